Context: an optimization exercise on an open-source flow, tuned for small area. The choices shown serve that exercise and are no tape-out recipe.
Only simulation tests tie the RTL to the original design; equivalence was not proved.
Order is by start time. A run may have started before the one above it ended, and the first run may already hold edits.
The series may have gaps, and a smaller design here may also do less where the tests do not look.
The flow treats the clock pin as an ideal source, which a real chip does not have.
Power is estimated from default activity; no workload was simulated.

==> constraint.sdc <==
create_clock -name core_clock -period 16.0 [get_ports {clk}]
set_input_delay 3.2000 -clock core_clock [delete_from_list [all_inputs] [get_ports {clk}]]
set_output_delay 3.2000 -clock core_clock [all_outputs]
set_load 0.01 [all_outputs]
==> config.mk <==
export PLATFORM = sky130hd
export DESIGN_NAME = ddr_main
export DESIGN_NICKNAME = ddr_main
export VERILOG_FILES = /design/flow/design.v
export SDC_FILE = /design/flow/constraint.sdc
export NUM_CORES = 4
export LEC_CHECK = 0
export CAP_MARGIN = 20
export CORE_MARGIN = 2
export CORE_UTILIZATION = 40
export SLEW_MARGIN = 20
==> design.v <==
`timescale 1ns / 1ps
module ddr_main
#(
parameter STATE_GAME = 0,
parameter STATE_PAUSE = 1,
parameter STATE_RESET = 2,
parameter STATE_BITS = 1,
parameter RANDOM_BITS = 6,
parameter NUM_ARROWS = 11,
parameter NUM_ARROWS_BITS = 4,
parameter ARROW_UP = 10,
parameter ARROW_DOWN = 11,
parameter ARROW_LEFT = 12,
parameter ARROW_RIGHT = 13,
parameter ARROW_UP_DOWN = 14,
parameter ARROW_UP_LEFT = 15,
parameter ARROW_UP_RIGHT = 16,
parameter ARROW_DOWN_LEFT = 17,
parameter ARROW_DOWN_RIGHT = 18,
parameter ARROW_LEFT_RIGHT = 19,
parameter ARROW_NONE = 20,
parameter SEG_ARROW_UP = 7'b1111110,
parameter SEG_ARROW_DOWN = 7'b1110111,
parameter SEG_ARROW_LEFT = 7'b1001111,
parameter SEG_ARROW_RIGHT = 7'b1111001,
parameter SEG_ARROW_UP_DOWN = SEG_ARROW_UP & SEG_ARROW_DOWN,
parameter SEG_ARROW_UP_LEFT = SEG_ARROW_UP & SEG_ARROW_LEFT,
parameter SEG_ARROW_UP_RIGHT = SEG_ARROW_UP & SEG_ARROW_RIGHT,
parameter SEG_ARROW_DOWN_LEFT = SEG_ARROW_DOWN & SEG_ARROW_LEFT,
parameter SEG_ARROW_DOWN_RIGHT = SEG_ARROW_DOWN & SEG_ARROW_RIGHT,
parameter SEG_ARROW_LEFT_RIGHT = SEG_ARROW_LEFT & SEG_ARROW_RIGHT,
parameter SEG_ARROW_NONE = 7'b1111111,
parameter SEG_ZERO = 7'b1000000,  
parameter SEG_ONE = 7'b1111001,  
parameter SEG_TWO = 7'b0100100,  
parameter SEG_THREE = 7'b0110000,  
parameter SEG_FOUR = 7'b0011001,  
parameter SEG_FIVE = 7'b0010010,  
parameter SEG_SIX = 7'b0000010,  
parameter SEG_SEVEN = 7'b1111000,  
parameter SEG_EIGHT = 7'b0000000,  
parameter SEG_NINE = 7'b0011000  
)
(
						clk, rst, btnU, btnD, btnL, btnR, sw,
						led, seg, an
    );
input clk;
input rst;
input btnU;
input btnD;
input btnL;
input btnR;
input [7:0] sw;
output [7:0] led;
output [6:0] seg;
output [3:0] an;
wire oneHz;
wire oneHz_tick;
wire display;
wire combo_en;
wire [13:0] score;
wire [13:0] comboCount;
wire [RANDOM_BITS:0] randomNum;
wire [NUM_ARROWS_BITS:0] randomArrow;
wire [STATE_BITS:0] state;
wire [NUM_ARROWS_BITS:0] curArrow0;
wire [NUM_ARROWS_BITS:0] curArrow1;
wire [NUM_ARROWS_BITS:0] curArrow2;
wire [NUM_ARROWS_BITS:0] curArrow3;
wire correctHit;
wire incorrectHit;
wire [3:0] multiplier;
wire partialArrow;
clock clkModule ( .clk(clk), .rst(rst), .state(state), .oneHz_CLK(oneHz), .oneHz_tick(oneHz_tick), .display_CLK(display));
stateGenerator stateModule (.output_state(state), .display_combo_en(combo_en), .clk(clk), .rst_in(rst), .pauseSwitch(sw[0]), .btnR(btnR), .btnL(btnL));
random randomModule(.clk(clk), .rst(rst), .tick(oneHz_tick), .sw(sw[7:1]), .random_num(randomNum), .random_arrow(randomArrow), .state(state));
score scoreModule (.clk(clk), .rst(rst), .state(state), .multiplier(multiplier), .comboCount(comboCount), .score(score), .correctHit(correctHit), .incorrectHit(incorrectHit));
arrow arrowModule(.state(state), .clk(clk), .rst(rst), .metronome_clk(oneHz), .next_arrow(randomArrow), .arrow0(curArrow0), .arrow1(curArrow1), .arrow2(curArrow2), .arrow3(curArrow3));
display displayModule (.seg(seg), .an(an), .clk(clk), .rst(rst), .en(display), .metronome_clk(oneHz), .state(state),  .cur_arrow0(curArrow0), .cur_arrow1(curArrow1), .cur_arrow2(curArrow2), .cur_arrow3(curArrow3), .score(score), .comboCount(comboCount), .combo_enable(combo_en));
collision collisionModule(.partialArrow(partialArrow), .clk(clk), .rst(rst), .state(state), .metronome_clk(oneHz), .btnU(btnU), .btnD(btnD), .btnL(btnL), .btnR(btnR), .arrow(curArrow3), .correctHit(correctHit), .incorrectHit(incorrectHit));
assign led[7] = multiplier[3];
assign led[6] = multiplier[2];
assign led[5] = multiplier[1];
assign led[4] = multiplier[0];
assign led[3] = correctHit;
assign led[2] = incorrectHit;
assign led[1] = state[1];
assign led[0] = state[0];
endmodule
`timescale 1ns / 1ps
module clock
#(
parameter STATE_GAME = 0,
parameter STATE_PAUSE = 1,
parameter STATE_RESET = 2,
parameter STATE_BITS = 1,
parameter RANDOM_BITS = 6,
parameter NUM_ARROWS = 11,
parameter NUM_ARROWS_BITS = 4,
parameter ARROW_UP = 10,
parameter ARROW_DOWN = 11,
parameter ARROW_LEFT = 12,
parameter ARROW_RIGHT = 13,
parameter ARROW_UP_DOWN = 14,
parameter ARROW_UP_LEFT = 15,
parameter ARROW_UP_RIGHT = 16,
parameter ARROW_DOWN_LEFT = 17,
parameter ARROW_DOWN_RIGHT = 18,
parameter ARROW_LEFT_RIGHT = 19,
parameter ARROW_NONE = 20,
parameter SEG_ARROW_UP = 7'b1111110,
parameter SEG_ARROW_DOWN = 7'b1110111,
parameter SEG_ARROW_LEFT = 7'b1001111,
parameter SEG_ARROW_RIGHT = 7'b1111001,
parameter SEG_ARROW_UP_DOWN = SEG_ARROW_UP & SEG_ARROW_DOWN,
parameter SEG_ARROW_UP_LEFT = SEG_ARROW_UP & SEG_ARROW_LEFT,
parameter SEG_ARROW_UP_RIGHT = SEG_ARROW_UP & SEG_ARROW_RIGHT,
parameter SEG_ARROW_DOWN_LEFT = SEG_ARROW_DOWN & SEG_ARROW_LEFT,
parameter SEG_ARROW_DOWN_RIGHT = SEG_ARROW_DOWN & SEG_ARROW_RIGHT,
parameter SEG_ARROW_LEFT_RIGHT = SEG_ARROW_LEFT & SEG_ARROW_RIGHT,
parameter SEG_ARROW_NONE = 7'b1111111,
parameter SEG_ZERO = 7'b1000000,  
parameter SEG_ONE = 7'b1111001,  
parameter SEG_TWO = 7'b0100100,  
parameter SEG_THREE = 7'b0110000,  
parameter SEG_FOUR = 7'b0011001,  
parameter SEG_FIVE = 7'b0010010,  
parameter SEG_SIX = 7'b0000010,  
parameter SEG_SEVEN = 7'b1111000,  
parameter SEG_EIGHT = 7'b0000000,  
parameter SEG_NINE = 7'b0011000  
)
(   
                    clk, rst, state,
                    oneHz_CLK,
                    oneHz_tick,
                    display_CLK
						  );
localparam DISPLAY_DIV = 1;
input clk;
input rst;
input [1:0] state;
output oneHz_CLK;
output oneHz_tick;
output display_CLK;
wire [8:0]  oneHz_counter;
reg [7:0]   oneHz_dv;
reg         oneHz_en;
reg         oneHz_rise;
reg         display_en;
wire [1:0] display_counter;
reg [0:0] display_dv;
assign display_counter = display_dv + 1;
assign oneHz_counter = oneHz_dv + 1;
always @ (posedge clk)
    if (rst || state == STATE_RESET)
		begin
			display_dv <= 0;
			oneHz_dv <= 0;
			oneHz_en <= 0;
			oneHz_rise <= 0;
			display_en <= 0;
        end
    else
		begin
			if(display_dv == DISPLAY_DIV)
				begin
					display_en <= 1;
					display_dv <= 0;
				end
			else
				begin
					display_en <= 0;
					display_dv <= display_counter[0:0];
				end
			if(display_en)
				begin
					oneHz_dv <= oneHz_counter[7:0];
					oneHz_en <= ~oneHz_counter[8];  
					oneHz_rise <= ~oneHz_counter[8] & ~oneHz_en;
				end
			else
				oneHz_rise <= 0;
		end
assign oneHz_CLK = oneHz_en;
assign oneHz_tick = oneHz_rise;
assign display_CLK = display_en;
endmodule
module stateGenerator
#(
parameter STATE_GAME = 0,
parameter STATE_PAUSE = 1,
parameter STATE_RESET = 2,
parameter STATE_BITS = 1,
parameter RANDOM_BITS = 6,
parameter NUM_ARROWS = 11,
parameter NUM_ARROWS_BITS = 4,
parameter ARROW_UP = 10,
parameter ARROW_DOWN = 11,
parameter ARROW_LEFT = 12,
parameter ARROW_RIGHT = 13,
parameter ARROW_UP_DOWN = 14,
parameter ARROW_UP_LEFT = 15,
parameter ARROW_UP_RIGHT = 16,
parameter ARROW_DOWN_LEFT = 17,
parameter ARROW_DOWN_RIGHT = 18,
parameter ARROW_LEFT_RIGHT = 19,
parameter ARROW_NONE = 20,
parameter SEG_ARROW_UP = 7'b1111110,
parameter SEG_ARROW_DOWN = 7'b1110111,
parameter SEG_ARROW_LEFT = 7'b1001111,
parameter SEG_ARROW_RIGHT = 7'b1111001,
parameter SEG_ARROW_UP_DOWN = SEG_ARROW_UP & SEG_ARROW_DOWN,
parameter SEG_ARROW_UP_LEFT = SEG_ARROW_UP & SEG_ARROW_LEFT,
parameter SEG_ARROW_UP_RIGHT = SEG_ARROW_UP & SEG_ARROW_RIGHT,
parameter SEG_ARROW_DOWN_LEFT = SEG_ARROW_DOWN & SEG_ARROW_LEFT,
parameter SEG_ARROW_DOWN_RIGHT = SEG_ARROW_DOWN & SEG_ARROW_RIGHT,
parameter SEG_ARROW_LEFT_RIGHT = SEG_ARROW_LEFT & SEG_ARROW_RIGHT,
parameter SEG_ARROW_NONE = 7'b1111111,
parameter SEG_ZERO = 7'b1000000,  
parameter SEG_ONE = 7'b1111001,  
parameter SEG_TWO = 7'b0100100,  
parameter SEG_THREE = 7'b0110000,  
parameter SEG_FOUR = 7'b0011001,  
parameter SEG_FIVE = 7'b0010010,  
parameter SEG_SIX = 7'b0000010,  
parameter SEG_SEVEN = 7'b1111000,  
parameter SEG_EIGHT = 7'b0000000,  
parameter SEG_NINE = 7'b0011000  
)
(
	output_state, display_combo_en,
	btnR, clk, rst_in, btnL, pauseSwitch
	);
output [STATE_BITS:0] output_state;
output display_combo_en;
input btnR;  
input btnL;  
input pauseSwitch;  
input clk;
input rst_in;
reg [STATE_BITS:0] state;
reg display_combo_reg;
wire 			rst;
reg [1:0]	arst_ff;
assign rst = arst_ff[0];
always @ (posedge clk)
	if (rst_in)
		arst_ff <= 2'b00;
	else if (btnR)
		arst_ff <= 2'b11;
	else
		arst_ff <= {1'b0, arst_ff[1]};
wire 			display_combo_i;
reg [1:0]	async_displayCombo_ff;
assign display_combo_i = async_displayCombo_ff[0];
always @ (posedge clk)
	if (rst_in)
		async_displayCombo_ff <= 2'b00;
	else if (btnL)
		async_displayCombo_ff <= 2'b11;
	else
		async_displayCombo_ff <= {1'b0, async_displayCombo_ff[1]};
always @ (posedge clk)
    if (rst_in)
        begin
            state <= STATE_RESET;
            display_combo_reg <= 0;
        end
    else
    begin
        if (pauseSwitch)  
            begin
                if (rst)
                    state <= STATE_RESET;
                else
                    state <= STATE_PAUSE;
            end
        else
            begin
                state <= STATE_GAME;
            end
        if (pauseSwitch && display_combo_i)
            display_combo_reg <= 1;
        else
            display_combo_reg <= 0;
    end
assign output_state = state;
assign display_combo_en = display_combo_reg;
endmodule
`timescale 1ns / 1ps
module random
#(
parameter STATE_GAME = 0,
parameter STATE_PAUSE = 1,
parameter STATE_RESET = 2,
parameter STATE_BITS = 1,
parameter RANDOM_BITS = 6,
parameter NUM_ARROWS = 11,
parameter NUM_ARROWS_BITS = 4,
parameter ARROW_UP = 10,
parameter ARROW_DOWN = 11,
parameter ARROW_LEFT = 12,
parameter ARROW_RIGHT = 13,
parameter ARROW_UP_DOWN = 14,
parameter ARROW_UP_LEFT = 15,
parameter ARROW_UP_RIGHT = 16,
parameter ARROW_DOWN_LEFT = 17,
parameter ARROW_DOWN_RIGHT = 18,
parameter ARROW_LEFT_RIGHT = 19,
parameter ARROW_NONE = 20,
parameter SEG_ARROW_UP = 7'b1111110,
parameter SEG_ARROW_DOWN = 7'b1110111,
parameter SEG_ARROW_LEFT = 7'b1001111,
parameter SEG_ARROW_RIGHT = 7'b1111001,
parameter SEG_ARROW_UP_DOWN = SEG_ARROW_UP & SEG_ARROW_DOWN,
parameter SEG_ARROW_UP_LEFT = SEG_ARROW_UP & SEG_ARROW_LEFT,
parameter SEG_ARROW_UP_RIGHT = SEG_ARROW_UP & SEG_ARROW_RIGHT,
parameter SEG_ARROW_DOWN_LEFT = SEG_ARROW_DOWN & SEG_ARROW_LEFT,
parameter SEG_ARROW_DOWN_RIGHT = SEG_ARROW_DOWN & SEG_ARROW_RIGHT,
parameter SEG_ARROW_LEFT_RIGHT = SEG_ARROW_LEFT & SEG_ARROW_RIGHT,
parameter SEG_ARROW_NONE = 7'b1111111,
parameter SEG_ZERO = 7'b1000000,  
parameter SEG_ONE = 7'b1111001,  
parameter SEG_TWO = 7'b0100100,  
parameter SEG_THREE = 7'b0110000,  
parameter SEG_FOUR = 7'b0011001,  
parameter SEG_FIVE = 7'b0010010,  
parameter SEG_SIX = 7'b0000010,  
parameter SEG_SEVEN = 7'b1111000,  
parameter SEG_EIGHT = 7'b0000000,  
parameter SEG_NINE = 7'b0011000  
)
(
    clk, rst, tick, sw, state,
    random_num,
    random_arrow
    );
input clk;
input rst;
input tick;
input [STATE_BITS:0] state;
input [RANDOM_BITS:0] sw;
output [RANDOM_BITS:0] random_num;
output [NUM_ARROWS_BITS:0] random_arrow;
reg [RANDOM_BITS:0] random_reg;
reg newBit;
always @ (posedge clk)
begin
    if(rst) begin
        random_reg <= 0;
        newBit <= 0;
    end
    else if(state == STATE_RESET) begin
        random_reg <= sw;
        newBit <= 0;
    end
    else if(tick) begin
        newBit <= random_num[RANDOM_BITS] + random_reg[RANDOM_BITS-1] + 1;
        random_reg <= {newBit, random_reg[RANDOM_BITS:1]};
    end
end
assign random_num = random_reg;
assign random_arrow = (random_reg % NUM_ARROWS) + 10;
endmodule
`timescale 1ns / 1ps
module arrow
#(
parameter STATE_GAME = 0,
parameter STATE_PAUSE = 1,
parameter STATE_RESET = 2,
parameter STATE_BITS = 1,
parameter RANDOM_BITS = 6,
parameter NUM_ARROWS = 11,
parameter NUM_ARROWS_BITS = 4,
parameter ARROW_UP = 10,
parameter ARROW_DOWN = 11,
parameter ARROW_LEFT = 12,
parameter ARROW_RIGHT = 13,
parameter ARROW_UP_DOWN = 14,
parameter ARROW_UP_LEFT = 15,
parameter ARROW_UP_RIGHT = 16,
parameter ARROW_DOWN_LEFT = 17,
parameter ARROW_DOWN_RIGHT = 18,
parameter ARROW_LEFT_RIGHT = 19,
parameter ARROW_NONE = 20,
parameter SEG_ARROW_UP = 7'b1111110,
parameter SEG_ARROW_DOWN = 7'b1110111,
parameter SEG_ARROW_LEFT = 7'b1001111,
parameter SEG_ARROW_RIGHT = 7'b1111001,
parameter SEG_ARROW_UP_DOWN = SEG_ARROW_UP & SEG_ARROW_DOWN,
parameter SEG_ARROW_UP_LEFT = SEG_ARROW_UP & SEG_ARROW_LEFT,
parameter SEG_ARROW_UP_RIGHT = SEG_ARROW_UP & SEG_ARROW_RIGHT,
parameter SEG_ARROW_DOWN_LEFT = SEG_ARROW_DOWN & SEG_ARROW_LEFT,
parameter SEG_ARROW_DOWN_RIGHT = SEG_ARROW_DOWN & SEG_ARROW_RIGHT,
parameter SEG_ARROW_LEFT_RIGHT = SEG_ARROW_LEFT & SEG_ARROW_RIGHT,
parameter SEG_ARROW_NONE = 7'b1111111,
parameter SEG_ZERO = 7'b1000000,  
parameter SEG_ONE = 7'b1111001,  
parameter SEG_TWO = 7'b0100100,  
parameter SEG_THREE = 7'b0110000,  
parameter SEG_FOUR = 7'b0011001,  
parameter SEG_FIVE = 7'b0010010,  
parameter SEG_SIX = 7'b0000010,  
parameter SEG_SEVEN = 7'b1111000,  
parameter SEG_EIGHT = 7'b0000000,  
parameter SEG_NINE = 7'b0011000  
)
(
    arrow0, arrow1, arrow2, arrow3,
    clk, rst, metronome_clk, next_arrow, state);
input clk;
input rst;
input metronome_clk;
input [NUM_ARROWS_BITS:0] next_arrow;
input [STATE_BITS:0] state;
output [NUM_ARROWS_BITS:0] arrow0;
output [NUM_ARROWS_BITS:0] arrow1;
output [NUM_ARROWS_BITS:0] arrow2;
output [NUM_ARROWS_BITS:0] arrow3;
reg [NUM_ARROWS_BITS:0] arrow0_reg;
reg [NUM_ARROWS_BITS:0] arrow1_reg;
reg [NUM_ARROWS_BITS:0] arrow2_reg;
reg [NUM_ARROWS_BITS:0] arrow3_reg;
reg [2:0] posedge_metronome_clk;
reg is_posedge_metronome_clk;
always @ (posedge clk) begin
    if (rst) begin
        posedge_metronome_clk <= 0;
        is_posedge_metronome_clk <= 0;
    end else begin
        posedge_metronome_clk <= {metronome_clk, posedge_metronome_clk[2:1]};
        is_posedge_metronome_clk <= ~posedge_metronome_clk[0] & posedge_metronome_clk[1];
    end
end
always @ (posedge clk) begin
    if (rst) begin
        arrow3_reg <= ARROW_NONE;
        arrow2_reg <= ARROW_NONE;
        arrow1_reg <= ARROW_NONE;
        arrow0_reg <= ARROW_NONE;
    end else
    case(state)
        STATE_GAME: begin
            if(is_posedge_metronome_clk) begin
            arrow3_reg <= arrow2_reg;
            arrow2_reg <= arrow1_reg;
            arrow1_reg <= arrow0_reg;
            arrow0_reg <= next_arrow;
            end
        end
        STATE_RESET: begin
            arrow3_reg <= ARROW_NONE;
            arrow2_reg <= ARROW_NONE;
            arrow1_reg <= ARROW_NONE;
            arrow0_reg <= ARROW_NONE;
        end
        default: ;
    endcase
end
assign arrow0 = arrow0_reg;
assign arrow1 = arrow1_reg;
assign arrow2 = arrow2_reg;
assign arrow3 = arrow3_reg;
endmodule
`timescale 1ns / 1ps
module score
#(
parameter STATE_GAME = 0,
parameter STATE_PAUSE = 1,
parameter STATE_RESET = 2,
parameter STATE_BITS = 1,
parameter RANDOM_BITS = 6,
parameter NUM_ARROWS = 11,
parameter NUM_ARROWS_BITS = 4,
parameter ARROW_UP = 10,
parameter ARROW_DOWN = 11,
parameter ARROW_LEFT = 12,
parameter ARROW_RIGHT = 13,
parameter ARROW_UP_DOWN = 14,
parameter ARROW_UP_LEFT = 15,
parameter ARROW_UP_RIGHT = 16,
parameter ARROW_DOWN_LEFT = 17,
parameter ARROW_DOWN_RIGHT = 18,
parameter ARROW_LEFT_RIGHT = 19,
parameter ARROW_NONE = 20,
parameter SEG_ARROW_UP = 7'b1111110,
parameter SEG_ARROW_DOWN = 7'b1110111,
parameter SEG_ARROW_LEFT = 7'b1001111,
parameter SEG_ARROW_RIGHT = 7'b1111001,
parameter SEG_ARROW_UP_DOWN = SEG_ARROW_UP & SEG_ARROW_DOWN,
parameter SEG_ARROW_UP_LEFT = SEG_ARROW_UP & SEG_ARROW_LEFT,
parameter SEG_ARROW_UP_RIGHT = SEG_ARROW_UP & SEG_ARROW_RIGHT,
parameter SEG_ARROW_DOWN_LEFT = SEG_ARROW_DOWN & SEG_ARROW_LEFT,
parameter SEG_ARROW_DOWN_RIGHT = SEG_ARROW_DOWN & SEG_ARROW_RIGHT,
parameter SEG_ARROW_LEFT_RIGHT = SEG_ARROW_LEFT & SEG_ARROW_RIGHT,
parameter SEG_ARROW_NONE = 7'b1111111,
parameter SEG_ZERO = 7'b1000000,  
parameter SEG_ONE = 7'b1111001,  
parameter SEG_TWO = 7'b0100100,  
parameter SEG_THREE = 7'b0110000,  
parameter SEG_FOUR = 7'b0011001,  
parameter SEG_FIVE = 7'b0010010,  
parameter SEG_SIX = 7'b0000010,  
parameter SEG_SEVEN = 7'b1111000,  
parameter SEG_EIGHT = 7'b0000000,  
parameter SEG_NINE = 7'b0011000  
)
(
    clk, rst, correctHit, incorrectHit, state,
    score, comboCount, multiplier);
input clk;
input rst;
input [STATE_BITS:0] state;
input correctHit;
input incorrectHit;
output [13:0] score;
output [13:0] comboCount;
output [3:0] multiplier;
reg [13:0] score_q;
reg [3:0] multiplier_q;
reg [13:0] combos_q;
reg [13:0] score_reg;
reg [3:0] multiplier_reg;
reg [13:0] combos;
reg [2:0] posedge_correctHit;
reg is_posedge_correctHit;
always @ (posedge clk) begin
    if (rst) begin
        posedge_correctHit <= 0;
        is_posedge_correctHit <= 0;
    end else begin
        posedge_correctHit <= {correctHit, posedge_correctHit[2:1]};
        is_posedge_correctHit <= ~posedge_correctHit[0] & posedge_correctHit[1];
    end
end
reg [2:0] posedge_incorrectHit;
reg is_posedge_incorrectHit;
always @ (posedge clk) begin
    if (rst) begin
        posedge_incorrectHit <= 0;
        is_posedge_incorrectHit <= 0;
    end else begin
        posedge_incorrectHit <= {incorrectHit, posedge_incorrectHit[2:1]};
        is_posedge_incorrectHit <= ~posedge_incorrectHit[0] & posedge_incorrectHit[1];
    end
end
always @(posedge clk) begin
    score_reg = score_q;
    multiplier_reg = multiplier_q;
    combos = combos_q;
    if (is_posedge_correctHit) begin
        if (combos >= 15)
            multiplier_reg = 8;
        else if (combos >= 10)
            multiplier_reg = 4;
        else if (combos >= 4)
            multiplier_reg = 2;
        else
            multiplier_reg = 1;
    end
    if (is_posedge_incorrectHit) begin
        multiplier_reg = 1;
        combos = 0;
    end
    case(state)
        STATE_RESET: begin  
            score_reg = 0;
            combos = 0;
            multiplier_reg = 1;
        end
        STATE_GAME: begin
            score_reg = score_reg + (is_posedge_correctHit * multiplier_reg);
            combos = combos + is_posedge_correctHit;
        end
        default: ;
    endcase
    if (rst) begin
        score_q <= 0;
        combos_q <= 0;
        multiplier_q <= 1;
    end else begin
        score_q <= score_reg;
        combos_q <= combos;
        multiplier_q <= multiplier_reg;
    end
end
assign score = score_q;
assign comboCount = combos_q;
assign multiplier = multiplier_q;
endmodule
`timescale 1ns / 1ps
module display
#(
parameter STATE_GAME = 0,
parameter STATE_PAUSE = 1,
parameter STATE_RESET = 2,
parameter STATE_BITS = 1,
parameter RANDOM_BITS = 6,
parameter NUM_ARROWS = 11,
parameter NUM_ARROWS_BITS = 4,
parameter ARROW_UP = 10,
parameter ARROW_DOWN = 11,
parameter ARROW_LEFT = 12,
parameter ARROW_RIGHT = 13,
parameter ARROW_UP_DOWN = 14,
parameter ARROW_UP_LEFT = 15,
parameter ARROW_UP_RIGHT = 16,
parameter ARROW_DOWN_LEFT = 17,
parameter ARROW_DOWN_RIGHT = 18,
parameter ARROW_LEFT_RIGHT = 19,
parameter ARROW_NONE = 20,
parameter SEG_ARROW_UP = 7'b1111110,
parameter SEG_ARROW_DOWN = 7'b1110111,
parameter SEG_ARROW_LEFT = 7'b1001111,
parameter SEG_ARROW_RIGHT = 7'b1111001,
parameter SEG_ARROW_UP_DOWN = SEG_ARROW_UP & SEG_ARROW_DOWN,
parameter SEG_ARROW_UP_LEFT = SEG_ARROW_UP & SEG_ARROW_LEFT,
parameter SEG_ARROW_UP_RIGHT = SEG_ARROW_UP & SEG_ARROW_RIGHT,
parameter SEG_ARROW_DOWN_LEFT = SEG_ARROW_DOWN & SEG_ARROW_LEFT,
parameter SEG_ARROW_DOWN_RIGHT = SEG_ARROW_DOWN & SEG_ARROW_RIGHT,
parameter SEG_ARROW_LEFT_RIGHT = SEG_ARROW_LEFT & SEG_ARROW_RIGHT,
parameter SEG_ARROW_NONE = 7'b1111111,
parameter SEG_ZERO = 7'b1000000,  
parameter SEG_ONE = 7'b1111001,  
parameter SEG_TWO = 7'b0100100,  
parameter SEG_THREE = 7'b0110000,  
parameter SEG_FOUR = 7'b0011001,  
parameter SEG_FIVE = 7'b0010010,  
parameter SEG_SIX = 7'b0000010,  
parameter SEG_SEVEN = 7'b1111000,  
parameter SEG_EIGHT = 7'b0000000,  
parameter SEG_NINE = 7'b0011000  
)
(
	seg, an,
	clk, rst, en, metronome_clk, state, cur_arrow0, cur_arrow1, cur_arrow2, cur_arrow3, score, comboCount, combo_enable);
input clk;
input rst;
input en;  
input metronome_clk;
input [STATE_BITS:0] state;
input [NUM_ARROWS_BITS:0] cur_arrow3;
input [NUM_ARROWS_BITS:0] cur_arrow2;
input [NUM_ARROWS_BITS:0] cur_arrow1;
input [NUM_ARROWS_BITS:0] cur_arrow0;
input [13:0] score;
input [13:0] comboCount;
input combo_enable;
reg [NUM_ARROWS_BITS:0] num0;
reg [NUM_ARROWS_BITS:0] num1;
reg [NUM_ARROWS_BITS:0] num2;
reg [NUM_ARROWS_BITS:0] num3;
output [6:0] seg;
output [3:0] an;
reg [1:0] numTracker;  
reg [NUM_ARROWS_BITS:0] numToDisplay;  
reg [3:0] anToDisplay;
reg [6:0] segToDisplay;
reg [2:0] posedge_metronome_clk;
reg is_posedge_metronome_clk;
always @ (posedge clk) begin
    if (rst) begin
        posedge_metronome_clk <= 0;
        is_posedge_metronome_clk <= 0;
    end else if (en) begin
        posedge_metronome_clk <= {metronome_clk, posedge_metronome_clk[2:1]};
        is_posedge_metronome_clk <= ~posedge_metronome_clk[1] & posedge_metronome_clk[2];
    end
end
always @(posedge clk) begin
  if (rst) begin
    num0 = ARROW_NONE;
    num1 = ARROW_NONE;
    num2 = ARROW_NONE;
    num3 = ARROW_NONE;
    numTracker = 0;
    numToDisplay = ARROW_NONE;
    anToDisplay = 4'b1111;
    segToDisplay = SEG_ARROW_NONE;
  end else if (en) begin
    case(state)
        STATE_GAME: begin
            if(is_posedge_metronome_clk) begin
                num3 = cur_arrow3;  
                num2 = cur_arrow2;
                num1 = cur_arrow1;
                num0 = cur_arrow0;
            end
        end
        STATE_PAUSE:
        begin
            if (combo_enable)
            begin
	            num0 = comboCount / 1000;
	            num1 = (comboCount % 1000) / 100;
	            num2 = (comboCount % 100) / 10;
	            num3 = comboCount % 10;
            end
            else
            begin
	            num0 = score / 1000;
	            num1 = (score % 1000) / 100;
	            num2 = (score % 100) / 10;
	            num3 = score % 10;
            end
        end
        default: ;
    endcase
	numTracker = numTracker + 1;
	case(numTracker)
		0: begin
			anToDisplay = 4'b0111;
			numToDisplay = num0;
		end
		1: begin
			anToDisplay = 4'b1011;
			numToDisplay = num1;
		end
		2: begin
			anToDisplay = 4'b1101;
			numToDisplay = num2;
		end
		3: begin
			anToDisplay = 4'b1110;
			numToDisplay = num3;
		end
		default: ;
	endcase
    case(numToDisplay)
        0: segToDisplay = SEG_ZERO;
        1: segToDisplay = SEG_ONE;
        2: segToDisplay = SEG_TWO;
        3: segToDisplay = SEG_THREE;
        4: segToDisplay = SEG_FOUR;
        5: segToDisplay = SEG_FIVE;
        6: segToDisplay = SEG_SIX;
        7: segToDisplay = SEG_SEVEN;
        8: segToDisplay = SEG_EIGHT;
        9: segToDisplay = SEG_NINE;
        10: segToDisplay = SEG_ARROW_UP;
        11: segToDisplay = SEG_ARROW_DOWN;
        12: segToDisplay = SEG_ARROW_LEFT;
        13: segToDisplay = SEG_ARROW_RIGHT;
        14: segToDisplay = SEG_ARROW_UP_DOWN;
        15: segToDisplay = SEG_ARROW_UP_LEFT;
        16: segToDisplay = SEG_ARROW_UP_RIGHT;
        17: segToDisplay = SEG_ARROW_DOWN_LEFT;
        18: segToDisplay = SEG_ARROW_DOWN_RIGHT;
        19: segToDisplay = SEG_ARROW_LEFT_RIGHT;
        20: segToDisplay = SEG_ARROW_NONE;
        default: ;
    endcase
  end
end
assign seg = segToDisplay;
assign an = anToDisplay;
endmodule
`timescale 1ns / 1ps
module collision
#(
parameter STATE_GAME = 0,
parameter STATE_PAUSE = 1,
parameter STATE_RESET = 2,
parameter STATE_BITS = 1,
parameter RANDOM_BITS = 6,
parameter NUM_ARROWS = 11,
parameter NUM_ARROWS_BITS = 4,
parameter ARROW_UP = 10,
parameter ARROW_DOWN = 11,
parameter ARROW_LEFT = 12,
parameter ARROW_RIGHT = 13,
parameter ARROW_UP_DOWN = 14,
parameter ARROW_UP_LEFT = 15,
parameter ARROW_UP_RIGHT = 16,
parameter ARROW_DOWN_LEFT = 17,
parameter ARROW_DOWN_RIGHT = 18,
parameter ARROW_LEFT_RIGHT = 19,
parameter ARROW_NONE = 20,
parameter SEG_ARROW_UP = 7'b1111110,
parameter SEG_ARROW_DOWN = 7'b1110111,
parameter SEG_ARROW_LEFT = 7'b1001111,
parameter SEG_ARROW_RIGHT = 7'b1111001,
parameter SEG_ARROW_UP_DOWN = SEG_ARROW_UP & SEG_ARROW_DOWN,
parameter SEG_ARROW_UP_LEFT = SEG_ARROW_UP & SEG_ARROW_LEFT,
parameter SEG_ARROW_UP_RIGHT = SEG_ARROW_UP & SEG_ARROW_RIGHT,
parameter SEG_ARROW_DOWN_LEFT = SEG_ARROW_DOWN & SEG_ARROW_LEFT,
parameter SEG_ARROW_DOWN_RIGHT = SEG_ARROW_DOWN & SEG_ARROW_RIGHT,
parameter SEG_ARROW_LEFT_RIGHT = SEG_ARROW_LEFT & SEG_ARROW_RIGHT,
parameter SEG_ARROW_NONE = 7'b1111111,
parameter SEG_ZERO = 7'b1000000,  
parameter SEG_ONE = 7'b1111001,  
parameter SEG_TWO = 7'b0100100,  
parameter SEG_THREE = 7'b0110000,  
parameter SEG_FOUR = 7'b0011001,  
parameter SEG_FIVE = 7'b0010010,  
parameter SEG_SIX = 7'b0000010,  
parameter SEG_SEVEN = 7'b1111000,  
parameter SEG_EIGHT = 7'b0000000,  
parameter SEG_NINE = 7'b0011000  
)
(
	clk, rst, metronome_clk, btnU, btnD, btnL, btnR, arrow, state,
	correctHit, incorrectHit, partialArrow
);
input clk;
input rst;
input metronome_clk;
input btnU;
input btnD;
input btnL;
input btnR;
input [STATE_BITS:0] state;
input [NUM_ARROWS_BITS:0] arrow;
output correctHit;
output incorrectHit;
output partialArrow;
reg [2:0] posedge_up;
reg is_posedge_up;
always @ (posedge clk) begin
    if (rst) begin
        posedge_up <= 0;
        is_posedge_up <= 0;
    end else begin
        posedge_up <= {btnU, posedge_up[2:1]};
        is_posedge_up <= ~posedge_up[0] & posedge_up[1];
    end
end
reg [2:0] posedge_down;
reg is_posedge_down;
always @ (posedge clk) begin
    if (rst) begin
        posedge_down <= 0;
        is_posedge_down <= 0;
    end else begin
        posedge_down <= {btnD, posedge_down[2:1]};
        is_posedge_down <= ~posedge_down[0] & posedge_down[1];
    end
end
reg [2:0] posedge_left;
reg is_posedge_left;
always @ (posedge clk) begin
    if (rst) begin
        posedge_left <= 0;
        is_posedge_left <= 0;
    end else begin
        posedge_left <= {btnL, posedge_left[2:1]};
        is_posedge_left <= ~posedge_left[0] & posedge_left[1];
    end
end
reg [2:0] posedge_right;
reg is_posedge_right;
always @ (posedge clk) begin
    if (rst) begin
        posedge_right <= 0;
        is_posedge_right <= 0;
    end else begin
        posedge_right <= {btnR, posedge_right[2:1]};
        is_posedge_right <= ~posedge_right[0] & posedge_right[1];
    end
end
reg [2:0] posedge_metronome_clk;
reg is_posedge_metronome_clk;
always @ (posedge clk) begin
    if (rst) begin
        posedge_metronome_clk <= 0;
        is_posedge_metronome_clk <= 0;
    end else begin
        posedge_metronome_clk <= {metronome_clk, posedge_metronome_clk[2:1]};
        is_posedge_metronome_clk <= ~posedge_metronome_clk[0] & posedge_metronome_clk[1];
    end
end
reg hasPressedPartialArrow_q;
reg [NUM_ARROWS_BITS:0] keysPressed_q;
reg correctHit_q;
reg incorrectHit_q;
reg hasPressedPartialArrow;
reg [NUM_ARROWS_BITS:0] keysPressed;
reg correctHit_reg;
reg incorrectHit_reg;
always @(posedge clk) begin
    hasPressedPartialArrow = hasPressedPartialArrow_q;
    keysPressed = keysPressed_q;
    correctHit_reg = correctHit_q;
    incorrectHit_reg = incorrectHit_q;
    if(is_posedge_metronome_clk) begin
        correctHit_reg = 0;
        incorrectHit_reg = 0;
		keysPressed = ARROW_NONE;
        hasPressedPartialArrow = 0;
    end
    if(state == STATE_GAME) begin
        if(metronome_clk && !correctHit_reg && !incorrectHit_reg) begin
            if(is_posedge_up) begin
                case(keysPressed) 
                    ARROW_NONE: keysPressed = ARROW_UP;
                    ARROW_LEFT: keysPressed = ARROW_UP_LEFT;
                    ARROW_RIGHT: keysPressed = ARROW_UP_RIGHT;
                    ARROW_DOWN: keysPressed = ARROW_UP_DOWN;
                    default: incorrectHit_reg = 1;
                endcase
            end
            if(is_posedge_down) begin
                case(keysPressed) 
                    ARROW_NONE: keysPressed = ARROW_DOWN;
                    ARROW_LEFT: keysPressed = ARROW_DOWN_LEFT;
                    ARROW_RIGHT: keysPressed = ARROW_DOWN_RIGHT;
                    ARROW_UP: keysPressed = ARROW_UP_DOWN;
                    default: incorrectHit_reg = 1;
                endcase
            end
            if(is_posedge_left) begin
                case(keysPressed) 
                    ARROW_NONE: keysPressed = ARROW_LEFT;
                    ARROW_RIGHT: keysPressed = ARROW_LEFT_RIGHT;
                    ARROW_UP: keysPressed = ARROW_UP_LEFT;
                    ARROW_DOWN: keysPressed = ARROW_DOWN_LEFT;
                    default: incorrectHit_reg = 1;
                endcase
            end
            if(is_posedge_right) begin
                case(keysPressed) 
                    ARROW_NONE: keysPressed = ARROW_RIGHT;
                    ARROW_LEFT: keysPressed = ARROW_LEFT_RIGHT;
                    ARROW_UP: keysPressed = ARROW_UP_RIGHT;
                    ARROW_DOWN: keysPressed = ARROW_DOWN_RIGHT;
                    default: incorrectHit_reg = 1;
                endcase
            end
            if(keysPressed == arrow) begin 
                correctHit_reg = 1;
                hasPressedPartialArrow = 0;
            end
            else if(keysPressed != ARROW_NONE) begin
                case(arrow) 
                    ARROW_UP_DOWN: begin
                        hasPressedPartialArrow = (keysPressed == ARROW_UP || keysPressed == ARROW_DOWN);
                    end
                    ARROW_UP_LEFT: begin
                        hasPressedPartialArrow = (keysPressed == ARROW_UP || keysPressed == ARROW_LEFT);
                    end
                    ARROW_UP_RIGHT: begin
                        hasPressedPartialArrow = (keysPressed == ARROW_UP || keysPressed == ARROW_RIGHT); 
                    end
                    ARROW_DOWN_LEFT: begin
                        hasPressedPartialArrow = (keysPressed == ARROW_DOWN || keysPressed == ARROW_LEFT); 
                    end
                    ARROW_DOWN_RIGHT: begin
                        hasPressedPartialArrow = (keysPressed == ARROW_DOWN || keysPressed == ARROW_RIGHT); 
                    end
                    ARROW_LEFT_RIGHT: begin
                        hasPressedPartialArrow = (keysPressed == ARROW_LEFT || keysPressed == ARROW_RIGHT); 
                    end
                    default:
                        hasPressedPartialArrow = 0;
                endcase
                if(!hasPressedPartialArrow && !correctHit_reg)
                    incorrectHit_reg = 1;
            end  
        end  
        else if(!metronome_clk) begin
            if(is_posedge_up || is_posedge_down || is_posedge_left || is_posedge_right) begin
                incorrectHit_reg = 1;
            end
            if(!incorrectHit_reg && !correctHit_reg) begin
                incorrectHit_reg = 1;
            end
        end
    end  
    if (rst) begin
        hasPressedPartialArrow_q <= 0;
        keysPressed_q <= ARROW_NONE;
        correctHit_q <= 0;
        incorrectHit_q <= 0;
    end else begin
        hasPressedPartialArrow_q <= hasPressedPartialArrow;
        keysPressed_q <= keysPressed;
        correctHit_q <= correctHit_reg;
        incorrectHit_q <= incorrectHit_reg;
    end
end
assign correctHit = correctHit_q;
assign incorrectHit = incorrectHit_q;
assign partialArrow = hasPressedPartialArrow_q;
endmodule
==> run.sh <==
#!/bin/bash
# synth_recipe.tcl (not shown) runs the flow's synth.tcl, then flattens the netlist and writes it again
# the make line also repeats each setting of config.mk as NAME=value (left out here)
make -C /OpenROAD-flow-scripts/flow DESIGN_CONFIG=/design/flow/config.mk WORK_HOME=/design/flow/orfs CLKGATE_MAP_FILE= SYNTH_SCRIPT=/design/flow/synth_recipe.tcl finish
==> flow_summary_export.csv, run 1 <==
group,metric,value,unit
outcome,status,"timing/DRC/antenna clean",
cts,holdBufCountCts,0,
die,dieArea,36100,um^2
placement,dp_hpwl,28100,um
worst_setup_path,path_max_fanout,40,
hold_path,worstHoldPathCells,1,
power_and_ir_drop,ir_drop,0.000103,V
detailed_routing,drtIter0Drc,959,
detailed_routing,wl,38600,um
cells_and_area,num_antenna_cells,0,
cts,ctsLongestPathBuffers,2,
worst_setup_path,end_kind,"flip-flop",
global_route,grt_overflow_total,0,
synthesis,syn_area,13800,um^2
hold_path,hold_path_class,"flip-flop to flip-flop",
cts,cts_made_buffers,17,
die,rows,68,
cells_and_area,area_growth,8.04,%
global_route,grt_pass1_vias,13200,
synthesis,synth_common_cells,"nor2_1, nand2_1, dfxtp_1",
synthesis,synthFlopType,"dfxtp_1",
cts,clkTransAtPathRegs,0.07,ns
synthesis,ys_types,111,
global_route,grt_pass1_wl,64700,um
job,cap_violations,0,
power_and_ir_drop,p_leak,0.00527,uW
synthesis,async_flop_share,0,
synthesis,yosys-top-cells-area,"dfxtp_1, nor2_1, nand2_1",
timing,setup_viol,0,
cts,cts-resized-gates,0,
worst_setup_path,cp-start-kind,"flip-flop",
cts,clk_latency,0.43,ns
detailed_routing,detail-route-antenna-nets,0,
cts,clock_sinks,148,
worst_setup_path,cp_data_arrival_time,13.65,ns
timing,slew_headroom,0.308,
power_and_ir_drop,power_density,63.0,nW/um^2
die,start_util,0.403,
synthesis,yosys.area.top_type_share,0.214,
worst_setup_path,r2r_cells,36,
timing,clock.fmax,75.1,MHz
timing,worst_slew_pin_slew,1.03,ns
synthesis,syn_nets,1921,
global_route,grtUsageTotal,0.213,
timing,fin_setup_tns,0,ns
timing,period_needed,13.32,ns
die,ios,33,
global_route,grt_max_degree,67,
placement,gp_congestion,0.882,
timing,post-route-period-util,0.833,
cells_and_area,largestRegisters,"scoreModule.combos_q x14, scoreModule.score_q x14, clkModule.oneHz_dv x8",
cells_and_area,finish.utilization,0.436,
synthesis,yosysTopAreaCell,"dfxtp_1",
synthesis,ys_warn_count,7,
timing,grt_setup_unrepaired,"no",
cells_and_area,layout.nets,1877,
die,die_w,190,um
synthesis,synth-edff-count,0,
die,die_y,190,um
die,coreArea,34300,um^2
cts,h-tree-depth,4,
cts,cts_tree,"done",
worst_setup_path,required,16.32,ns
timing,skew,0.00743,ns
worst_setup_path,crit_top_cell,"nor2_1",
detailed_routing,drt_pre_antenna_iters,5,
detailed_routing,wire_per_inst,16.7,um
global_route,antenna_found_initial,0,
worst_setup_path,critical_path_class,"flip-flop to flip-flop",
cells_and_area,fillCellCount,3475,
cells_and_area,drive_gt1_frac,0.0798,
detailed_routing,drc,0,
worst_setup_path,crit_slowest_cell,"o31ai_2",
synthesis,yosysSeqAreaShare,0.214,
cts,clock-root-buffer,"clkbuf_16",
worst_setup_path,cp_slowest_stage_delay,0.88,ns
timing,hold_viol_final,0,
timing,slew_violations,0,
detailed_routing,viasPerCell,6.09,
synthesis,synthCells,1886,
timing,hold_ws,0.382,ns
synthesis,ys_ff_latch,148,
placement,port_buffers,32,
synthesis,syn-mean-instance-area,7.33,um^2
cts,postCtsSetupRepairBufs,0,
synthesis,synth_most_common_cell,"nor2_1",
detailed_routing,vias,14100,
where the power goes:
part	leakage (uW)	switching (uW)	total, uW	internal, uW
Combinational	0.00378	94.3	160	65.7
Clock	0.000282	174	397	223
Sequential	0.00120	9.16	384	375
Total	0.00527	278	942	664
stage by stage:
stage / worst slack (ns) / std cells / total power (uW) / area (um^2)
floorplan: 5.81 / 1886 / 517 / 13800
global placement: 3.18 / 2278 / 548 / 14400
detailed placement: 2.82 / 2278 / 551 / 14400
CTS: 2.80 / 2310 / 948 / 14900
global route: 1.54 / 2310 / 985 / 14900
finish: 2.68 / 2310 / 942 / 14900
metal layers:
layer / part of all wire / track usage / up-vias
li1: - / - / 6929
met1: 0.46 / 0.277 / 6720
met2: 0.48 / 0.368 / 371
met3: 0.039 / 0.0229 / 56
met4: 0.021 / 0.0713 / 0
met5: 0 / 0 / -
layout by cell type, fill, tap and decap left out, types with 25 or more instances in the layout:
master	Yosys	routed
a21oi_1	132	132
dfxtp_1	148	146
nand4_1	25	25
nor2b_1	57	57
xnor2_1	79	79
xor2_1	26	26
a211oi_1	36	36
nand2b_1	33	33
nor2_1	222	222
mux2i_1	52	51
nor3_1	58	58
nand2_1	185	185
clkdlybuf4s50_1	0	31
nand3_1	70	70
inv_1	30	30
o21ai_0	107	107
final cells by class:
class	instances	area (um^2)	area share
multi-input combinational	1595	10300	0.687
clock buffer	18	439	0.0294
sequential	148	2970	0.199
tap	455	569	0.0381
timing repair buffer	50	453	0.0303
clock inverter	14	143	0.00955
inverter	30	113	0.00754
cell families after synthesis:
| logic type | after synthesis | share of synthesized area |
|---|---|---|
| buffers and inverters | 143 | 0.0443 |
| AND/OR/NAND/NOR | 766 | 0.269 |
| AO/OA/AOI/OAI | 608 | 0.311 |
| XOR/XNOR | 108 | 0.0705 |
| flip-flops | 148 | 0.214 |
| multiplexers | 83 | 0.0655 |
| adder cells (fa/ha/maj) | 30 | 0.0261 |
worst paths after layout:
path	startpoint	endpoint	slack (ns)
worst max-delay path	stateModule.display_combo_reg$_SDFF_PP0_	displayModule.segToDisplay[5]$_SDFFE_PP1P_	2.68
worst min-delay path	scoreModule.posedge_correctHit[0]$_SDFF_PP0_	scoreModule.is_posedge_correctHit$_SDFF_PP0_	0.38
worst max register to register	stateModule.display_combo_reg$_SDFF_PP0_	displayModule.segToDisplay[5]$_SDFFE_PP1P_	2.68
worst min register to register	scoreModule.posedge_correctHit[0]$_SDFF_PP0_	scoreModule.is_posedge_correctHit$_SDFF_PP0_	0.38
worst max-delay path, delay by kind of cell (launching register included):
| kind | cells | cell delay (ns) |
|---|---|---|
| DFF | 1 | 0.31 |
| adders and majority gates | 1 | 0.40 |
| buffers and inverters | 2 | 1.00 |
| and+or+nand+nor | 10 | 2.64 |
| xor gates and xnor gates | 1 | 0.43 |
| muxes | 3 | 1.38 |
| AOI/OAI and AO/OA | 19 | 6.99 |
==> run 2: changes to the inputs <==
==> design.v (replaced) <==
`timescale 1ns / 1ps
module ddr_main (
    input        clk,
    input        rst,
    input        btnU,
    input        btnD,
    input        btnL,
    input        btnR,
    input  [7:0] sw,
    output [7:0] led,
    output [6:0] seg,
    output [3:0] an
);
localparam [1:0] ST_GAME = 2'd0, ST_PAUSE = 2'd1, ST_RESET = 2'd2;
reg [1:0] state;
wire s_game  = (state == ST_GAME);
wire s_pause = (state == ST_PAUSE);
wire s_reset = (state == ST_RESET);
reg [2:0] pu, pd, pl, pr;
reg isU, isD, isL, isR;
always @(posedge clk)
    if (rst) begin
        pu <= 0; pd <= 0; pl <= 0; pr <= 0;
        isU <= 0; isD <= 0; isL <= 0; isR <= 0;
    end else begin
        pu <= {btnU, pu[2:1]};
        pd <= {btnD, pd[2:1]};
        pl <= {btnL, pl[2:1]};
        pr <= {btnR, pr[2:1]};
        isU <= ~pu[0] & pu[1];
        isD <= ~pd[0] & pd[1];
        isL <= ~pl[0] & pl[1];
        isR <= ~pr[0] & pr[1];
    end
wire game_rst   = pr[2] | pr[1];
wire combo_hold = pl[2] | pl[1];
reg combo_en;
always @(posedge clk)
    if (rst) begin
        state <= ST_RESET;
        combo_en <= 1'b0;
    end else begin
        state <= sw[0] ? (game_rst ? ST_RESET : ST_PAUSE) : ST_GAME;
        combo_en <= sw[0] & combo_hold;
    end
reg ddv, den;
reg [7:0] dv;
always @(posedge clk)
    if (rst || s_reset) begin
        ddv <= 1'b0;
        den <= 1'b0;
        dv <= 8'd0;
    end else begin
        ddv <= ~ddv;
        den <= ddv;
        if (den) dv <= dv + 8'd1;
    end
wire met  = |dv;                  
wire tick = (dv == 8'd1) & ddv;   
reg [6:0] rr;
reg nb;
always @(posedge clk)
    if (rst) begin
        rr <= 7'd0;
        nb <= 1'b0;
    end else if (s_reset) begin
        rr <= sw[7:1];
        nb <= 1'b0;
    end else if (tick) begin
        nb <= ~(rr[6] ^ rr[5]);
        rr <= {nb, rr[6:1]};
    end
reg [3:0] next_mask;
always @* begin
    case (rr % 7'd11)
        7'd0:  next_mask = 4'b1000;
        7'd1:  next_mask = 4'b0100;
        7'd2:  next_mask = 4'b0010;
        7'd3:  next_mask = 4'b0001;
        7'd4:  next_mask = 4'b1100;
        7'd5:  next_mask = 4'b1010;
        7'd6:  next_mask = 4'b1001;
        7'd7:  next_mask = 4'b0110;
        7'd8:  next_mask = 4'b0101;
        7'd9:  next_mask = 4'b0011;
        default: next_mask = 4'b0000;
    endcase
end
reg [2:0] pm;
reg isM;
always @(posedge clk)
    if (rst) begin
        pm <= 0;
        isM <= 0;
    end else begin
        pm <= {met, pm[2:1]};
        isM <= ~pm[0] & pm[1];
    end
reg [3:0] q0, q1, q2, q3;
always @(posedge clk)
    if (rst || s_reset) begin
        q0 <= 0; q1 <= 0; q2 <= 0; q3 <= 0;
    end else if (s_game && isM) begin
        q3 <= q2; q2 <= q1; q1 <= q0; q0 <= next_mask;
    end
reg [3:0] keys;
reg hitC, hitI;
reg [3:0] k;
reg c, i;
always @* begin
    k = keys; c = hitC; i = hitI;
    if (isM) begin
        k = 4'd0; c = 1'b0; i = 1'b0;
    end
    if (s_game) begin
        if (met && !c && !i) begin
            if (isU) begin if (!k[3] && !(k[2]&k[1]) && !(k[2]&k[0]) && !(k[1]&k[0])) k[3] = 1'b1; else i = 1'b1; end
            if (isD) begin if (!k[2] && !(k[3]&k[1]) && !(k[3]&k[0]) && !(k[1]&k[0])) k[2] = 1'b1; else i = 1'b1; end
            if (isL) begin if (!k[1] && !(k[3]&k[2]) && !(k[3]&k[0]) && !(k[2]&k[0])) k[1] = 1'b1; else i = 1'b1; end
            if (isR) begin if (!k[0] && !(k[3]&k[2]) && !(k[3]&k[1]) && !(k[2]&k[1])) k[0] = 1'b1; else i = 1'b1; end
            if (k == q3)
                c = 1'b1;
            else if (k != 4'd0 && (k & ~q3) != 4'd0)
                i = 1'b1;
        end else if (!met) begin
            if (isU | isD | isL | isR) i = 1'b1;
            if (!i && !c) i = 1'b1;
        end
    end
end
always @(posedge clk)
    if (rst) begin
        keys <= 0; hitC <= 0; hitI <= 0;
    end else begin
        keys <= k; hitC <= c; hitI <= i;
    end
reg [2:0] pc, pi;
reg isC, isI;
always @(posedge clk)
    if (rst) begin
        pc <= 0; pi <= 0; isC <= 0; isI <= 0;
    end else begin
        pc <= {hitC, pc[2:1]};
        pi <= {hitI, pi[2:1]};
        isC <= ~pc[0] & pc[1];
        isI <= ~pi[0] & pi[1];
    end
reg [4:0] sT, cT;
reg [3:0] sH, sE, sO, cH, cE, cO;
reg [1:0] mul;    
wire ge4  = (cT != 0) | (cH != 0) | (cE != 0) | (cO >= 4);
wire ge10 = (cT != 0) | (cH != 0) | (cE != 0);
wire ge15 = (cT != 0) | (cH != 0) | (cE >= 2) | ((cE == 1) & (cO >= 5));
reg [1:0] mul_n;
always @* begin
    mul_n = mul;
    if (isC) mul_n = ge15 ? 2'd3 : ge10 ? 2'd2 : ge4 ? 2'd1 : 2'd0;
    if (isI) mul_n = 2'd0;
end
wire [3:0] addv = isC ? (4'd1 << mul_n) : 4'd0;
wire [4:0] so_s = sO + addv;
wire       so_c = (so_s >= 10);
wire [3:0] so_n = so_c ? so_s - 5'd10 : so_s[3:0];
wire [3:0] se_s = sE + so_c;
wire       se_c = (se_s == 10);
wire [3:0] se_n = se_c ? 4'd0 : se_s;
wire [3:0] sh_s = sH + se_c;
wire       sh_c = (sh_s == 10);
wire [3:0] sh_n = sh_c ? 4'd0 : sh_s;
wire [4:0] st_n = sT + sh_c;
wire s_wrap = (st_n == 16) & (sh_n == 3) & ((se_n == 9) | ((se_n == 8) & (so_n >= 4)));
wire [3:0] sw_o = (se_n == 9) ? so_n + 4'd6 : so_n - 4'd4;
wire cwrap = (cT == 16) & (cH == 3) & (cE == 8) & (cO == 3);
wire co_c  = (cO == 9);
wire ce_c  = co_c & (cE == 9);
wire ch_c  = ce_c & (cH == 9);
always @(posedge clk)
    if (rst || s_reset) begin
        sT <= 0; sH <= 0; sE <= 0; sO <= 0;
        cT <= 0; cH <= 0; cE <= 0; cO <= 0;
        mul <= 2'd0;
    end else begin
        mul <= mul_n;
        if (s_game) begin
            if (s_wrap) begin
                sT <= 0; sH <= 0; sE <= 0; sO <= sw_o;
            end else begin
                sT <= st_n; sH <= sh_n; sE <= se_n; sO <= so_n;
            end
        end
        if (isI) begin
            cT <= 0; cH <= 0; cE <= 0; cO <= (s_game & isC) ? 4'd1 : 4'd0;
        end else if (s_game & isC) begin
            if (cwrap) begin
                cT <= 0; cH <= 0; cE <= 0; cO <= 0;
            end else begin
                cO <= co_c ? 4'd0 : cO + 4'd1;
                if (co_c) cE <= ce_c ? 4'd0 : cE + 4'd1;
                if (ce_c) cH <= ch_c ? 4'd0 : cH + 4'd1;
                if (ch_c) cT <= cT + 5'd1;
            end
        end
    end
reg dp2, dp1, disM;
always @(posedge clk)
    if (rst) begin
        dp2 <= 0; dp1 <= 0; disM <= 0;
    end else if (den) begin
        dp2 <= met;
        dp1 <= dp2;
        disM <= ~dp1 & dp2;
    end
reg dmode;            
reg [4:0] n0;
reg [3:0] n1, n2, n3;
reg [1:0] trk;
reg shown;
always @(posedge clk)
    if (rst) begin
        dmode <= 0; n0 <= 0; n1 <= 0; n2 <= 0; n3 <= 0;
        trk <= 0; shown <= 0;
    end else if (den) begin
        if (s_game && disM) begin
            dmode <= 1'b0;
            n0 <= {1'b0, q0}; n1 <= q1; n2 <= q2; n3 <= q3;
        end else if (s_pause) begin
            dmode <= 1'b1;
            if (combo_en) begin
                n0 <= cT; n1 <= cH; n2 <= cE; n3 <= cO;
            end else begin
                n0 <= sT; n1 <= sH; n2 <= sE; n3 <= sO;
            end
        end
        trk <= trk + 2'd1;
        shown <= 1'b1;
    end
reg [4:0] cur;
always @* begin
    case (trk)
        2'd0: cur = n0;
        2'd1: cur = {1'b0, n1};
        2'd2: cur = {1'b0, n2};
        default: cur = {1'b0, n3};
    endcase
end
reg [3:0] amask;
always @* begin
    if (!dmode) amask = cur[3:0];
    else case (cur)
        5'd10: amask = 4'b1000;
        5'd11: amask = 4'b0100;
        5'd12: amask = 4'b0010;
        5'd13: amask = 4'b0001;
        5'd14: amask = 4'b1100;
        5'd15: amask = 4'b1010;
        5'd16: amask = 4'b1001;
        default: amask = 4'b0000;
    endcase
end
reg [6:0] dseg;
always @* begin
    case (cur[3:0])
        4'd0: dseg = 7'b1000000;
        4'd1: dseg = 7'b1111001;
        4'd2: dseg = 7'b0100100;
        4'd3: dseg = 7'b0110000;
        4'd4: dseg = 7'b0011001;
        4'd5: dseg = 7'b0010010;
        4'd6: dseg = 7'b0000010;
        4'd7: dseg = 7'b1111000;
        4'd8: dseg = 7'b0000000;
        default: dseg = 7'b0011000;
    endcase
end
wire [6:0] aseg = {1'b1, ~amask[1], ~amask[1], ~amask[2], ~amask[0], ~amask[0], ~amask[3]};
wire is_digit = dmode & (cur < 5'd10);
assign seg = !shown ? 7'b1111111 : is_digit ? dseg : aseg;
assign an  = !shown ? 4'b1111 : ~(4'b1000 >> trk);
assign led = {4'b0001 << mul, hitC, hitI, state};
endmodule
==> flow_summary_export.csv, run 2 <==
group,metric,value,unit
synthesis,synth-edff-count,0,
global_route,antenna_found_initial,0,
power_and_ir_drop,ir_drop,0.0000714,V
detailed_routing,drc,0,
cts,h-tree-depth,4,
synthesis,ys_types,78,
cells_and_area,num_antenna_cells,0,
timing,worst_slew_pin_slew,1.00,ns
cells_and_area,layout.nets,996,
die,die_y,141,um
cts,clkTransAtPathRegs,0.06,ns
timing,setup_viol,0,
synthesis,synthCells,931,
detailed_routing,wl,17200,um
worst_setup_path,cp-start-kind,"flip-flop",
power_and_ir_drop,p_leak,0.00316,uW
placement,gp_congestion,0.855,
synthesis,yosysSeqAreaShare,0.347,
timing,slew_violations,0,
synthesis,synth_compound_area_frac,0.190,
cells_and_area,drive_gt1_frac,0.0539,
die,dieArea,20000,um^2
cts,clock_sinks,131,
synthesis,yosys.area_share.simple,0.236,
synthesis,ys_warn_count,1,
synthesis,yosys.area.top_type_share,0.347,
die,coreArea,18600,um^2
synthesis,ys_ff_latch,131,
cells_and_area,layout_common_cells,"dfxtp_1, nor2_1, nand2_1",
power_and_ir_drop,power_density,94.8,nW/um^2
synthesis,yosys-top-cells-area,"dfxtp_1, ha_1, nor2_1",
die,start_util,0.405,
timing,fin_setup_tns,0,ns
cts,clock-root-buffer,"clkbuf_16",
cts,clk_latency,0.43,ns
synthesis,synth_xor_area_frac,0.0406,
global_route,grt_max_degree,65,
worst_setup_path,path_max_fanout,6,
timing,grt_setup_unrepaired,"no",
global_route,grtUsageTotal,0.180,
worst_setup_path,end_kind,"output port",
cells_and_area,area_growth,12.9,%
synthesis,syn_nets,993,
global_route,grt_pass1_vias,5948,
synthesis,yosysTopAreaCell,"dfxtp_1",
cells_and_area,fillCellCount,1855,
timing,skew,0.0193,ns
global_route,grt_pass1_wl,29400,um
job,cap_violations,0,
cts,ctsLongestPathBuffers,2,
cts,holdBufCountCts,0,
timing,slew_headroom,0.330,
detailed_routing,vias,6346,
die,die_w,141,um
die,ios,33,
die,rows,50,
synthesis,synth_most_common_cell,"dfxtp_1",
worst_setup_path,critical_path_class,"flip-flop to output port",
timing,hold_viol_final,0,
timing,post-route-period-util,0.454,
detailed_routing,drtIter0Drc,391,
placement,port_buffers,32,
cells_and_area,largestRegisters,"dv x8, rr x7",
outcome,status,"timing/DRC/antenna clean",
cells_and_area,largest_reg_flops,8,
cts,cts-resized-gates,0,
synthesis,synth_top_family_by_area,"simple AND/OR/NAND/NOR gates",
synthesis,async_flop_share,0,
synthesis,synthAdderAreaFrac,0.0805,
cts,cts_made_buffers,17,
synthesis,syn-mean-instance-area,8.11,um^2
global_route,grt_overflow_total,0,
cts,cts_tree,"done",
worst_setup_path,required,12.80,ns
hold_path,hold_path_class,"flip-flop to flip-flop",
detailed_routing,viasPerCell,5.37,
detailed_routing,wire_per_inst,14.5,um
detailed_routing,detail-route-antenna-nets,0,
timing,clock.fmax,138,MHz
cells_and_area,top_register,"dv",
synthesis,synthMuxAreaShare,0.0577,
cells_and_area,finish.utilization,0.457,
cts,postCtsSetupRepairBufs,0,
cells_and_area,final_common_cell,"dfxtp_1",
synthesis,synth_common_cells,"dfxtp_1, nor2_1, nand2_1",
worst_setup_path,cp_data_arrival_time,4.07,ns
timing,period_needed,7.27,ns
placement,dp_hpwl,12100,um
synthesis,syn_area,7550,um^2
synthesis,synthFlopType,"dfxtp_1",
detailed_routing,drt_pre_antenna_iters,7,
-- run 2: cell count changes in the layout (fill, tap and decap cells not counted), sizes merged, moves of 27 or more --
cell,delta
nor2,-101
o21ai,-84
xnor2,-64
nor3,-44
ha,+27
nand2,-102
a21oi,-69
nand3,-50
-- run 2: report_power, final --
group / internal [uW] / total [uW] / switching [uW]
Sequential: 332 / 345 / 13.4
Clock: 208 / 360 / 152
Combinational: 46.2 / 104 / 57.4
Total: 586 / 809 / 223
-- run 2: final timing paths --
check,start,slack (ns),to,cells after the start
worst max-delay path,trk[0]$_SDFFE_PP0P_,8.73,seg[4],15
worst min-delay path,pr[0]$_SDFF_PP0_,0.38,isR$_SDFF_PP0_,1
worst max register to register,cE[0]$_SDFFE_PP0P_,9.42,sO[2]$_SDFFE_PP0N_,29
worst min register to register,pr[0]$_SDFF_PP0_,0.38,isR$_SDFF_PP0_,1
-- run 2: final cells by class --
| type | count | area [um^2] | share of cell area |
|---|---|---|---|
| timing repair buffer | 35 | 338 | 0.0396 |
| clock inverter | 13 | 101 | 0.0119 |
| clock buffer | 19 | 453 | 0.0531 |
| tap | 234 | 293 | 0.0343 |
| sequential | 131 | 2620 | 0.308 |
| inverter | 38 | 143 | 0.0167 |
| multi-input combinational | 711 | 4580 | 0.537 |
-- run 2: worst max-delay path, stage by stage (launching register included) --
cell and delay, ns:
dfxtp_1 0.42, inv_1 0.09, ha_1 0.27, a222oi_1 0.36, nand2_1 0.08, o21ai_0 0.29
inv_1 0.17, ha_1 0.30, nand2_1 0.10, nand2b_1 0.07, a21boi_0 0.23, a21boi_1 0.12
o2111a_1 0.13, o31ai_1 0.34, a31o_2 0.16, clkdlybuf4s50_1 0.53
-- run 2: per-stage QoR --
stage	power (uW)	std cells	hold WS [ns]	area, um^2	worst slack [ns]
final	809	1181	0.378	8530	8.73
after CTS	820	1181	0.381	8530	8.75
after global routing	849	1181	0.392	8530	8.33
after detailed placement	455	1149	0.375	7970	9.22
after floorplan	432	931	0.367	7550	10.09
after global placement	454	1149	0.372	7970	9.35
-- run 2: cells by family (layout without fill, tap and decap cells) --
family,count (synthesis),in the layout
simple gates,367,367
compound gates,218,218
flops,131,131
buf+inv,89,105
fa+ha+maj,48,48
mux,43,43
xor+xnor,35,35
-- run 2: per-layer routing --
metal,up-vias,GRT usage,part of all wire
met2,87,0.289,0.46
met3,15,0.0368,0.025
met5,-,0,0
met1,2959,0.240,0.50
met4,0,0.0626,0.013
li1,3285,-,-
==> run 3: changes to the inputs <==
--- a/config.mk
+++ b/config.mk
@@ -5,7 +5,11 @@
 export SDC_FILE = /design/flow/constraint.sdc
 export NUM_CORES = 4
 export LEC_CHECK = 0
+export ABC_AREA = 1
 export CAP_MARGIN = 20
 export CORE_MARGIN = 2
-export CORE_UTILIZATION = 40
+export CORE_UTILIZATION = 60
+export CTS_BUF_LIST = sky130_fd_sc_hd__clkbuf_8
+export CTS_CLUSTER_DIAMETER = 200
+export CTS_CLUSTER_SIZE = 40
 export SLEW_MARGIN = 20
==> flow_summary_export.csv, run 3 <==
group,metric,value,unit
power_and_ir_drop,clockPowerShare,0.388,
cells_and_area,num_antenna_cells,0,
synthesis,ys_warn_count,1,
cells_and_area,largestRegisters,"dv x8, rr x7",
synthesis,syn_nets,1107,
timing,slew_headroom,0.419,
timing,setup_viol,0,
die,ios,33,
timing,fin_setup_tns,0,ns
synthesis,synthFlopType,"dfxtp_1",
global_route,grtUsageTotal,0.266,
timing,period_needed,7.49,ns
detailed_routing,detail-route-antenna-nets,0,
global_route,grt_pass1_vias,5986,
die,start_util,0.611,
cts,cts_tree,"done",
synthesis,syn_area,7280,um^2
power_and_ir_drop,p_leak,0.00348,uW
placement,placedCellCount,1197,
worst_setup_path,end_kind,"flip-flop",
global_route,antenna_found_initial,0,
cts,clock_sinks,131,
power_and_ir_drop,internal_power,482,uW
detailed_routing,drt_pre_antenna_iters,7,
worst_setup_path,required,16.39,ns
cells_and_area,post-route-cell-area,8080,um^2
cts,cts_made_buffers,17,
worst_setup_path,rrSetupSlack,8.51,ns
worst_setup_path,rr_endpoint,"sO[3]$_SDFFE_PP0N_",
timing,grt_setup_unrepaired,"no",
synthesis,synth_most_common_cell,"nand2_1",
global_route,use_met1,0.342,
power_and_ir_drop,swShare,0.320,
placement,dpl_cell_area,7680,um^2
cells_and_area,layout_common_cells,"nand2_1, inv_1, dfxtp_1",
worst_setup_path,path_max_fanout,6,
cts,ctsLongestPathBuffers,2,
power_and_ir_drop,seq_power_share,0.475,
synthesis,yosysTopAreaCell,"dfxtp_1",
detailed_routing,vias,6708,
cells_and_area,finish.utilization,0.678,
cells_and_area,drive_gt1_frac,0.0545,
cells_and_area,layout.nets,1131,
worst_setup_path,cp-start-kind,"flip-flop",
cts,clkTransAtPathRegs,0.10,ns
global_route,grt_use_met3,0.0519,
synthesis,synth-edff-count,0,
power_and_ir_drop,ir_drop,0.0000782,V
cells_and_area,top_register,"dv",
synthesis,yosys.area.top_type_share,0.360,
detailed_routing,viasPerCell,5.46,
timing,clock.fmax,134,MHz
cts,h-tree-depth,4,
detailed_routing,wl,16800,um
detailed_routing,drc,0,
cts,cts-resized-gates,0,
worst_setup_path,crit_slowest_cell,"o41ai_1",
die,die_w,114,um
cells_and_area,area_growth,10.9,%
job,cap_violations,0,
cells_and_area,final_common_cell,"nand2_1",
global_route,grt_use_met2,0.445,
cts,clk_latency,0.46,ns
timing,skew,0.0134,ns
placement,gp_congestion,0.948,
cells_and_area,stdcell_count,1229,
worst_setup_path,critical_path_class,"flip-flop to flip-flop",
detailed_routing,wire_per_inst,13.7,um
hold_path,hold_path_class,"flip-flop to flip-flop",
detailed_routing,drtIter0Drc,603,
hold_path,worst_hold_startpoint,"pl[0]$_SDFF_PP0_",
cts,holdBufCountCts,0,
placement,dp_hpwl,12400,um
cells_and_area,largest_reg_flops,8,
power_and_ir_drop,p_switching,227,uW
synthesis,ys_types,46,
timing,slew_violations,0,
timing,worst_slew_pin_slew,0.871,ns
worst_setup_path,timing.rr.start,"cE[0]$_SDFFE_PP0P_",
outcome,status,"timing/DRC/antenna clean",
global_route,grt_pass1_wl,27800,um
die,rows,40,
synthesis,yosys-top-cells-area,"dfxtp_1, nand2_1, ha_1",
die,die_y,114,um
global_route,grt_busiest_layer,"met2",
worst_setup_path,worstSetupStartpoint,"cE[0]$_SDFFE_PP0P_",
global_route,grt_max_degree,48,
worst_setup_path,cp_slowest_stage_delay,0.68,ns
power_and_ir_drop,power_density,87.8,nW/um^2
synthesis,ys_ff_latch,131,
worst_setup_path,cp_data_arrival_time,7.88,ns
synthesis,synth_common_cells,"nand2_1, inv_1, dfxtp_1",
placement,port_buffers,32,
hold_path,worstHoldPathCells,1,
synthesis,synthCells,1045,
cts,postCtsSetupRepairBufs,0,
timing,post-route-period-util,0.468,
synthesis,syn-mean-instance-area,6.97,um^2
hold_path,min_to,"isL$_SDFF_PP0_",
synthesis,async_flop_share,0,
power_and_ir_drop,combPwrFrac,0.138,
global_route,grt_overflow_total,0,
die,dieArea,13000,um^2
worst_setup_path,r2r_cells,37,
cts,clock-root-buffer,"clkbuf_8",
die,coreArea,11900,um^2
timing,hold_viol_final,0,
synthesis,yosysSeqAreaShare,0.360,
==> run 3: cell count changes after synthesis, sizes merged, moves of 36 or more <==
cell / before / now
inv: 37 / 161
nand3: 20 / 63
nand2: 85 / 197
nor2b: 42 / 0
o21ai: 36 / 72
mux2i: 39 / 1
==> run 3: per-layer routing <==
metal / up-vias / wire (um)
met3: 30 / 673
met1: 3044 / 7790
met2: 147 / 7930
met4: 0 / 416
met5: - / 0
li1: 3487 / -
==> run 3: worst max-delay path by stage <==
stage,depth (start not counted),end
2_1_floorplan,43,sO[3]$_SDFFE_PP0N_
3_3_place_gp,37,sO[3]$_SDFFE_PP0N_
3_5_place_dp,37,sO[3]$_SDFFE_PP0N_
4_1_cts,37,sO[3]$_SDFFE_PP0N_
5_1_grt,37,sO[3]$_SDFFE_PP0N_
6_report,37,sO[3]$_SDFFE_PP0N_
==> run 3: final cells by class <==
| type | instances | area, um^2 |
|---|---|---|
| Multi-Input combinational cell | 716 | 3900 |
| Fill cell | 1098 | 3840 |
| Sequential cell | 131 | 2620 |
| Inverter | 167 | 627 |
| Timing Repair Buffer | 36 | 345 |
| Clock buffer | 17 | 234 |
| Tap cell | 147 | 184 |
| Clock inverter | 15 | 160 |
==> run 3: cell families after synthesis <==
group           synth area share
buf+inv                    0.104
flops                      0.360
xor+xnor                  0.0180
compound gates             0.174
mux                      0.00138
fa+ha+maj                 0.0835
simple gates               0.259
==> run 3: metrics by stage <==
stage               worst slack [ns]  hold slack (ns)  power (uW)
floorplan                       9.48            0.373         420
global placement                8.91            0.374         441
detailed placement              8.68            0.383         442
CTS                             8.61            0.392         715
global route                    7.66            0.398         744
finish                          8.51            0.387         709
==> run 3: power by group through the flow <==
stage	registers (uW)	logic, uW	clock network [uW]
6_report	337	97.8	275
5_1_grt	337	113	294
4_1_cts	337	98.4	280
3_5_place_dp	344	98.0	0
3_3_place_gp	344	97.3	0
2_1_floorplan	342	78.5	0
==> run 3: critical path, delay by kind of cell, from the launching register on <==
| family | cells | cell delay, ns |
|---|---|---|
| and+or+nand+nor | 9 | 2.09 |
| buffers and inverters | 8 | 0.72 |
| DFF | 1 | 0.38 |
| xor gates and xnor gates | 4 | 0.65 |
| AOI/OAI and AO/OA | 7 | 1.55 |
| adders and majority gates | 9 | 2.04 |
==> run 4: changes to the inputs <==
--- a/config.mk
+++ b/config.mk
@@ -8,8 +8,7 @@
 export ABC_AREA = 1
 export CAP_MARGIN = 20
 export CORE_MARGIN = 2
-export CORE_UTILIZATION = 60
-export CTS_BUF_LIST = sky130_fd_sc_hd__clkbuf_8
-export CTS_CLUSTER_DIAMETER = 200
-export CTS_CLUSTER_SIZE = 40
+export CORE_UTILIZATION = 70
+export CTS_CLUSTER_DIAMETER = 500
+export CTS_CLUSTER_SIZE = 100
 export SLEW_MARGIN = 20
==> flow_summary_export.csv, run 4 <==
group,metric,value,unit
worst_setup_path,rr_endpoint,"sO[3]$_SDFFE_PP0N_",
detailed_routing,drc,0,
cts,clock-root-buffer,"clkbuf_8",
synthesis,yosys.area.top_type_share,0.360,
die,die_w,106,um
die,die_y,106,um
cells_and_area,num_antenna_cells,0,
synthesis,synth-edff-count,0,
hold_path,worst_hold_startpoint,"pr[0]$_SDFF_PP0_",
worst_setup_path,cp-start-kind,"flip-flop",
timing,fin_setup_tns,0,ns
cells_and_area,drive_gt1_frac,0.0527,
placement,port_buffers,32,
timing,grt_setup_unrepaired,"no",
job,cap_violations,0,
synthesis,yosys-top-cells-area,"dfxtp_1, nand2_1, ha_1",
global_route,grt_max_degree,48,
timing,slew_headroom,0.258,
timing,slew_violations,0,
timing,setup_viol,0,
cts,postCtsSetupRepairBufs,0,
timing,period_needed,7.78,ns
hold_path,worstHoldPathCells,1,
die,dieArea,11200,um^2
power_and_ir_drop,p_leak,0.00356,uW
timing,post-route-period-util,0.487,
global_route,grtUsageTotal,0.320,
synthesis,syn_area,7280,um^2
cts,clk_latency,0.53,ns
synthesis,ys_ff_latch,131,
detailed_routing,detail-route-antenna-nets,0,
timing,clock.fmax,128,MHz
detailed_routing,wl,17400,um
cells_and_area,area_growth,13.0,%
worst_setup_path,cp_data_arrival_time,8.24,ns
cts,ctsLongestPathBuffers,2,
synthesis,ys_types,46,
global_route,grt_use_met3,0.0619,
detailed_routing,wire_per_inst,14.3,um
cts,cts_made_buffers,17,
synthesis,syn-mean-instance-area,6.97,um^2
synthesis,synth_most_common_cell,"nand2_1",
cells_and_area,layout_common_cells,"nand2_1, inv_1, dfxtp_1",
global_route,grt_busiest_layer,"met2",
power_and_ir_drop,p_total,805,uW
cells_and_area,largest_reg_flops,8,
placement,gp_congestion,0.955,
synthesis,yosysTopAreaCell,"dfxtp_1",
cts,holdBufCountCts,0,
synthesis,synthCells,1045,
global_route,antenna_found_initial,0,
die,rows,37,
global_route,grt_pass1_vias,6377,
worst_setup_path,end_kind,"flip-flop",
power_and_ir_drop,power_density,97.9,nW/um^2
worst_setup_path,r2r_cells,37,
cts,cts-resized-gates,0,
global_route,grt_use_met2,0.558,
cts,clkTransAtPathRegs,0.06,ns
global_route,grt_pass1_wl,28900,um
worst_setup_path,crit_slowest_cell,"o41ai_1",
synthesis,yosysSeqAreaShare,0.360,
cells_and_area,top_register,"dv",
worst_setup_path,rrSetupSlack,8.22,ns
global_route,grt_overflow_total,0,
outcome,status,"timing/DRC/antenna clean",
placement,dp_hpwl,12400,um
die,ios,33,
synthesis,ys_warn_count,1,
cts,clock_sinks,131,
global_route,use_met1,0.394,
detailed_routing,drtIter0Drc,655,
hold_path,hold_path_class,"flip-flop to flip-flop",
worst_setup_path,path_max_fanout,6,
worst_setup_path,required,16.46,ns
cts,h-tree-depth,4,
worst_setup_path,timing.rr.start,"cE[1]$_SDFFE_PP0P_",
detailed_routing,viasPerCell,5.67,
cells_and_area,layout.nets,1130,
power_and_ir_drop,ir_drop,0.0000843,V
cts,cts_tree,"done",
die,start_util,0.712,
die,coreArea,10200,um^2
timing,skew,0.00483,ns
timing,hold_viol_final,0,
timing,worst_slew_pin_slew,1.11,ns
detailed_routing,vias,6900,
worst_setup_path,critical_path_class,"flip-flop to flip-flop",
synthesis,synth_common_cells,"nand2_1, inv_1, dfxtp_1",
hold_path,min_to,"isR$_SDFF_PP0_",
synthesis,syn_nets,1107,
cells_and_area,largestRegisters,"dv x8, rr x7",
synthesis,synthFlopType,"dfxtp_1",
worst_setup_path,cp_slowest_stage_delay,0.70,ns
cells_and_area,final_common_cell,"nand2_1",
synthesis,async_flop_share,0,
detailed_routing,drt_pre_antenna_iters,7,
-- run 4: cell counts after synthesis --
No cell type changed its count.
-- run 4: cells by family (layout without fill, tap and decap cells) --
logic type	count (synthesis)	in the layout	share of synthesized area
AO/OA/AOI/OAI	218	218	0.174
XOR/XNOR	15	15	0.0180
adder cells (fa/ha/maj)	48	48	0.0835
buffers and inverters	198	234	0.104
flip-flops	131	131	0.360
multiplexers	1	1	0.00138
AND/OR/NAND/NOR	434	434	0.259
-- run 4: worst max-delay path by stage --
stage,start,endpoint,cells after the start
finish,cE[1]$_SDFFE_PP0P_,sO[3]$_SDFFE_PP0N_,37
global route,cE[1]$_SDFFE_PP0P_,sO[3]$_SDFFE_PP0N_,37
CTS,cE[1]$_SDFFE_PP0P_,sO[3]$_SDFFE_PP0N_,37
detailed placement,cE[1]$_SDFFE_PP0P_,sO[3]$_SDFFE_PP0N_,37
global placement,cE[0]$_SDFFE_PP0P_,sO[3]$_SDFFE_PP0N_,37
floorplan,cE[1]$_SDFFE_PP0P_,sO[3]$_SDFFE_PP0N_,43
-- run 4: cell type report --
cell class | count | area, um^2
multi-input combinational | 716 | 3900
fill | 741 | 2000
tap | 136 | 170
sequential | 131 | 2620
clock buffer | 19 | 432
clock inverter | 13 | 135
inverter | 167 | 627
timing repair buffer | 35 | 338
-- run 4: where the power goes --
group | switching (uW) | internal [uW]
logic | 64.6 | 34.0
clock network | 143 | 225
registers | 6.17 | 332
total | 214 | 591
-- run 4: per-layer routing --
layer | up-vias | routed length (um) | share of wire
met2 | 262 | 8460 | 0.49
li1 | 3481 | - | -
met3 | 43 | 1050 | 0.060
met1 | 3114 | 7470 | 0.43
met4 | 0 | 419 | 0.024
met5 | - | 0 | 0
-- run 4: critical path, delay by kind of cell, from the launching register on --
kind,cells,cell delay (ns)
buffers and inverters,8,0.78
adder cells (fa/ha/maj),9,2.07
AO/OA/AOI/OAI,7,1.61
AND/OR/NAND/NOR,9,2.21
XOR/XNOR,4,0.67
flip-flops,1,0.35
-- run 4: metrics by stage --
stage	cell area, um^2	setup slack [ns]	hold WS, ns	instances	utilization
after floorplan	7280	9.48	0.373	1045	-
after global placement	7660	8.92	0.376	1185	0.749
after detailed placement	7660	8.49	0.380	1185	0.749
after CTS	8230	8.34	0.390	1217	0.804
after global routing	8230	7.60	0.396	1217	0.804
final	8230	8.22	0.389	1217	0.804
==> run 5: changes to the inputs <==
==> flow/run.sh (new file) <==
#!/bin/bash
# Own layout flow: the standard synthesis, then an area re-mapping of the
# combinational logic (registers untouched), then the standard layout steps
# with the clock tree built without dummy loads.
set -euo pipefail
W=$(pwd)
R=$W/orfs/results/${FLOW_PLATFORM}/ddr_main/base
YOSYS=yosys
if ! command -v yosys >/dev/null 2>&1; then
  YOSYS=$FLOW_HOME/../tools/install/yosys/bin/yosys
fi

bash standard.sh synth > $W/log_synth.txt 2>&1
cp $R/1_2_yosys.v $W/standard_synth.v
REOPT_IN=$W/standard_synth.v REOPT_OUT=$W/reopt.v REOPT_ABC=$W/flow/area.abc \
  $YOSYS -c $W/flow/reopt.tcl > $W/log_reopt.txt 2>&1
cp $W/reopt.v $R/1_2_yosys.v
touch $R/1_2_yosys.v

CTS="-sink_clustering_enable -repair_clock_nets -dont_use_dummy_load"
CTS="$CTS -buf_list sky130_fd_sc_hd__clkbuf_8 -sink_clustering_size 40 -sink_clustering_max_diameter 200"
bash standard.sh "CTS_ARGS=$CTS" finish > $W/log_layout.txt 2>&1
==> flow/area.abc (new file) <==
strash
balance; rewrite; refactor; balance; rewrite; rewrite -z; balance; refactor -z; rewrite -z; balance
balance; rewrite; refactor; balance; rewrite; rewrite -z; balance; refactor -z; rewrite -z; balance
dch -f
amap
==> flow/reopt.tcl (new file) <==
# Re-map the combinational logic of the standard synthesis netlist for area.
# Registers (and every other cell that is not plain combinational logic) are
# kept as they are, with their instance names.
yosys -import
set lib $::env(FLOW_HOME)/platforms/sky130hd/lib/sky130_fd_sc_hd__tt_025C_1v80.lib
set net $::env(REOPT_IN)
set out $::env(REOPT_OUT)
set script $::env(REOPT_ABC)

read_liberty -ignore_miss_func $lib
foreach m {sky130_fd_sc_hd__dfxtp_1 sky130_fd_sc_hd__conb_1} {
  blackbox =$m
}
read_verilog $net
hierarchy -top ddr_main
flatten -wb
opt_clean -purge
tee -o $::env(REOPT_OUT).before.txt stat -liberty $lib
abc -liberty $lib -dont_use *probe* -dont_use *lpflow* -script $script
opt_clean -purge
splitnets
opt_clean -purge
hilomap -singleton -hicell sky130_fd_sc_hd__conb_1 HI -locell sky130_fd_sc_hd__conb_1 LO
insbuf -buf sky130_fd_sc_hd__buf_4 A X
opt_clean -purge
tee -o $::env(REOPT_OUT).after.txt stat -liberty $lib
check
write_verilog -noattr -nohex -nodec -selected $out
==> standard.sh (new file) <==
#!/bin/bash
# synth_recipe.tcl (not shown) runs the flow's synth.tcl, then flattens the netlist and writes it again
# the make line also repeats each setting of config.mk as NAME=value (left out here)
make -C /OpenROAD-flow-scripts/flow DESIGN_CONFIG=/design/flow/config.mk WORK_HOME=/design/flow/orfs CLKGATE_MAP_FILE= SYNTH_SCRIPT=/design/flow/synth_recipe.tcl "${@:-finish}"
==> config.mk (replaced) <==
export PLATFORM = sky130hd
export DESIGN_NAME = ddr_main
export DESIGN_NICKNAME = ddr_main
export VERILOG_FILES = /design/flow/design.v
export SDC_FILE = /design/flow/constraint.sdc
export NUM_CORES = 4
export LEC_CHECK = 0
export CAP_MARGIN = 20
export CORE_MARGIN = 2
export CORE_UTILIZATION = 60
export SLEW_MARGIN = 20
removed: run.sh
==> flow_summary_export.csv, run 5 <==
group,metric,value,unit
timing,post-route-period-util,0.441,
timing,setup_viol,0,
worst_setup_path,critical_path_class,"flip-flop to output port",
power_and_ir_drop,p_leak,0.00237,uW
detailed_routing,vias,6354,
cells_and_area,largest_reg_flops,8,
timing,clock.fmax,142,MHz
synthesis,ys_warn_count,1,
die,dieArea,11300,um^2
detailed_routing,drtIter0Drc,615,
cells_and_area,drive_gt1_frac,0.0230,
global_route,grtUsageTotal,0.292,
cells_and_area,top_register,"dv",
global_route,grt_max_degree,61,
cts,cts-resized-gates,0,
worst_setup_path,rrSetupSlack,9.63,ns
timing,fin_setup_tns,0,ns
die,rows,37,
synthesis,syn_nets,880,
global_route,grt_pass1_wl,26400,um
worst_setup_path,required,12.80,ns
cells_and_area,layout.nets,930,
global_route,antenna_found_initial,0,
timing,grt_setup_unrepaired,"no",
cells_and_area,layout_common_cells,"nor2_1, dfxtp_1, clkinv_1",
placement,gp_congestion,0.939,
timing,slew_violations,0,
cts,cts_made_buffers,17,
cells_and_area,seqCellArea,2620,um^2
worst_setup_path,timing.rr.start,"cT[0]$_SDFFE_PP0P_",
hold_path,hold_path_class,"flip-flop to flip-flop",
timing,period_needed,7.05,ns
global_route,grt_pass1_vias,5779,
cells_and_area,area_growth,11.3,%
timing,slew_headroom,0.353,
worst_setup_path,cp-start-kind,"flip-flop",
cts,clkTransAtPathRegs,0.09,ns
cells_and_area,multi_input_area,3170,um^2
detailed_routing,wire_per_inst,15.2,um
hold_path,worst_hold_startpoint,"pd[0]$_SDFF_PP0_",
cts,postCtsSetupRepairBufs,0,
cts,cts_tree,"done",
global_route,grt_overflow_total,0,
cells_and_area,largestRegisters,"dv x8, rr x7",
detailed_routing,viasPerCell,6.05,
worst_setup_path,end_kind,"output port",
hold_path,worstHoldPathCells,1,
cts,clk_latency,0.44,ns
power_and_ir_drop,power_density,85.8,nW/um^2
timing,skew,0.0299,ns
detailed_routing,drc,0,
worst_setup_path,r2r_cells,33,
die,die_w,106,um
worst_setup_path,path_max_fanout,8,
cts,holdBufCountCts,0,
die,die_y,106,um
detailed_routing,drt_pre_antenna_iters,6,
die,start_util,0.615,
synthesis,synthCells,866,
placement,dp_hpwl,11700,um
die,ios,33,
cts,clock_sinks,131,
synthesis,syn_area,6290,um^2
timing,worst_slew_pin_slew,0.964,ns
synthesis,syn-mean-instance-area,7.26,um^2
power_and_ir_drop,ir_drop,0.0000775,V
placement,port_buffers,32,
cts,h-tree-depth,4,
worst_setup_path,rr_endpoint,"sO[2]$_SDFFE_PP0N_",
worst_setup_path,cp_data_arrival_time,3.85,ns
job,cap_violations,0,
cells_and_area,num_antenna_cells,0,
cells_and_area,finish.utilization,0.684,
detailed_routing,wl,16000,um
detailed_routing,detail-route-antenna-nets,0,
outcome,status,"timing/DRC/antenna clean",
timing,hold_viol_final,0,
cts,ctsLongestPathBuffers,2,
cells_and_area,fillCellCount,873,
cells_and_area,final_common_cell,"nor2_1",
cts,clock-root-buffer,"clkbuf_8",
hold_path,min_to,"isD$_SDFF_PP0_",
die,coreArea,10200,um^2
-- run 5: critical path, cell delays in order (launching register included) --
cell and delay, ns:
dfxtp_1 0.45, clkinv_1 0.12, and3_1 0.17, o32ai_1 0.66, clkinv_1 0.34, nor2_1 0.25, nand4_1 0.16, a31oi_1 0.24
a31oi_1 0.08, nor2_1 0.16, o21ai_0 0.13, a31o_1 0.22, clkdlybuf4s50_1 0.47
-- run 5: stage by stage --
stage | total power (uW) | cell area (um^2) | hold WS [ns] | std cells | setup WS [ns]
3_5_place_dp | 410 | 6770 | 0.371 | 1033 | 9.46
6_report | 600 | 7000 | 0.387 | 1050 | 8.95
2_1_floorplan | 390 | 6290 | 0.367 | 866 | 10.33
3_3_place_gp | 408 | 6770 | 0.372 | 1033 | 9.72
5_1_grt | 627 | 7000 | 0.396 | 1050 | 8.59
4_1_cts | 604 | 7000 | 0.387 | 1050 | 9.00
-- run 5: routing by layer --
metal  wire [um]  track usage
met1        6920        0.362
met5           0            0
met4         418        0.116
met2        7600        0.494
met3        1040       0.0656
-- run 5: cell type report --
class	instances	share of cell area
sequential	131	0.375
multi-input combinational	606	0.452
timing repair buffer	35	0.0483
inverter	125	0.0670
tap	136	0.0243
clock buffer	17	0.0334
-- run 5: report_power, final --
part	switching (uW)	leakage, uW	internal (uW)
Clock	102	0.000122	93.0
Sequential	7.35	0.00106	332
Combinational	43.3	0.00118	22.8
Total	153	0.00237	447
-- run 5: worst max path at each step --
stage / start / endpoint / slack (ns)
6_report: trk[1]$_SDFFE_PP0P_ / seg[2] / 8.95
2_1_floorplan: trk[1]$_SDFFE_PP0P_ / seg[4] / 10.33
3_3_place_gp: trk[1]$_SDFFE_PP0P_ / seg[4] / 9.72
3_5_place_dp: trk[1]$_SDFFE_PP0P_ / seg[2] / 9.46
5_1_grt: trk[1]$_SDFFE_PP0P_ / seg[2] / 8.59
4_1_cts: trk[1]$_SDFFE_PP0P_ / seg[2] / 9.00
==> run 6: changes to the inputs <==
--- a/config.mk
+++ b/config.mk
@@ -5,6 +5,7 @@
 export SDC_FILE = /design/flow/constraint.sdc
 export NUM_CORES = 4
 export LEC_CHECK = 0
+export ABC_AREA = 1
 export CAP_MARGIN = 20
 export CORE_MARGIN = 2
 export CORE_UTILIZATION = 60
==> flow_summary_export.csv, run 6 <==
group,metric,value,unit
worst_setup_path,r2r_cells,30,
die,ios,33,
timing,skew,0.0258,ns
worst_setup_path,cp_cell_sequence,"nor2b_1 > a22oi_1 > nand3_1 > o21ai_0 > clkinv_1 > a211oi_1 > clkinv_1 > nor3_1 > clkinv_1 > o221ai_1 > clkdlybuf4s50_1",
power_and_ir_drop,ir_drop,0.0000860,V
synthesis,syn-mean-instance-area,7.62,um^2
cts,cts_made_buffers,17,
timing,post-route-period-util,0.441,
worst_setup_path,worstSetupStartpoint,"trk[1]$_SDFFE_PP0P_",
power_and_ir_drop,p_total,592,uW
worst_setup_path,timing.rr.start,"isC$_SDFF_PP0_",
timing,period_needed,7.06,ns
power_and_ir_drop,combPwrFrac,0.095,
detailed_routing,wire_per_inst,15.2,um
job,cap_violations,0,
timing,slew_violations,0,
cells_and_area,final_common_cell,"nor2_1",
cells_and_area,top_register,"dv",
timing,setup_viol,0,
die,coreArea,9770,um^2
detailed_routing,drtIter0Drc,427,
synthesis,syn_nets,805,
detailed_routing,drt_pre_antenna_iters,5,
cts,cts-resized-gates,0,
cts,clock_sinks,131,
die,die_y,104,um
placement,gp_congestion,1.01,
outcome,status,"timing/DRC/antenna clean",
global_route,grt_max_degree,50,
placement,port_buffers,32,
timing,fin_setup_tns,0,ns
synthesis,ys_warn_count,1,
detailed_routing,detail-route-antenna-nets,0,
timing,slew_headroom,0.370,
timing,clock.fmax,142,MHz
global_route,grt_pass1_vias,5411,
worst_setup_path,end_kind,"output port",
hold_path,worstHoldPathCells,1,
cells_and_area,largest_reg_flops,8,
cells_and_area,layout.nets,856,
worst_setup_path,critical_path_buf_inv_count,4,
cts,h-tree-depth,4,
timing,worst_slew_pin_slew,0.942,ns
worst_setup_path,crit_top_cell,"clkinv_1",
detailed_routing,drc,0,
cts,holdBufCountCts,0,
worst_setup_path,cp.depth,11,
worst_setup_path,rrSetupSlack,9.94,ns
power_and_ir_drop,seq_power_share,0.568,
cells_and_area,largestRegisters,"dv x8, rr x7",
cts,ctsLongestPathBuffers,2,
global_route,grt_overflow_total,0,
cts,clkTransAtPathRegs,0.07,ns
synthesis,synthCells,791,
power_and_ir_drop,p_leak,0.00221,uW
detailed_routing,vias,5864,
die,rows,36,
timing,grt_setup_unrepaired,"no",
die,dieArea,10900,um^2
cts,clock-root-buffer,"clkbuf_8",
worst_setup_path,cp-start-kind,"flip-flop",
detailed_routing,wl,14800,um
hold_path,worst_hold_startpoint,"pi[0]$_SDFF_PP0_",
synthesis,syn_area,6030,um^2
power_and_ir_drop,internal_power,444,uW
worst_setup_path,crit_family,"compound AO/OA/AOI/OAI gates",
cells_and_area,drive_gt1_frac,0.0262,
worst_setup_path,cp_data_arrival_time,3.86,ns
cts,cts_tree,"done",
global_route,grtUsageTotal,0.282,
cells_and_area,num_antenna_cells,0,
die,die_w,104,um
detailed_routing,viasPerCell,6.03,
power_and_ir_drop,power_density,87.7,nW/um^2
cells_and_area,layout_common_cells,"nor2_1, dfxtp_1, clkinv_1",
cts,postCtsSetupRepairBufs,0,
worst_setup_path,critical_path_class,"flip-flop to output port",
worst_setup_path,crit_slowest_cell,"a211oi_1",
global_route,antenna_found_initial,0,
die,start_util,0.617,
power_and_ir_drop,clockPowerShare,0.337,
timing,hold_viol_final,0,
power_and_ir_drop,swShare,0.249,
global_route,grt_pass1_wl,24600,um
cells_and_area,area_growth,11.9,%
worst_setup_path,cp_slowest_stage_delay,0.66,ns
cts,clk_latency,0.45,ns
worst_setup_path,required,12.80,ns
hold_path,hold_path_class,"flip-flop to flip-flop",
power_and_ir_drop,p_switching,147,uW
worst_setup_path,path_max_fanout,8,
placement,dp_hpwl,11100,um
## run 6: metal layers
metal / share of wire / global-route usage
met5: 0 / 0
met4: 0.042 / 0.162
met3: 0.053 / 0.0664
met2: 0.46 / 0.459
met1: 0.44 / 0.343
## run 6: power groups by stage
| stage | registers, uW | logic (uW) | clock network, uW |
|---|---|---|---|
| floorplan | 342 | 38.5 | 0 |
| global placement | 343 | 52.6 | 0 |
| detailed placement | 343 | 55.4 | 0 |
| CTS | 336 | 55.7 | 203 |
| global route | 336 | 63.1 | 215 |
| finish | 336 | 56.4 | 199 |
## run 6: worst paths after layout
path	to
setup / recovery	seg[0]
hold reg to reg	isI$_SDFF_PP0_
setup reg to reg	sO[3]$_SDFFE_PP0N_
hold / removal	isI$_SDFF_PP0_
## run 6: cell type report
class	count	area [um^2]
clock buffers	17	234
flip-flops and latches	131	2620
multi-input cells	539	2940
well taps	133	166
inverters	117	439
repair buffers	36	345
fillers	843	3030
## run 6: per-stage QoR
stage / std cells / utilization / worst slack, ns / cell area (um^2) / hold slack [ns]
final: 973 / 0.690 / 8.94 / 6750 / 0.381
after global routing: 973 / 0.690 / 8.75 / 6750 / 0.404
after CTS: 973 / 0.690 / 8.99 / 6750 / 0.381
after detailed placement: 956 / 0.666 / 9.48 / 6510 / 0.371
after global placement: 955 / 0.665 / 9.76 / 6500 / 0.373
after floorplan: 791 / - / 10.45 / 6030 / 0.367
==> run 7: changes to the inputs <==
--- a/flow/run.sh
+++ b/flow/run.sh
@@ -18,5 +18,6 @@
 touch $R/1_2_yosys.v
 
 CTS="-sink_clustering_enable -repair_clock_nets -dont_use_dummy_load"
-CTS="$CTS -buf_list sky130_fd_sc_hd__clkbuf_8 -sink_clustering_size 40 -sink_clustering_max_diameter 200"
-bash standard.sh "CTS_ARGS=$CTS" finish > $W/log_layout.txt 2>&1
+CTS="$CTS -buf_list sky130_fd_sc_hd__clkbuf_16 -sink_clustering_size 100 -sink_clustering_max_diameter 500"
+BUF="-inputs -outputs -buffer_cell sky130_fd_sc_hd__buf_1"
+bash standard.sh "CTS_ARGS=$CTS" "BUFFER_PORTS_ARGS=$BUF" finish > $W/log_layout.txt 2>&1
==> flow_summary_export.csv, run 7 <==
group,metric,value,unit
worst_setup_path,required,12.80,ns
placement,port_buffers,32,
cts,cts-resized-gates,0,
synthesis,syn_area,6030,um^2
detailed_routing,wl,15400,um
cells_and_area,layout.nets,856,
hold_path,worstHoldPathCells,1,
detailed_routing,drtIter0Drc,455,
die,ios,33,
cells_and_area,seqCellArea,2620,um^2
detailed_routing,detail-route-antenna-nets,0,
outcome,status,"timing/DRC/antenna clean",
timing,hold_viol_final,0,
power_and_ir_drop,power_density,103,nW/um^2
die,rows,36,
cells_and_area,largestRegisters,"dv x8, rr x7",
cells_and_area,num_antenna_cells,0,
die,coreArea,9770,um^2
detailed_routing,wire_per_inst,15.8,um
cts,holdBufCountCts,0,
job,cap_violations,0,
timing,fin_setup_tns,0,ns
timing,skew,0.0196,ns
power_and_ir_drop,p_leak,0.00221,uW
detailed_routing,drt_pre_antenna_iters,7,
die,start_util,0.617,
cells_and_area,area_growth,11.9,%
die,die_y,104,um
cells_and_area,multi_input_area,2940,um^2
worst_setup_path,timing.rr.start,"isC$_SDFF_PP0_",
timing,post-route-period-util,0.410,
worst_setup_path,r2r_cells,30,
cts,clock-root-buffer,"clkbuf_16",
global_route,grt_max_degree,50,
cts,cts_tree,"done",
cts,cts_made_buffers,17,
global_route,grtUsageTotal,0.292,
cts,clkTransAtPathRegs,0.05,ns
global_route,grt_pass1_vias,5399,
hold_path,hold_path_class,"flip-flop to flip-flop",
detailed_routing,vias,5937,
synthesis,ys_warn_count,1,
synthesis,synthCells,791,
cells_and_area,largest_reg_flops,8,
worst_setup_path,path_max_fanout,8,
placement,dp_hpwl,11200,um
die,dieArea,10900,um^2
worst_setup_path,critical_path_class,"flip-flop to output port",
worst_setup_path,end_kind,"output port",
synthesis,syn-mean-instance-area,7.62,um^2
cts,h-tree-depth,4,
timing,fin_ws,9.44,ns
timing,grt_setup_unrepaired,"no",
synthesis,syn_nets,805,
worst_setup_path,rrSetupSlack,9.98,ns
cells_and_area,fillCellCount,841,
cells_and_area,drive_gt1_frac,0.0274,
power_and_ir_drop,ir_drop,0.0000935,V
cells_and_area,top_register,"dv",
timing,clock.fmax,152,MHz
global_route,antenna_found_initial,0,
hold_path,min_to,"isL$_SDFF_PP0_",
placement,gp_congestion,0.945,
timing,worst_slew_pin_slew,0.979,ns
placement,pre_cts_ws,9.93,ns
cells_and_area,final_common_cell,"nor2_1",
cts,ctsLongestPathBuffers,2,
detailed_routing,drc,0,
global_route,grt_pass1_wl,25600,um
cts,clk_latency,0.41,ns
timing,slew_violations,0,
cts,clock_sinks,131,
timing,period_needed,6.56,ns
global_route,grt_overflow_total,0,
timing,slew_headroom,0.345,
cells_and_area,layout_common_cells,"nor2_1, dfxtp_1, clkinv_1",
worst_setup_path,cp-start-kind,"flip-flop",
worst_setup_path,cp_data_arrival_time,3.36,ns
cts,postCtsSetupRepairBufs,0,
worst_setup_path,rr_endpoint,"sO[3]$_SDFFE_PP0N_",
die,die_w,104,um
timing,setup_viol,0,
power_and_ir_drop,p_total,692,uW
detailed_routing,viasPerCell,6.10,
hold_path,worst_hold_startpoint,"pl[0]$_SDFF_PP0_",
-- run 7: area by class of cell --
| cell class | count | share of cell area |
|---|---|---|
| Clock buffer | 17 | 0.0631 |
| Sequential cell | 131 | 0.389 |
| Timing Repair Buffer | 36 | 0.0224 |
| Tap cell | 133 | 0.0247 |
| Multi-Input combinational cell | 539 | 0.436 |
| Inverter | 117 | 0.0651 |
-- run 7: worst max path at each step --
stage                         from                 end  slack [ns]  depth (start not counted)
2_1_floorplan  trk[1]$_SDFFE_PP0P_              seg[0]       10.45                         10
3_3_place_gp                   rst  cO[2]$_SDFFE_PP0P_       10.10                          5
3_5_place_dp   trk[1]$_SDFFE_PP0P_              seg[0]        9.93                         11
4_1_cts        trk[1]$_SDFFE_PP0P_              seg[0]        9.54                         11
5_1_grt        trk[1]$_SDFFE_PP0P_              seg[0]        9.02                         11
6_report       trk[1]$_SDFFE_PP0P_              seg[0]        9.44                         11
-- run 7: critical path: stages (launching register included) --
cell,delay [ns]
dfxtp_1,0.36
nor2b_1,0.19
a22oi_1,0.20
nand3_1,0.09
o21ai_0,0.18
clkinv_1,0.28
a211oi_1,0.62
clkinv_1,0.27
nor3_1,0.31
clkinv_1,0.12
o221ai_1,0.18
buf_1,0.18
-- run 7: stage by stage --
stage,utilization,cell area [um^2],instances,hold slack (ns)
after global placement,0.646,6320,956,0.375
final,0.690,6750,973,0.382
after CTS,0.690,6740,973,0.387
after detailed placement,0.646,6320,956,0.373
after floorplan,-,6030,791,0.367
after global routing,0.690,6750,973,0.398
-- run 7: power breakdown --
group          internal (uW)  total (uW)  switching, uW
logic                   17.7        53.5           35.9
clock network            183         301            118
registers                332         337           5.06
total                    532         692            159
-- run 7: per-layer routing --
| layer | up-vias | part of all wire | global-route usage |
|---|---|---|---|
| met2 | 205 | 0.48 | 0.484 |
| met1 | 2764 | 0.45 | 0.378 |
| met5 | - | 0 | 0 |
| li1 | 2937 | - | - |
| met4 | 0 | 0.020 | 0.0898 |
| met3 | 31 | 0.059 | 0.0670 |
==> run 8: changes to the inputs <==
--- a/flow/run.sh
+++ b/flow/run.sh
@@ -18,6 +18,6 @@
 touch $R/1_2_yosys.v
 
 CTS="-sink_clustering_enable -repair_clock_nets -dont_use_dummy_load"
-CTS="$CTS -buf_list sky130_fd_sc_hd__clkbuf_16 -sink_clustering_size 100 -sink_clustering_max_diameter 500"
+CTS="$CTS -buf_list sky130_fd_sc_hd__clkbuf_8 -sink_clustering_size 40 -sink_clustering_max_diameter 200"
 BUF="-inputs -outputs -buffer_cell sky130_fd_sc_hd__buf_1"
 bash standard.sh "CTS_ARGS=$CTS" "BUFFER_PORTS_ARGS=$BUF" finish > $W/log_layout.txt 2>&1
==> flow_summary_export.csv, run 8 <==
group,metric,value,unit
outcome,status,"timing/DRC/antenna clean",
global_route,grt_overflow_total,0,
placement,port_buffers,32,
die,die_y,104,um
timing,worst_slew_pin_slew,0.993,ns
cells_and_area,largest_reg_flops,8,
worst_setup_path,required,12.80,ns
global_route,grtUsageTotal,0.287,
cts,clk_latency,0.44,ns
detailed_routing,drt_pre_antenna_iters,7,
placement,gp_congestion,0.945,
global_route,antenna_found_initial,0,
cts,clock_sinks,131,
die,start_util,0.617,
detailed_routing,detail-route-antenna-nets,0,
synthesis,ys_warn_count,1,
cts,clkTransAtPathRegs,0.07,ns
power_and_ir_drop,ir_drop,0.0000769,V
worst_setup_path,end_kind,"output port",
synthesis,synthCells,791,
detailed_routing,wl,15100,um
detailed_routing,viasPerCell,6.06,
global_route,grt_pass1_vias,5250,
timing,slew_violations,0,
die,dieArea,10900,um^2
die,die_w,104,um
timing,fin_setup_tns,0,ns
power_and_ir_drop,p_total,589,uW
worst_setup_path,critical_path_class,"flip-flop to output port",
worst_setup_path,timing.rr.start,"isC$_SDFF_PP0_",
cells_and_area,top_register,"dv",
cells_and_area,layout_common_cells,"nor2_1, dfxtp_1, clkinv_1",
cells_and_area,finish.utilization,0.671,
placement,dp_hpwl,11200,um
detailed_routing,drc,0,
die,rows,36,
cells_and_area,drive_gt1_frac,0.0274,
synthesis,syn_nets,805,
cts,ctsLongestPathBuffers,2,
global_route,grt_max_degree,50,
power_and_ir_drop,power_density,89.8,nW/um^2
detailed_routing,wire_per_inst,15.5,um
cts,holdBufCountCts,0,
cts,postCtsSetupRepairBufs,0,
timing,skew,0.0259,ns
synthesis,syn_area,6030,um^2
timing,grt_setup_unrepaired,"no",
die,coreArea,9770,um^2
cts,cts-resized-gates,0,
timing,period_needed,6.58,ns
hold_path,worst_hold_startpoint,"pl[0]$_SDFF_PP0_",
power_and_ir_drop,p_leak,0.00212,uW
timing,hold_viol_final,0,
timing,setup_viol,0,
cells_and_area,area_growth,8.69,%
cells_and_area,final_common_cell,"nor2_1",
timing,slew_headroom,0.335,
synthesis,syn-mean-instance-area,7.62,um^2
cells_and_area,num_antenna_cells,0,
cells_and_area,layout.nets,856,
cells_and_area,largestRegisters,"dv x8, rr x7",
detailed_routing,vias,5893,
timing,clock.fmax,152,MHz
cts,cts_made_buffers,17,
timing,post-route-period-util,0.411,
cts,h-tree-depth,4,
worst_setup_path,path_max_fanout,8,
worst_setup_path,cp-start-kind,"flip-flop",
worst_setup_path,cp_data_arrival_time,3.38,ns
cells_and_area,fillCellCount,871,
die,ios,33,
detailed_routing,drtIter0Drc,480,
worst_setup_path,worstSetupStartpoint,"trk[1]$_SDFFE_PP0P_",
cts,cts_tree,"done",
cts,clock-root-buffer,"clkbuf_8",
global_route,grt_pass1_wl,25100,um
job,cap_violations,0,
hold_path,hold_path_class,"flip-flop to flip-flop",
==> run 8: cell type report <==
cell class | count | area, um^2 | share of cell area
multi-input cells | 539 | 2940 | 0.449
flip-flops and latches | 131 | 2620 | 0.400
inverters | 117 | 439 | 0.0670
clock buffers | 17 | 234 | 0.0357
well taps | 133 | 166 | 0.0254
repair buffers | 36 | 151 | 0.0231
==> run 8: final timing paths <==
kind | slack, ns | depth (start not counted) | end
worst min register to register | 0.38 | 1 | isL$_SDFF_PP0_
worst min-delay path | 0.38 | 1 | isL$_SDFF_PP0_
worst max-delay path | 9.42 | 11 | seg[0]
worst max register to register | 10.10 | 30 | sO[3]$_SDFFE_PP0N_
==> run 8: per-stage QoR <==
stage	hold WS (ns)	instance area, um^2	std cells	setup slack (ns)
final	0.383	6550	973	9.42
after global routing	0.396	6550	973	8.99
after CTS	0.384	6550	973	9.50
after detailed placement	0.373	6320	956	9.93
after global placement	0.375	6320	956	10.10
after floorplan	0.367	6030	791	10.45
==> run 8: worst max-delay path, stage by stage, from the launching register on <==
cell and delay [ns]:
dfxtp_1 0.36, nor2b_1 0.19, a22oi_1 0.19, nand3_1 0.09, o21ai_0 0.18, clkinv_1 0.28
a211oi_1 0.62, clkinv_1 0.27, nor3_1 0.30, clkinv_1 0.12, o221ai_1 0.18, buf_1 0.18
==> run 8: metal layers <==
metal  part of all wire  vias up  track usage
met4              0.018        0       0.0927
met5                  0        -            0
met2               0.48      218        0.475
met3              0.070       23       0.0576
li1                   -     2943            -
met1               0.43     2709        0.378
==> run 8: power breakdown <==
group	total, uW	switching, uW	leakage [uW]	internal [uW]
combinational	53.3	35.6	0.000941	17.7
sequential	336	4.96	0.00106	331
clock	199	106	0.000122	93.2
total	589	147	0.00212	442
==> run 9: changes to the inputs <==
--- a/design.v
+++ b/design.v
@@ -16,54 +16,53 @@
 wire s_game  = (state == ST_GAME);
 wire s_pause = (state == ST_PAUSE);
 wire s_reset = (state == ST_RESET);
-reg [2:0] pu, pd, pl, pr;
-reg isU, isD, isL, isR;
+reg [2:1] pu, pd, pl, pr;    
+reg pu0, pd0, pl0, pr0;      
+reg isU, isD, isL, isR;      
 always @(posedge clk)
     if (rst) begin
         pu <= 0; pd <= 0; pl <= 0; pr <= 0;
-        isU <= 0; isD <= 0; isL <= 0; isR <= 0;
-    end else begin
-        pu <= {btnU, pu[2:1]};
-        pd <= {btnD, pd[2:1]};
-        pl <= {btnL, pl[2:1]};
-        pr <= {btnR, pr[2:1]};
-        isU <= ~pu[0] & pu[1];
-        isD <= ~pd[0] & pd[1];
-        isL <= ~pl[0] & pl[1];
-        isR <= ~pr[0] & pr[1];
-    end
+    end else begin
+        pu <= {btnU, pu[2]};
+        pd <= {btnD, pd[2]};
+        pl <= {btnL, pl[2]};
+        pr <= {btnR, pr[2]};
+    end
+always @(posedge clk) begin
+    pu0 <= pu[1]; pd0 <= pd[1]; pl0 <= pl[1]; pr0 <= pr[1];
+    isU <= ~pu0 & pu[1];
+    isD <= ~pd0 & pd[1];
+    isL <= ~pl0 & pl[1];
+    isR <= ~pr0 & pr[1];
+end
 wire game_rst   = pr[2] | pr[1];
 wire combo_hold = pl[2] | pl[1];
-reg combo_en;
-always @(posedge clk)
-    if (rst) begin
+reg combo_en;    
+always @(posedge clk) begin
+    if (rst)
         state <= ST_RESET;
-        combo_en <= 1'b0;
-    end else begin
+    else
         state <= sw[0] ? (game_rst ? ST_RESET : ST_PAUSE) : ST_GAME;
-        combo_en <= sw[0] & combo_hold;
-    end
+    combo_en <= sw[0] & combo_hold;
+end
 reg ddv, den;
 reg [7:0] dv;
-always @(posedge clk)
+always @(posedge clk) begin
     if (rst || s_reset) begin
-        ddv <= 1'b0;
         den <= 1'b0;
         dv <= 8'd0;
     end else begin
-        ddv <= ~ddv;
         den <= ddv;
         if (den) dv <= dv + 8'd1;
     end
+    ddv <= ~s_reset & ~ddv;
+end
 wire met  = |dv;                  
 wire tick = (dv == 8'd1) & ddv;   
 reg [6:0] rr;
 reg nb;
 always @(posedge clk)
-    if (rst) begin
-        rr <= 7'd0;
-        nb <= 1'b0;
-    end else if (s_reset) begin
+    if (s_reset) begin
         rr <= sw[7:1];
         nb <= 1'b0;
     end else if (tick) begin
@@ -86,19 +85,19 @@
         default: next_mask = 4'b0000;
     endcase
 end
-reg [2:0] pm;
-reg isM;
-always @(posedge clk)
-    if (rst) begin
+reg [2:1] pm;    
+reg pm0, isM;    
+always @(posedge clk) begin
+    if (rst)
         pm <= 0;
-        isM <= 0;
-    end else begin
-        pm <= {met, pm[2:1]};
-        isM <= ~pm[0] & pm[1];
-    end
+    else
+        pm <= {met, pm[2]};
+    pm0 <= pm[1];
+    isM <= ~pm0 & pm[1];
+end
 reg [3:0] q0, q1, q2, q3;
 always @(posedge clk)
-    if (rst || s_reset) begin
+    if (s_reset) begin
         q0 <= 0; q1 <= 0; q2 <= 0; q3 <= 0;
     end else if (s_game && isM) begin
         q3 <= q2; q2 <= q1; q1 <= q0; q0 <= next_mask;
@@ -134,82 +133,106 @@
     end else begin
         keys <= k; hitC <= c; hitI <= i;
     end
-reg [2:0] pc, pi;
-reg isC, isI;
-always @(posedge clk)
-    if (rst) begin
-        pc <= 0; pi <= 0; isC <= 0; isI <= 0;
-    end else begin
-        pc <= {hitC, pc[2:1]};
-        pi <= {hitI, pi[2:1]};
-        isC <= ~pc[0] & pc[1];
-        isI <= ~pi[0] & pi[1];
-    end
+reg [2:1] pc, pi;     
+reg pc0, pi0, isC, isI;   
+always @(posedge clk) begin
+    if (rst) begin
+        pc <= 0; pi <= 0;
+    end else begin
+        pc <= {hitC, pc[2]};
+        pi <= {hitI, pi[2]};
+    end
+    pc0 <= pc[1]; pi0 <= pi[1];
+    isC <= ~pc0 & pc[1];
+    isI <= ~pi0 & pi[1];
+end
 reg [4:0] sT, cT;
 reg [3:0] sH, sE, sO, cH, cE, cO;
 reg [1:0] mul;    
-wire ge4  = (cT != 0) | (cH != 0) | (cE != 0) | (cO >= 4);
-wire ge10 = (cT != 0) | (cH != 0) | (cE != 0);
-wire ge15 = (cT != 0) | (cH != 0) | (cE >= 2) | ((cE == 1) & (cO >= 5));
+wire c_hi = (|cT) | (|cH);
+wire ge4  = c_hi | (|cE) | cO[3] | cO[2];
+wire ge10 = c_hi | (|cE);
+wire ge15 = c_hi | cE[3] | cE[2] | cE[1] | (cE[0] & (cO[3] | (cO[2] & (cO[1] | cO[0]))));
 reg [1:0] mul_n;
 always @* begin
     mul_n = mul;
     if (isC) mul_n = ge15 ? 2'd3 : ge10 ? 2'd2 : ge4 ? 2'd1 : 2'd0;
     if (isI) mul_n = 2'd0;
 end
-wire [3:0] addv = isC ? (4'd1 << mul_n) : 4'd0;
+function [4:0] binc;
+    input [3:0] d;
+    input e;
+    begin
+        binc[0] = d[0] ^ e;
+        binc[1] = d[1] ^ (e & d[0] & ~d[3]);
+        binc[2] = d[2] ^ (e & d[0] & d[1]);
+        binc[3] = (d[3] & ~(e & d[0])) | (e & d[0] & d[1] & d[2]);
+        binc[4] = e & d[0] & d[3];
+    end
+endfunction
+function [4:0] tinc;
+    input [4:0] t;
+    input e;
+    begin
+        tinc[0] = t[0] ^ e;
+        tinc[1] = t[1] ^ (e & t[0]);
+        tinc[2] = t[2] ^ (e & t[0] & t[1]);
+        tinc[3] = t[3] ^ (e & t[0] & t[1] & t[2]);
+        tinc[4] = t[4] | (e & t[0] & t[1] & t[2] & t[3]);
+    end
+endfunction
+wire       sadd = s_game & isC;
+wire [3:0] addv = sadd ? (4'd1 << mul_n) : 4'd0;
 wire [4:0] so_s = sO + addv;
-wire       so_c = (so_s >= 10);
-wire [3:0] so_n = so_c ? so_s - 5'd10 : so_s[3:0];
-wire [3:0] se_s = sE + so_c;
-wire       se_c = (se_s == 10);
-wire [3:0] se_n = se_c ? 4'd0 : se_s;
-wire [3:0] sh_s = sH + se_c;
-wire       sh_c = (sh_s == 10);
-wire [3:0] sh_n = sh_c ? 4'd0 : sh_s;
-wire [4:0] st_n = sT + sh_c;
-wire s_wrap = (st_n == 16) & (sh_n == 3) & ((se_n == 9) | ((se_n == 8) & (so_n >= 4)));
-wire [3:0] sw_o = (se_n == 9) ? so_n + 4'd6 : so_n - 4'd4;
-wire cwrap = (cT == 16) & (cH == 3) & (cE == 8) & (cO == 3);
-wire co_c  = (cO == 9);
-wire ce_c  = co_c & (cE == 9);
-wire ch_c  = ce_c & (cH == 9);
-always @(posedge clk)
-    if (rst || s_reset) begin
+wire       so_c = (so_s >= 5'd10);
+wire [3:0] so_n = so_c ? so_s[3:0] - 4'd10 : so_s[3:0];
+wire [4:0] se_i = binc(sE, so_c);
+wire [4:0] sh_i = binc(sH, se_i[4]);
+wire [4:0] st_n = tinc(sT, sh_i[4]);
+wire [3:0] se_n = se_i[3:0];
+wire [3:0] sh_n = sh_i[3:0];
+wire s_wrap = st_n[4] & (sh_n == 4'd3) & se_n[3] & (se_n[0] | so_n[3] | so_n[2]);
+wire [3:0] sw_o = se_n[0] ? so_n + 4'd6 : so_n - 4'd4;
+wire cinc = s_game & isC;
+wire cwrap = cT[4] & (cH == 4'd3) & (cE == 4'd8) & (cO == 4'd3);
+wire [4:0] co_i = binc(cO, cinc);
+wire [4:0] ce_i = binc(cE, co_i[4]);
+wire [4:0] ch_i = binc(cH, ce_i[4]);
+wire [4:0] ct_n = tinc(cT, ch_i[4]);
+always @(posedge clk)
+    if (rst || s_reset)
+        mul <= 2'd0;
+    else
+        mul <= mul_n;
+always @(posedge clk)
+    if (s_reset) begin
         sT <= 0; sH <= 0; sE <= 0; sO <= 0;
         cT <= 0; cH <= 0; cE <= 0; cO <= 0;
-        mul <= 2'd0;
-    end else begin
-        mul <= mul_n;
-        if (s_game) begin
-            if (s_wrap) begin
-                sT <= 0; sH <= 0; sE <= 0; sO <= sw_o;
-            end else begin
-                sT <= st_n; sH <= sh_n; sE <= se_n; sO <= so_n;
-            end
+    end else begin
+        if (s_wrap) begin
+            sT <= 0; sH <= 0; sE <= 0; sO <= sw_o;
+        end else begin
+            sT <= st_n; sH <= sh_n; sE <= se_n; sO <= so_n;
         end
         if (isI) begin
-            cT <= 0; cH <= 0; cE <= 0; cO <= (s_game & isC) ? 4'd1 : 4'd0;
-        end else if (s_game & isC) begin
-            if (cwrap) begin
-                cT <= 0; cH <= 0; cE <= 0; cO <= 0;
-            end else begin
-                cO <= co_c ? 4'd0 : cO + 4'd1;
-                if (co_c) cE <= ce_c ? 4'd0 : cE + 4'd1;
-                if (ce_c) cH <= ch_c ? 4'd0 : cH + 4'd1;
-                if (ch_c) cT <= cT + 5'd1;
-            end
+            cT <= 0; cH <= 0; cE <= 0; cO <= {3'b000, cinc};
+        end else if (cinc & cwrap) begin
+            cT <= 0; cH <= 0; cE <= 0; cO <= 0;
+        end else begin
+            cT <= ct_n; cH <= ch_i[3:0]; cE <= ce_i[3:0]; cO <= co_i[3:0];
         end
     end
-reg dp2, dp1, disM;
-always @(posedge clk)
-    if (rst) begin
-        dp2 <= 0; dp1 <= 0; disM <= 0;
+reg dp2, dp1;    
+reg disM;        
+always @(posedge clk)
+    if (rst) begin
+        dp2 <= 0; dp1 <= 0;
     end else if (den) begin
         dp2 <= met;
         dp1 <= dp2;
-        disM <= ~dp1 & dp2;
-    end
+    end
+always @(posedge clk)
+    if (den) disM <= ~dp1 & dp2;
 reg dmode;            
 reg [4:0] n0;
 reg [3:0] n1, n2, n3;
@@ -274,7 +297,7 @@
 end
 wire [6:0] aseg = {1'b1, ~amask[1], ~amask[1], ~amask[2], ~amask[0], ~amask[0], ~amask[3]};
 wire is_digit = dmode & (cur < 5'd10);
-assign seg = !shown ? 7'b1111111 : is_digit ? dseg : aseg;
+assign seg = is_digit ? dseg : aseg;
 assign an  = !shown ? 4'b1111 : ~(4'b1000 >> trk);
 assign led = {4'b0001 << mul, hitC, hitI, state};
 endmodule
--- a/flow/reopt.tcl
+++ b/flow/reopt.tcl
@@ -8,9 +8,8 @@
 set script $::env(REOPT_ABC)
 
 read_liberty -ignore_miss_func $lib
-foreach m {sky130_fd_sc_hd__dfxtp_1 sky130_fd_sc_hd__conb_1} {
-  blackbox =$m
-}
+# keep every flip-flop, latch, delay cell and tie cell as it is
+blackbox =sky130_fd_sc_hd__*df* =sky130_fd_sc_hd__*dl* =sky130_fd_sc_hd__conb_1
 read_verilog $net
 hierarchy -top ddr_main
 flatten -wb
==> flow_summary_export.csv, run 9 <==
group,metric,value,unit
power_and_ir_drop,power_density,101,nW/um^2
cts,clock_sinks,131,
timing,clock.fmax,158,MHz
global_route,grt_pass1_wl,22300,um
worst_setup_path,end_kind,"output port",
global_route,grt_overflow_total,0,
die,die_w,101,um
job,cap_violations,0,
cells_and_area,final_common_cell,"nor2_1",
worst_setup_path,crit_family,"compound AO/OA/AOI/OAI gates",
placement,gp_congestion,0.996,
outcome,status,"timing/DRC/antenna clean",
power_and_ir_drop,ir_drop,0.0000978,V
worst_setup_path,cp_cell_sequence,"clkinv_1 > nor2_1 > a222oi_1 > o21ai_0 > clkinv_1 > o21ai_0 > nor2_1 > o22ai_1 > o311a_1 > a31o_1 > buf_1",
detailed_routing,drc,0,
detailed_routing,detail-route-antenna-nets,0,
detailed_routing,vias,5228,
synthesis,ys_warn_count,1,
timing,setup_viol,0,
global_route,antenna_found_initial,0,
global_route,grtUsageTotal,0.278,
cells_and_area,drive_gt1_frac,0.0267,
worst_setup_path,critical_path_buf_inv_count,3,
placement,dp_hpwl,9660,um
worst_setup_path,crit_slowest_cell,"dfxtp_1",
detailed_routing,viasPerCell,6.09,
timing,hold_viol_final,0,
cells_and_area,num_antenna_cells,0,
timing,slew_violations,0,
power_and_ir_drop,p_leak,0.00211,uW
cells_and_area,largestRegisters,"dv x8, rr x7",
worst_setup_path,required,12.80,ns
cells_and_area,top_register,"dv",
synthesis,syn-mean-instance-area,8.11,um^2
cts,cts-resized-gates,0,
die,dieArea,10300,um^2
worst_setup_path,path_max_fanout,9,
worst_setup_path,cp_data_arrival_time,3.13,ns
global_route,grt_pass1_vias,4856,
timing,worst_slew_pin_slew,0.910,ns
cells_and_area,largest_reg_flops,8,
timing,fin_setup_tns,0,ns
synthesis,synthCells,700,
cells_and_area,layout.nets,764,
cts,cts_tree,"done",
die,die_y,101,um
timing,slew_headroom,0.387,
worst_setup_path,cp-start-kind,"flip-flop",
timing,post-route-period-util,0.395,
cts,holdBufCountCts,0,
detailed_routing,wire_per_inst,15.5,um
cts,clk_latency,0.44,ns
cts,cts_made_buffers,17,
cts,postCtsSetupRepairBufs,0,
placement,dpl_cell_area,5930,um^2
cells_and_area,layout_common_cells,"nor2_1, dfxtp_1, clkinv_1",
timing,period_needed,6.33,ns
cts,h-tree-depth,4,
die,rows,35,
die,coreArea,9200,um^2
worst_setup_path,critical_path_class,"flip-flop to output port",
timing,skew,0.0282,ns
placement,port_buffers,32,
worst_setup_path,cp_slowest_stage_delay,0.40,ns
cells_and_area,area_growth,8.55,%
global_route,grt_max_degree,30,
hold_path,hold_path_class,"flip-flop to flip-flop",
cts,clkTransAtPathRegs,0.08,ns
detailed_routing,wl,13300,um
cells_and_area,post-route-cell-area,6160,um^2
synthesis,syn_area,5680,um^2
die,ios,33,
synthesis,syn_nets,714,
cts,clock-root-buffer,"clkbuf_8",
die,start_util,0.618,
detailed_routing,drtIter0Drc,346,
cts,ctsLongestPathBuffers,2,
timing,grt_setup_unrepaired,"no",
detailed_routing,drt_pre_antenna_iters,7,
[run 9: worst reg2reg max path, delay by kind of cell, from the launching register on]
family | cells | cell delay [ns]
and+or+nand+nor | 16 | 3.28
DFF | 1 | 0.37
buffers and inverters | 3 | 0.51
AOI/OAI and AO/OA | 5 | 1.27
[run 9: final timing paths]
kind / from / endpoint / slack [ns] / cells past startpoint
max reg2reg: cT[2]$_SDFF_PP0_ / sT[2]$_SDFF_PP0_ / 10.43 / 24
min reg2reg: pm[1]$_SDFF_PP0_ / pm0$_DFF_P_ / 0.33 / 0
max: trk[0]$_SDFFE_PP0P_ / seg[0] / 9.67 / 11
min: pm[1]$_SDFF_PP0_ / pm0$_DFF_P_ / 0.33 / 0
[run 9: power breakdown]
part / total (uW) / internal [uW] / switching (uW)
Sequential: 343 / 338 / 5.50
Clock: 198 / 93.2 / 105
Combinational: 83.3 / 28.7 / 54.6
[run 9: layout make-up]
cell class / instances / area [um^2]
multi-input combinational: 482 / 2640
tap: 111 / 139
inverter: 83 / 312
timing repair buffer: 35 / 143
sequential: 131 / 2700
fill: 813 / 3030
clock buffer: 17 / 234
[run 9: layer usage]
| metal | vias to the layer above | part of all wire | track usage |
|---|---|---|---|
| li1 | 2614 | - | - |
| met1 | 2417 | 0.46 | 0.361 |
| met2 | 164 | 0.46 | 0.441 |
| met3 | 33 | 0.057 | 0.0676 |
| met4 | 0 | 0.028 | 0.125 |
| met5 | - | 0 | 0 |
[run 9: through the flow]
step                      setup slack, ns  total power (uW)  cells  hold slack [ns]   util
after floorplan                     10.62               413    700            0.324      -
after global placement              10.37               429    842            0.329  0.645
after detailed placement            10.18               432    842            0.332  0.645
after CTS                            9.70               626    859            0.340  0.670
after global routing                 9.36               653    859            0.347  0.670
final                                9.67               624    859            0.334  0.670
==> run 10: changes to the inputs <==
--- a/config.mk
+++ b/config.mk
@@ -8,5 +8,5 @@
 export ABC_AREA = 1
 export CAP_MARGIN = 20
 export CORE_MARGIN = 2
-export CORE_UTILIZATION = 60
+export CORE_UTILIZATION = 80
 export SLEW_MARGIN = 20
==> flow_summary_export.csv, run 10 <==
group,metric,value,unit
cells_and_area,largestRegisters,"dv x8, rr x7",
die,ios,33,
die,die_y,88.3,um
worst_setup_path,rr_endpoint,"sH[2]$_SDFF_PP0_",
global_route,grt_pass1_vias,5188,
worst_setup_path,path_max_fanout,9,
timing,fin_setup_tns,0,ns
global_route,grt_pass1_wl,23600,um
cells_and_area,finish.utilization,0.900,
worst_setup_path,rrSetupSlack,10.03,ns
detailed_routing,viasPerCell,6.65,
power_and_ir_drop,power_density,103,nW/um^2
synthesis,syn-mean-instance-area,8.11,um^2
placement,pre_cts_ws,10.09,ns
cts,postCtsSetupRepairBufs,0,
cts,clock_sinks,131,
cells_and_area,multi_input_area,2640,um^2
global_route,grt_overflow_total,0,
cts,clk_latency,0.44,ns
die,start_util,0.831,
worst_setup_path,crit_family,"compound AO/OA/AOI/OAI gates",
detailed_routing,drc,0,
placement,port_buffers,32,
cells_and_area,drive_gt1_frac,0.0267,
cts,ctsLongestPathBuffers,2,
power_and_ir_drop,ir_drop,0.0000956,V
global_route,grt_max_degree,31,
worst_setup_path,critical_path_class,"flip-flop to output port",
detailed_routing,vias,5613,
timing,skew,0.0197,ns
detailed_routing,drtIter0Drc,801,
cells_and_area,fillCellCount,334,
hold_path,worstHoldPathCells,0,
detailed_routing,detail-route-antenna-nets,0,
timing,grt_setup_unrepaired,"no",
worst_setup_path,crit_slowest_cell,"dfxtp_1",
cells_and_area,layout.nets,764,
global_route,grtUsageTotal,0.397,
worst_setup_path,critical_path_buf_inv_count,3,
timing,fin_ws,9.52,ns
cells_and_area,largest_reg_flops,8,
synthesis,ys_warn_count,1,
synthesis,syn_nets,714,
placement,dp_hpwl,10300,um
timing,worst_slew_pin_slew,0.897,ns
die,rows,30,
worst_setup_path,cp_cell_sequence,"clkinv_1 > nor2_1 > a222oi_1 > o21ai_0 > clkinv_1 > o21ai_0 > nor2_1 > o22ai_1 > o311a_1 > a31o_1 > buf_1",
hold_path,min_to,"pm0$_DFF_P_",
detailed_routing,drt_pre_antenna_iters,9,
worst_setup_path,cp_slowest_stage_delay,0.39,ns
worst_setup_path,r2r_cells,25,
worst_setup_path,end_kind,"output port",
cts,clock-root-buffer,"clkbuf_8",
cts,h-tree-depth,4,
timing,hold_viol_final,0,
timing,slew_violations,0,
timing,post-route-period-util,0.405,
synthesis,synthCells,700,
die,die_w,88.3,um
timing,period_needed,6.48,ns
hold_path,hold_path_class,"flip-flop to flip-flop",
cts,cts-resized-gates,0,
detailed_routing,wl,14900,um
timing,hold_ws,0.352,ns
power_and_ir_drop,p_leak,0.00211,uW
hold_path,worst_hold_startpoint,"pm[1]$_SDFF_PP0_",
job,cap_violations,0,
worst_setup_path,cp_data_arrival_time,3.28,ns
worst_setup_path,required,12.80,ns
global_route,antenna_found_initial,0,
cells_and_area,seqCellArea,2700,um^2
timing,clock.fmax,154,MHz
outcome,status,"timing/DRC/antenna clean",
cells_and_area,layout_common_cells,"nor2_1, dfxtp_1, clkinv_1",
cts,holdBufCountCts,0,
placement,gp_congestion,1.00,
die,coreArea,6830,um^2
die,dieArea,7790,um^2
timing,setup_viol,0,
synthesis,syn_area,5680,um^2
cells_and_area,top_register,"dv",
cells_and_area,area_growth,8.22,%
cells_and_area,final_common_cell,"nor2_1",
worst_setup_path,cp-start-kind,"flip-flop",
cts,clkTransAtPathRegs,0.07,ns
detailed_routing,wire_per_inst,17.7,um
timing,slew_headroom,0.396,
cells_and_area,num_antenna_cells,0,
worst_setup_path,timing.rr.start,"isC$_DFF_P_",
cts,cts_tree,"done",
cts,cts_made_buffers,17,
-- run 10: cell counts in the layout (fill, tap and decap cells not counted) --
No cell type changed its count.
-- run 10: layout make-up --
class,instances,share of cell area
Timing Repair Buffer,35,0.0232
Multi-Input combinational cell,482,0.429
Tap cell,96,0.0195
Clock buffer,17,0.0381
Inverter,83,0.0507
Sequential cell,131,0.440
-- run 10: metal layers --
| layer | track usage | wire length, um | vias up | share of wire |
|---|---|---|---|---|
| met1 | 0.457 | 5590 | 2515 | 0.37 |
| met5 | 0 | 0 | - | 0 |
| met4 | 0.197 | 762 | 0 | 0.051 |
| met2 | 0.661 | 7010 | 399 | 0.47 |
| li1 | - | - | 2598 | - |
| met3 | 0.136 | 1540 | 101 | 0.10 |
-- run 10: power breakdown --
part	leakage [uW]	internal, uW	switching, uW	total, uW
logic	0.000913	28.7	59.6	88.4
clock network	0.000122	93.2	106	199
registers	0.00107	338	5.79	344
total	0.00211	460	172	631
-- run 10: worst max-delay path by stage --
stage	from	endpoint	slack (ns)	depth (start not counted)
global placement	trk[0]$_SDFFE_PP0P_	seg[0]	10.41	11
CTS	trk[0]$_SDFFE_PP0P_	seg[0]	9.62	11
global route	trk[0]$_SDFFE_PP0P_	seg[0]	9.30	11
detailed placement	trk[0]$_SDFFE_PP0P_	seg[0]	10.09	11
floorplan	trk[0]$_SDFFE_PP0P_	seg[3]	10.62	10
finish	trk[0]$_SDFFE_PP0P_	seg[0]	9.52	11
-- run 10: through the flow --
step	cells	area (um^2)	total power (uW)
after floorplan	700	5680	413
after global placement	827	5910	427
after detailed placement	827	5910	434
after CTS	844	6150	625
after global routing	844	6150	651
final	844	6150	631
-- run 10: worst register-to-register path, delay by kind of cell, from the launching register on --
| family | cells | cell delay (ns) |
|---|---|---|
| AO/OA/AOI/OAI | 5 | 1.35 |
| AND/OR/NAND/NOR | 16 | 3.49 |
| flip-flops | 1 | 0.33 |
| buffers and inverters | 4 | 0.68 |
==> run 11: changes to the inputs <==
--- a/flow/run.sh
+++ b/flow/run.sh
@@ -20,4 +20,5 @@
 CTS="-sink_clustering_enable -repair_clock_nets -dont_use_dummy_load"
 CTS="$CTS -buf_list sky130_fd_sc_hd__clkbuf_8 -sink_clustering_size 40 -sink_clustering_max_diameter 200"
 BUF="-inputs -outputs -buffer_cell sky130_fd_sc_hd__buf_1"
-bash standard.sh "CTS_ARGS=$CTS" "BUFFER_PORTS_ARGS=$BUF" finish > $W/log_layout.txt 2>&1
+bash standard.sh "CTS_ARGS=$CTS" "BUFFER_PORTS_ARGS=$BUF" \
+  "PRE_CTS_TCL=$W/flow/pre_cts.tcl" "CLK_SLEW_TARGET=0.100" ${STOP_AT:-finish} > $W/log_layout.txt 2>&1
==> flow/downsize.tcl (new file) <==
# Downsize clock tree buffers while every register clock pin keeps a slew
# below the target (placement parasitics).
proc clk_max_slew {} {
  set mx 0
  foreach pin [get_pins -hierarchical */CLK] {
    foreach rf {rise fall} {
      set s [get_property $pin slew_max_$rf]
      if {$s > $mx} {set mx $s}
    }
  }
  return $mx
}
proc downsize_clock_buffers {target} {
  set db [ord::get_db]
  set block [ord::get_db_block]
  set sizes {sky130_fd_sc_hd__clkbuf_1 sky130_fd_sc_hd__clkbuf_2 sky130_fd_sc_hd__clkbuf_4 sky130_fd_sc_hd__clkbuf_8 sky130_fd_sc_hd__clkbuf_16}
  set bufs {}
  foreach inst [$block getInsts] {
    set m [[$inst getMaster] getName]
    if {[string match "clkbuf_*" [$inst getName]] && [lsearch $sizes $m] >= 0} {
      lappend bufs $inst
    }
  }
  # leaves first (their output nets drive registers)
  set changed 1
  while {$changed} {
    set changed 0
    foreach inst $bufs {
      set m [[$inst getMaster] getName]
      set i [lsearch $sizes $m]
      if {$i <= 0} continue
      set smaller [lindex $sizes [expr {$i - 1}]]
      $inst swapMaster [$db findMaster $smaller]
      estimate_parasitics -placement
      if {[clk_max_slew] > $target} {
        $inst swapMaster [$db findMaster $m]
        estimate_parasitics -placement
      } else {
        set changed 1
      }
    }
  }
  puts "clock buffer downsizing done: max clock pin slew [clk_max_slew]"
}
==> flow/pre_cts.tcl (new file) <==
# Hook sourced by ORFS's cts.tcl before clock tree synthesis: after the
# standard clock_tree_synthesis, shrink clock buffers that have slew margin.
source [file join [file dirname [info script]] downsize.tcl]
rename clock_tree_synthesis orfs_clock_tree_synthesis
proc clock_tree_synthesis {args} {
  orfs_clock_tree_synthesis {*}$args
  set_propagated_clock [all_clocks]
  estimate_parasitics -placement
  puts "clock buffers before downsizing: max clock pin slew [clk_max_slew]"
  downsize_clock_buffers $::env(CLK_SLEW_TARGET)
}
--- a/config.mk
+++ b/config.mk
@@ -8,5 +8,5 @@
 export ABC_AREA = 1
 export CAP_MARGIN = 20
 export CORE_MARGIN = 2
-export CORE_UTILIZATION = 80
+export CORE_UTILIZATION = 75
 export SLEW_MARGIN = 20
==> flow_summary_export.csv, run 11 <==
group,metric,value,unit
die,die_w,91.0,um
die,die_y,91.0,um
cts,clk_latency,0.54,ns
synthesis,syn_area,5680,um^2
cells_and_area,num_antenna_cells,0,
cts,cts_tree,"done",
cells_and_area,final_common_cell,"nor2_1",
timing,slew_violations,0,
worst_setup_path,end_kind,"output port",
cells_and_area,drive_gt1_frac,0.0268,
detailed_routing,drt_pre_antenna_iters,6,
global_route,grt_overflow_total,0,
timing,worst_slew_pin_slew,0.970,ns
power_and_ir_drop,power_density,96.2,nW/um^2
power_and_ir_drop,p_leak,0.00207,uW
timing,grt_setup_unrepaired,"no",
detailed_routing,drtIter0Drc,582,
placement,dp_hpwl,10000,um
die,start_util,0.779,
timing,slew_headroom,0.346,
detailed_routing,wire_per_inst,16.5,um
global_route,grt_pass1_wl,23500,um
timing,fin_setup_tns,0,ns
placement,pre_cts_ws,10.18,ns
placement,gp_congestion,0.989,
placement,port_buffers,32,
cts,postCtsSetupRepairBufs,0,
outcome,status,"timing/DRC/antenna clean",
timing,post-route-period-util,0.403,
worst_setup_path,path_max_fanout,9,
timing,hold_ws,0.350,ns
cells_and_area,area_growth,6.79,%
die,coreArea,7290,um^2
worst_setup_path,required,12.80,ns
placement,dpl_cell_area,5920,um^2
synthesis,syn_nets,714,
worst_setup_path,cp_data_arrival_time,3.25,ns
detailed_routing,viasPerCell,6.43,
global_route,grt_max_degree,30,
timing,skew,0.0449,ns
cts,clkTransAtPathRegs,0.10,ns
cells_and_area,layout_common_cells,"nor2_1, dfxtp_1, clkinv_1",
global_route,grtUsageTotal,0.350,
die,dieArea,8280,um^2
timing,fin_ws,9.55,ns
worst_setup_path,critical_path_class,"flip-flop to output port",
global_route,grt_pass1_vias,5206,
cts,cts_made_buffers,17,
cells_and_area,finish.utilization,0.832,
worst_setup_path,cp-start-kind,"flip-flop",
cells_and_area,layout.nets,763,
timing,setup_viol,0,
cts,holdBufCountCts,0,
synthesis,synthCells,700,
job,cap_violations,0,
timing,period_needed,6.45,ns
timing,clock.fmax,155,MHz
worst_setup_path,crit_family,"compound AO/OA/AOI/OAI gates",
detailed_routing,vias,5443,
die,ios,33,
cts,cts-resized-gates,0,
worst_setup_path,crit_slowest_cell,"dfxtp_1",
power_and_ir_drop,ir_drop,0.0000843,V
hold_path,hold_path_class,"flip-flop to flip-flop",
worst_setup_path,critical_path_buf_inv_count,3,
cells_and_area,largestRegisters,"dv x8, rr x7",
worst_setup_path,cp_cell_sequence,"clkinv_1 > nor2_1 > a222oi_1 > o21ai_0 > clkinv_1 > o21ai_0 > nor2_1 > o22ai_1 > o311a_1 > a31o_1 > buf_1",
synthesis,ys_warn_count,1,
detailed_routing,wl,14000,um
cells_and_area,largest_reg_flops,8,
timing,hold_viol_final,0,
detailed_routing,detail-route-antenna-nets,0,
cells_and_area,post-route-cell-area,6060,um^2
cts,clock_sinks,131,
cells_and_area,top_register,"dv",
detailed_routing,drc,0,
worst_setup_path,cp_slowest_stage_delay,0.41,ns
global_route,antenna_found_initial,0,
synthesis,syn-mean-instance-area,8.11,um^2
die,rows,31,
run 11: where the power goes:
part / leakage [uW] / switching [uW] / total, uW / internal (uW)
registers: 0.00107 / 5.49 / 343 / 337
clock network: 0.0000846 / 102 / 154 / 52.6
logic: 0.000911 / 57.4 / 86.1 / 28.7
run 11: final timing paths:
path | cells past startpoint | end | slack [ns] | from
max | 11 | seg[0] | 9.55 | trk[0]$_SDFFE_PP0P_
min | 0 | pm0$_DFF_P_ | 0.35 | pm[1]$_SDFF_PP0_
max reg2reg | 25 | sT[3]$_SDFF_PP0_ | 10.00 | isC$_DFF_P_
min reg2reg | 0 | pm0$_DFF_P_ | 0.35 | pm[1]$_SDFF_PP0_
run 11: cell type report:
class | instances | area (um^2)
tap | 99 | 124
timing repair buffer | 34 | 135
inverter | 83 | 312
sequential | 131 | 2700
clock buffer | 17 | 139
multi-input combinational | 482 | 2650
fill | 507 | 1230
run 11: per-stage QoR:
| stage | instances | power (uW) |
|---|---|---|
| finish | 846 | 583 |
| global route | 846 | 605 |
| CTS | 846 | 579 |
| detailed placement | 829 | 434 |
| global placement | 829 | 428 |
| floorplan | 700 | 413 |
run 11: metal layers:
| layer | GRT usage | vias to the layer above | part of all wire |
|---|---|---|---|
| met4 | 0.129 | 0 | 0.030 |
| li1 | - | 2597 | - |
| met3 | 0.0921 | 50 | 0.083 |
| met2 | 0.576 | 287 | 0.47 |
| met1 | 0.445 | 2509 | 0.41 |
| met5 | 0 | - | 0 |
==> run 12: changes to the inputs <==
--- a/flow/run.sh
+++ b/flow/run.sh
@@ -12,7 +12,7 @@
 
 bash standard.sh synth > $W/log_synth.txt 2>&1
 cp $R/1_2_yosys.v $W/standard_synth.v
-REOPT_IN=$W/standard_synth.v REOPT_OUT=$W/reopt.v REOPT_ABC=$W/flow/area.abc \
+REOPT_IN=$W/standard_synth.v REOPT_OUT=$W/reopt.v REOPT_ABC="$W/flow/area.abc $W/flow/area_lut.abc $W/flow/area_deep.abc" \
   $YOSYS -c $W/flow/reopt.tcl > $W/log_reopt.txt 2>&1
 cp $W/reopt.v $R/1_2_yosys.v
 touch $R/1_2_yosys.v
==> flow/area_deep.abc (new file) <==
strash
balance; rewrite; refactor; balance; rewrite; rewrite -z; balance; refactor -z; rewrite -z; balance
&get -n
&deepsyn -T 20
&put
dch -f
amap
==> flow/area_lut.abc (new file) <==
strash
balance; rewrite; refactor; balance; rewrite; rewrite -z; balance; refactor -z; rewrite -z; balance
balance; rewrite; refactor; balance; rewrite; rewrite -z; balance; refactor -z; rewrite -z; balance
dch -f
if -K 4 -a
strash
dch -f
amap
--- a/flow/reopt.tcl
+++ b/flow/reopt.tcl
@@ -5,7 +5,7 @@
 set lib $::env(FLOW_HOME)/platforms/sky130hd/lib/sky130_fd_sc_hd__tt_025C_1v80.lib
 set net $::env(REOPT_IN)
 set out $::env(REOPT_OUT)
-set script $::env(REOPT_ABC)
+set scripts $::env(REOPT_ABC)
 
 read_liberty -ignore_miss_func $lib
 # keep every flip-flop, latch, delay cell and tie cell as it is
@@ -15,7 +15,26 @@
 flatten -wb
 opt_clean -purge
 tee -o $::env(REOPT_OUT).before.txt stat -liberty $lib
-abc -liberty $lib -dont_use *probe* -dont_use *lpflow* -script $script
+design -save base
+# map with each script given and keep the smallest result
+set best_area 1e18
+foreach script $scripts {
+  design -load base
+  abc -liberty $lib -dont_use *probe* -dont_use *lpflow* -script $script
+  opt_clean -purge
+  tee -q -o $out.try.txt stat -liberty $lib
+  set fh [open $out.try.txt r]
+  set txt [read $fh]
+  close $fh
+  regexp {Chip area for module '\\ddr_main': ([0-9.]+)} $txt -> area
+  puts "REOPT script $script area $area"
+  if {$area < $best_area} {
+    set best_area $area
+    design -save best
+  }
+}
+design -load best
+puts "REOPT best area $best_area"
 opt_clean -purge
 splitnets
 opt_clean -purge
==> flow_summary_export.csv, run 12 <==
group,metric,value,unit
worst_setup_path,cp_cell_sequence,"clkinv_1 > nand2_1 > o22ai_1 > nor2_1 > clkinv_1 > nand2_1 > nor3_1 > a21oi_1 > nor2_1 > a2111oi_0 > nor2_1 > o211a_1 > nor3_1 > buf_1",
detailed_routing,drtIter0Drc,638,
worst_setup_path,rrSetupSlack,9.97,ns
timing,hold_viol_final,0,
global_route,grt_overflow_total,0,
die,ios,33,
cells_and_area,largest_reg_flops,8,
global_route,grtUsageTotal,0.370,
worst_setup_path,end_kind,"output port",
worst_setup_path,cp_slowest_stage_delay,0.49,ns
worst_setup_path,worstSetupStartpoint,"trk[0]$_SDFFE_PP0P_",
cells_and_area,final_common_cell,"nor2_1",
cells_and_area,drive_gt1_frac,0.0268,
die,coreArea,7210,um^2
detailed_routing,detail-route-antenna-nets,0,
global_route,grt_pass1_wl,24200,um
cells_and_area,layout_common_cells,"nor2_1, dfxtp_1, clkinv_1",
die,start_util,0.773,
synthesis,syn-mean-instance-area,7.99,um^2
placement,placedCellCount,827,
power_and_ir_drop,ir_drop,0.000101,V
placement,port_buffers,32,
hold_path,worstHoldPathCells,0,
global_route,grt_use_met3,0.0796,
cts,cts_made_buffers,17,
detailed_routing,drc,0,
cells_and_area,finish.utilization,0.825,
timing,fin_setup_tns,0,ns
global_route,grt_busiest_layer,"met2",
cts,clock_sinks,131,
synthesis,synthCells,698,
power_and_ir_drop,p_leak,0.00201,uW
timing,slew_headroom,0.285,
cells_and_area,fillCellCount,476,
die,rows,31,
placement,dp_hpwl,10400,um
hold_path,min_to,"pd0$_DFF_P_",
worst_setup_path,critical_path_class,"flip-flop to output port",
timing,worst_slew_pin_slew,1.07,ns
timing,skew,0.0614,ns
detailed_routing,wl,14300,um
timing,grt_setup_unrepaired,"no",
hold_path,worst_hold_startpoint,"pd[1]$_SDFF_PP0_",
worst_setup_path,cp_data_arrival_time,3.82,ns
die,die_w,90.2,um
worst_setup_path,path_max_fanout,8,
detailed_routing,drt_pre_antenna_iters,6,
hold_path,hold_path_class,"flip-flop to flip-flop",
worst_setup_path,cp-start-kind,"flip-flop",
timing,fin_ws,8.98,ns
cells_and_area,area_growth,6.75,%
cts,cts-resized-gates,0,
global_route,grt_max_degree,26,
global_route,grt_pass1_vias,5135,
detailed_routing,wire_per_inst,17.0,um
worst_setup_path,rr_endpoint,"sT[1]$_SDFF_PP0_",
timing,slew_violations,0,
worst_setup_path,crit_slowest_cell,"a2111oi_0",
cts,clk_latency,0.70,ns
worst_setup_path,required,12.80,ns
detailed_routing,viasPerCell,6.43,
synthesis,ys_warn_count,1,
die,die_y,90.2,um
cells_and_area,seqCellArea,2700,um^2
cells_and_area,multi_input_area,2420,um^2
global_route,antenna_found_initial,0,
timing,post-route-period-util,0.439,
cells_and_area,num_antenna_cells,0,
outcome,status,"timing/DRC/antenna clean",
die,dieArea,8140,um^2
cells_and_area,largestRegisters,"dv x8, rr x7",
worst_setup_path,r2r_cells,21,
global_route,grt_use_met2,0.613,
cells_and_area,top_register,"dv",
worst_setup_path,crit_top_cell,"nor2_1",
synthesis,syn_area,5580,um^2
cells_and_area,stdcell_count,844,
cts,cts_tree,"done",
timing,clock.fmax,142,MHz
cts,postCtsSetupRepairBufs,0,
cts,clkTransAtPathRegs,0.11,ns
placement,gp_congestion,1.05,
timing,setup_viol,0,
placement,pre_cts_ws,9.91,ns
job,cap_violations,0,
synthesis,syn_nets,712,
detailed_routing,vias,5425,
cells_and_area,layout.nets,761,
global_route,use_met1,0.485,
timing,period_needed,7.02,ns
worst_setup_path,timing.rr.start,"isC$_DFF_P_",
cts,holdBufCountCts,0,
power_and_ir_drop,power_density,104,nW/um^2
==> run 12: how the worst max path moves through the flow <==
stage                     endpoint  slack [ns]
after floorplan             seg[1]       10.35
after global placement      seg[3]       10.05
after detailed placement    seg[3]        9.91
after CTS                   seg[3]        9.18
after global routing        seg[3]        8.75
final                       seg[3]        8.98
==> run 12: area by class of cell <==
cell class | count | share of cell area
Clock buffer | 17 | 0.0240
Inverter | 115 | 0.0725
Multi-Input combinational cell | 448 | 0.406
Sequential cell | 131 | 0.454
Tap cell | 99 | 0.0208
Timing Repair Buffer | 34 | 0.0227
==> run 12: critical path: cells and delay by family, from the launching register on <==
kind	cells	cell delay, ns
AND/OR/NAND/NOR	7	1.10
AO/OA/AOI/OAI	4	0.95
buffers and inverters	3	0.65
flip-flops	1	0.44
==> run 12: per-layer routing <==
layer / vias to the layer above / part of all wire / wire length, um
met5: - / 0 / 0
met4: 0 / 0.028 / 395
met3: 60 / 0.097 / 1390
met2: 361 / 0.47 / 6730
met1: 2441 / 0.41 / 5830
li1: 2563 / - / -
==> run 12: power breakdown <==
group	internal (uW)	switching (uW)	leakage, uW	total (uW)
combinational	34.0	74.2	0.000848	108
clock	53.9	101	0.0000868	155
sequential	343	11.7	0.00107	354
==> run 12: stage by stage <==
stage	area [um^2]	total power [uW]	hold WS [ns]
3_3_place_gp	5810	457	0.328
6_report	5950	617	0.334
3_5_place_dp	5810	464	0.331
5_1_grt	5950	643	0.345
2_1_floorplan	5580	437	0.324
4_1_cts	5950	611	0.340
==> run 13: changes to the inputs <==
--- a/design.v
+++ b/design.v
@@ -35,16 +35,13 @@
     isL <= ~pl0 & pl[1];
     isR <= ~pr0 & pr[1];
 end
-wire game_rst   = pr[2] | pr[1];
-wire combo_hold = pl[2] | pl[1];
-reg combo_en;    
-always @(posedge clk) begin
+wire game_rst = pr[2] | pr[1];
+wire combo_en = pl[1] | pl0;
+always @(posedge clk)
     if (rst)
         state <= ST_RESET;
     else
         state <= sw[0] ? (game_rst ? ST_RESET : ST_PAUSE) : ST_GAME;
-    combo_en <= sw[0] & combo_hold;
-end
 reg ddv, den;
 reg [7:0] dv;
 always @(posedge clk) begin
@@ -53,7 +50,7 @@
         dv <= 8'd0;
     end else begin
         den <= ddv;
-        if (den) dv <= dv + 8'd1;
+        if (den) dv <= {dv[6:0], dv[7] ^ dv[5] ^ dv[4] ^ dv[3] ^ (dv[6:0] == 7'd0)};
     end
     ddv <= ~s_reset & ~ddv;
 end
@@ -70,6 +67,7 @@
         rr <= {nb, rr[6:1]};
     end
 reg [3:0] next_mask;
+wire [3:0] next_nmask = ~next_mask;
 always @* begin
     case (rr % 7'd11)
         7'd0:  next_mask = 4'b1000;
@@ -98,10 +96,11 @@
 reg [3:0] q0, q1, q2, q3;
 always @(posedge clk)
     if (s_reset) begin
-        q0 <= 0; q1 <= 0; q2 <= 0; q3 <= 0;
+        q0 <= 4'hf; q1 <= 4'hf; q2 <= 4'hf; q3 <= 4'hf;
     end else if (s_game && isM) begin
-        q3 <= q2; q2 <= q1; q1 <= q0; q0 <= next_mask;
+        q3 <= q2; q2 <= q1; q1 <= q0; q0 <= next_nmask;
     end
+wire [3:0] arrow = ~q3;
 reg [3:0] keys;
 reg hitC, hitI;
 reg [3:0] k;
@@ -117,9 +116,9 @@
             if (isD) begin if (!k[2] && !(k[3]&k[1]) && !(k[3]&k[0]) && !(k[1]&k[0])) k[2] = 1'b1; else i = 1'b1; end
             if (isL) begin if (!k[1] && !(k[3]&k[2]) && !(k[3]&k[0]) && !(k[2]&k[0])) k[1] = 1'b1; else i = 1'b1; end
             if (isR) begin if (!k[0] && !(k[3]&k[2]) && !(k[3]&k[1]) && !(k[2]&k[1])) k[0] = 1'b1; else i = 1'b1; end
-            if (k == q3)
+            if (k == arrow)
                 c = 1'b1;
-            else if (k != 4'd0 && (k & ~q3) != 4'd0)
+            else if (k != 4'd0 && (k & q3) != 4'd0)
                 i = 1'b1;
         end else if (!met) begin
             if (isU | isD | isL | isR) i = 1'b1;
@@ -240,7 +239,7 @@
 reg shown;
 always @(posedge clk)
     if (rst) begin
-        dmode <= 0; n0 <= 0; n1 <= 0; n2 <= 0; n3 <= 0;
+        dmode <= 0; n0 <= 5'h0f; n1 <= 4'hf; n2 <= 4'hf; n3 <= 4'hf;
         trk <= 0; shown <= 0;
     end else if (den) begin
         if (s_game && disM) begin
@@ -266,18 +265,18 @@
         default: cur = {1'b0, n3};
     endcase
 end
-reg [3:0] amask;
+reg [3:0] namask;
 always @* begin
-    if (!dmode) amask = cur[3:0];
+    if (!dmode) namask = cur[3:0];
     else case (cur)
-        5'd10: amask = 4'b1000;
-        5'd11: amask = 4'b0100;
-        5'd12: amask = 4'b0010;
-        5'd13: amask = 4'b0001;
-        5'd14: amask = 4'b1100;
-        5'd15: amask = 4'b1010;
-        5'd16: amask = 4'b1001;
-        default: amask = 4'b0000;
+        5'd10: namask = 4'b0111;
+        5'd11: namask = 4'b1011;
+        5'd12: namask = 4'b1101;
+        5'd13: namask = 4'b1110;
+        5'd14: namask = 4'b0011;
+        5'd15: namask = 4'b0101;
+        5'd16: namask = 4'b0110;
+        default: namask = 4'b1111;
     endcase
 end
 reg [6:0] dseg;
@@ -295,7 +294,7 @@
         default: dseg = 7'b0011000;
     endcase
 end
-wire [6:0] aseg = {1'b1, ~amask[1], ~amask[1], ~amask[2], ~amask[0], ~amask[0], ~amask[3]};
+wire [6:0] aseg = {1'b1, namask[1], namask[1], namask[2], namask[0], namask[0], namask[3]};
 wire is_digit = dmode & (cur < 5'd10);
 assign seg = is_digit ? dseg : aseg;
 assign an  = !shown ? 4'b1111 : ~(4'b1000 >> trk);
--- a/flow/run.sh
+++ b/flow/run.sh
@@ -12,8 +12,32 @@
 
 bash standard.sh synth > $W/log_synth.txt 2>&1
 cp $R/1_2_yosys.v $W/standard_synth.v
-REOPT_IN=$W/standard_synth.v REOPT_OUT=$W/reopt.v REOPT_ABC="$W/flow/area.abc $W/flow/area_lut.abc $W/flow/area_deep.abc" \
-  $YOSYS -c $W/flow/reopt.tcl > $W/log_reopt.txt 2>&1
+# Re-map the combinational logic with several ABC scripts in parallel and
+# keep the smallest netlist.
+R2="balance; rewrite; refactor; balance; rewrite; rewrite -z; balance; refactor -z; rewrite -z; balance"
+mkdir -p $W/reopt
+SCRIPTS="$W/flow/area.abc $W/flow/area_lut.abc"
+for seed in ${DEEP_SEEDS:-1 2 3 4 5 6 7 8 9 10}; do
+  printf "strash\n$R2\n&get -n\n&deepsyn -S $seed -T ${DEEP_T:-40}\n&put\ndch -f\namap\n" > $W/reopt/deep$seed.abc
+  SCRIPTS="$SCRIPTS $W/reopt/deep$seed.abc"
+done
+n=0
+for sc in $SCRIPTS; do
+  n=$((n+1))
+  REOPT_IN=$W/standard_synth.v REOPT_OUT=$W/reopt/r$n.v REOPT_ABC=$sc \
+    $YOSYS -c $W/flow/reopt.tcl > $W/reopt/log_r$n.txt 2>&1 &
+  if (( n % ${NUM_CORES:-4} == 0 )); then wait; fi
+done
+wait
+best=""
+best_area=1e18
+for f in $W/reopt/r*.v; do
+  a=$(sed -n "s/.*Chip area for module '.ddr_main': \([0-9.]*\).*/\1/p" $f.after.txt)
+  echo "$f $a" >> $W/log_reopt.txt
+  if awk "BEGIN{exit !($a < $best_area)}"; then best=$f; best_area=$a; fi
+done
+echo "best $best $best_area" >> $W/log_reopt.txt
+cp $best $W/reopt.v
 cp $W/reopt.v $R/1_2_yosys.v
 touch $R/1_2_yosys.v
 
@@ -21,4 +45,4 @@
 CTS="$CTS -buf_list sky130_fd_sc_hd__clkbuf_8 -sink_clustering_size 40 -sink_clustering_max_diameter 200"
 BUF="-inputs -outputs -buffer_cell sky130_fd_sc_hd__buf_1"
 bash standard.sh "CTS_ARGS=$CTS" "BUFFER_PORTS_ARGS=$BUF" \
-  "PRE_CTS_TCL=$W/flow/pre_cts.tcl" "CLK_SLEW_TARGET=0.100" ${STOP_AT:-finish} > $W/log_layout.txt 2>&1
+  "PRE_CTS_TCL=$W/flow/pre_cts.tcl" "CLK_SLEW_TARGET=0.090" ${STOP_AT:-finish} > $W/log_layout.txt 2>&1
removed: flow/area_deep.abc
==> flow_summary_export.csv, run 13 <==
group,metric,value,unit
worst_setup_path,rrSetupSlack,11.02,ns
detailed_routing,wl,13400,um
die,rows,31,
timing,period_needed,6.69,ns
cells_and_area,fillCellCount,506,
hold_path,hold_path_class,"flip-flop to flip-flop",
timing,setup_viol,0,
worst_setup_path,worstSetupStartpoint,"trk[1]$_SDFFE_PP0P_",
detailed_routing,drt_pre_antenna_iters,8,
die,dieArea,7970,um^2
placement,dpl_cell_area,5680,um^2
cells_and_area,top_register,"dv",
synthesis,syn-mean-instance-area,8.02,um^2
cells_and_area,finish.utilization,0.817,
cells_and_area,layout.nets,742,
cts,clock_sinks,130,
cts,holdBufCountCts,0,
cells_and_area,layout_common_cells,"nor2_1, dfxtp_1, clkinv_1",
timing,worst_slew_pin_slew,0.753,ns
global_route,grtUsageTotal,0.347,
worst_setup_path,cp-endpoint,"seg[1]",
placement,dp_hpwl,9730,um
cells_and_area,seqCellArea,2680,um^2
die,die_w,89.3,um
cts,cts_tree,"done",
power_and_ir_drop,power_density,95.3,nW/um^2
power_and_ir_drop,swShare,0.258,
cells_and_area,num_antenna_cells,0,
synthesis,syn_area,5460,um^2
die,coreArea,7140,um^2
die,start_util,0.765,
timing,skew,0.0339,ns
detailed_routing,vias,5152,
global_route,grt_overflow_total,0,
cts,clk_latency,0.54,ns
synthesis,ys_warn_count,1,
detailed_routing,drc,0,
cells_and_area,largest_reg_flops,8,
placement,port_buffers,32,
power_and_ir_drop,combPwrFrac,0.101,
timing,hold_ws,0.325,ns
global_route,antenna_found_initial,0,
outcome,status,"timing/DRC/antenna clean",
worst_setup_path,critical_path_class,"flip-flop to output port",
placement,gp_congestion,0.966,
cells_and_area,largestRegisters,"dv x8, rr x7",
power_and_ir_drop,internal_power,413,uW
job,cap_violations,0,
die,die_y,89.3,um
power_and_ir_drop,seq_power_share,0.612,
die,ios,33,
cells_and_area,multi_input_area,2380,um^2
cells_and_area,area_growth,6.93,%
global_route,grt_pass1_vias,4650,
synthesis,syn_nets,694,
detailed_routing,detail-route-antenna-nets,0,
power_and_ir_drop,clockPowerShare,0.287,
timing,slew_headroom,0.495,
timing,clock.fmax,149,MHz
worst_setup_path,rr_endpoint,"sO[1]$_SDFF_PP0_",
worst_setup_path,timing.rr.start,"cT[0]$_SDFF_PP0_",
detailed_routing,wire_per_inst,16.3,um
detailed_routing,drtIter0Drc,537,
power_and_ir_drop,p_switching,143,uW
timing,fin_ws,9.31,ns
worst_setup_path,path_max_fanout,9,
worst_setup_path,required,12.80,ns
worst_setup_path,r2r_cells,23,
cts,postCtsSetupRepairBufs,0,
global_route,grt_max_degree,31,
cells_and_area,post-route-cell-area,5830,um^2
cts,cts-resized-gates,0,
timing,slew_violations,0,
cts,cts_made_buffers,17,
global_route,grt_pass1_wl,20900,um
worst_setup_path,cp_data_arrival_time,3.49,ns
worst_setup_path,cp-start-kind,"flip-flop",
power_and_ir_drop,ir_drop,0.0000798,V
placement,pre_cts_ws,10.02,ns
cells_and_area,drive_gt1_frac,0.0248,
power_and_ir_drop,p_leak,0.00198,uW
synthesis,synthCells,680,
timing,grt_setup_unrepaired,"no",
detailed_routing,viasPerCell,6.24,
cells_and_area,final_common_cell,"nor2_1",
timing,hold_viol_final,0,
cts,clkTransAtPathRegs,0.08,ns
timing,fin_setup_tns,0,ns
worst_setup_path,end_kind,"output port",
timing,post-route-period-util,0.418,
-- run 13: power by group through the flow --
stage	clock network (uW)	logic (uW)	registers, uW
6_report	159	56.0	341
5_1_grt	172	62.6	341
4_1_cts	158	54.9	340
3_5_place_dp	0	54.7	348
3_3_place_gp	0	51.3	347
2_1_floorplan	0	40.9	346
-- run 13: area by class of cell --
class | count | area share
Clock buffer | 17 | 0.0268
Inverter | 96 | 0.0618
Multi-Input combinational cell | 450 | 0.409
Sequential cell | 130 | 0.460
Tap cell | 99 | 0.0212
Timing Repair Buffer | 33 | 0.0219
-- run 13: through the flow --
stage          power [uW]  cells
2_1_floorplan         387    680
3_3_place_gp          399    808
3_5_place_dp          402    808
4_1_cts               553    825
5_1_grt               576    825
6_report              556    825
-- run 13: critical path: stages (launching register included) --
cell and delay (ns):
dfxtp_1 0.48, clkinv_1 0.22, nand2_1 0.18, o221ai_1 0.13
a31oi_1 0.41, clkinv_1 0.28, or3_1 0.43, nor2_1 0.15
a22oi_1 0.09, o21ai_0 0.19, nor2_1 0.12, a21oi_1 0.13
buf_1 0.16
-- run 13: worst min-delay path by stage --
stage | from | endpoint | slack [ns] | cells after the start
5_1_grt | pi[1]$_SDFF_PP0_ | pi0$_DFF_P_ | 0.34 | 0
2_1_floorplan | pc[1]$_SDFF_PP0_ | pc0$_DFF_P_ | 0.32 | 0
3_3_place_gp | pu[1]$_SDFF_PP0_ | pu0$_DFF_P_ | 0.33 | 0
6_report | pi[1]$_SDFF_PP0_ | pi0$_DFF_P_ | 0.33 | 0
4_1_cts | pi[1]$_SDFF_PP0_ | pi0$_DFF_P_ | 0.33 | 0
3_5_place_dp | pc[1]$_SDFF_PP0_ | pc0$_DFF_P_ | 0.33 | 0
-- run 13: routing by layer --
| layer | global-route usage | part of all wire | up-vias | wire length, um |
|---|---|---|---|---|
| met1 | 0.435 | 0.41 | 2392 | 5560 |
| met5 | 0 | 0 | - | 0 |
| met2 | 0.576 | 0.48 | 236 | 6380 |
| met4 | 0.138 | 0.020 | 0 | 265 |
| li1 | - | - | 2497 | - |
| met3 | 0.0868 | 0.090 | 27 | 1200 |
==> run 14: changes to the inputs <==
--- a/flow/run.sh
+++ b/flow/run.sh
@@ -17,8 +17,8 @@
 R2="balance; rewrite; refactor; balance; rewrite; rewrite -z; balance; refactor -z; rewrite -z; balance"
 mkdir -p $W/reopt
 SCRIPTS="$W/flow/area.abc $W/flow/area_lut.abc"
-for seed in ${DEEP_SEEDS:-1 2 3 4 5 6 7 8 9 10}; do
-  printf "strash\n$R2\n&get -n\n&deepsyn -S $seed -T ${DEEP_T:-40}\n&put\ndch -f\namap\n" > $W/reopt/deep$seed.abc
+for seed in ${DEEP_SEEDS:-$(seq 1 22)}; do
+  printf "strash\n$R2\n&get -n\n&deepsyn -S $seed -T ${DEEP_T:-30}\n&put\ndch -f\namap\n" > $W/reopt/deep$seed.abc
   SCRIPTS="$SCRIPTS $W/reopt/deep$seed.abc"
 done
 n=0
@@ -45,4 +45,4 @@
 CTS="$CTS -buf_list sky130_fd_sc_hd__clkbuf_8 -sink_clustering_size 40 -sink_clustering_max_diameter 200"
 BUF="-inputs -outputs -buffer_cell sky130_fd_sc_hd__buf_1"
 bash standard.sh "CTS_ARGS=$CTS" "BUFFER_PORTS_ARGS=$BUF" \
-  "PRE_CTS_TCL=$W/flow/pre_cts.tcl" "CLK_SLEW_TARGET=0.090" ${STOP_AT:-finish} > $W/log_layout.txt 2>&1
+  "PRE_CTS_TCL=$W/flow/pre_cts.tcl" "CLK_SLEW_TARGET=0.095" ${STOP_AT:-finish} > $W/log_layout.txt 2>&1
==> flow_summary_export.csv, run 14 <==
group,metric,value,unit
outcome,status,"timing/DRC/antenna clean",
global_route,grtUsageTotal,0.346,
synthesis,syn-mean-instance-area,8.02,um^2
cts,cts-resized-gates,0,
timing,fin_setup_tns,0,ns
cells_and_area,layout_common_cells,"nor2_1, dfxtp_1, clkinv_1",
global_route,antenna_found_initial,0,
timing,hold_viol_final,0,
detailed_routing,drc,0,
cells_and_area,area_growth,6.81,%
die,coreArea,7140,um^2
hold_path,hold_path_class,"flip-flop to flip-flop",
placement,dpl_cell_area,5680,um^2
job,cap_violations,0,
worst_setup_path,critical_path_class,"flip-flop to output port",
global_route,grt_overflow_total,0,
cells_and_area,post-route-cell-area,5830,um^2
cells_and_area,drive_gt1_frac,0.0248,
die,ios,33,
worst_setup_path,cp_data_arrival_time,3.51,ns
timing,post-route-period-util,0.420,
synthesis,syn_nets,694,
cts,cts_made_buffers,17,
timing,skew,0.0503,ns
cells_and_area,top_register,"dv",
die,start_util,0.765,
detailed_routing,vias,5177,
timing,clock.fmax,149,MHz
cts,clk_latency,0.55,ns
cells_and_area,num_antenna_cells,0,
timing,period_needed,6.71,ns
placement,gp_congestion,0.966,
detailed_routing,viasPerCell,6.28,
synthesis,synthCells,680,
synthesis,ys_warn_count,1,
global_route,grt_pass1_vias,4634,
global_route,grt_max_degree,31,
timing,grt_setup_unrepaired,"no",
timing,worst_slew_pin_slew,0.738,ns
cts,clkTransAtPathRegs,0.08,ns
detailed_routing,wl,13400,um
detailed_routing,wire_per_inst,16.2,um
global_route,grt_pass1_wl,20900,um
placement,port_buffers,32,
detailed_routing,detail-route-antenna-nets,0,
placement,dp_hpwl,9730,um
timing,slew_violations,0,
worst_setup_path,cp-start-kind,"flip-flop",
cells_and_area,largestRegisters,"dv x8, rr x7",
cells_and_area,layout.nets,742,
cts,clock_sinks,130,
worst_setup_path,path_max_fanout,9,
detailed_routing,drtIter0Drc,503,
cells_and_area,largest_reg_flops,8,
detailed_routing,drt_pre_antenna_iters,6,
worst_setup_path,end_kind,"output port",
die,die_y,89.3,um
timing,hold_ws,0.325,ns
synthesis,syn_area,5460,um^2
cells_and_area,final_common_cell,"nor2_1",
die,rows,31,
cts,cts_tree,"done",
die,die_w,89.3,um
worst_setup_path,required,12.80,ns
die,dieArea,7970,um^2
timing,setup_viol,0,
cts,postCtsSetupRepairBufs,0,
cts,holdBufCountCts,0,
power_and_ir_drop,p_leak,0.00197,uW
power_and_ir_drop,ir_drop,0.0000799,V
power_and_ir_drop,power_density,94.8,nW/um^2
timing,slew_headroom,0.505,
run 14: cell type report:
cell class / instances / area, um^2
multi-input combinational: 450 / 2380
tap: 99 / 124
sequential: 130 / 2680
fill: 508 / 1310
clock buffer: 17 / 150
inverter: 96 / 360
timing repair buffer: 33 / 128
run 14: worst paths after layout:
check / to / startpoint / slack [ns] / cells past startpoint
setup reg to reg: sO[1]$_SDFF_PP0_ / cT[1]$_SDFF_PP0_ / 10.94 / 23
hold reg to reg: pi0$_DFF_P_ / pi[1]$_SDFF_PP0_ / 0.33 / 0
setup / recovery: seg[1] / trk[1]$_SDFFE_PP0P_ / 9.29 / 12
hold / removal: pi0$_DFF_P_ / pi[1]$_SDFF_PP0_ / 0.33 / 0
run 14: report_power, final:
group | internal [uW] | switching, uW
registers | 334 | 5.96
logic | 18.0 | 37.8
clock network | 57.5 | 98.7
total | 410 | 142
run 14: worst max-delay path, cell delays in order, from the launching register on:
cell	delay, ns
dfxtp_1	0.48
clkinv_1	0.22
nand2_1	0.18
o221ai_1	0.14
a31oi_1	0.41
clkinv_1	0.27
or3_1	0.43
nor2_1	0.16
a22oi_1	0.10
o21ai_0	0.19
nor2_1	0.12
a21oi_1	0.13
buf_1	0.16
run 14: layer usage:
| layer | up-vias | GRT usage | wire (um) |
|---|---|---|---|
| met1 | 2399 | 0.434 | 5590 |
| met3 | 33 | 0.0859 | 1160 |
| li1 | 2494 | - | - |
| met2 | 251 | 0.578 | 6420 |
| met4 | 0 | 0.132 | 236 |
| met5 | - | 0 | 0 |
run 14: metrics by stage:
| step | util | worst slack (ns) | total power (uW) | std cells |
|---|---|---|---|---|
| 6_report | 0.817 | 9.29 | 552 | 825 |
| 5_1_grt | 0.817 | 9.13 | 573 | 825 |
| 4_1_cts | 0.817 | 9.45 | 550 | 825 |
| 3_5_place_dp | 0.796 | 10.02 | 402 | 808 |
| 3_3_place_gp | 0.796 | 10.18 | 399 | 808 |
| 2_1_floorplan | - | 10.48 | 387 | 680 |
==> run 15: changes to the inputs <==
--- a/flow/run.sh
+++ b/flow/run.sh
@@ -17,8 +17,8 @@
 R2="balance; rewrite; refactor; balance; rewrite; rewrite -z; balance; refactor -z; rewrite -z; balance"
 mkdir -p $W/reopt
 SCRIPTS="$W/flow/area.abc $W/flow/area_lut.abc"
-for seed in ${DEEP_SEEDS:-$(seq 1 22)}; do
-  printf "strash\n$R2\n&get -n\n&deepsyn -S $seed -T ${DEEP_T:-30}\n&put\ndch -f\namap\n" > $W/reopt/deep$seed.abc
+for seed in ${DEEP_SEEDS:-1 2 3 4 5 6 7 8 9 10}; do
+  printf "strash\n$R2\n&get -n\n&deepsyn -S $seed -T ${DEEP_T:-40}\n&put\ndch -f\namap\n" > $W/reopt/deep$seed.abc
   SCRIPTS="$SCRIPTS $W/reopt/deep$seed.abc"
 done
 n=0
@@ -45,4 +45,4 @@
 CTS="$CTS -buf_list sky130_fd_sc_hd__clkbuf_8 -sink_clustering_size 40 -sink_clustering_max_diameter 200"
 BUF="-inputs -outputs -buffer_cell sky130_fd_sc_hd__buf_1"
 bash standard.sh "CTS_ARGS=$CTS" "BUFFER_PORTS_ARGS=$BUF" \
-  "PRE_CTS_TCL=$W/flow/pre_cts.tcl" "CLK_SLEW_TARGET=0.095" ${STOP_AT:-finish} > $W/log_layout.txt 2>&1
+  "PRE_CTS_TCL=$W/flow/pre_cts.tcl" "CLK_SLEW_TARGET=0.090" ${STOP_AT:-finish} > $W/log_layout.txt 2>&1
--- a/config.mk
+++ b/config.mk
@@ -8,5 +8,5 @@
 export ABC_AREA = 1
 export CAP_MARGIN = 20
 export CORE_MARGIN = 2
-export CORE_UTILIZATION = 75
+export CORE_UTILIZATION = 88
 export SLEW_MARGIN = 20
==> flow_summary_export.csv, run 15 <==
group,metric,value,unit
synthesis,syn_nets,694,
die,die_y,82.7,um
synthesis,syn-mean-instance-area,8.02,um^2
synthesis,syn_area,5460,um^2
die,rows,28,
outcome,status,"stopped before the end",
synthesis,synthCells,680,
outcome,firstError,"[ERROR GPL-0301] Utilization 105.084 % exceeds 100%.",
die,die_w,82.7,um
outcome,stop_stage,"global placement without I/O",
synthesis,ys_warn_count,1,
die,start_util,0.916,
==> run 16: changes to the inputs <==
--- a/design.v
+++ b/design.v
@@ -232,6 +232,20 @@
     end
 always @(posedge clk)
     if (den) disM <= ~dp1 & dp2;
+wire [4:0] tsel = combo_en ? cT : sT;
+reg [4:0] tcode;
+always @* begin
+    case (tsel)
+        5'd10: tcode = 5'b10111;
+        5'd11: tcode = 5'b11011;
+        5'd12: tcode = 5'b11101;
+        5'd13: tcode = 5'b11110;
+        5'd14: tcode = 5'b10011;
+        5'd15: tcode = 5'b10101;
+        5'd16: tcode = 5'b10110;
+        default: tcode = {1'b0, tsel[3:0]};
+    endcase
+end
 reg dmode;            
 reg [4:0] n0;
 reg [3:0] n1, n2, n3;
@@ -239,44 +253,31 @@
 reg shown;
 always @(posedge clk)
     if (rst) begin
-        dmode <= 0; n0 <= 5'h0f; n1 <= 4'hf; n2 <= 4'hf; n3 <= 4'hf;
+        dmode <= 0; n0 <= 5'h1f; n1 <= 4'hf; n2 <= 4'hf; n3 <= 4'hf;
         trk <= 0; shown <= 0;
     end else if (den) begin
         if (s_game && disM) begin
             dmode <= 1'b0;
-            n0 <= {1'b0, q0}; n1 <= q1; n2 <= q2; n3 <= q3;
+            n0 <= {1'b1, q0}; n1 <= q1; n2 <= q2; n3 <= q3;
         end else if (s_pause) begin
             dmode <= 1'b1;
+            n0 <= tcode;
             if (combo_en) begin
-                n0 <= cT; n1 <= cH; n2 <= cE; n3 <= cO;
+                n1 <= cH; n2 <= cE; n3 <= cO;
             end else begin
-                n0 <= sT; n1 <= sH; n2 <= sE; n3 <= sO;
+                n1 <= sH; n2 <= sE; n3 <= sO;
             end
         end
         trk <= trk + 2'd1;
         shown <= 1'b1;
     end
-reg [4:0] cur;
+reg [4:0] cur;        
 always @* begin
     case (trk)
         2'd0: cur = n0;
-        2'd1: cur = {1'b0, n1};
-        2'd2: cur = {1'b0, n2};
-        default: cur = {1'b0, n3};
-    endcase
-end
-reg [3:0] namask;
-always @* begin
-    if (!dmode) namask = cur[3:0];
-    else case (cur)
-        5'd10: namask = 4'b0111;
-        5'd11: namask = 4'b1011;
-        5'd12: namask = 4'b1101;
-        5'd13: namask = 4'b1110;
-        5'd14: namask = 4'b0011;
-        5'd15: namask = 4'b0101;
-        5'd16: namask = 4'b0110;
-        default: namask = 4'b1111;
+        2'd1: cur = {~dmode, n1};
+        2'd2: cur = {~dmode, n2};
+        default: cur = {~dmode, n3};
     endcase
 end
 reg [6:0] dseg;
@@ -294,8 +295,8 @@
         default: dseg = 7'b0011000;
     endcase
 end
-wire [6:0] aseg = {1'b1, namask[1], namask[1], namask[2], namask[0], namask[0], namask[3]};
-wire is_digit = dmode & (cur < 5'd10);
+wire [6:0] aseg = {1'b1, cur[1], cur[1], cur[2], cur[0], cur[0], cur[3]};
+wire is_digit = ~cur[4];
 assign seg = is_digit ? dseg : aseg;
 assign an  = !shown ? 4'b1111 : ~(4'b1000 >> trk);
 assign led = {4'b0001 << mul, hitC, hitI, state};
--- a/flow/run.sh
+++ b/flow/run.sh
@@ -17,8 +17,8 @@
 R2="balance; rewrite; refactor; balance; rewrite; rewrite -z; balance; refactor -z; rewrite -z; balance"
 mkdir -p $W/reopt
 SCRIPTS="$W/flow/area.abc $W/flow/area_lut.abc"
-for seed in ${DEEP_SEEDS:-1 2 3 4 5 6 7 8 9 10}; do
-  printf "strash\n$R2\n&get -n\n&deepsyn -S $seed -T ${DEEP_T:-40}\n&put\ndch -f\namap\n" > $W/reopt/deep$seed.abc
+for seed in ${DEEP_SEEDS:-$(seq 1 22)}; do
+  printf "strash\n$R2\n&get -n\n&deepsyn -S $seed -T ${DEEP_T:-30}\n&put\ndch -f\namap\n" > $W/reopt/deep$seed.abc
   SCRIPTS="$SCRIPTS $W/reopt/deep$seed.abc"
 done
 n=0
@@ -45,4 +45,4 @@
 CTS="$CTS -buf_list sky130_fd_sc_hd__clkbuf_8 -sink_clustering_size 40 -sink_clustering_max_diameter 200"
 BUF="-inputs -outputs -buffer_cell sky130_fd_sc_hd__buf_1"
 bash standard.sh "CTS_ARGS=$CTS" "BUFFER_PORTS_ARGS=$BUF" \
-  "PRE_CTS_TCL=$W/flow/pre_cts.tcl" "CLK_SLEW_TARGET=0.090" ${STOP_AT:-finish} > $W/log_layout.txt 2>&1
+  "PRE_CTS_TCL=$W/flow/pre_cts.tcl" "CLK_SLEW_TARGET=0.095" ${STOP_AT:-finish} > $W/log_layout.txt 2>&1
--- a/config.mk
+++ b/config.mk
@@ -8,5 +8,5 @@
 export ABC_AREA = 1
 export CAP_MARGIN = 20
 export CORE_MARGIN = 2
-export CORE_UTILIZATION = 88
+export CORE_UTILIZATION = 75
 export SLEW_MARGIN = 20
==> flow_summary_export.csv, run 16 <==
group,metric,value,unit
cells_and_area,largest_reg_flops,8,
die,start_util,0.766,
worst_setup_path,crit_family,"compound AO/OA/AOI/OAI gates",
cells_and_area,top_register,"dv",
placement,dp_hpwl,10200,um
die,ios,33,
cells_and_area,layout.nets,747,
worst_setup_path,cp_data_arrival_time,3.15,ns
global_route,grt_overflow_total,0,
timing,post-route-period-util,0.397,
worst_setup_path,path_max_fanout,8,
die,dieArea,8030,um^2
placement,port_buffers,32,
detailed_routing,drt_pre_antenna_iters,5,
timing,slew_violations,0,
worst_setup_path,worstSetupStartpoint,"trk[1]$_SDFFE_PP0P_",
detailed_routing,wire_per_inst,16.9,um
global_route,antenna_found_initial,0,
cts,postCtsSetupRepairBufs,0,
timing,period_needed,6.35,ns
hold_path,worst_hold_startpoint,"pu[1]$_SDFF_PP0_",
power_and_ir_drop,ir_drop,0.0000851,V
worst_setup_path,cp-start-kind,"flip-flop",
placement,gp_congestion,1.03,
worst_setup_path,timing.rr.start,"cH[3]$_SDFF_PP0_",
cells_and_area,layout_common_cells,"nor2_1, dfxtp_1, clkinv_1",
cells_and_area,largestRegisters,"dv x8, rr x7",
power_and_ir_drop,swShare,0.262,
cells_and_area,num_antenna_cells,0,
die,rows,31,
cts,cts-resized-gates,0,
detailed_routing,vias,5281,
synthesis,syn_area,5500,um^2
synthesis,syn_nets,698,
timing,slew_headroom,0.440,
power_and_ir_drop,p_total,559,uW
timing,fin_setup_tns,0,ns
cts,holdBufCountCts,0,
detailed_routing,viasPerCell,6.36,
timing,hold_ws,0.351,ns
hold_path,hold_path_class,"flip-flop to flip-flop",
global_route,grt_pass1_vias,4743,
cells_and_area,finish.utilization,0.820,
timing,hold_viol_final,0,
cts,clk_latency,0.70,ns
detailed_routing,wl,14000,um
global_route,grtUsageTotal,0.359,
cts,cts_made_buffers,17,
power_and_ir_drop,combPwrFrac,0.095,
power_and_ir_drop,seq_power_share,0.614,
worst_setup_path,cp_cell_sequence,"clkinv_1 > nand2_1 > o22ai_1 > nor2_1 > clkinv_1 > nand2_1 > nor2_1 > o22ai_1 > nand2b_1 > o21ai_0 > clkinv_1 > o21ai_0 > buf_1",
global_route,grt_pass1_wl,21800,um
power_and_ir_drop,internal_power,412,uW
synthesis,synthCells,684,
die,coreArea,7180,um^2
power_and_ir_drop,clockPowerShare,0.291,
worst_setup_path,cp_slowest_stage_delay,0.46,ns
cts,clkTransAtPathRegs,0.09,ns
worst_setup_path,critical_path_buf_inv_count,4,
detailed_routing,drtIter0Drc,571,
timing,clock.fmax,158,MHz
synthesis,ys_warn_count,1,
worst_setup_path,end_kind,"output port",
detailed_routing,detail-route-antenna-nets,0,
die,die_y,89.6,um
power_and_ir_drop,p_leak,0.00202,uW
power_and_ir_drop,p_switching,147,uW
outcome,status,"timing/DRC/antenna clean",
timing,grt_setup_unrepaired,"no",
timing,setup_viol,0,
worst_setup_path,required,12.80,ns
global_route,grt_max_degree,22,
synthesis,syn-mean-instance-area,8.04,um^2
job,cap_violations,0,
cts,clock_sinks,130,
cells_and_area,final_common_cell,"nor2_1",
die,die_w,89.6,um
detailed_routing,drc,0,
worst_setup_path,critical_path_class,"flip-flop to output port",
cells_and_area,area_growth,7.01,%
cts,cts_tree,"done",
cells_and_area,drive_gt1_frac,0.0260,
timing,skew,0.0303,ns
worst_setup_path,crit_top_cell,"clkinv_1",
power_and_ir_drop,power_density,95.0,nW/um^2
timing,worst_slew_pin_slew,0.838,ns
worst_setup_path,crit_slowest_cell,"dfxtp_1",
-- run 16: area by class of cell --
cell class,instances,area (um^2)
Multi-Input combinational cell,463,2460
Fill cell,452,1290
Tap cell,99,124
Clock buffer,17,156
Sequential cell,130,2680
Timing Repair Buffer,34,135
Inverter,87,327
-- run 16: worst paths after layout --
path | endpoint | slack (ns) | cells past startpoint
setup / recovery | seg[5] | 9.65 | 13
hold reg to reg | pu0$_DFF_P_ | 0.35 | 0
setup reg to reg | sO[1]$_SDFF_PP0_ | 10.19 | 22
hold / removal | pu0$_DFF_P_ | 0.35 | 0
-- run 16: power groups by stage --
| stage | clock, uW | combinational, uW | sequential (uW) |
|---|---|---|---|
| final | 162 | 53.3 | 343 |
| after global routing | 174 | 59.1 | 344 |
| after CTS | 161 | 52.4 | 343 |
| after detailed placement | 0 | 52.2 | 350 |
| after global placement | 0 | 50.1 | 350 |
| after floorplan | 0 | 38.4 | 348 |
-- run 16: per-layer routing --
layer,share of wire,GRT usage
met1,0.39,0.429
met2,0.48,0.601
met3,0.089,0.104
met4,0.042,0.159
met5,0,0
-- run 16: worst reg2reg max path, delay by kind of cell, from the launching register on --
| family | cells | cell delay (ns) |
|---|---|---|
| flops | 1 | 0.36 |
| simple gates | 13 | 3.50 |
| buf+inv | 2 | 0.23 |
| compound gates | 7 | 1.63 |
-- run 16: stage by stage --
stage / worst slack, ns / instances / area (um^2)
after floorplan: 10.65 / 684 / 5500
after global placement: 10.69 / 813 / 5730
after detailed placement: 10.39 / 813 / 5730
after CTS: 9.76 / 830 / 5880
after global routing: 9.33 / 830 / 5880
final: 9.65 / 830 / 5880
==> run 17: changes to the inputs <==
--- a/design.v
+++ b/design.v
@@ -18,7 +18,7 @@
 wire s_reset = (state == ST_RESET);
 reg [2:1] pu, pd, pl, pr;    
 reg pu0, pd0, pl0, pr0;      
-reg isU, isD, isL, isR;      
+reg isUn, isDn, isLn, isRn;  
 always @(posedge clk)
     if (rst) begin
         pu <= 0; pd <= 0; pl <= 0; pr <= 0;
@@ -30,11 +30,12 @@
     end
 always @(posedge clk) begin
     pu0 <= pu[1]; pd0 <= pd[1]; pl0 <= pl[1]; pr0 <= pr[1];
-    isU <= ~pu0 & pu[1];
-    isD <= ~pd0 & pd[1];
-    isL <= ~pl0 & pl[1];
-    isR <= ~pr0 & pr[1];
+    isUn <= pu0 | ~pu[1];
+    isDn <= pd0 | ~pd[1];
+    isLn <= pl0 | ~pl[1];
+    isRn <= pr0 | ~pr[1];
 end
+wire isU = ~isUn, isD = ~isDn, isL = ~isLn, isR = ~isRn;
 wire game_rst = pr[2] | pr[1];
 wire combo_en = pl[1] | pl0;
 always @(posedge clk)
@@ -43,14 +44,15 @@
     else
         state <= sw[0] ? (game_rst ? ST_RESET : ST_PAUSE) : ST_GAME;
 reg ddv, den;
-reg [7:0] dv;
+reg [7:0] dvn;    
+wire [7:0] dv = ~dvn;
 always @(posedge clk) begin
     if (rst || s_reset) begin
         den <= 1'b0;
-        dv <= 8'd0;
+        dvn <= 8'hff;
     end else begin
         den <= ddv;
-        if (den) dv <= {dv[6:0], dv[7] ^ dv[5] ^ dv[4] ^ dv[3] ^ (dv[6:0] == 7'd0)};
+        if (den) dvn <= ~{dv[6:0], dv[7] ^ dv[5] ^ dv[4] ^ dv[3] ^ (dv[6:0] == 7'd0)};
     end
     ddv <= ~s_reset & ~ddv;
 end
@@ -101,7 +103,8 @@
         q3 <= q2; q2 <= q1; q1 <= q0; q0 <= next_nmask;
     end
 wire [3:0] arrow = ~q3;
-reg [3:0] keys;
+reg [3:0] keysn;    
+wire [3:0] keys = ~keysn;
 reg hitC, hitI;
 reg [3:0] k;
 reg c, i;
@@ -128,12 +131,12 @@
 end
 always @(posedge clk)
     if (rst) begin
-        keys <= 0; hitC <= 0; hitI <= 0;
+        keysn <= 4'hf; hitC <= 0; hitI <= 0;
     end else begin
-        keys <= k; hitC <= c; hitI <= i;
+        keysn <= ~k; hitC <= c; hitI <= i;
     end
 reg [2:1] pc, pi;     
-reg pc0, pi0, isC, isI;   
+reg pc0, pi0, isCn, isIn;   
 always @(posedge clk) begin
     if (rst) begin
         pc <= 0; pi <= 0;
@@ -142,12 +145,14 @@
         pi <= {hitI, pi[2]};
     end
     pc0 <= pc[1]; pi0 <= pi[1];
-    isC <= ~pc0 & pc[1];
-    isI <= ~pi0 & pi[1];
+    isCn <= pc0 | ~pc[1];
+    isIn <= pi0 | ~pi[1];
 end
+wire isC = ~isCn, isI = ~isIn;
 reg [4:0] sT, cT;
 reg [3:0] sH, sE, sO, cH, cE, cO;
-reg [1:0] mul;    
+reg [1:0] muln;   
+wire [1:0] mul = ~muln;
 wire c_hi = (|cT) | (|cH);
 wire ge4  = c_hi | (|cE) | cO[3] | cO[2];
 wire ge10 = c_hi | (|cE);
@@ -200,9 +205,9 @@
 wire [4:0] ct_n = tinc(cT, ch_i[4]);
 always @(posedge clk)
     if (rst || s_reset)
-        mul <= 2'd0;
+        muln <= 2'b11;
     else
-        mul <= mul_n;
+        muln <= ~mul_n;
 always @(posedge clk)
     if (s_reset) begin
         sT <= 0; sH <= 0; sE <= 0; sO <= 0;
@@ -232,52 +237,52 @@
     end
 always @(posedge clk)
     if (den) disM <= ~dp1 & dp2;
-wire [4:0] tsel = combo_en ? cT : sT;
-reg [4:0] tcode;
-always @* begin
-    case (tsel)
-        5'd10: tcode = 5'b10111;
-        5'd11: tcode = 5'b11011;
-        5'd12: tcode = 5'b11101;
-        5'd13: tcode = 5'b11110;
-        5'd14: tcode = 5'b10011;
-        5'd15: tcode = 5'b10101;
-        5'd16: tcode = 5'b10110;
-        default: tcode = {1'b0, tsel[3:0]};
-    endcase
-end
 reg dmode;            
 reg [4:0] n0;
 reg [3:0] n1, n2, n3;
-reg [1:0] trk;
+reg [1:0] trkn;    
+wire [1:0] trk = ~trkn;
 reg shown;
 always @(posedge clk)
     if (rst) begin
-        dmode <= 0; n0 <= 5'h1f; n1 <= 4'hf; n2 <= 4'hf; n3 <= 4'hf;
-        trk <= 0; shown <= 0;
+        dmode <= 0; n0 <= 5'h0f; n1 <= 4'hf; n2 <= 4'hf; n3 <= 4'hf;
+        trkn <= 2'b11; shown <= 0;
     end else if (den) begin
         if (s_game && disM) begin
             dmode <= 1'b0;
-            n0 <= {1'b1, q0}; n1 <= q1; n2 <= q2; n3 <= q3;
+            n0 <= {1'b0, q0}; n1 <= q1; n2 <= q2; n3 <= q3;
         end else if (s_pause) begin
             dmode <= 1'b1;
-            n0 <= tcode;
             if (combo_en) begin
-                n1 <= cH; n2 <= cE; n3 <= cO;
+                n0 <= cT; n1 <= cH; n2 <= cE; n3 <= cO;
             end else begin
-                n1 <= sH; n2 <= sE; n3 <= sO;
+                n0 <= sT; n1 <= sH; n2 <= sE; n3 <= sO;
             end
         end
-        trk <= trk + 2'd1;
+        trkn <= ~(trk + 2'd1);
         shown <= 1'b1;
     end
-reg [4:0] cur;        
+reg [4:0] cur;
 always @* begin
     case (trk)
         2'd0: cur = n0;
-        2'd1: cur = {~dmode, n1};
-        2'd2: cur = {~dmode, n2};
-        default: cur = {~dmode, n3};
+        2'd1: cur = {1'b0, n1};
+        2'd2: cur = {1'b0, n2};
+        default: cur = {1'b0, n3};
+    endcase
+end
+reg [3:0] namask;
+always @* begin
+    if (!dmode) namask = cur[3:0];
+    else case (cur)
+        5'd10: namask = 4'b0111;
+        5'd11: namask = 4'b1011;
+        5'd12: namask = 4'b1101;
+        5'd13: namask = 4'b1110;
+        5'd14: namask = 4'b0011;
+        5'd15: namask = 4'b0101;
+        5'd16: namask = 4'b0110;
+        default: namask = 4'b1111;
     endcase
 end
 reg [6:0] dseg;
@@ -295,8 +300,8 @@
         default: dseg = 7'b0011000;
     endcase
 end
-wire [6:0] aseg = {1'b1, cur[1], cur[1], cur[2], cur[0], cur[0], cur[3]};
-wire is_digit = ~cur[4];
+wire [6:0] aseg = {1'b1, namask[1], namask[1], namask[2], namask[0], namask[0], namask[3]};
+wire is_digit = dmode & (cur < 5'd10);
 assign seg = is_digit ? dseg : aseg;
 assign an  = !shown ? 4'b1111 : ~(4'b1000 >> trk);
 assign led = {4'b0001 << mul, hitC, hitI, state};
==> flow_summary_export.csv, run 17 <==
group,metric,value,unit
cts,clkTransAtPathRegs,0.09,ns
global_route,grt_pass1_vias,4764,
detailed_routing,wire_per_inst,17.2,um
power_and_ir_drop,seq_power_share,0.611,
cells_and_area,largestRegisters,"dvn x8, rr x7",
global_route,grt_use_met2,0.586,
synthesis,ys_warn_count,1,
worst_setup_path,cp_slowest_stage_delay,0.62,ns
placement,dp_hpwl,10300,um
cts,clk_latency,0.68,ns
power_and_ir_drop,ir_drop,0.0000831,V
job,cap_violations,0,
cts,postCtsSetupRepairBufs,0,
die,dieArea,7900,um^2
power_and_ir_drop,clockPowerShare,0.275,
placement,port_buffers,32,
global_route,antenna_found_initial,0,
cells_and_area,layout.nets,717,
worst_setup_path,cp_data_arrival_time,3.41,ns
die,coreArea,6870,um^2
timing,hold_viol_final,0,
detailed_routing,viasPerCell,6.48,
worst_setup_path,path_max_fanout,7,
detailed_routing,drt_pre_antenna_iters,8,
cts,cts_tree,"done",
cells_and_area,layout_common_cells,"nor2_1, dfxtp_1, clkinv_1",
global_route,grt_overflow_total,0,
detailed_routing,drtIter0Drc,850,
worst_setup_path,cp-start-kind,"flip-flop",
global_route,grtUsageTotal,0.369,
timing,setup_viol,0,
worst_setup_path,crit_slowest_cell,"a221oi_1",
worst_setup_path,worstSetupStartpoint,"trkn[0]$_SDFFE_PP1P_",
cts,clock_sinks,130,
cells_and_area,top_register,"dvn",
cts,holdBufCountCts,0,
power_and_ir_drop,p_switching,145,uW
power_and_ir_drop,p_leak,0.00203,uW
power_and_ir_drop,swShare,0.259,
timing,slew_headroom,0.323,
cells_and_area,final_common_cell,"nor2_1",
synthesis,syn_area,5400,um^2
cells_and_area,num_antenna_cells,0,
power_and_ir_drop,power_density,96.6,nW/um^2
synthesis,syn_nets,668,
power_and_ir_drop,combPwrFrac,0.114,
detailed_routing,wl,13700,um
timing,hold_ws,0.349,ns
timing,post-route-period-util,0.413,
die,ios,33,
cells_and_area,area_growth,6.95,%
die,die_y,88.9,um
cts,cts-resized-gates,0,
detailed_routing,drc,0,
cells_and_area,largest_reg_flops,8,
hold_path,hold_path_class,"flip-flop to flip-flop",
placement,gp_congestion,0.975,
timing,skew,0.0392,ns
worst_setup_path,critical_path_class,"flip-flop to output port",
detailed_routing,vias,5166,
power_and_ir_drop,internal_power,414,uW
outcome,status,"timing/DRC/antenna clean",
timing,slew_violations,0,
die,die_w,88.9,um
die,start_util,0.787,
global_route,use_met1,0.455,
worst_setup_path,crit_top_cell,"nor2_1",
detailed_routing,detail-route-antenna-nets,0,
global_route,grt_use_met3,0.102,
global_route,grt_pass1_wl,22100,um
cts,cts_made_buffers,17,
hold_path,worst_hold_startpoint,"pm[1]$_SDFF_PP0_",
synthesis,synthCells,654,
cells_and_area,drive_gt1_frac,0.0271,
global_route,grt_busiest_layer,"met2",
timing,clock.fmax,151,MHz
timing,period_needed,6.61,ns
die,rows,30,
global_route,grt_max_degree,24,
synthesis,syn-mean-instance-area,8.26,um^2
worst_setup_path,cp_cell_sequence,"clkinv_1 > nor2_1 > a22o_1 > a221oi_1 > nand2_1 > nor2_1 > nor2_1 > a22oi_1 > nor4_1 > a21oi_1 > nand2_1 > o21ai_0 > buf_1",
timing,fin_setup_tns,0,ns
worst_setup_path,required,12.80,ns
timing,worst_slew_pin_slew,1.01,ns
timing,grt_setup_unrepaired,"no",
worst_setup_path,end_kind,"output port",
worst_setup_path,timing.rr.start,"cT[2]$_SDFF_PP0_",
[run 17: changes by cell type in the layout (fill, tap and decap cells not counted), moves of 4 or more]
| cell | change |
|---|---|
| a21oi_1 | +5 |
| a221oi_1 | +4 |
| a222oi_1 | +15 |
| clkinv_1 | -11 |
| nand2_1 | +6 |
| nand3_1 | +9 |
| nor2_1 | -10 |
| nor2b_1 | -8 |
| o22a_1 | +11 |
| o22ai_1 | -30 |
[run 17: worst paths after layout]
kind | slack (ns) | cells after the start | endpoint
setup / recovery | 9.39 | 13 | seg[5]
hold / removal | 0.35 | 0 | pm0$_DFF_P_
setup reg to reg | 10.84 | 23 | sO[1]$_SDFF_PP0_
hold reg to reg | 0.35 | 0 | pm0$_DFF_P_
[run 17: critical path, delay by kind of cell (launching register included)]
kind	cells	cell delay (ns)
flip-flops	1	0.35
AO/OA/AOI/OAI	5	1.39
AND/OR/NAND/NOR	6	0.75
buffers and inverters	2	0.25
[run 17: final cells by class]
cell class / count / area [um^2]
clock buffer: 17 / 150
inverter: 76 / 285
tap: 96 / 120
timing repair buffer: 34 / 135
fill: 435 / 1090
sequential: 130 / 2680
multi-input combinational: 444 / 2400
[run 17: metrics by stage]
step	std cells	worst slack, ns	cell area [um^2]	util	total power, uW
after floorplan	654	10.51	5400	-	393
after global placement	780	10.37	5630	0.819	406
after detailed placement	780	10.17	5630	0.819	410
after CTS	797	9.43	5780	0.841	556
after global routing	797	9.10	5780	0.841	579
final	797	9.39	5780	0.841	558
[run 17: power groups by stage]
stage                     registers (uW)  clock network (uW)  logic, uW
final                                341                 153       63.7
after global routing                 342                 166       70.6
after CTS                            341                 153       62.3
after detailed placement             348                   0       62.0
after global placement               348                   0       58.3
after floorplan                      346                   0       46.9
[run 17: layer usage]
metal	part of all wire	wire, um
met1	0.39	5280
met4	0.047	641
met2	0.46	6340
met5	0	0
met3	0.11	1440
==> run 18: changes to the inputs <==
--- a/design.v
+++ b/design.v
@@ -58,15 +58,16 @@
 end
 wire met  = |dv;                  
 wire tick = (dv == 8'd1) & ddv;   
-reg [6:0] rr;
-reg nb;
+reg [6:0] rrn;
+reg nbn;
+wire [6:0] rr = ~rrn;
 always @(posedge clk)
     if (s_reset) begin
-        rr <= sw[7:1];
-        nb <= 1'b0;
+        rrn <= ~sw[7:1];
+        nbn <= 1'b1;
     end else if (tick) begin
-        nb <= ~(rr[6] ^ rr[5]);
-        rr <= {nb, rr[6:1]};
+        nbn <= rrn[6] ^ rrn[5];
+        rrn <= {nbn, rrn[6:1]};
     end
 reg [3:0] next_mask;
 wire [3:0] next_nmask = ~next_mask;
==> flow_summary_export.csv, run 18 <==
group,metric,value,unit
placement,dpl_cell_area,5700,um^2
placement,gp_congestion,0.935,
detailed_routing,drt_pre_antenna_iters,7,
power_and_ir_drop,internal_power,420,uW
hold_path,hold_path_class,"flip-flop to flip-flop",
cells_and_area,post-route-cell-area,5860,um^2
worst_setup_path,cp_cell_sequence,"clkinv_1 > nor2_1 > nand2_1 > o21ai_0 > o21ai_0 > nor2_1 > o21ai_0 > or2_0 > nor2_1 > o21ai_0 > a31oi_1 > o211ai_1 > o211ai_1 > o21ai_0 > buf_1",
cells_and_area,top_register,"dvn",
cts,postCtsSetupRepairBufs,0,
worst_setup_path,crit_slowest_cell,"nor2_1",
cts,clkTransAtPathRegs,0.09,ns
cells_and_area,area_growth,6.94,%
global_route,grt_pass1_vias,4739,
cts,cts_tree,"done",
power_and_ir_drop,p_switching,163,uW
die,ios,33,
cts,clk_latency,0.68,ns
worst_setup_path,crit_top_cell,"o21ai_0",
cells_and_area,layout.nets,740,
power_and_ir_drop,swShare,0.280,
synthesis,syn-mean-instance-area,8.09,um^2
die,die_y,89.5,um
timing,setup_viol,0,
cells_and_area,final_common_cell,"nor2_1",
detailed_routing,drtIter0Drc,602,
worst_setup_path,path_max_fanout,9,
outcome,status,"timing/DRC/antenna clean",
worst_setup_path,cp_data_arrival_time,3.78,ns
job,cap_violations,0,
timing,hold_viol_final,0,
worst_setup_path,crit_family,"compound AO/OA/AOI/OAI gates",
worst_setup_path,critical_path_class,"flip-flop to output port",
cells_and_area,stdcell_count,823,
placement,port_buffers,32,
synthesis,syn_nets,692,
timing,period_needed,6.98,ns
detailed_routing,detail-route-antenna-nets,0,
timing,fin_ws,9.02,ns
placement,pre_cts_ws,9.83,ns
timing,slew_violations,0,
die,die_w,89.5,um
power_and_ir_drop,ir_drop,0.000115,V
worst_setup_path,cp-start-kind,"flip-flop",
detailed_routing,drc,0,
timing,worst_slew_pin_slew,0.880,ns
global_route,grt_overflow_total,0,
cts,clock_sinks,130,
synthesis,syn_area,5480,um^2
power_and_ir_drop,p_total,583,uW
die,dieArea,8010,um^2
placement,dp_hpwl,9790,um
timing,fin_setup_tns,0,ns
worst_setup_path,cp_slowest_stage_delay,0.38,ns
cts,cts_made_buffers,17,
worst_setup_path,critical_path_buf_inv_count,2,
timing,grt_setup_unrepaired,"no",
power_and_ir_drop,p_leak,0.00205,uW
detailed_routing,vias,5139,
cts,cts-resized-gates,0,
die,coreArea,7180,um^2
cells_and_area,largestRegisters,"dvn x8, rrn x7",
global_route,grt_max_degree,27,
worst_setup_path,required,12.80,ns
power_and_ir_drop,combPwrFrac,0.144,
die,start_util,0.764,
detailed_routing,viasPerCell,6.24,
timing,clock.fmax,143,MHz
global_route,grtUsageTotal,0.352,
placement,placedCellCount,806,
cells_and_area,num_antenna_cells,0,
detailed_routing,wire_per_inst,16.5,um
power_and_ir_drop,seq_power_share,0.583,
cts,holdBufCountCts,0,
synthesis,ys_warn_count,1,
detailed_routing,wl,13500,um
cells_and_area,drive_gt1_frac,0.0262,
die,rows,31,
global_route,antenna_found_initial,0,
cells_and_area,layout_common_cells,"nor2_1, dfxtp_1, clkinv_1",
timing,post-route-period-util,0.437,
timing,slew_headroom,0.408,
power_and_ir_drop,power_density,99.5,nW/um^2
worst_setup_path,end_kind,"output port",
synthesis,synthCells,678,
cells_and_area,largest_reg_flops,8,
global_route,grt_pass1_wl,21400,um
power_and_ir_drop,clockPowerShare,0.273,
timing,skew,0.0291,ns
[run 18: cell types whose count changed in the layout (fill, tap and decap cells not counted), moves of 5 or more]
cell,before,now
a31oi_1,8,3
a22oi_1,7,0
o21ai_0,35,48
a21oi_1,44,34
o22a_1,25,20
o22ai_1,15,20
clkinv_1,76,86
o211ai_1,6,14
nand2_1,54,62
[run 18: cell type report]
type / count / area (um^2)
Timing Repair Buffer: 33 / 128
Clock buffer: 17 / 156
Multi-Input combinational cell: 458 / 2450
Sequential cell: 130 / 2680
Fill cell: 486 / 1310
Tap cell: 99 / 124
Inverter: 86 / 323
[run 18: final timing paths]
path / end / start / cells after the start / slack (ns)
worst max register to register: sE[2]$_SDFF_PP0_ / cE[3]$_SDFF_PP0_ / 27 / 10.74
worst min register to register: pd0$_DFF_P_ / pd[1]$_SDFF_PP0_ / 0 / 0.35
worst max-delay path: seg[5] / trkn[1]$_SDFFE_PP1P_ / 15 / 9.02
worst min-delay path: pd0$_DFF_P_ / pd[1]$_SDFF_PP0_ / 0 / 0.35
[run 18: routing by layer]
| layer | vias to the layer above | track usage | wire length, um |
|---|---|---|---|
| met5 | - | 0 | 0 |
| met4 | 0 | 0.156 | 555 |
| met3 | 62 | 0.0960 | 986 |
| met2 | 265 | 0.609 | 6670 |
| met1 | 2327 | 0.408 | 5330 |
| li1 | 2485 | - | - |
[run 18: power by group through the flow]
stage               combinational (uW)  sequential, uW  clock [uW]
detailed placement                80.9             347           0
floorplan                         62.4             345           0
CTS                               81.6             340         158
finish                            83.7             340         159
global placement                  75.4             347           0
global route                      93.2             341         171
[run 18: metrics by stage]
stage / utilization / hold WS (ns)
finish: 0.817 / 0.353
global route: 0.817 / 0.363
CTS: 0.817 / 0.358
detailed placement: 0.795 / 0.339
global placement: 0.795 / 0.333
floorplan: - / 0.324
==> run 19: changes to the inputs <==
--- a/design.v
+++ b/design.v
@@ -58,34 +58,48 @@
 end
 wire met  = |dv;                  
 wire tick = (dv == 8'd1) & ddv;   
-reg [6:0] rrn;
-reg nbn;
-wire [6:0] rr = ~rrn;
+reg [6:0] rr;
+reg nb;
 always @(posedge clk)
     if (s_reset) begin
-        rrn <= ~sw[7:1];
-        nbn <= 1'b1;
+        rr <= sw[7:1];
+        nb <= 1'b0;
     end else if (tick) begin
-        nbn <= rrn[6] ^ rrn[5];
-        rrn <= {nbn, rrn[6:1]};
+        nb <= ~(rr[6] ^ rr[5]);
+        rr <= {nb, rr[6:1]};
     end
+reg [3:0] rhi;    
+always @* begin
+    case (rr[6:4])
+        3'd0: rhi = 4'd0;
+        3'd1: rhi = 4'd5;
+        3'd2: rhi = 4'd10;
+        3'd3: rhi = 4'd4;
+        3'd4: rhi = 4'd9;
+        3'd5: rhi = 4'd3;
+        3'd6: rhi = 4'd8;
+        default: rhi = 4'd2;
+    endcase
+end
+wire [4:0] rsum = rhi + rr[3:0];    
+wire [4:0] rmod = (rsum >= 5'd22) ? rsum - 5'd22 : (rsum >= 5'd11) ? rsum - 5'd11 : rsum;
 reg [3:0] next_mask;
-wire [3:0] next_nmask = ~next_mask;
 always @* begin
-    case (rr % 7'd11)
-        7'd0:  next_mask = 4'b1000;
-        7'd1:  next_mask = 4'b0100;
-        7'd2:  next_mask = 4'b0010;
-        7'd3:  next_mask = 4'b0001;
-        7'd4:  next_mask = 4'b1100;
-        7'd5:  next_mask = 4'b1010;
-        7'd6:  next_mask = 4'b1001;
-        7'd7:  next_mask = 4'b0110;
-        7'd8:  next_mask = 4'b0101;
-        7'd9:  next_mask = 4'b0011;
+    case (rmod)
+        5'd0:  next_mask = 4'b1000;
+        5'd1:  next_mask = 4'b0100;
+        5'd2:  next_mask = 4'b0010;
+        5'd3:  next_mask = 4'b0001;
+        5'd4:  next_mask = 4'b1100;
+        5'd5:  next_mask = 4'b1010;
+        5'd6:  next_mask = 4'b1001;
+        5'd7:  next_mask = 4'b0110;
+        5'd8:  next_mask = 4'b0101;
+        5'd9:  next_mask = 4'b0011;
         default: next_mask = 4'b0000;
     endcase
 end
+wire [3:0] next_nmask = ~next_mask;
 reg [2:1] pm;    
 reg pm0, isM;    
 always @(posedge clk) begin
==> flow_summary_export.csv, run 19 <==
group,metric,value,unit
power_and_ir_drop,internal_power,426,uW
timing,hold_viol_final,0,
die,die_y,88.9,um
die,coreArea,6870,um^2
worst_setup_path,r2r_cells,22,
power_and_ir_drop,combPwrFrac,0.150,
worst_setup_path,timing.rr.start,"cE[1]$_SDFF_PP0_",
power_and_ir_drop,clockPowerShare,0.271,
cts,cts_made_buffers,17,
power_and_ir_drop,power_density,103,nW/um^2
detailed_routing,viasPerCell,6.67,
cells_and_area,seqCellArea,2680,um^2
timing,post-route-period-util,0.466,
detailed_routing,vias,5246,
power_and_ir_drop,seq_power_share,0.579,
timing,setup_viol,0,
cells_and_area,final_common_cell,"dfxtp_1",
worst_setup_path,required,12.80,ns
timing,fin_setup_tns,0,ns
worst_setup_path,cp_data_arrival_time,4.26,ns
die,die_w,88.9,um
cts,cts-resized-gates,0,
cts,clk_latency,0.54,ns
worst_setup_path,cp-endpoint,"seg[3]",
worst_setup_path,critical_path_class,"flip-flop to output port",
cts,clock_sinks,130,
die,ios,33,
detailed_routing,wl,14200,um
cells_and_area,finish.utilization,0.844,
global_route,antenna_found_initial,0,
cells_and_area,fillCellCount,413,
placement,placedCellCount,769,
cells_and_area,layout.nets,706,
power_and_ir_drop,swShare,0.285,
cts,holdBufCountCts,0,
timing,worst_slew_pin_slew,1.04,ns
cells_and_area,largestRegisters,"dvn x8, rr x7",
cts,postCtsSetupRepairBufs,0,
power_and_ir_drop,ir_drop,0.0000811,V
cells_and_area,drive_gt1_frac,0.0290,
global_route,grtUsageTotal,0.374,
timing,skew,0.0276,ns
placement,dp_hpwl,10100,um
timing,slew_violations,0,
detailed_routing,drt_pre_antenna_iters,9,
detailed_routing,drtIter0Drc,732,
placement,port_buffers,32,
timing,period_needed,7.46,ns
worst_setup_path,worstSetupStartpoint,"trkn[0]$_SDFFE_PP1P_",
power_and_ir_drop,p_leak,0.00196,uW
cts,cts_tree,"done",
synthesis,ys_warn_count,1,
global_route,grt_overflow_total,0,
die,start_util,0.787,
worst_setup_path,cp-start-kind,"flip-flop",
job,cap_violations,0,
outcome,status,"timing/DRC/antenna clean",
cells_and_area,multi_input_area,2440,um^2
placement,gp_congestion,0.963,
detailed_routing,drc,0,
global_route,grt_max_degree,27,
worst_setup_path,path_max_fanout,12,
power_and_ir_drop,p_total,595,uW
timing,clock.fmax,134,MHz
cells_and_area,area_growth,7.24,%
synthesis,syn-mean-instance-area,8.42,um^2
die,dieArea,7900,um^2
cts,clkTransAtPathRegs,0.07,ns
worst_setup_path,rrSetupSlack,10.26,ns
global_route,grt_pass1_wl,22600,um
worst_setup_path,rr_endpoint,"sO[1]$_SDFF_PP0_",
worst_setup_path,end_kind,"output port",
die,rows,30,
timing,grt_setup_unrepaired,"no",
detailed_routing,detail-route-antenna-nets,0,
synthesis,syn_area,5410,um^2
cells_and_area,layout_common_cells,"dfxtp_1, nor2_1, clkinv_1",
timing,slew_headroom,0.302,
synthesis,synthCells,642,
cells_and_area,stdcell_count,786,
hold_path,hold_path_class,"flip-flop to flip-flop",
power_and_ir_drop,p_switching,169,uW
cells_and_area,num_antenna_cells,0,
synthesis,syn_nets,656,
cells_and_area,largest_reg_flops,8,
cells_and_area,top_register,"dvn",
global_route,grt_pass1_vias,4836,
detailed_routing,wire_per_inst,18.0,um
-- run 19: cell type report --
class	instances	area share
Inverter	68	0.0440
Tap cell	96	0.0207
Sequential cell	130	0.463
Timing Repair Buffer	35	0.0246
Multi-Input combinational cell	440	0.421
Clock buffer	17	0.0274
-- run 19: how the worst min path moves through the flow --
stage                                start           to  slack, ns  depth (start not counted)
after floorplan           pm[1]$_SDFF_PP0_  pm0$_DFF_P_       0.32                          0
after global placement    pm[1]$_SDFF_PP0_  pm0$_DFF_P_       0.33                          0
after detailed placement  pm[1]$_SDFF_PP0_  pm0$_DFF_P_       0.33                          0
after CTS                 pm[1]$_SDFF_PP0_  pm0$_DFF_P_       0.35                          0
after global routing      pm[1]$_SDFF_PP0_  pm0$_DFF_P_       0.36                          0
final                     pm[1]$_SDFF_PP0_  pm0$_DFF_P_       0.35                          0
-- run 19: stage by stage --
step                      hold WS (ns)  cell area (um^2)  setup WS [ns]
after global placement           0.326              5640           9.48
after floorplan                  0.324              5410           9.69
after global routing             0.357              5800           8.16
final                            0.351              5800           8.54
after CTS                        0.351              5800           8.66
after detailed placement         0.333              5640           9.22
-- run 19: critical path, stage by stage (launching register included) --
cell and delay [ns]:
dfxtp_1 0.55, clkinv_1 0.28, nand2_1 0.21, o22ai_1 0.10, nor2_1 0.30, clkinv_1 0.19
nor3_1 0.34, o21ai_0 0.18, o31ai_1 0.30, nor2_1 0.11, clkinv_1 0.06, o32ai_1 0.10
o21ai_0 0.15, o21ai_0 0.14, and2_0 0.22, nor2_1 0.16, o21a_1 0.15, a31oi_1 0.04
buf_1 0.14
-- run 19: power by group through the flow --
stage	sequential (uW)	clock [uW]	combinational [uW]
after floorplan	349	0	65.5
after global placement	351	0	79.2
after detailed placement	351	0	84.1
after CTS	344	158	86.6
after global routing	345	173	99.0
final	344	161	89.2
-- run 19: layer usage --
| metal | vias to the layer above | track usage | part of all wire |
|---|---|---|---|
| met2 | 329 | 0.632 | 0.48 |
| met3 | 81 | 0.113 | 0.095 |
| li1 | 2428 | - | - |
| met5 | - | 0 | 0 |
| met4 | 0 | 0.149 | 0.045 |
| met1 | 2408 | 0.449 | 0.38 |
==> run 20: changes to the inputs <==
--- a/design.v
+++ b/design.v
@@ -68,38 +68,23 @@
         nb <= ~(rr[6] ^ rr[5]);
         rr <= {nb, rr[6:1]};
     end
-reg [3:0] rhi;    
-always @* begin
-    case (rr[6:4])
-        3'd0: rhi = 4'd0;
-        3'd1: rhi = 4'd5;
-        3'd2: rhi = 4'd10;
-        3'd3: rhi = 4'd4;
-        3'd4: rhi = 4'd9;
-        3'd5: rhi = 4'd3;
-        3'd6: rhi = 4'd8;
-        default: rhi = 4'd2;
-    endcase
-end
-wire [4:0] rsum = rhi + rr[3:0];    
-wire [4:0] rmod = (rsum >= 5'd22) ? rsum - 5'd22 : (rsum >= 5'd11) ? rsum - 5'd11 : rsum;
 reg [3:0] next_mask;
+wire [3:0] next_nmask = ~next_mask;
 always @* begin
-    case (rmod)
-        5'd0:  next_mask = 4'b1000;
-        5'd1:  next_mask = 4'b0100;
-        5'd2:  next_mask = 4'b0010;
-        5'd3:  next_mask = 4'b0001;
-        5'd4:  next_mask = 4'b1100;
-        5'd5:  next_mask = 4'b1010;
-        5'd6:  next_mask = 4'b1001;
-        5'd7:  next_mask = 4'b0110;
-        5'd8:  next_mask = 4'b0101;
-        5'd9:  next_mask = 4'b0011;
+    case (rr % 7'd11)
+        7'd0:  next_mask = 4'b1000;
+        7'd1:  next_mask = 4'b0100;
+        7'd2:  next_mask = 4'b0010;
+        7'd3:  next_mask = 4'b0001;
+        7'd4:  next_mask = 4'b1100;
+        7'd5:  next_mask = 4'b1010;
+        7'd6:  next_mask = 4'b1001;
+        7'd7:  next_mask = 4'b0110;
+        7'd8:  next_mask = 4'b0101;
+        7'd9:  next_mask = 4'b0011;
         default: next_mask = 4'b0000;
     endcase
 end
-wire [3:0] next_nmask = ~next_mask;
 reg [2:1] pm;    
 reg pm0, isM;    
 always @(posedge clk) begin
--- a/flow/run.sh
+++ b/flow/run.sh
@@ -17,7 +17,7 @@
 R2="balance; rewrite; refactor; balance; rewrite; rewrite -z; balance; refactor -z; rewrite -z; balance"
 mkdir -p $W/reopt
 SCRIPTS="$W/flow/area.abc $W/flow/area_lut.abc"
-for seed in ${DEEP_SEEDS:-$(seq 1 22)}; do
+for seed in ${DEEP_SEEDS:-$(seq 1 40)}; do
   printf "strash\n$R2\n&get -n\n&deepsyn -S $seed -T ${DEEP_T:-30}\n&put\ndch -f\namap\n" > $W/reopt/deep$seed.abc
   SCRIPTS="$SCRIPTS $W/reopt/deep$seed.abc"
 done
==> flow_summary_export.csv, run 20 <==
group,metric,value,unit
detailed_routing,drtIter0Drc,850,
cells_and_area,area_growth,6.95,%
power_and_ir_drop,internal_power,414,uW
global_route,grtUsageTotal,0.369,
timing,worst_slew_pin_slew,1.01,ns
detailed_routing,wl_met3,1440,um
die,die_w,88.9,um
timing,skew,0.0392,ns
outcome,status,"timing/DRC/antenna clean",
detailed_routing,drc,0,
synthesis,syn_area,5400,um^2
global_route,grt_max_degree,24,
timing,slew_violations,0,
global_route,grt_pass1_wl,22100,um
die,dieArea,7900,um^2
cells_and_area,largestRegisters,"dvn x8, rr x7",
worst_setup_path,rrSetupSlack,10.84,ns
power_and_ir_drop,p_leak,0.00203,uW
cells_and_area,final_common_cell,"nor2_1",
placement,port_buffers,32,
timing,clock.fmax,151,MHz
detailed_routing,wire_per_inst,17.2,um
detailed_routing,wl,13700,um
power_and_ir_drop,p_switching,145,uW
worst_setup_path,cp_cell_sequence,"clkinv_1 > nor2_1 > a22o_1 > a221oi_1 > nand2_1 > nor2_1 > nor2_1 > a22oi_1 > nor4_1 > a21oi_1 > nand2_1 > o21ai_0 > buf_1",
power_and_ir_drop,ir_drop,0.0000831,V
cells_and_area,drive_gt1_frac,0.0271,
timing,hold_ws,0.349,ns
placement,gp_congestion,0.975,
job,cap_violations,0,
cells_and_area,largest_reg_flops,8,
worst_setup_path,worstSetupStartpoint,"trkn[0]$_SDFFE_PP1P_",
global_route,grt_overflow_total,0,
worst_setup_path,cp_data_arrival_time,3.41,ns
worst_setup_path,timing.rr.start,"cT[2]$_SDFF_PP0_",
cells_and_area,num_antenna_cells,0,
synthesis,ys_warn_count,1,
cts,clk_latency,0.68,ns
worst_setup_path,cp-start-kind,"flip-flop",
cts,clock_sinks,130,
cells_and_area,layout_common_cells,"nor2_1, dfxtp_1, clkinv_1",
detailed_routing,drt_pre_antenna_iters,8,
timing,post-route-period-util,0.413,
die,die_y,88.9,um
synthesis,synthCells,654,
cts,cts_made_buffers,17,
worst_setup_path,rr_endpoint,"sO[1]$_SDFF_PP0_",
worst_setup_path,cp.depth,13,
worst_setup_path,r2r_cells,23,
cells_and_area,layout.nets,717,
power_and_ir_drop,power_density,96.6,nW/um^2
worst_setup_path,crit_family,"compound AO/OA/AOI/OAI gates",
worst_setup_path,end_kind,"output port",
hold_path,worstHoldPathCells,0,
timing,fin_setup_tns,0,ns
timing,setup_viol,0,
synthesis,syn_nets,668,
hold_path,worst_hold_startpoint,"pm[1]$_SDFF_PP0_",
detailed_routing,highest_layer,"met4",
die,ios,33,
power_and_ir_drop,combPwrFrac,0.114,
power_and_ir_drop,swShare,0.259,
cells_and_area,top_register,"dvn",
detailed_routing,detail-route-antenna-nets,0,
synthesis,syn-mean-instance-area,8.26,um^2
worst_setup_path,path_max_fanout,7,
detailed_routing,vias,5166,
worst_setup_path,crit_slowest_cell,"a221oi_1",
timing,period_needed,6.61,ns
worst_setup_path,cp_slowest_stage_delay,0.62,ns
cells_and_area,finish.utilization,0.841,
cts,clkTransAtPathRegs,0.09,ns
cts,cts-resized-gates,0,
die,start_util,0.787,
placement,dp_hpwl,10300,um
detailed_routing,wl_met1,5280,um
worst_setup_path,critical_path_buf_inv_count,2,
worst_setup_path,required,12.80,ns
global_route,grt_pass1_vias,4764,
power_and_ir_drop,clockPowerShare,0.275,
power_and_ir_drop,seq_power_share,0.611,
die,rows,30,
worst_setup_path,critical_path_class,"flip-flop to output port",
cts,holdBufCountCts,0,
hold_path,min_to,"pm0$_DFF_P_",
detailed_routing,met2WireLength,6340,um
global_route,antenna_found_initial,0,
worst_setup_path,crit_top_cell,"nor2_1",
cts,postCtsSetupRepairBufs,0,
timing,slew_headroom,0.323,
hold_path,hold_path_class,"flip-flop to flip-flop",
die,coreArea,6870,um^2
cts,cts_tree,"done",
detailed_routing,viasPerCell,6.48,
timing,hold_viol_final,0,
timing,grt_setup_unrepaired,"no",
[run 20: metrics by stage]
stage	total power, uW	std cells	cell area (um^2)	worst slack (ns)
final	558	797	5780	9.39
after global routing	579	797	5780	9.10
after CTS	556	797	5780	9.43
after detailed placement	410	780	5630	10.17
after global placement	406	780	5630	10.37
after floorplan	393	654	5400	10.51
[run 20: power by group through the flow]
stage | Clock, uW | Combinational, uW | Sequential (uW)
floorplan | 0 | 46.9 | 346
global placement | 0 | 58.3 | 348
detailed placement | 0 | 62.0 | 348
CTS | 153 | 62.3 | 341
global route | 166 | 70.6 | 342
finish | 153 | 63.7 | 341
[run 20: area by class of cell]
type                            count  area (um^2)
Fill cell                         435         1090
Multi-Input combinational cell    444         2400
Tap cell                           96          120
Inverter                           76          285
Sequential cell                   130         2680
Timing Repair Buffer               34          135
Clock buffer                       17          150
[run 20: worst max-delay path by stage]
stage / end / slack, ns
final: seg[5] / 9.39
after detailed placement: seg[5] / 10.17
after global placement: seg[5] / 10.37
after floorplan: seg[5] / 10.51
after global routing: seg[5] / 9.10
after CTS: seg[5] / 9.43
[run 20: routing by layer]
layer	vias to the layer above	track usage
met3	68	0.102
met4	0	0.205
met2	323	0.586
li1	2441	-
met5	-	0
met1	2334	0.455
==> run 21: changes to the inputs <==
--- a/design.v
+++ b/design.v
@@ -68,23 +68,38 @@
         nb <= ~(rr[6] ^ rr[5]);
         rr <= {nb, rr[6:1]};
     end
+reg [3:0] rhi;    
+always @* begin
+    case (rr[6:4])
+        3'd0: rhi = 4'd0;
+        3'd1: rhi = 4'd5;
+        3'd2: rhi = 4'd10;
+        3'd3: rhi = 4'd4;
+        3'd4: rhi = 4'd9;
+        3'd5: rhi = 4'd3;
+        3'd6: rhi = 4'd8;
+        default: rhi = 4'd2;
+    endcase
+end
+wire [4:0] rsum = rhi + rr[3:0];    
+wire [4:0] rmod = (rsum >= 5'd22) ? rsum - 5'd22 : (rsum >= 5'd11) ? rsum - 5'd11 : rsum;
 reg [3:0] next_mask;
-wire [3:0] next_nmask = ~next_mask;
 always @* begin
-    case (rr % 7'd11)
-        7'd0:  next_mask = 4'b1000;
-        7'd1:  next_mask = 4'b0100;
-        7'd2:  next_mask = 4'b0010;
-        7'd3:  next_mask = 4'b0001;
-        7'd4:  next_mask = 4'b1100;
-        7'd5:  next_mask = 4'b1010;
-        7'd6:  next_mask = 4'b1001;
-        7'd7:  next_mask = 4'b0110;
-        7'd8:  next_mask = 4'b0101;
-        7'd9:  next_mask = 4'b0011;
+    case (rmod)
+        5'd0:  next_mask = 4'b1000;
+        5'd1:  next_mask = 4'b0100;
+        5'd2:  next_mask = 4'b0010;
+        5'd3:  next_mask = 4'b0001;
+        5'd4:  next_mask = 4'b1100;
+        5'd5:  next_mask = 4'b1010;
+        5'd6:  next_mask = 4'b1001;
+        5'd7:  next_mask = 4'b0110;
+        5'd8:  next_mask = 4'b0101;
+        5'd9:  next_mask = 4'b0011;
         default: next_mask = 4'b0000;
     endcase
 end
+wire [3:0] next_nmask = ~next_mask;
 reg [2:1] pm;    
 reg pm0, isM;    
 always @(posedge clk) begin
==> flow_summary_export.csv, run 21 <==
group,metric,value,unit
die,dieArea,7840,um^2
timing,setup_viol,0,
detailed_routing,wire_per_inst,18.0,um
detailed_routing,vias,5091,
worst_setup_path,path_max_fanout,13,
global_route,antenna_found_initial,0,
power_and_ir_drop,power_density,106,nW/um^2
power_and_ir_drop,p_leak,0.00200,uW
worst_setup_path,crit_family,"simple AND/OR/NAND/NOR gates",
worst_setup_path,cp_slowest_stage_delay,0.40,ns
cells_and_area,top_register,"dvn",
cts,clk_latency,0.75,ns
cells_and_area,layout_common_cells,"dfxtp_1, nor2_1, clkinv_1",
detailed_routing,met2WireLength,6680,um
timing,slew_headroom,0.258,
synthesis,syn-mean-instance-area,8.45,um^2
detailed_routing,viasPerCell,6.54,
cells_and_area,largest_reg_flops,8,
timing,slew_violations,0,
timing,period_needed,7.16,ns
placement,port_buffers,32,
die,die_w,88.5,um
outcome,status,"timing/DRC/antenna clean",
detailed_routing,drtIter0Drc,803,
worst_setup_path,cp_data_arrival_time,3.96,ns
detailed_routing,detail-route-antenna-nets,0,
die,rows,30,
timing,worst_slew_pin_slew,1.11,ns
power_and_ir_drop,clockPowerShare,0.260,
detailed_routing,drt_pre_antenna_iters,7,
cts,cts-resized-gates,0,
worst_setup_path,critical_path_class,"flip-flop to output port",
job,cap_violations,0,
die,die_y,88.5,um
timing,post-route-period-util,0.447,
cts,clock_sinks,130,
synthesis,syn_nets,648,
timing,grt_setup_unrepaired,"no",
power_and_ir_drop,combPwrFrac,0.181,
placement,dp_hpwl,9860,um
hold_path,hold_path_class,"flip-flop to flip-flop",
timing,skew,0.0682,ns
cells_and_area,fillCellCount,434,
cells_and_area,layout.nets,698,
cells_and_area,largestRegisters,"dvn x8, rr x7",
global_route,grt_pass1_vias,4673,
power_and_ir_drop,seq_power_share,0.559,
die,ios,33,
worst_setup_path,cp_cell_sequence,"clkinv_1 > nor2_1 > nand2_1 > o21ai_0 > o21ai_0 > o21ai_0 > nand2_1 > nor2_1 > o221ai_1 > nor3_1 > nand2_1 > o32ai_1 > buf_1",
synthesis,synthCells,634,
hold_path,worst_hold_startpoint,"pm[1]$_SDFF_PP0_",
worst_setup_path,end_kind,"output port",
global_route,grt_max_degree,24,
placement,gp_congestion,0.996,
cts,clkTransAtPathRegs,0.08,ns
worst_setup_path,crit_slowest_cell,"nor2_1",
detailed_routing,wl_met3,1380,um
worst_setup_path,cp-start-kind,"flip-flop",
die,start_util,0.780,
global_route,grt_overflow_total,0,
worst_setup_path,required,12.80,ns
detailed_routing,highest_layer,"met4",
global_route,grtUsageTotal,0.373,
detailed_routing,wl_met1,5440,um
timing,clock.fmax,140,MHz
power_and_ir_drop,internal_power,429,uW
die,coreArea,6870,um^2
cts,postCtsSetupRepairBufs,0,
cells_and_area,final_common_cell,"dfxtp_1",
cells_and_area,drive_gt1_frac,0.0293,
global_route,grt_pass1_wl,21900,um
power_and_ir_drop,p_switching,183,uW
cells_and_area,area_growth,7.19,%
power_and_ir_drop,swShare,0.299,
cts,cts_tree,"done",
cts,holdBufCountCts,0,
power_and_ir_drop,ir_drop,0.0000867,V
worst_setup_path,worstSetupStartpoint,"trkn[0]$_SDFFE_PP1P_",
synthesis,ys_warn_count,1,
detailed_routing,drc,0,
synthesis,syn_area,5360,um^2
cells_and_area,finish.utilization,0.836,
timing,fin_setup_tns,0,ns
worst_setup_path,critical_path_buf_inv_count,2,
cells_and_area,num_antenna_cells,0,
detailed_routing,wl,14000,um
timing,hold_viol_final,0,
worst_setup_path,timing.rr.start,"cT[4]$_SDFF_PP0_",
cts,cts_made_buffers,17,
-- run 21: area by class of cell --
class,instances,area (um^2),area share
Clock buffer,17,151,0.0264
Inverter,65,244,0.0425
Multi-Input combinational cell,435,2400,0.419
Sequential cell,130,2680,0.467
Tap cell,96,120,0.0209
Timing Repair Buffer,35,143,0.0248
-- run 21: through the flow --
stage | hold WS, ns | power [uW] | std cells | setup WS (ns) | area (um^2)
after floorplan | 0.324 | 429 | 634 | 10.39 | 5360
after global placement | 0.328 | 449 | 761 | 10.06 | 5590
after detailed placement | 0.336 | 456 | 761 | 9.79 | 5590
after CTS | 0.353 | 606 | 778 | 9.02 | 5740
after global routing | 0.365 | 636 | 778 | 8.56 | 5750
final | 0.355 | 612 | 778 | 8.84 | 5750
-- run 21: path summary, 6_finish.rpt --
check | endpoint | slack, ns | depth (start not counted)
setup / recovery | seg[0] | 8.84 | 13
hold / removal | pm0$_DFF_P_ | 0.36 | 0
hold reg to reg | pm0$_DFF_P_ | 0.36 | 0
setup reg to reg | sO[1]$_SDFF_PP0_ | 10.41 | 21
-- run 21: power by group through the flow --
stage	Clock [uW]	Sequential, uW	Combinational [uW]
after floorplan	0	347	81.6
after global placement	0	349	101
after detailed placement	0	349	107
after CTS	158	341	107
after global routing	170	343	123
final	159	342	111
-- run 21: layer usage --
metal / GRT usage / vias to the layer above
met1: 0.461 / 2326
li1: - / 2387
met4: 0.160 / 0
met2: 0.627 / 316
met3: 0.0877 / 62
met5: 0 / -
==> run 22: changes to the inputs <==
--- a/design.v
+++ b/design.v
@@ -164,8 +164,10 @@
     isIn <= pi0 | ~pi[1];
 end
 wire isC = ~isCn, isI = ~isIn;
-reg [4:0] sT, cT;
-reg [3:0] sH, sE, sO, cH, cE, cO;
+reg [4:0] sTn, cTn;
+reg [3:0] sHn, sEn, sOn, cHn, cEn, cOn;
+wire [4:0] sT = ~sTn, cT = ~cTn;
+wire [3:0] sH = ~sHn, sE = ~sEn, sO = ~sOn, cH = ~cHn, cE = ~cEn, cO = ~cOn;
 reg [1:0] muln;   
 wire [1:0] mul = ~muln;
 wire c_hi = (|cT) | (|cH);
@@ -223,24 +225,30 @@
         muln <= 2'b11;
     else
         muln <= ~mul_n;
-always @(posedge clk)
+reg [4:0] sT_d, cT_d;
+reg [3:0] sH_d, sE_d, sO_d, cH_d, cE_d, cO_d;
+always @*
     if (s_reset) begin
-        sT <= 0; sH <= 0; sE <= 0; sO <= 0;
-        cT <= 0; cH <= 0; cE <= 0; cO <= 0;
+        sT_d = 0; sH_d = 0; sE_d = 0; sO_d = 0;
+        cT_d = 0; cH_d = 0; cE_d = 0; cO_d = 0;
     end else begin
         if (s_wrap) begin
-            sT <= 0; sH <= 0; sE <= 0; sO <= sw_o;
+            sT_d = 0; sH_d = 0; sE_d = 0; sO_d = sw_o;
         end else begin
-            sT <= st_n; sH <= sh_n; sE <= se_n; sO <= so_n;
+            sT_d = st_n; sH_d = sh_n; sE_d = se_n; sO_d = so_n;
         end
         if (isI) begin
-            cT <= 0; cH <= 0; cE <= 0; cO <= {3'b000, cinc};
+            cT_d = 0; cH_d = 0; cE_d = 0; cO_d = {3'b000, cinc};
         end else if (cinc & cwrap) begin
-            cT <= 0; cH <= 0; cE <= 0; cO <= 0;
+            cT_d = 0; cH_d = 0; cE_d = 0; cO_d = 0;
         end else begin
-            cT <= ct_n; cH <= ch_i[3:0]; cE <= ce_i[3:0]; cO <= co_i[3:0];
+            cT_d = ct_n; cH_d = ch_i[3:0]; cE_d = ce_i[3:0]; cO_d = co_i[3:0];
         end
     end
+always @(posedge clk) begin
+    sTn <= ~sT_d; sHn <= ~sH_d; sEn <= ~sE_d; sOn <= ~sO_d;
+    cTn <= ~cT_d; cHn <= ~cH_d; cEn <= ~cE_d; cOn <= ~cO_d;
+end
 reg dp2, dp1;    
 reg disM;        
 always @(posedge clk)
==> flow_summary_export.csv, run 22 <==
group,metric,value,unit
global_route,grt_pass1_wl,21500,um
die,die_y,89.0,um
outcome,status,"timing/DRC/antenna clean",
detailed_routing,drt_pre_antenna_iters,9,
worst_setup_path,critical_path_class,"flip-flop to output port",
timing,post-route-period-util,0.421,
placement,gp_congestion,1.01,
detailed_routing,drc,0,
timing,slew_violations,0,
global_route,grt_overflow_total,0,
global_route,grtUsageTotal,0.359,
cts,cts_made_buffers,17,
cts,clkTransAtPathRegs,0.10,ns
cts,holdBufCountCts,0,
cts,cts-resized-gates,0,
cells_and_area,area_growth,6.92,%
timing,clock.fmax,148,MHz
cells_and_area,drive_gt1_frac,0.0276,
die,start_util,0.785,
placement,port_buffers,32,
detailed_routing,detail-route-antenna-nets,0,
cells_and_area,top_register,"dvn",
timing,period_needed,6.73,ns
timing,fin_setup_tns,0,ns
timing,worst_slew_pin_slew,0.897,ns
worst_setup_path,rr_endpoint,"sEn[2]$_DFF_P_",
power_and_ir_drop,ir_drop,0.0000796,V
die,coreArea,6910,um^2
worst_setup_path,cp_cell_sequence,"clkinv_1 > a32o_1 > a221oi_1 > nor2_1 > a21oi_1 > nor2_1 > a2111oi_0 > nor2_1 > nor2_1 > buf_1",
cts,clock_sinks,130,
worst_setup_path,end_kind,"output port",
power_and_ir_drop,swShare,0.255,
worst_setup_path,timing.rr.start,"cTn[2]$_DFF_P_",
die,ios,33,
worst_setup_path,rrSetupSlack,11.24,ns
synthesis,syn-mean-instance-area,8.46,um^2
worst_setup_path,crit_top_cell,"nor2_1",
worst_setup_path,cp-start-kind,"flip-flop",
die,dieArea,7930,um^2
cells_and_area,num_antenna_cells,0,
worst_setup_path,crit_family,"compound AO/OA/AOI/OAI gates",
cells_and_area,layout.nets,704,
timing,skew,0.0317,ns
power_and_ir_drop,seq_power_share,0.619,
cells_and_area,final_common_cell,"dfxtp_1",
power_and_ir_drop,power_density,94.7,nW/um^2
synthesis,ys_warn_count,1,
detailed_routing,viasPerCell,6.60,
power_and_ir_drop,p_total,549,uW
hold_path,hold_path_class,"flip-flop to flip-flop",
power_and_ir_drop,p_leak,0.00200,uW
power_and_ir_drop,p_switching,140,uW
cts,cts_tree,"done",
detailed_routing,wire_per_inst,17.4,um
timing,hold_viol_final,0,
detailed_routing,drtIter0Drc,600,
timing,grt_setup_unrepaired,"no",
power_and_ir_drop,clockPowerShare,0.283,
hold_path,worst_hold_startpoint,"pi[1]$_SDFF_PP0_",
worst_setup_path,cp_slowest_stage_delay,0.68,ns
timing,slew_headroom,0.400,
global_route,antenna_found_initial,0,
worst_setup_path,path_max_fanout,7,
detailed_routing,vias,5174,
worst_setup_path,crit_slowest_cell,"a221oi_1",
cells_and_area,largestRegisters,"dvn x8, rr x7",
worst_setup_path,r2r_cells,19,
power_and_ir_drop,internal_power,409,uW
power_and_ir_drop,combPwrFrac,0.098,
timing,setup_viol,0,
synthesis,syn_area,5420,um^2
placement,dp_hpwl,10200,um
global_route,grt_max_degree,26,
cells_and_area,fillCellCount,434,
synthesis,synthCells,641,
die,rows,30,
hold_path,worstHoldPathCells,0,
job,cap_violations,0,
detailed_routing,wl,13600,um
synthesis,syn_nets,655,
cts,postCtsSetupRepairBufs,0,
cts,clk_latency,0.69,ns
worst_setup_path,required,12.80,ns
die,die_w,89.0,um
worst_setup_path,cp_data_arrival_time,3.53,ns
cells_and_area,largest_reg_flops,8,
hold_path,min_to,"pi0$_DFF_P_",
worst_setup_path,critical_path_buf_inv_count,2,
cells_and_area,layout_common_cells,"dfxtp_1, nor2_1, clkinv_1",
global_route,grt_pass1_vias,4688,
run 22: final cells by class:
type / count / area [um^2] / area share
timing repair buffer: 34 / 135 / 0.0233
multi-input combinational: 433 / 2430 / 0.420
inverter: 74 / 278 / 0.0479
tap: 96 / 120 / 0.0207
clock buffer: 17 / 150 / 0.0259
sequential: 130 / 2680 / 0.463
run 22: routing by layer:
| layer | vias to the layer above | wire length [um] | track usage |
|---|---|---|---|
| met1 | 2372 | 5250 | 0.423 |
| met2 | 327 | 6390 | 0.600 |
| met4 | 0 | 589 | 0.172 |
| li1 | 2415 | - | - |
| met3 | 60 | 1390 | 0.113 |
| met5 | - | 0 | 0 |
run 22: worst max path at each step:
stage | end | cells past startpoint | start | slack (ns)
6_report | seg[1] | 10 | trkn[1]$_SDFFE_PP1P_ | 9.27
4_1_cts | seg[1] | 10 | trkn[1]$_SDFFE_PP1P_ | 9.30
2_1_floorplan | seg[1] | 9 | trkn[1]$_SDFFE_PP1P_ | 10.24
3_5_place_dp | seg[1] | 10 | trkn[1]$_SDFFE_PP1P_ | 10.04
3_3_place_gp | seg[5] | 9 | trkn[1]$_SDFFE_PP1P_ | 10.32
5_1_grt | seg[1] | 10 | trkn[1]$_SDFFE_PP1P_ | 9.04
run 22: stage by stage:
stage	utilization	setup WS (ns)	cells	area [um^2]	hold slack (ns)
2_1_floorplan	-	10.24	641	5420	0.324
3_3_place_gp	0.818	10.32	767	5650	0.327
3_5_place_dp	0.818	10.04	767	5650	0.336
4_1_cts	0.839	9.30	784	5800	0.352
5_1_grt	0.839	9.04	784	5800	0.357
6_report	0.839	9.27	784	5800	0.358
run 22: power by group through the flow:
stage / Combinational, uW / Sequential [uW] / Clock, uW
floorplan: 39.3 / 345 / 0
global placement: 49.3 / 347 / 0
detailed placement: 52.3 / 347 / 0
CTS: 52.6 / 339 / 156
global route: 59.7 / 340 / 167
finish: 53.9 / 340 / 156
==> run 23: changes to the inputs <==
--- a/design.v
+++ b/design.v
@@ -164,10 +164,8 @@
     isIn <= pi0 | ~pi[1];
 end
 wire isC = ~isCn, isI = ~isIn;
-reg [4:0] sTn, cTn;
-reg [3:0] sHn, sEn, sOn, cHn, cEn, cOn;
-wire [4:0] sT = ~sTn, cT = ~cTn;
-wire [3:0] sH = ~sHn, sE = ~sEn, sO = ~sOn, cH = ~cHn, cE = ~cEn, cO = ~cOn;
+reg [4:0] sT, cT;
+reg [3:0] sH, sE, sO, cH, cE, cO;
 reg [1:0] muln;   
 wire [1:0] mul = ~muln;
 wire c_hi = (|cT) | (|cH);
@@ -225,30 +223,24 @@
         muln <= 2'b11;
     else
         muln <= ~mul_n;
-reg [4:0] sT_d, cT_d;
-reg [3:0] sH_d, sE_d, sO_d, cH_d, cE_d, cO_d;
-always @*
+always @(posedge clk)
     if (s_reset) begin
-        sT_d = 0; sH_d = 0; sE_d = 0; sO_d = 0;
-        cT_d = 0; cH_d = 0; cE_d = 0; cO_d = 0;
+        sT <= 0; sH <= 0; sE <= 0; sO <= 0;
+        cT <= 0; cH <= 0; cE <= 0; cO <= 0;
     end else begin
         if (s_wrap) begin
-            sT_d = 0; sH_d = 0; sE_d = 0; sO_d = sw_o;
+            sT <= 0; sH <= 0; sE <= 0; sO <= sw_o;
         end else begin
-            sT_d = st_n; sH_d = sh_n; sE_d = se_n; sO_d = so_n;
+            sT <= st_n; sH <= sh_n; sE <= se_n; sO <= so_n;
         end
         if (isI) begin
-            cT_d = 0; cH_d = 0; cE_d = 0; cO_d = {3'b000, cinc};
+            cT <= 0; cH <= 0; cE <= 0; cO <= {3'b000, cinc};
         end else if (cinc & cwrap) begin
-            cT_d = 0; cH_d = 0; cE_d = 0; cO_d = 0;
+            cT <= 0; cH <= 0; cE <= 0; cO <= 0;
         end else begin
-            cT_d = ct_n; cH_d = ch_i[3:0]; cE_d = ce_i[3:0]; cO_d = co_i[3:0];
+            cT <= ct_n; cH <= ch_i[3:0]; cE <= ce_i[3:0]; cO <= co_i[3:0];
         end
     end
-always @(posedge clk) begin
-    sTn <= ~sT_d; sHn <= ~sH_d; sEn <= ~sE_d; sOn <= ~sO_d;
-    cTn <= ~cT_d; cHn <= ~cH_d; cEn <= ~cE_d; cOn <= ~cO_d;
-end
 reg dp2, dp1;    
 reg disM;        
 always @(posedge clk)
@@ -260,6 +252,20 @@
     end
 always @(posedge clk)
     if (den) disM <= ~dp1 & dp2;
+wire [4:0] tsel = combo_en ? cT : sT;
+reg [4:0] tcode;
+always @* begin
+    case (tsel)
+        5'd10: tcode = 5'b10111;
+        5'd11: tcode = 5'b11011;
+        5'd12: tcode = 5'b11101;
+        5'd13: tcode = 5'b11110;
+        5'd14: tcode = 5'b10011;
+        5'd15: tcode = 5'b10101;
+        5'd16: tcode = 5'b10110;
+        default: tcode = {1'b0, tsel[3:0]};
+    endcase
+end
 reg dmode;            
 reg [4:0] n0;
 reg [3:0] n1, n2, n3;
@@ -268,44 +274,31 @@
 reg shown;
 always @(posedge clk)
     if (rst) begin
-        dmode <= 0; n0 <= 5'h0f; n1 <= 4'hf; n2 <= 4'hf; n3 <= 4'hf;
+        dmode <= 0; n0 <= 5'h1f; n1 <= 4'hf; n2 <= 4'hf; n3 <= 4'hf;
         trkn <= 2'b11; shown <= 0;
     end else if (den) begin
         if (s_game && disM) begin
             dmode <= 1'b0;
-            n0 <= {1'b0, q0}; n1 <= q1; n2 <= q2; n3 <= q3;
+            n0 <= {1'b1, q0}; n1 <= q1; n2 <= q2; n3 <= q3;
         end else if (s_pause) begin
             dmode <= 1'b1;
+            n0 <= tcode;
             if (combo_en) begin
-                n0 <= cT; n1 <= cH; n2 <= cE; n3 <= cO;
+                n1 <= cH; n2 <= cE; n3 <= cO;
             end else begin
-                n0 <= sT; n1 <= sH; n2 <= sE; n3 <= sO;
+                n1 <= sH; n2 <= sE; n3 <= sO;
             end
         end
         trkn <= ~(trk + 2'd1);
         shown <= 1'b1;
     end
-reg [4:0] cur;
+reg [4:0] cur;        
 always @* begin
     case (trk)
         2'd0: cur = n0;
-        2'd1: cur = {1'b0, n1};
-        2'd2: cur = {1'b0, n2};
-        default: cur = {1'b0, n3};
-    endcase
-end
-reg [3:0] namask;
-always @* begin
-    if (!dmode) namask = cur[3:0];
-    else case (cur)
-        5'd10: namask = 4'b0111;
-        5'd11: namask = 4'b1011;
-        5'd12: namask = 4'b1101;
-        5'd13: namask = 4'b1110;
-        5'd14: namask = 4'b0011;
-        5'd15: namask = 4'b0101;
-        5'd16: namask = 4'b0110;
-        default: namask = 4'b1111;
+        2'd1: cur = {~dmode, n1};
+        2'd2: cur = {~dmode, n2};
+        default: cur = {~dmode, n3};
     endcase
 end
 reg [6:0] dseg;
@@ -323,8 +316,8 @@
         default: dseg = 7'b0011000;
     endcase
 end
-wire [6:0] aseg = {1'b1, namask[1], namask[1], namask[2], namask[0], namask[0], namask[3]};
-wire is_digit = dmode & (cur < 5'd10);
+wire [6:0] aseg = {1'b1, cur[1], cur[1], cur[2], cur[0], cur[0], cur[3]};
+wire is_digit = ~cur[4];
 assign seg = is_digit ? dseg : aseg;
 assign an  = !shown ? 4'b1111 : ~(4'b1000 >> trk);
 assign led = {4'b0001 << mul, hitC, hitI, state};
==> flow_summary_export.csv, run 23 <==
group,metric,value,unit
outcome,status,"timing/DRC/antenna clean",
worst_setup_path,crit_top_cell,"clkinv_1",
worst_setup_path,cp_data_arrival_time,3.55,ns
cts,clock_sinks,130,
worst_setup_path,path_max_fanout,8,
worst_setup_path,r2r_cells,19,
detailed_routing,vias,5092,
worst_setup_path,crit_family,"compound AO/OA/AOI/OAI gates",
power_and_ir_drop,p_leak,0.00198,uW
placement,placedCellCount,790,
timing,grt_setup_unrepaired,"no",
die,coreArea,6910,um^2
cells_and_area,largest_reg_flops,8,
cells_and_area,top_register,"dvn",
timing,post-route-period-util,0.422,
synthesis,synthCells,664,
cells_and_area,largestRegisters,"dvn x8, rr x7",
cells_and_area,fillCellCount,442,
cts,cts_tree,"done",
worst_setup_path,cp.depth,12,
power_and_ir_drop,internal_power,415,uW
global_route,antenna_found_initial,0,
cells_and_area,final_common_cell,"nor2_1",
timing,worst_slew_pin_slew,0.899,ns
cells_and_area,num_antenna_cells,0,
cts,cts-resized-gates,0,
global_route,grtUsageTotal,0.334,
die,die_y,89.0,um
worst_setup_path,critical_path_buf_inv_count,5,
hold_path,hold_path_class,"flip-flop to flip-flop",
detailed_routing,drt_pre_antenna_iters,6,
cells_and_area,area_growth,7.00,%
power_and_ir_drop,combPwrFrac,0.121,
timing,setup_viol,0,
global_route,grt_max_degree,25,
worst_setup_path,worstSetupStartpoint,"trkn[0]$_SDFFE_PP1P_",
cells_and_area,layout_common_cells,"nor2_1, dfxtp_1, clkinv_1",
timing,period_needed,6.75,ns
worst_setup_path,cp_cell_sequence,"clkinv_1 > nor2_1 > clkinv_1 > o22ai_1 > clkinv_1 > nor2_1 > nand2_1 > o21ai_0 > clkinv_1 > o21ai_0 > o21ai_0 > buf_1",
power_and_ir_drop,clockPowerShare,0.274,
synthesis,ys_warn_count,1,
cts,clkTransAtPathRegs,0.09,ns
global_route,grt_overflow_total,0,
synthesis,syn_nets,678,
timing,hold_viol_final,0,
worst_setup_path,critical_path_class,"flip-flop to output port",
die,dieArea,7920,um^2
power_and_ir_drop,power_density,97.2,nW/um^2
power_and_ir_drop,swShare,0.263,
synthesis,syn-mean-instance-area,8.16,um^2
detailed_routing,viasPerCell,6.31,
hold_path,worstHoldPathCells,0,
timing,slew_headroom,0.396,
die,rows,30,
hold_path,worst_hold_startpoint,"pd[1]$_SDFF_PP0_",
worst_setup_path,cp-start-kind,"flip-flop",
worst_setup_path,end_kind,"output port",
detailed_routing,wire_per_inst,16.0,um
die,die_w,89.0,um
global_route,grt_pass1_vias,4601,
synthesis,syn_area,5420,um^2
global_route,grt_pass1_wl,20500,um
timing,skew,0.0450,ns
worst_setup_path,cp_slowest_stage_delay,0.47,ns
worst_setup_path,timing.rr.start,"cT[4]$_SDFF_PP0_",
die,ios,33,
cts,cts_made_buffers,17,
placement,port_buffers,32,
power_and_ir_drop,p_switching,148,uW
timing,clock.fmax,148,MHz
worst_setup_path,required,12.80,ns
placement,gp_congestion,1.01,
job,cap_violations,0,
timing,fin_setup_tns,0,ns
die,start_util,0.784,
cts,holdBufCountCts,0,
power_and_ir_drop,seq_power_share,0.605,
timing,slew_violations,0,
cells_and_area,layout.nets,727,
placement,dp_hpwl,9660,um
cells_and_area,stdcell_count,807,
detailed_routing,drc,0,
detailed_routing,drtIter0Drc,563,
cts,postCtsSetupRepairBufs,0,
cts,clk_latency,0.66,ns
cells_and_area,finish.utilization,0.839,
power_and_ir_drop,ir_drop,0.000116,V
worst_setup_path,crit_slowest_cell,"dfxtp_1",
cells_and_area,drive_gt1_frac,0.0267,
detailed_routing,wl,12900,um
detailed_routing,detail-route-antenna-nets,0,
run 23: cell type report:
cell class,count,area [um^2],area share
Timing Repair Buffer,34,135,0.0233
Tap cell,96,120,0.0207
Inverter,80,300,0.0518
Clock buffer,17,154,0.0266
Multi-Input combinational cell,450,2400,0.415
Sequential cell,130,2680,0.463
run 23: power by group through the flow:
stage,Combinational [uW],Sequential [uW],Clock (uW)
floorplan,51.0,346,0
detailed placement,66.6,348,0
global route,76.6,341,165
CTS,67.0,340,153
global placement,62.8,348,0
finish,68.3,341,154
run 23: routing by layer:
metal,GRT usage,vias up,share of wire
li1,-,2438,-
met1,0.420,2364,0.42
met2,0.571,247,0.49
met3,0.0739,43,0.072
met4,0.119,0,0.027
met5,0,-,0
run 23: path summary, 6_finish.rpt:
| path | endpoint | slack, ns |
|---|---|---|
| setup / recovery | seg[5] | 9.25 |
| hold / removal | pd0$_DFF_P_ | 0.35 |
| setup reg to reg | sO[1]$_SDFF_PP0_ | 11.01 |
| hold reg to reg | pd0$_DFF_P_ | 0.35 |
run 23: stage by stage:
stage | total power, uW | setup slack [ns] | hold WS [ns] | area, um^2
4_1_cts | 560 | 9.32 | 0.357 | 5790
3_3_place_gp | 410 | 10.31 | 0.333 | 5640
5_1_grt | 583 | 8.91 | 0.364 | 5790
6_report | 563 | 9.25 | 0.354 | 5790
3_5_place_dp | 415 | 10.00 | 0.343 | 5640
2_1_floorplan | 397 | 10.53 | 0.324 | 5420

==> afterwards: timing with drivers on the ports <==
How much do the figures lean on ideal ports? The routed layouts below were timed once more, with nothing changed but the port constraints. Step 1 sets driving cells, clkbuf_16 on the clock port and buf_2 on the other inputs (assumed; they add their load-dependent delay and slew). Step 2 times the ports against the registers' clock, not the clock port: input delays grow and output delays shrink by t, the midpoint of the rising clock arrivals with the driver on. Three values: ideal ports, drivers, drivers and shift; two values: the first two.
run	shift t [ns]	slack for setup (ns)	hold WS [ns]	pins driven straight from the clock port
run 1	0.477	2.676 / 2.676 / 2.676	0.382 / 0.382 / 0.382	1
run 2	0.463	8.730 / 8.684 / 9.147	0.378 / 0.378 / 0.378	1
run 3	0.497	8.515 / 8.515 / 8.515	0.387 / 0.387 / 0.387	1
run 4	0.567	8.216 / 8.216 / 8.216	0.389 / 0.389 / 0.389	1
run 5	0.468	8.948 / 8.911 / 9.379	0.387 / 0.387 / 0.387	1
run 6	0.479	8.940 / 8.904 / 9.383	0.381 / 0.381 / 0.381	1
run 7	0.444	9.442 / 9.401 / 9.844	0.382 / 0.382 / 0.382	1
run 8	0.465	9.424 / 9.386 / 9.850	0.383 / 0.383 / 0.383	1
run 9	0.463	9.674 / 9.641 / 10.104	0.334 / 0.334 / 0.334	1
run 10	0.466	9.521 / 9.488 / 9.953	0.352 / 0.352 / 0.352	1
run 11	0.547	9.548 / 9.516 / 10.004	0.350 / 0.350 / 0.350	1
run 12	0.700	8.980 / 8.948 / 9.647	0.334 / 0.334 / 0.334	1
run 13	0.558	9.305 / 9.273 / 9.831	0.325 / 0.325 / 0.325	1
run 14	0.557	9.287 / 9.255 / 9.812	0.325 / 0.325 / 0.325	1
run 16	0.717	9.654 / 9.620 / 10.195	0.351 / 0.351 / 0.351	1
run 17	0.696	9.388 / 9.356 / 10.052	0.349 / 0.349 / 0.349	1
run 18	0.697	9.015 / 8.986 / 9.683	0.353 / 0.353 / 0.353	1
run 19	0.549	8.543 / 8.516 / 9.065	0.351 / 0.351 / 0.351	1
run 20	0.696	9.388 / 9.356 / 10.052	0.349 / 0.349 / 0.349	1
run 21	0.743	8.843 / 8.812 / 9.555	0.355 / 0.355 / 0.355	1
run 22	0.704	9.266 / 9.236 / 9.940	0.358 / 0.358 / 0.358	1
run 23	0.663	9.248 / 9.218 / 9.881	0.354 / 0.354 / 0.354	1
After both steps every run listed still meets setup and hold.
